What follows belongs to an exercise in optimizing a design on an open flow for small area; a production flow would make more cautious choices.
Function was checked by simulation only, so behaviour that the tests miss may differ from the original.
Order is by start time. A run may have started before the one above it ended, and the first run may already hold edits.
Not every run is shown, and edits may drop behaviour that the tests do not exercise.
No activity file was given, so power comes from the tool's default toggle rates.

==> design/flow/design.v <==
module buzzer(clk, rst, pitch, note, buzz);
parameter CLK_HZ = 50_000_000;
localparam HALF = CLK_HZ / 2;
input clk;
input rst;
input [2:0] note;
input pitch;
output reg buzz;
reg [25:0] limiter;
reg [25:0] counter;
always @(*) begin
	case (note)
		1:  limiter = HALF / (pitch == 1 ? 523 : 261);  
		2:  limiter = HALF / (pitch == 1 ? 587 : 293);  
		3:  limiter = HALF / (pitch == 1 ? 622 : 311);  
		4:  limiter = HALF / (pitch == 1 ? 698 : 349);  
		5:  limiter = HALF / (pitch == 1 ? 784 : 392);  
		6:  limiter = HALF / (pitch == 1 ? 830 : 415);  
		7:  limiter = HALF / (pitch == 1 ? 932 : 466);  
		default: limiter = 0;
	endcase
end
always @(posedge clk) begin
	if (rst) begin
		counter = 0;
		buzz = 0;
	end else begin
	counter = counter + 1;
	if (counter >= limiter) begin
		if (limiter > 0)
			buzz = ~buzz;
		else
			buzz = 0;
		counter = 0;
	end
	end
end
endmodule
module musicbox(clk, rst, buzz);
input clk;
input rst;
output buzz;
parameter CLK_HZ = 100_000;
reg [25:0] counter;
parameter base_limiter = CLK_HZ / 4;	 
parameter delay = CLK_HZ * 3 / 100;		 
reg [29:0] limiter;
reg [6:0] index;
reg [2:0] note;
reg pitch;
reg [3:0] length;
reg [3:0] len;
reg [2:0] rom_note;
reg rom_pitch;
always @(*) begin
    begin
        case(index)
            0:  begin rom_note = 5;  rom_pitch = 0;  length = 2;  end
            1:  begin rom_note = 7;  rom_pitch = 0;  length = 1;  end
            2:  begin rom_note = 1;  rom_pitch = 1;  length = 1;  end
            3:  begin rom_note = 0;  rom_pitch = 0;  length = 1;  end
            4:  begin rom_note = 2;  rom_pitch = 1;  length = 2;  end
            5:  begin rom_note = 7;  rom_pitch = 0;  length = 9;  end
            6:  begin rom_note = 5;  rom_pitch = 0;  length = 2;  end
            7:  begin rom_note = 7;  rom_pitch = 0;  length = 1;  end
            8:  begin rom_note = 1;  rom_pitch = 1;  length = 1;  end
            9:  begin rom_note = 0;  rom_pitch = 0;  length = 1;  end
            10: begin rom_note = 2;  rom_pitch = 1;  length = 2;  end
            11: begin rom_note = 7;  rom_pitch = 0;  length = 9;  end
            12: begin rom_note = 7;  rom_pitch = 0;  length = 3;  end
            13: begin rom_note = 1;  rom_pitch = 1;  length = 3;  end
            14: begin rom_note = 2;  rom_pitch = 1;  length = 3;  end
            15: begin rom_note = 3;  rom_pitch = 1;  length = 3;  end
            16: begin rom_note = 2;  rom_pitch = 1;  length = 1;  end
            17: begin rom_note = 0;  rom_pitch = 0;  length = 1;  end
            18: begin rom_note = 1;  rom_pitch = 1;  length = 1;  end
            19: begin rom_note = 0;  rom_pitch = 0;  length = 1;  end
            20: begin rom_note = 4;  rom_pitch = 1;  length = 3;  end
            21: begin rom_note = 3;  rom_pitch = 1;  length = 3;  end
            22: begin rom_note = 2;  rom_pitch = 1;  length = 3;  end
            23: begin rom_note = 1;  rom_pitch = 1;  length = 3;  end
            24: begin rom_note = 7;  rom_pitch = 0;  length = 4;  end
			25: begin rom_note = 7;  rom_pitch = 0;  length = 3;  end
            26: begin rom_note = 1;  rom_pitch = 1;  length = 2;  end
            27: begin rom_note = 0;  rom_pitch = 0;  length = 1;  end
            28: begin rom_note = 7;  rom_pitch = 0;  length = 3;  end
            29: begin rom_note = 1;  rom_pitch = 1;  length = 2;  end
            30: begin rom_note = 0;  rom_pitch = 0;  length = 1;  end
            31: begin rom_note = 7;  rom_pitch = 0;  length = 2;  end
            32: begin rom_note = 4;  rom_pitch = 0;  length = 2;  end
            33: begin rom_note = 5;  rom_pitch = 0;  length = 3;  end
            34: begin rom_note = 7;  rom_pitch = 0;  length = 2;  end
            35: begin rom_note = 0;  rom_pitch = 0;  length = 1;  end
            36: begin rom_note = 5;  rom_pitch = 0;  length = 3;  end
            37: begin rom_note = 7;  rom_pitch = 0;  length = 2;  end
            38: begin rom_note = 0;  rom_pitch = 0;  length = 1;  end
            39: begin rom_note = 5;  rom_pitch = 0;  length = 2;  end
            40: begin rom_note = 7;  rom_pitch = 0;  length = 5;  end
            41: begin rom_note = 1;  rom_pitch = 1;  length = 2;  end
            42: begin rom_note = 0;  rom_pitch = 0;  length = 1;  end
            43: begin rom_note = 7;  rom_pitch = 0;  length = 3;  end
            44: begin rom_note = 1;  rom_pitch = 1;  length = 2;  end
            45: begin rom_note = 0;  rom_pitch = 0;  length = 1;  end
            46: begin rom_note = 7;  rom_pitch = 0;  length = 2;  end
            47: begin rom_note = 4;  rom_pitch = 0;  length = 2;  end
            48: begin rom_note = 5;  rom_pitch = 0;  length = 3;  end
            49: begin rom_note = 7;  rom_pitch = 0;  length = 2;  end
            50: begin rom_note = 0;  rom_pitch = 0;  length = 1;  end
            51: begin rom_note = 5;  rom_pitch = 0;  length = 3;  end
            52: begin rom_note = 7;  rom_pitch = 0;  length = 2;  end
            53: begin rom_note = 0;  rom_pitch = 0;  length = 1;  end
            54: begin rom_note = 7;  rom_pitch = 0;  length = 1;  end
            55: begin rom_note = 1;  rom_pitch = 1;  length = 1;  end
            56: begin rom_note = 3;  rom_pitch = 1;  length = 3;  end
            57: begin rom_note = 5;  rom_pitch = 0;  length = 1;  end
            58: begin rom_note = 4;  rom_pitch = 0;  length = 1;  end
            59: begin rom_note = 5;  rom_pitch = 0;  length = 1;  end
            60: begin rom_note = 7;  rom_pitch = 0;  length = 1;  end
            61: begin rom_note = 4;  rom_pitch = 0;  length = 1;  end
            62: begin rom_note = 0;  rom_pitch = 0;  length = 1;  end
            63: begin rom_note = 5;  rom_pitch = 0;  length = 1;  end
            64: begin rom_note = 4;  rom_pitch = 0;  length = 1;  end
            65: begin rom_note = 5;  rom_pitch = 0;  length = 1;  end
            66: begin rom_note = 7;  rom_pitch = 0;  length = 1;  end
            67: begin rom_note = 1;  rom_pitch = 0;  length = 1;  end
            68: begin rom_note = 0;  rom_pitch = 0;  length = 1;  end
            69: begin rom_note = 4;  rom_pitch = 0;  length = 1;  end
            70: begin rom_note = 3;  rom_pitch = 0;  length = 1;  end
            71: begin rom_note = 2;  rom_pitch = 0;  length = 1;  end
            72: begin rom_note = 3;  rom_pitch = 0;  length = 1;  end
            73: begin rom_note = 4;  rom_pitch = 0;  length = 1;  end
            74: begin rom_note = 3;  rom_pitch = 0;  length = 1;  end
            75: begin rom_note = 4;  rom_pitch = 0;  length = 1;  end
            76: begin rom_note = 5;  rom_pitch = 0;  length = 1;  end
            77: begin rom_note = 1;  rom_pitch = 0;  length = 1;  end
            78: begin rom_note = 0;  rom_pitch = 0;  length = 1;  end
            79: begin rom_note = 4;  rom_pitch = 0;  length = 1;  end
            80: begin rom_note = 3;  rom_pitch = 0;  length = 1;  end
            81: begin rom_note = 4;  rom_pitch = 0;  length = 1;  end
            82: begin rom_note = 5;  rom_pitch = 0;  length = 1;  end
            83: begin rom_note = 1;  rom_pitch = 0;  length = 2;  end
            84: begin rom_note = 2;  rom_pitch = 0;  length = 2;  end
            85: begin rom_note = 3;  rom_pitch = 0;  length = 2;  end
            86: begin rom_note = 5;  rom_pitch = 0;  length = 1;  end
            87: begin rom_note = 4;  rom_pitch = 0;  length = 1;  end
            88: begin rom_note = 5;  rom_pitch = 0;  length = 1;  end
            89: begin rom_note = 7;  rom_pitch = 0;  length = 1;  end
            90: begin rom_note = 4;  rom_pitch = 0;  length = 1;  end
            91: begin rom_note = 0;  rom_pitch = 0;  length = 1;  end
            92: begin rom_note = 5;  rom_pitch = 0;  length = 1;  end
            93: begin rom_note = 4;  rom_pitch = 0;  length = 1;  end
            94: begin rom_note = 5;  rom_pitch = 0;  length = 1;  end
            95: begin rom_note = 7;  rom_pitch = 0;  length = 2;  end
            96: begin rom_note = 1;  rom_pitch = 0;  length = 1;  end
            97: begin rom_note = 0;  rom_pitch = 0;  length = 1;  end
            98: begin rom_note = 5;  rom_pitch = 0;  length = 1;  end
            99: begin rom_note = 4;  rom_pitch = 0;  length = 1;  end
           100: begin rom_note = 3;  rom_pitch = 0;  length = 1;  end
           101: begin rom_note = 4;  rom_pitch = 0;  length = 1;  end
           102: begin rom_note = 3;  rom_pitch = 0;  length = 1;  end
           103: begin rom_note = 4;  rom_pitch = 0;  length = 1;  end
           104: begin rom_note = 5;  rom_pitch = 0;  length = 1;  end
           105: begin rom_note = 4;  rom_pitch = 0;  length = 2;  end
           106: begin rom_note = 5;  rom_pitch = 0;  length = 1;  end
           107: begin rom_note = 7;  rom_pitch = 0;  length = 1;  end
           108: begin rom_note = 7;  rom_pitch = 0;  length = 1;  end
           109: begin rom_note = 3;  rom_pitch = 1;  length = 1;  end
           110: begin rom_note = 3;  rom_pitch = 1;  length = 1;  end
           111: begin rom_note = 2;  rom_pitch = 1;  length = 1;  end
           112: begin rom_note = 2;  rom_pitch = 1;  length = 1;  end
           113: begin rom_note = 1;  rom_pitch = 1;  length = 1;  end
           114: begin rom_note = 7;  rom_pitch = 0;  length = 1;  end
            default: begin rom_note = 0;  rom_pitch = 0;  length = 6; end
        endcase
    end
    if (len >= length) begin
        note = 0;
        pitch = 0;
    end else begin
        note = rom_note;
        pitch = rom_pitch;
    end
end
always @(posedge clk) begin
    if (rst) begin
        counter = 0;
        len = 0;
        index = 0;
    end else if (index > 115) begin
        index = 0;
    end else begin
		counter = counter + 1;
		if (len >= length) begin
			if (counter >= delay) begin
				counter = 0;
				len = 0;
                index = index + 1;
			end
		end else begin
			if (counter >= base_limiter) begin
				counter = 0;
				len = len + 1;
			end
		end
    end
end
buzzer #(.CLK_HZ(CLK_HZ)) bz1(clk, rst, pitch, note, buzz);
endmodule
==> design/flow/run.sh <==
#!/bin/bash
# synth_recipe.tcl (not shown) runs the flow's synth.tcl, then flattens the netlist and writes it again
# the make line also repeats each setting of config.mk as NAME=value (left out here)
make -C /OpenROAD-flow-scripts/flow DESIGN_CONFIG=/design/flow/config.mk WORK_HOME=/design/flow/orfs CLKGATE_MAP_FILE= SYNTH_SCRIPT=/design/flow/synth_recipe.tcl finish
==> design/flow/config.mk <==
export PLATFORM = sky130hd
export DESIGN_NAME = musicbox
export DESIGN_NICKNAME = musicbox
export VERILOG_FILES = /design/flow/design.v
export SDC_FILE = /design/flow/constraint.sdc
export NUM_CORES = 4
export LEC_CHECK = 0
export CAP_MARGIN = 20
export CORE_MARGIN = 2
export CORE_UTILIZATION = 40
export SLEW_MARGIN = 20
==> design/flow/constraint.sdc <==
create_clock -name core_clock -period 100.0 [get_ports {clk}]
set_input_delay 20.0000 -clock core_clock [delete_from_list [all_inputs] [get_ports {clk}]]
set_output_delay 20.0000 -clock core_clock [all_outputs]
set_load 0.01 [all_outputs]
==> results of run 1 <==
sequential cells by signal (all words and copies together), names as in the netlist:
signal       count
bz1.buzz         1
bz1.counter     26
counter         26
index            7
len              4
length           4
rom_note         3
rom_pitch        1
critical path, delay by kind of cell (launching register included):
kind                       cells  cell delay, ns
muxes                          4            1.58
adders and majority gates     26            8.24
and+or+nand+nor              117           24.52
buffers and inverters          6            1.07
DFF                            1            0.38
AOI/OAI and AO/OA            184           39.29
per-stage QoR:
step | worst slack, ns | hold WS, ns
3_5_place_dp | 25.71 | 0.489
5_1_grt | 16.65 | 0.520
4_1_cts | 25.40 | 0.499
2_1_floorplan | 33.78 | 0.454
6_report | 24.71 | 0.499
3_3_place_gp | 27.27 | 0.485
logic make-up (layout without fill, tap and decap cells):
kind of cell	after synthesis	count (layout)	synth area share
mux	46	46	0.0230
fa+ha+maj	243	243	0.134
simple gates	1388	1388	0.312
buf+inv	217	127	0.0395
compound gates	1102	1102	0.332
flops	72	72	0.0633
xor+xnor	249	249	0.0962
other cells	2	10	0.000330
final cells by class:
class                      count  area (µm²)  share of cell area
multi-input combinational   3038       20500               0.865
timing repair buffer          32         245              0.0103
clock inverter                 5        40.0             0.00169
sequential                    72        1440              0.0608
tap                          756         946              0.0399
inverter                      79         297              0.0125
clock buffer                  11         243              0.0102
routing by layer:
layer	up-vias	GRT usage	part of all wire
met4	0	0.0507	0.019
met2	793	0.382	0.45
met5	-	0	0
li1	12300	-	-
met1	11200	0.318	0.48
met3	104	0.0176	0.054
cell usage after synthesis (26+ instances only):
master | count | share of area
sky130_fd_sc_hd__o21a_1 | 77 | 0.025
sky130_fd_sc_hd__and2_1 | 49 | 0.013
sky130_fd_sc_hd__and3_1 | 49 | 0.013
sky130_fd_sc_hd__a211oi_1 | 37 | 0.012
sky130_fd_sc_hd__o211ai_1 | 38 | 0.013
sky130_fd_sc_hd__ha_1 | 243 | 0.13
sky130_fd_sc_hd__a21oi_1 | 286 | 0.063
sky130_fd_sc_hd__xnor2_1 | 155 | 0.060
sky130_fd_sc_hd__nand3_1 | 92 | 0.020
sky130_fd_sc_hd__o31ai_1 | 37 | 0.012
sky130_fd_sc_hd__nor4_1 | 36 | 0.0099
sky130_fd_sc_hd__xor2_1 | 93 | 0.036
sky130_fd_sc_hd__nand2b_1 | 74 | 0.020
sky130_fd_sc_hd__inv_1 | 74 | 0.012
sky130_fd_sc_hd__o21bai_1 | 26 | 0.0086
sky130_fd_sc_hd__a31oi_1 | 65 | 0.018
sky130_fd_sc_hd__nor2b_1 | 67 | 0.018
sky130_fd_sc_hd__clkbuf_1 | 93 | 0.015
sky130_fd_sc_hd__nor3_1 | 127 | 0.028
sky130_fd_sc_hd__or3_1 | 34 | 0.0093
sky130_fd_sc_hd__nor2_1 | 372 | 0.061
sky130_fd_sc_hd__o21ai_1 | 26 | 0.0057
sky130_fd_sc_hd__a21o_1 | 89 | 0.029
sky130_fd_sc_hd__dfxtp_1 | 72 | 0.063
sky130_fd_sc_hd__or2_2 | 26 | 0.0071
sky130_fd_sc_hd__nand4_1 | 64 | 0.018
sky130_fd_sc_hd__nand2_1 | 290 | 0.048
sky130_fd_sc_hd__o21ai_0 | 164 | 0.036
path summary, 6_finish.rpt:
| path | startpoint | to | cells after the start |
|---|---|---|---|
| min | counter[24] | counter[24] | 1 |
| max | len[0] | bz1.counter[7] | 337 |
| max reg2reg | len[0] | bz1.counter[7] | 337 |
| min reg2reg | counter[24] | counter[24] | 1 |
==> flow_metrics.tcl, run 1 <==
set metrics [dict create \
    outcome "no timing/DRC/antenna violations" \
    detail_route.vias_per_cell 6.11 \
    portBuffers 2 \
    startpoint_kind_of_the_worst_setup_timing_path "flop" \
    cts.clk_slew.worst_paths_ns 0.06 \
    track_usage 0.228 \
    num_io_pins 3 \
    cts_resized 0 \
    gp_congestion 0.909 \
    postSynth.asyncResetShare 0 \
    post_synth_edffs 0 \
    clk_path_buf_depth 2 \
    min_period_over_period 0.753 \
    slowest_stage "sky130_fd_sc_hd__o21a_2" \
    timing.critical_path.mode_cell "sky130_fd_sc_hd__a21oi_1" \
    layout_commonest_cell "sky130_fd_sc_hd__nor2_1" \
    hp-class "reg -> reg" \
    die-height_um 243 \
    clockRootBuffer "sky130_fd_sc_hd__clkbuf_16" \
    most-common-layout-cells "sky130_fd_sc_hd__nor2_1 (369), sky130_fd_sc_hd__nand2_1 (290), sky130_fd_sc_hd__a21oi_1 (285)" \
    synth_ff_type "sky130_fd_sc_hd__dfxtp_1" \
    worst_slew_pin_slew_ns 0.976 \
    dieArea_um2 58800 \
    cts_inserted_buffers 9 \
    critical_path_peak_fanout 33 \
    postRouteAntennaNets 0 \
    final.setup_skew_ns 0.00812 \
    postLayoutCoreUtil 0.421 \
    grt_first_pass_wirelength_um 115000 \
    count_of_distinct_cell_types_in_the_synthesized_netlist 124 \
    cts.htree.levels 3 \
    worstSetupEndpointType "flop" \
    pre_repair_dr_iteration_count 7 \
    number_of_max_cap_violations 0 \
    setup_slack_of_the_worst_register_to_register_path_ns 24.71 \
    worstSetupPathType "reg -> reg" \
    timing.critical_path.required_ns 100.26 \
    timing.critical_path.slowest_cell_delay_ns 0.78 \
    rsz0062_at_grt "no" \
    mappedNetlistArea_um2 22800 \
    antennaDiodeCount 0 \
    tritoncts "built" \
    floorplan.initialDensity 0.404 \
    nNetsFinal 3477 \
    routedWlPerCell_um 17.6 \
    synth.yosys.seq_area_share 0.0633 \
    achievable-frequency_mhz 13.3 \
    dp.cells 3977 \
    area_growth_syn_to_layout_pct 4.21 \
    finalWorstPathRequiredPeriod_ns 75.29 \
    total_global_routing_overflow 0 \
    post_detailed_placement_half_perimeter_wirelength_um 53800 \
    final-instance-count-excl-fill 3993 \
    slew-limit-headroom 0.333 \
    dieWidth_um 243 \
    routed_wl_um 70100 \
    largest_net_degree_at_the_start_of_global_routing 50 \
    synthesis.instances 3319 \
    synthesis.yosys.warnings 2 \
    cts_hold_repair.buffers 0 \
    cts_setup_buffers 0 \
    finalHoldViolCount 0 \
    std_cell_rows 87 \
    worstPathArrival_ns 75.55 \
    fin_area_um2 23700 \
    detailed_place.area_um2 23400 \
    drc_errors 0 \
    timing.final.setup_violations 0 \
    synth.avg_cell_area_um2 6.86 \
    setup_tns_ns 0 \
    grt_antenna_before_repair 0 \
    vias_in_the_first_global_route 22400 \
    drv_slew 0 \
    clkLatencyLatePin_ns 0.34 \
    clock-sinks 72 \
    drive_above_1_share 0.0602 \
    dr_total_vias 24400 \
    drt_iter0_markers 2075 \
    total_of_flip_flops_plus_latches_after_synthesis 72 \
    filler_cell_count 5939 \
    core-area_um2 56300 \
]
Power of run 1 is left out: the tool's default activity adds up to more than one toggle a clock period on the data nets, which glitch-free logic cannot reach.
==> run 2, diff against run 1 <==
==> design/flow/design.v (replaced) <==
module songrom(a, y);
input [7:0] a;
output [4:0] y;
wire n14, n15, n16, n17, n18, n19, n20,
    n21, n22, n23, n24, n25, n26, n27, n28,
    n29, n30, n31, n32, n33, n34, n35, n36,
    n37, n38, n39, n40, n41, n42, n43, n44,
    n45, n46, n47, n48, n49, n50, n51, n52,
    n53, n54, n55, n56, n57, n58, n59, n60,
    n61, n62, n63, n64, n65, n66, n67, n68,
    n69, n70, n71, n72, n73, n74, n75, n76,
    n77, n78, n79, n80, n81, n82, n84, n85,
    n86, n87, n88, n89, n90, n91, n92, n93,
    n94, n95, n96, n97, n98, n99, n100,
    n101, n102, n103, n104, n105, n106, n107,
    n108, n109, n110, n111, n112, n113, n114,
    n115, n116, n117, n118, n119, n120, n121,
    n122, n123, n124, n125, n126, n127, n128,
    n129, n130, n131, n132, n133, n134, n135,
    n136, n137, n138, n139, n140, n141, n142,
    n143, n144, n145, n146, n147, n148, n149,
    n150, n152, n153, n154, n155, n157, n158,
    n159, n160, n161, n162, n163, n164, n165,
    n166, n168, n169, n170, n171, n172, n173,
    n174, n175, n176, n177, n178, n179, n180,
    n181, n182, n183, n184, n185, n186, n187,
    n188, n189, n190, n191, n192, n193, n194,
    n195, n196, n197, n198, n199, n200, n201;
  assign n14 = ~a[6] & a[3];
  assign n15 = a[4] & a[2];
  assign n16 = a[5] & ~n15;
  assign n17 = n14 & ~n16;
  assign n18 = a[3] & a[1];
  assign n19 = ~a[3] & ~a[1];
  assign n20 = ~n18 & ~n19;
  assign n21 = a[6] & a[0];
  assign n22 = a[2] & ~a[1];
  assign n23 = ~n18 & ~n22;
  assign n24 = a[0] & n23;
  assign n25 = ~a[2] & ~n20;
  assign n26 = ~n24 & n25;
  assign n27 = n21 & n26;
  assign n28 = a[5] & a[4];
  assign n29 = a[3] & ~n28;
  assign n30 = ~n21 & ~n29;
  assign n31 = n22 & ~n30;
  assign n32 = a[2] & a[1];
  assign n33 = a[0] & n32;
  assign n34 = ~n28 & n33;
  assign n35 = ~a[6] & n34;
  assign n36 = ~a[2] & a[0];
  assign n37 = ~n19 & n36;
  assign n38 = n23 & ~n37;
  assign n39 = ~n35 & ~n38;
  assign n40 = ~n31 & n39;
  assign n41 = ~n27 & n40;
  assign n42 = ~n20 & ~n41;
  assign n43 = ~a[4] & n41;
  assign n44 = a[0] & n22;
  assign n45 = ~n29 & n44;
  assign n46 = a[5] & a[3];
  assign n47 = n32 & n46;
  assign n48 = a[6] & ~n47;
  assign n49 = ~n45 & n48;
  assign n50 = ~n43 & n49;
  assign n51 = ~n42 & n50;
  assign n52 = a[2] & ~a[0];
  assign n53 = ~n22 & ~n52;
  assign n54 = a[1] & a[0];
  assign n55 = ~a[5] & a[2];
  assign n56 = n54 & ~n55;
  assign n57 = ~a[3] & ~n56;
  assign n58 = n53 & n57;
  assign n59 = ~n51 & ~n58;
  assign n60 = ~n17 & n59;
  assign n61 = ~a[7] & ~n60;
  assign n62 = ~a[3] & n22;
  assign n63 = ~a[0] & n62;
  assign n64 = ~a[4] & n46;
  assign n65 = ~n33 & ~n64;
  assign n66 = ~n63 & n65;
  assign n67 = ~n34 & ~n66;
  assign n68 = ~a[4] & n24;
  assign n69 = ~a[1] & n46;
  assign n70 = ~a[5] & a[3];
  assign n71 = a[1] & n70;
  assign n72 = ~n69 & ~n71;
  assign n73 = ~a[2] & ~n54;
  assign n74 = ~n72 & n73;
  assign n75 = ~n68 & ~n74;
  assign n76 = ~n67 & n75;
  assign n77 = a[7] & ~a[6];
  assign n78 = ~a[0] & n20;
  assign n79 = ~n44 & ~n78;
  assign n80 = ~a[4] & ~n79;
  assign n81 = n77 & ~n80;
  assign n82 = ~n76 & n81;
  assign y[4] = n61 | n82;
  assign n84 = ~a[3] & n55;
  assign n85 = n32 & ~n84;
  assign n86 = a[0] & n85;
  assign n87 = ~n24 & ~n85;
  assign n88 = a[4] & ~n87;
  assign n89 = ~n86 & n88;
  assign n90 = ~a[2] & ~a[0];
  assign n91 = a[5] & ~a[1];
  assign n92 = ~a[4] & ~n91;
  assign n93 = ~n46 & ~n92;
  assign n94 = n90 & ~n93;
  assign n95 = ~a[4] & a[3];
  assign n96 = a[2] & n95;
  assign n97 = ~n46 & ~n96;
  assign n98 = n54 & ~n97;
  assign n99 = a[5] & a[0];
  assign n100 = a[4] & ~n99;
  assign n101 = n62 & ~n100;
  assign n102 = n44 & n70;
  assign n103 = ~n101 & ~n102;
  assign n104 = ~n98 & n103;
  assign n105 = ~n94 & n104;
  assign n106 = ~n89 & n105;
  assign n107 = n77 & ~n106;
  assign n108 = a[7] & ~n107;
  assign n109 = ~a[4] & ~a[0];
  assign n110 = ~a[4] & ~n59;
  assign n111 = ~a[6] & ~a[5];
  assign n112 = ~n41 & ~n111;
  assign n113 = ~n110 & n112;
  assign n114 = n109 & n113;
  assign n115 = n23 & n52;
  assign n116 = ~n19 & ~n115;
  assign n117 = n111 & ~n116;
  assign n118 = n45 & n117;
  assign n119 = ~n14 & n32;
  assign n120 = n59 & n119;
  assign n121 = ~n118 & ~n120;
  assign n122 = ~n114 & n121;
  assign n123 = ~n108 & ~n122;
  assign n124 = ~n64 & ~n100;
  assign n125 = n33 & ~n124;
  assign n126 = ~n16 & ~n33;
  assign n127 = n96 & n126;
  assign n128 = ~n125 & ~n127;
  assign n129 = ~a[4] & ~n44;
  assign n130 = n46 & ~n129;
  assign n131 = n22 & ~n46;
  assign n132 = n109 & n131;
  assign n133 = n77 & ~n132;
  assign n134 = ~n130 & n133;
  assign n135 = ~n128 & n134;
  assign n136 = ~n55 & ~n71;
  assign n137 = n76 & n136;
  assign n138 = a[7] & ~n137;
  assign n139 = ~a[1] & ~a[0];
  assign n140 = a[4] & ~n139;
  assign n141 = ~n22 & n46;
  assign n142 = ~n140 & n141;
  assign n143 = ~a[3] & n28;
  assign n144 = ~n73 & n143;
  assign n145 = ~a[7] & ~n144;
  assign n146 = ~n142 & n145;
  assign n147 = ~a[6] & ~n32;
  assign n148 = ~n146 & n147;
  assign n149 = ~n138 & n148;
  assign n150 = ~n135 & ~n149;
  assign y[3] = n123 | ~n150;
  assign n152 = n69 & n140;
  assign n153 = n113 & ~n152;
  assign n154 = ~a[7] & ~n117;
  assign n155 = ~n153 & n154;
  assign y[2] = n107 | n155;
  assign n157 = ~a[6] & a[5];
  assign n158 = n61 & ~n157;
  assign n159 = n26 & ~n106;
  assign n160 = n106 & n115;
  assign n161 = n134 & ~n160;
  assign n162 = ~n159 & n161;
  assign n163 = ~n158 & ~n162;
  assign n164 = ~n155 & ~n163;
  assign n165 = ~a[4] & n120;
  assign n166 = n155 & n165;
  assign y[1] = n164 | n166;
  assign n168 = ~n73 & ~n126;
  assign n169 = n14 & ~n168;
  assign n170 = ~n113 & n169;
  assign n171 = ~a[5] & ~a[0];
  assign n172 = ~a[6] & ~n99;
  assign n173 = ~n171 & n172;
  assign n174 = ~n53 & ~n173;
  assign n175 = ~a[2] & ~n99;
  assign n176 = ~n139 & n175;
  assign n177 = ~a[3] & ~n176;
  assign n178 = ~n174 & n177;
  assign n179 = a[4] & n32;
  assign n180 = ~n28 & n52;
  assign n181 = ~n179 & ~n180;
  assign n182 = ~n24 & n181;
  assign n183 = a[6] & ~n62;
  assign n184 = ~n182 & n183;
  assign n185 = ~n178 & ~n184;
  assign n186 = ~n170 & n185;
  assign n187 = n64 & n90;
  assign n188 = ~n44 & ~n54;
  assign n189 = a[4] & n70;
  assign n190 = ~n188 & n189;
  assign n191 = ~n187 & ~n190;
  assign n192 = n77 & n191;
  assign n193 = ~n186 & n192;
  assign n194 = ~a[6] & ~n45;
  assign n195 = n191 & n194;
  assign n196 = a[7] & ~n195;
  assign n197 = n186 & ~n196;
  assign n198 = a[6] & ~n84;
  assign n199 = a[7] & ~n198;
  assign n200 = n80 & n199;
  assign n201 = ~n197 & ~n200;
  assign y[0] = n193 | ~n201;
endmodule
module musicbox(clk, rst, buzz);
input clk;
input rst;
output reg buzz;
reg [7:0] pos;
reg gap;
reg [14:0] cnt;
reg [7:0] bcnt;
wire [3:0] code;
wire last;
wire [4:0] rom;
songrom r(.a(pos), .y(rom));
assign {code,last} = rom;
wire tb = ~gap & (cnt[0] & ~cnt[1] & ~cnt[2] & cnt[4] & cnt[5] & ~cnt[6] & cnt[7] & cnt[8] & cnt[9] & cnt[10] & cnt[11] & cnt[12] & cnt[13] & cnt[14]);
wire wrap = (pos[1] & pos[2] & pos[6] & pos[7]);
wire tg = gap & (~cnt[3] & cnt[5] & cnt[6] & ~cnt[7] & cnt[8] & cnt[9] & cnt[10] & cnt[11]);
wire clr = rst | tb | tg | wrap;
wire pclr = rst | wrap;
wire adv = tg | (tb & ~last);
wire silent = gap | (code == 4'd0);
reg bterm;
always @(*) begin
  case(code)
    4'd1: bterm = (~bcnt[0] & bcnt[1] & bcnt[2] & ~bcnt[3] & ~bcnt[5] & ~bcnt[6] & bcnt[7]);
    4'd2: bterm = (~bcnt[3] & ~bcnt[4] & ~bcnt[5] & bcnt[6] & bcnt[7]);
    4'd3: bterm = (~bcnt[0] & bcnt[2] & bcnt[3] & bcnt[4] & ~bcnt[5] & ~bcnt[6]);
    4'd4: bterm = (bcnt[0] & bcnt[2] & ~bcnt[4] & bcnt[5] & ~bcnt[6] & bcnt[7]);
    4'd5: bterm = (bcnt[0] & bcnt[2] & ~bcnt[3] & ~bcnt[5] & bcnt[6] & ~bcnt[7]);
    4'd6: bterm = (bcnt[1] & bcnt[3] & bcnt[5] & bcnt[6] & ~bcnt[7]);
    4'd7: bterm = (bcnt[0] & ~bcnt[1] & bcnt[3] & bcnt[5] & bcnt[6] & bcnt[7]);
    4'd8: bterm = (~bcnt[2] & ~bcnt[4] & ~bcnt[5] & bcnt[6] & bcnt[7]);
    4'd9: bterm = (bcnt[0] & bcnt[1] & bcnt[2] & bcnt[3] & ~bcnt[6] & bcnt[7]);
    4'd10: bterm = (bcnt[2] & ~bcnt[3] & ~bcnt[5] & ~bcnt[6] & ~bcnt[7]);
    default: bterm = 1'b0;
  endcase
end
wire bclr = rst | silent | bterm;
always @(posedge clk) begin
  cnt <= clr ? 15'd0 : {cnt[13:0] ^ 14'd16383, (cnt[14] ^ cnt[0])};
  gap <= ~rst & (gap ? ~tg : (tb & last));
  pos <= pclr ? 8'd0 : pos + {7'd0, adv};
  bcnt <= bclr ? 8'd0 : {bcnt[6:0] ^ 7'd127, (bcnt[7] ^ bcnt[2])};
  buzz <= ~(rst | silent) & (buzz ^ bterm);
end
endmodule
--- a/design/flow/config.mk
+++ b/design/flow/config.mk
@@ -6,6 +6,7 @@
 export NUM_CORES = 4
 export LEC_CHECK = 0
+export ABC_AREA = 1
 export CAP_MARGIN = 20
 export CORE_MARGIN = 2
-export CORE_UTILIZATION = 40
+export CORE_UTILIZATION = 60
 export SLEW_MARGIN = 20
==> flow_metrics.tcl, run 2 <==
set metrics [dict create \
    post_synth_edffs 0 \
    relative_contribution_of_the_clock_network_to_total_power 0.302 \
    achievable-frequency_mhz 47.1 \
    antennaDiodeCount 0 \
    cts_hold_repair.buffers 0 \
    drive_above_1_share 0.149 \
    netlist_top_cells_count "sky130_fd_sc_hd__nand2_1 (62), sky130_fd_sc_hd__nor2_1 (48), sky130_fd_sc_hd__nand3_1 (34), sky130_fd_sc_hd__dfxtp_1 (33), sky130_fd_sc_hd__inv_1 (31)" \
    final_critical_path_setup_slack_ns 78.77 \
    track_usage 0.272 \
    p_per_area_nw_per_um2 10.1 \
    yosys.area.top_type_share 0.301 \
    total_global_routing_overflow 0 \
    timing.final.setup_violations 0 \
    postSynth.asyncResetShare 0 \
    clock-sinks 33 \
    cts_resized 0 \
    grt_first_pass_wirelength_um 8960 \
    final.setup_skew_ns 0.00337 \
    worstPathArrival_ns 1.23 \
    total_of_flip_flops_plus_latches_after_synthesis 33 \
    largest_net_degree_at_the_start_of_global_routing 16 \
    worstSetupPathType "reg -> out" \
    num_io_pins 3 \
    post-place-ws_ns 78.76 \
    startpoint_kind_of_the_worst_setup_timing_path "flop" \
    leakage_nw 0.956 \
    power_frac_comb 0.061 \
    hp-class "reg -> reg" \
    grt_most_used_layer "met2" \
    most-common-layout-cells "sky130_fd_sc_hd__nand2_1 (62), sky130_fd_sc_hd__nor2_1 (48), sky130_fd_sc_hd__nand3_1 (34)" \
    switching_share 0.250 \
    slew-limit-headroom 0.642 \
    power_uw 22.9 \
    count_of_distinct_cell_types_in_the_synthesized_netlist 38 \
    nNetsFinal 347 \
    pre_repair_dr_iteration_count 5 \
    setup_tns_ns 0 \
    largest_reg_flops 15 \
    postRouteAntennaNets 0 \
    cts.htree.levels 2 \
    timing.critical_path.slowest_cell_delay_ns 0.54 \
    synthDominantAreaCellType "sky130_fd_sc_hd__dfxtp_1" \
    finalWorstPathRequiredPeriod_ns 21.23 \
    drc_errors 0 \
    mappedNetlistArea_um2 2190 \
    floorplan.initialDensity 0.642 \
    finalHoldViolCount 0 \
    top_register "cnt" \
    dieWidth_um 64.5 \
    outcome "no timing/DRC/antenna violations" \
    synthMostInstantiatedCell "sky130_fd_sc_hd__nand2_1" \
    drv_slew 0 \
    power.share.sequential 0.637 \
    routedWlPerCell_um 13.0 \
    dr_total_vias 2243 \
    grt_antenna_before_repair 0 \
    detail_route.vias_per_cell 5.77 \
    synth.avg_cell_area_um2 6.41 \
    worstSetupEndpointType "output port" \
    die-height_um 64.5 \
    dieArea_um2 4160 \
    hold_slack_ns 0.427 \
    post_detailed_placement_half_perimeter_wirelength_um 3920 \
    synth.yosys.seq_area_share 0.301 \
    clkLatencyLatePin_ns 0.33 \
    worstPathCellList "clkdlybuf4s50_1" \
    vias_in_the_first_global_route 2042 \
    portBuffers 2 \
    r2r_start "pos[3]" \
    groute.layer.met2.usage 0.430 \
    synth_ff_type "sky130_fd_sc_hd__dfxtp_1" \
    layout_commonest_cell "sky130_fd_sc_hd__nand2_1" \
    critical_path_peak_fanout 3 \
    globalRouteMet3Util 0.0365 \
    clockRootBuffer "sky130_fd_sc_hd__clkbuf_4" \
    synthesis.instances 342 \
    clk_path_buf_depth 2 \
    rsz0062_at_grt "no" \
    core-area_um2 3420 \
    min_period_over_period 0.212 \
    slowest_stage "sky130_fd_sc_hd__clkdlybuf4s50_1" \
    std_cell_rows 21 \
    crit_start "buzz" \
    number_of_max_cap_violations 0 \
    switching_power_uw 5.73 \
    routed_wl_um 5050 \
    yosys-top-cells-area "sky130_fd_sc_hd__dfxtp_1 (30%), sky130_fd_sc_hd__nand2_1 (11%), sky130_fd_sc_hd__nor2_1 (8.2%)" \
    internal_power_uw 17.2 \
    worst_slew_pin_slew_ns 0.536 \
    cp_top_family "buffers and inverters" \
    tritoncts "built" \
    cts_setup_buffers 0 \
    cts_inserted_buffers 5 \
    min_from "cnt[1]" \
    grt_util_met1 0.377 \
    synthesis.yosys.warnings 1 \
    peakVddDrop_uv 10.9 \
    postLayoutCoreUtil 0.667 \
    cts.clk_slew.worst_paths_ns 0.09 \
    timing.critical_path.required_ns 80.00 \
    area_growth_syn_to_layout_pct 3.94 \
    drt_iter0_markers 286 \
    path_buf_inv 1 \
    gp_congestion 1.04 \
]
==> run 2: through the flow <==
stage	area, µm²	instances
floorplan	2190	342
global placement	2230	381
detailed placement	2230	381
CTS	2280	389
global route	2280	389
finish	2280	389
==> run 2: kinds of logic after synthesis <==
| logic type | Yosys count | synth area share |
|---|---|---|
| simple gates | 204 | 0.451 |
| buf+inv | 51 | 0.0913 |
| compound gates | 49 | 0.132 |
| flops | 33 | 0.301 |
| fa+ha+maj | 3 | 0.0171 |
| xor+xnor | 2 | 0.00799 |
==> run 2: path summary, 6_finish.rpt <==
path	endpoint	slack, ns	cells after the start
worst max-delay path	buzz	78.77	1
worst min-delay path	cnt[2]	0.43	1
worst max register to register	pos[6]	96.33	22
worst min register to register	cnt[2]	0.43	1
==> run 2: cell type report <==
class / instances / area (µm²)
clock inverters: 2 / 10.0
inverters: 42 / 158
flip-flops and latches: 33 / 661
clock buffers: 6 / 41.3
well taps: 46 / 57.6
multi-input cells: 258 / 1330
fillers: 345 / 1140
repair buffers: 2 / 20.0
==> run 2: worst register-to-register path, stage by stage, from the launching register on <==
cell,delay [ns]
sky130_fd_sc_hd__dfxtp_1,0.56
sky130_fd_sc_hd__inv_2,0.20
sky130_fd_sc_hd__ha_1,0.35
sky130_fd_sc_hd__nor2_1,0.21
sky130_fd_sc_hd__nand2_1,0.08
sky130_fd_sc_hd__nor2_1,0.09
sky130_fd_sc_hd__o21bai_1,0.10
sky130_fd_sc_hd__nand3_2,0.09
sky130_fd_sc_hd__nand2_1,0.07
sky130_fd_sc_hd__nand2_2,0.08
sky130_fd_sc_hd__nand2_1,0.07
sky130_fd_sc_hd__nand3_1,0.09
sky130_fd_sc_hd__o311ai_0,0.19
sky130_fd_sc_hd__nand3_1,0.12
sky130_fd_sc_hd__o211ai_1,0.11
sky130_fd_sc_hd__a21oi_1,0.22
sky130_fd_sc_hd__ha_1,0.22
sky130_fd_sc_hd__ha_1,0.18
sky130_fd_sc_hd__nand2_1,0.07
sky130_fd_sc_hd__nor2_1,0.16
sky130_fd_sc_hd__inv_1,0.08
sky130_fd_sc_hd__o21ai_0,0.15
sky130_fd_sc_hd__a21oi_1,0.08
==> run 2: power by group through the flow <==
stage | clock network (mW) | registers [mW] | logic, mW
after floorplan | 0 | 0.0147 | 0.00114
after global placement | 0 | 0.0149 | 0.00134
after detailed placement | 0 | 0.0149 | 0.00141
after CTS | 0.00726 | 0.0146 | 0.00143
after global routing | 0.00782 | 0.0147 | 0.00164
final | 0.00692 | 0.0146 | 0.00140
==> run 2: layer usage <==
layer | routed length (µm) | vias to the layer above
li1 | - | 1131
met1 | 2350 | 1005
met2 | 2210 | 96
met3 | 398 | 11
met4 | 93 | 0
met5 | 0 | -
==> run 3, diff against run 2 <==
==> design/flow/design.v (replaced) <==
module musicbox(clk, rst, buzz);
  input clk;
  wire clk;
  input rst;
  wire rst;
  output buzz;
  reg buzz;
  wire _000_;
  wire _001_;
  wire _002_;
  wire _003_;
  wire _004_;
  wire _005_;
  wire _006_;
  wire _007_;
  wire _008_;
  wire _009_;
  wire _010_;
  wire _011_;
  wire _012_;
  wire _013_;
  wire _014_;
  wire _015_;
  wire _016_;
  wire _017_;
  wire _018_;
  wire _019_;
  wire _020_;
  wire _021_;
  wire _022_;
  wire _023_;
  wire _024_;
  wire _025_;
  wire _026_;
  wire _027_;
  wire _028_;
  wire _029_;
  wire _030_;
  wire _031_;
  wire _032_;
  wire _033_;
  wire _034_;
  wire _035_;
  wire _036_;
  wire _037_;
  wire _038_;
  wire _039_;
  wire _040_;
  wire _041_;
  wire _042_;
  wire _043_;
  wire _044_;
  wire _045_;
  wire _046_;
  wire _047_;
  wire _048_;
  wire _049_;
  wire _050_;
  wire _051_;
  wire _052_;
  wire _053_;
  wire _054_;
  wire _055_;
  wire _056_;
  wire _057_;
  wire _058_;
  wire _059_;
  wire _060_;
  wire _061_;
  wire _062_;
  wire _063_;
  wire _064_;
  wire _065_;
  wire _066_;
  wire _067_;
  wire _068_;
  wire _069_;
  wire _070_;
  wire _071_;
  wire _072_;
  wire _073_;
  wire _074_;
  wire _075_;
  wire _076_;
  wire _077_;
  wire _078_;
  wire _079_;
  wire _080_;
  wire _081_;
  wire _082_;
  wire _083_;
  wire _084_;
  wire _085_;
  wire _086_;
  wire _087_;
  wire _088_;
  wire _089_;
  wire _090_;
  wire _091_;
  wire _092_;
  wire _093_;
  wire _094_;
  wire _095_;
  wire _096_;
  wire _097_;
  wire _098_;
  wire _099_;
  wire _100_;
  wire _101_;
  wire _102_;
  wire _103_;
  wire _104_;
  wire _105_;
  wire _106_;
  wire _107_;
  wire _108_;
  wire _109_;
  wire _110_;
  wire _111_;
  wire _112_;
  wire _113_;
  wire _114_;
  wire _115_;
  wire _116_;
  wire _117_;
  wire _118_;
  wire _119_;
  wire _120_;
  wire _121_;
  wire _122_;
  wire _123_;
  wire _124_;
  wire _125_;
  wire _126_;
  wire _127_;
  wire _128_;
  wire _129_;
  wire _130_;
  wire _131_;
  wire _132_;
  wire _133_;
  wire _134_;
  wire _135_;
  wire _136_;
  wire _137_;
  wire _138_;
  wire _139_;
  wire _140_;
  wire _141_;
  wire _142_;
  wire _143_;
  wire _144_;
  wire _145_;
  wire _146_;
  wire _147_;
  wire _148_;
  wire _149_;
  wire _150_;
  wire _151_;
  wire _152_;
  wire _153_;
  wire _154_;
  wire _155_;
  wire _156_;
  wire _157_;
  wire _158_;
  wire _159_;
  wire _160_;
  wire _161_;
  wire _162_;
  wire _163_;
  wire _164_;
  wire _165_;
  wire _166_;
  wire _167_;
  wire _168_;
  wire _169_;
  wire _170_;
  wire _171_;
  wire _172_;
  wire _173_;
  wire _174_;
  wire _175_;
  wire _176_;
  wire _177_;
  wire _178_;
  wire _179_;
  wire _180_;
  wire _181_;
  wire _182_;
  wire _183_;
  wire _184_;
  wire _185_;
  wire _186_;
  wire _187_;
  wire _188_;
  wire _189_;
  wire _190_;
  wire _191_;
  wire _192_;
  wire _193_;
  wire _194_;
  wire _195_;
  wire _196_;
  wire _197_;
  wire _198_;
  wire _199_;
  wire _200_;
  wire _201_;
  wire _202_;
  wire _203_;
  wire _204_;
  wire _205_;
  wire _206_;
  wire _207_;
  wire _208_;
  wire _209_;
  wire _210_;
  wire _211_;
  wire _212_;
  wire _213_;
  wire _214_;
  wire _215_;
  wire _216_;
  wire _217_;
  wire _218_;
  wire _219_;
  wire _220_;
  wire _221_;
  wire _222_;
  wire _223_;
  wire _224_;
  wire _225_;
  wire _226_;
  wire _227_;
  wire _228_;
  wire _229_;
  wire _230_;
  wire _231_;
  wire _232_;
  wire _233_;
  wire _234_;
  wire _235_;
  wire _236_;
  wire _237_;
  wire _238_;
  wire _239_;
  wire _240_;
  wire _241_;
  wire _242_;
  wire _243_;
  wire _244_;
  wire _245_;
  wire _246_;
  wire _247_;
  wire _248_;
  wire _249_;
  wire _250_;
  wire _251_;
  wire _252_;
  wire _253_;
  wire _254_;
  wire _255_;
  wire _256_;
  wire _257_;
  wire _258_;
  wire _259_;
  wire _260_;
  wire _261_;
  wire _262_;
  wire _263_;
  wire _264_;
  wire _265_;
  wire _266_;
  wire _267_;
  wire _268_;
  wire _269_;
  wire _270_;
  wire _271_;
  wire _272_;
  wire _273_;
  wire _274_;
  wire _275_;
  wire _276_;
  wire _277_;
  wire _278_;
  wire _279_;
  wire _280_;
  wire _281_;
  wire _282_;
  wire _283_;
  wire _284_;
  wire _285_;
  wire _286_;
  wire _287_;
  wire _288_;
  wire _289_;
  wire _290_;
  wire _291_;
  wire _292_;
  wire _293_;
  wire _294_;
  wire _295_;
  wire _296_;
  wire _297_;
  wire _298_;
  wire _299_;
  wire _300_;
  wire _301_;
  wire _302_;
  wire _303_;
  wire _304_;
  wire _305_;
  wire _306_;
  wire _307_;
  wire _308_;
  wire _309_;
  wire _310_;
  wire _311_;
  wire _312_;
  wire _313_;
  wire _314_;
  wire _315_;
  wire _316_;
  wire _317_;
  wire _318_;
  wire _319_;
  wire _320_;
  wire _321_;
  wire _322_;
  wire _323_;
  wire _324_;
  wire _325_;
  wire _326_;
  wire _327_;
  wire _328_;
  wire _329_;
  wire _330_;
  wire _331_;
  wire _332_;
  wire _333_;
  wire _334_;
  wire _335_;
  wire _336_;
  wire _337_;
  wire _338_;
  wire _339_;
  wire _340_;
  wire _341_;
  wire _342_;
  wire _343_;
  wire _344_;
  wire _345_;
  wire _346_;
  wire _347_;
  reg [7:0] bcnt;
  reg [14:0] cnt;
  reg gap;
  reg [7:0] pos;
  assign _316_ = ~pos[7];
  assign _317_ = pos[3] & ~(pos[6]);
  assign _318_ = ~_317_;
  assign _319_ = pos[2] & pos[4];
  assign _320_ = pos[5] & ~(_319_);
  assign _321_ = _320_ | _318_;
  assign _322_ = pos[2] & ~(pos[1]);
  assign _323_ = ~_322_;
  assign _324_ = pos[5] & pos[4];
  assign _325_ = pos[3] & ~(_324_);
  assign _326_ = ~(_325_ | _323_);
  assign _327_ = ~pos[0];
  assign _328_ = ~pos[4];
  assign _329_ = pos[2] & pos[1];
  assign _330_ = _329_ & ~(_328_);
  assign _331_ = _327_ & ~(_330_);
  assign _332_ = ~pos[3];
  assign _333_ = pos[0] & ~(pos[2]);
  assign _334_ = ~_333_;
  assign _335_ = ~pos[5];
  assign _336_ = pos[1] & pos[0];
  assign _337_ = _336_ | _335_;
  assign _338_ = _334_ & ~(_337_);
  assign _339_ = _332_ & ~(_338_);
  assign _340_ = _339_ | _331_;
  assign _341_ = ~pos[2];
  assign _342_ = pos[5] & pos[3];
  assign _343_ = ~(pos[4] | pos[0]);
  assign _344_ = ~(_343_ & pos[1]);
  assign _345_ = _344_ & ~(_342_);
  assign _346_ = _341_ & ~(_345_);
  assign _347_ = ~(pos[1] | pos[4]);
  assign _033_ = ~_347_;
  assign _034_ = pos[2] & ~(pos[3]);
  assign _035_ = ~(pos[5] | pos[2]);
  assign _036_ = ~(_035_ | _034_);
  assign _037_ = ~(_036_ | _033_);
  assign _038_ = _336_ & ~(pos[5]);
  assign _039_ = _334_ & ~(_038_);
  assign _040_ = pos[4] & ~(_039_);
  assign _041_ = _040_ | _037_;
  assign _042_ = _041_ | _346_;
  assign _043_ = _340_ & ~(_042_);
  assign _044_ = _326_ & ~(_043_);
  assign _045_ = pos[1] | pos[3];
  assign _046_ = pos[0] & ~(_045_);
  assign _047_ = ~pos[6];
  assign _048_ = pos[1] & pos[3];
  assign _049_ = _048_ & _333_;
  assign _050_ = _049_ | _047_;
  assign _051_ = ~(_050_ | _046_);
  assign _052_ = _342_ & _329_;
  assign _053_ = ~(_048_ | _333_);
  assign _054_ = _328_ & ~(_053_);
  assign _055_ = ~(_054_ | _052_);
  assign _056_ = ~(_055_ & _051_);
  assign _057_ = _056_ | _044_;
  assign _058_ = ~(_034_ & _335_);
  assign _059_ = _336_ & ~(_058_);
  assign _060_ = ~(pos[2] | pos[3]);
  assign _061_ = _060_ & ~(_336_);
  assign _062_ = _061_ | _059_;
  assign _063_ = _057_ & ~(_062_);
  assign _064_ = _063_ & _321_;
  assign _065_ = _316_ & ~(_064_);
  assign _066_ = pos[5] & ~(pos[6]);
  assign _067_ = _065_ & ~(_066_);
  assign _068_ = pos[0] | ~(pos[2]);
  assign _069_ = ~_329_;
  assign _070_ = _048_ & ~(pos[5]);
  assign _071_ = _069_ & ~(_070_);
  assign _072_ = _068_ & ~(_071_);
  assign _073_ = pos[5] & ~(pos[1]);
  assign _074_ = _073_ & ~(pos[2]);
  assign _075_ = _074_ & ~(_332_);
  assign _076_ = _034_ & ~(pos[0]);
  assign _077_ = _076_ & ~(pos[1]);
  assign _078_ = _077_ | _054_;
  assign _079_ = _078_ | _075_;
  assign _080_ = _079_ | _072_;
  assign _081_ = ~(pos[2] | pos[0]);
  assign _082_ = _070_ & ~(_081_);
  assign _083_ = pos[6] | ~(pos[7]);
  assign _084_ = _083_ | _082_;
  assign _085_ = _084_ | ~(_080_);
  assign _086_ = _085_ & ~(_065_);
  assign _087_ = _329_ & ~(_317_);
  assign _088_ = ~(pos[5] | pos[6]);
  assign _089_ = ~(_034_ & pos[0]);
  assign _090_ = _088_ & ~(_089_);
  assign _091_ = ~(_090_ | _087_);
  assign _092_ = _063_ & ~(_091_);
  assign _093_ = _328_ & ~(_063_);
  assign _094_ = _038_ & _319_;
  assign _095_ = pos[2] & ~(pos[4]);
  assign _096_ = _095_ & ~(_332_);
  assign _097_ = _038_ | ~(_337_);
  assign _098_ = _096_ & ~(_097_);
  assign _099_ = _098_ | _094_;
  assign _100_ = _047_ & ~(_099_);
  assign _101_ = _100_ | _051_;
  assign _102_ = _053_ | ~(_045_);
  assign _103_ = _102_ & ~(_326_);
  assign _104_ = _101_ & ~(_103_);
  assign _105_ = _104_ | _088_;
  assign _106_ = _105_ | _093_;
  assign _107_ = _343_ & ~(_106_);
  assign _108_ = ~(_107_ | _092_);
  assign _109_ = _033_ & ~(_070_);
  assign _110_ = _095_ | _327_;
  assign _111_ = ~(_110_ | _109_);
  assign _112_ = _342_ & _322_;
  assign _113_ = _112_ | pos[6];
  assign _114_ = _113_ | _111_;
  assign _115_ = ~(_114_ | _043_);
  assign _116_ = pos[7] & ~(_115_);
  assign _117_ = ~(_116_ | _108_);
  assign _118_ = _322_ & ~(_327_);
  assign _119_ = _328_ & ~(_118_);
  assign _120_ = _342_ & ~(_119_);
  assign _121_ = pos[1] | pos[0];
  assign _122_ = _342_ | _121_;
  assign _123_ = _095_ & ~(_122_);
  assign _124_ = _123_ | _083_;
  assign _125_ = _124_ | _120_;
  assign _126_ = _099_ & ~(_125_);
  assign _127_ = _342_ | _324_;
  assign _128_ = ~(pos[3] & pos[4]);
  assign _129_ = _121_ & ~(_128_);
  assign _130_ = _127_ & ~(_129_);
  assign _131_ = _316_ & ~(_130_);
  assign _132_ = _070_ | pos[6];
  assign _133_ = pos[2] & ~(_073_);
  assign _134_ = _133_ | _096_;
  assign _135_ = _134_ | _132_;
  assign _136_ = _135_ | _131_;
  assign _137_ = _086_ & ~(_136_);
  assign _138_ = _137_ | _126_;
  assign _139_ = ~(_138_ | _117_);
  assign _140_ = _139_ & _086_;
  assign _141_ = ~(_140_ | _037_);
  assign _142_ = pos[3] | pos[0];
  assign _143_ = _142_ | _141_;
  assign _144_ = _048_ & _346_;
  assign _145_ = _144_ | _125_;
  assign _146_ = _143_ & ~(_145_);
  assign _147_ = _146_ | _067_;
  assign _148_ = _045_ & ~(_076_);
  assign _149_ = _088_ & ~(_148_);
  assign _150_ = _106_ & ~(_149_);
  assign _151_ = _316_ & ~(_150_);
  assign _152_ = ~(_151_ | _116_);
  assign _153_ = ~_152_;
  assign _154_ = ~(_153_ & _140_);
  assign _155_ = _154_ | _147_;
  assign _156_ = rst | gap;
  assign _157_ = _155_ & ~(_156_);
  assign _158_ = ~bcnt[0];
  assign _159_ = ~(bcnt[1] & bcnt[3]);
  assign _160_ = _159_ | _158_;
  assign _161_ = _160_ | _086_;
  assign _162_ = bcnt[3] | bcnt[5];
  assign _163_ = _140_ & ~(_162_);
  assign _164_ = bcnt[0] | ~(bcnt[1]);
  assign _165_ = _163_ & ~(_164_);
  assign _166_ = _161_ & ~(_165_);
  assign _167_ = _147_ & ~(_166_);
  assign _168_ = ~bcnt[5];
  assign _169_ = _139_ | _168_;
  assign _170_ = bcnt[0] & ~(_169_);
  assign _171_ = ~bcnt[4];
  assign _172_ = _171_ & ~(_147_);
  assign _173_ = _172_ & _170_;
  assign _174_ = _173_ | _167_;
  assign _175_ = bcnt[6] | ~(bcnt[2]);
  assign _176_ = _175_ | _152_;
  assign _177_ = _174_ & ~(_176_);
  assign _178_ = ~bcnt[6];
  assign _179_ = _096_ & _087_;
  assign _180_ = ~(_179_ | _146_);
  assign _181_ = ~(_152_ & bcnt[3]);
  assign _182_ = _181_ | _180_;
  assign _183_ = ~bcnt[1];
  assign _184_ = ~(_170_ & _183_);
  assign _185_ = _184_ | _182_;
  assign _186_ = bcnt[2] | bcnt[5];
  assign _187_ = _186_ | _086_;
  assign _188_ = _187_ | _152_;
  assign _189_ = _188_ & ~(_163_);
  assign _190_ = _172_ & ~(_189_);
  assign _191_ = _185_ & ~(_190_);
  assign _192_ = _191_ | _178_;
  assign _193_ = ~(_192_ & bcnt[7]);
  assign _194_ = _193_ | _177_;
  assign _195_ = ~(bcnt[0] & bcnt[2]);
  assign _196_ = _195_ | _178_;
  assign _197_ = _196_ | _162_;
  assign _198_ = _197_ | _152_;
  assign _199_ = _198_ | _139_;
  assign _200_ = _199_ | _180_;
  assign _201_ = _159_ | _178_;
  assign _202_ = _201_ | _169_;
  assign _203_ = _175_ | _162_;
  assign _204_ = ~(_203_ | _086_);
  assign _205_ = _202_ & ~(_204_);
  assign _206_ = _205_ | _153_;
  assign _207_ = _180_ & ~(_206_);
  assign _208_ = _207_ | bcnt[7];
  assign _209_ = _200_ & ~(_208_);
  assign _210_ = _194_ & ~(_209_);
  assign _211_ = bcnt[5] | ~(bcnt[4]);
  assign _212_ = ~(_211_ | _175_);
  assign _213_ = ~(_212_ & _140_);
  assign _214_ = _213_ | _182_;
  assign _215_ = _158_ & ~(_214_);
  assign _216_ = _215_ | _210_;
  assign _217_ = ~(_216_ ^ buzz);
  assign _000_ = _157_ & ~(_217_);
  assign _218_ = pos[4] & ~(pos[5]);
  assign _219_ = _047_ & ~(_218_);
  assign _220_ = _058_ & ~(_219_);
  assign _221_ = _220_ | _316_;
  assign _222_ = _095_ & ~(_335_);
  assign _223_ = _336_ & ~(_035_);
  assign _224_ = _223_ | _318_;
  assign _225_ = _224_ | _222_;
  assign _226_ = _106_ & ~(_225_);
  assign _227_ = ~(_336_ & pos[5]);
  assign _228_ = _066_ & ~(_068_);
  assign _229_ = _227_ & ~(_228_);
  assign _230_ = _341_ & ~(_121_);
  assign _231_ = _230_ | _074_;
  assign _232_ = _229_ & ~(_231_);
  assign _233_ = _332_ & ~(_232_);
  assign _234_ = _233_ | _090_;
  assign _235_ = ~(_234_ | _226_);
  assign _236_ = _235_ & ~(_347_);
  assign _237_ = _236_ ^ _343_;
  assign _238_ = _237_ | _221_;
  assign _239_ = pos[0] | ~(pos[1]);
  assign _240_ = _342_ & ~(_239_);
  assign _241_ = _083_ | _118_;
  assign _242_ = ~(_241_ | _240_);
  assign _243_ = _242_ & ~(_111_);
  assign _244_ = _323_ & ~(_096_);
  assign _245_ = _244_ | _327_;
  assign _246_ = _081_ | _326_;
  assign _247_ = _246_ | _050_;
  assign _248_ = _245_ & ~(_247_);
  assign _249_ = _248_ | pos[7];
  assign _250_ = _235_ & ~(_249_);
  assign _251_ = _250_ | _243_;
  assign _252_ = _238_ & ~(_251_);
  assign _253_ = ~(cnt[10] & cnt[11]);
  assign _254_ = cnt[8] & cnt[9];
  assign _255_ = ~(_254_ & cnt[5]);
  assign _256_ = _255_ | _253_;
  assign _257_ = cnt[1] | ~(cnt[4]);
  assign _258_ = cnt[2] | ~(cnt[13]);
  assign _259_ = _258_ | _257_;
  assign _260_ = ~(cnt[14] & cnt[0]);
  assign _261_ = cnt[6] | ~(cnt[7]);
  assign _262_ = gap | ~(cnt[12]);
  assign _263_ = _262_ | _261_;
  assign _264_ = _263_ | _260_;
  assign _265_ = _264_ | _259_;
  assign _266_ = _265_ | _256_;
  assign _267_ = ~(_266_ | _252_);
  assign _268_ = _267_ | gap;
  assign _269_ = cnt[3] | ~(cnt[6]);
  assign _270_ = cnt[7] | ~(gap);
  assign _271_ = _270_ | _269_;
  assign _272_ = ~(_271_ | _256_);
  assign _273_ = _272_ | rst;
  assign _001_ = _268_ & ~(_273_);
  assign _274_ = ~_272_;
  assign _275_ = gap | cnt[6];
  assign _276_ = ~(cnt[12] & cnt[7]);
  assign _277_ = _276_ | _260_;
  assign _278_ = _277_ | _259_;
  assign _279_ = _278_ | _256_;
  assign _280_ = _279_ | _275_;
  assign _281_ = _252_ & ~(_280_);
  assign _282_ = _274_ & ~(_281_);
  assign _283_ = pos[0] & ~(_282_);
  assign _284_ = _283_ & ~(_069_);
  assign _285_ = _284_ | pos[3];
  assign _286_ = ~(pos[7] & pos[6]);
  assign _287_ = _329_ & ~(_286_);
  assign _288_ = ~(_287_ | rst);
  assign _289_ = ~_288_;
  assign _290_ = _285_ & ~(_289_);
  assign _291_ = _284_ & ~(_332_);
  assign _002_ = _290_ & ~(_291_);
  assign _292_ = _252_ & ~(_266_);
  assign _293_ = _274_ & ~(_292_);
  assign _294_ = _293_ | _327_;
  assign _295_ = pos[1] & ~(_294_);
  assign _296_ = _295_ | pos[2];
  assign _297_ = _296_ & ~(_289_);
  assign _003_ = _297_ & ~(_284_);
  assign _298_ = _283_ | pos[1];
  assign _299_ = _289_ | _295_;
  assign _004_ = _298_ & ~(_299_);
  assign _300_ = _282_ ^ pos[0];
  assign _005_ = ~(_300_ | _289_);
  assign _301_ = _289_ | _272_;
  assign _302_ = _301_ | ~(_266_);
  assign _006_ = ~(_302_ | cnt[12]);
  assign _007_ = ~(_302_ | cnt[11]);
  assign _008_ = ~(_302_ | cnt[10]);
  assign _009_ = ~(_302_ | cnt[9]);
  assign _010_ = ~(_302_ | cnt[8]);
  assign _011_ = ~(_302_ | cnt[7]);
  assign _012_ = ~(_302_ | cnt[6]);
  assign _013_ = _288_ & ~(cnt[5]);
  assign _014_ = ~(_302_ | cnt[4]);
  assign _015_ = ~(_302_ | cnt[3]);
  assign _016_ = ~(_302_ | cnt[2]);
  assign _017_ = ~(_302_ | cnt[1]);
  assign _018_ = ~(_302_ | cnt[0]);
  assign _303_ = ~(cnt[14] ^ cnt[0]);
  assign _019_ = ~(_303_ | _302_);
  assign _304_ = _216_ | ~(_157_);
  assign _020_ = _168_ & ~(_304_);
  assign _021_ = _171_ & ~(_304_);
  assign _022_ = ~(_304_ | bcnt[3]);
  assign _023_ = _178_ & ~(_304_);
  assign _024_ = ~(_302_ | cnt[13]);
  assign _305_ = _291_ & _324_;
  assign _306_ = _305_ & ~(_047_);
  assign _307_ = _316_ & ~(_306_);
  assign _025_ = _288_ & ~(_307_);
  assign _026_ = ~(_304_ | bcnt[2]);
  assign _027_ = _183_ & ~(_304_);
  assign _028_ = _158_ & ~(_304_);
  assign _308_ = ~(bcnt[7] ^ bcnt[2]);
  assign _029_ = ~(_308_ | _304_);
  assign _309_ = _288_ & ~(_305_);
  assign _310_ = ~(rst | pos[6]);
  assign _311_ = _310_ & ~(_309_);
  assign _312_ = _309_ & ~(_047_);
  assign _030_ = _312_ | _311_;
  assign _313_ = _291_ & ~(_328_);
  assign _314_ = _335_ & ~(_313_);
  assign _031_ = _309_ & ~(_314_);
  assign _315_ = _291_ ^ _328_;
  assign _032_ = _288_ & ~(_315_);
  always @(posedge clk)
    bcnt[0] <= _029_;
  always @(posedge clk)
    bcnt[1] <= _028_;
  always @(posedge clk)
    bcnt[2] <= _027_;
  always @(posedge clk)
    bcnt[3] <= _026_;
  always @(posedge clk)
    bcnt[4] <= _022_;
  always @(posedge clk)
    bcnt[5] <= _021_;
  always @(posedge clk)
    bcnt[6] <= _020_;
  always @(posedge clk)
    bcnt[7] <= _023_;
  always @(posedge clk)
    cnt[0] <= _019_;
  always @(posedge clk)
    cnt[1] <= _018_;
  always @(posedge clk)
    cnt[2] <= _017_;
  always @(posedge clk)
    cnt[3] <= _016_;
  always @(posedge clk)
    cnt[4] <= _015_;
  always @(posedge clk)
    cnt[5] <= _014_;
  always @(posedge clk)
    cnt[6] <= _013_;
  always @(posedge clk)
    cnt[7] <= _012_;
  always @(posedge clk)
    cnt[8] <= _011_;
  always @(posedge clk)
    cnt[9] <= _010_;
  always @(posedge clk)
    cnt[10] <= _009_;
  always @(posedge clk)
    cnt[11] <= _008_;
  always @(posedge clk)
    cnt[12] <= _007_;
  always @(posedge clk)
    cnt[13] <= _006_;
  always @(posedge clk)
    cnt[14] <= _024_;
  always @(posedge clk)
    pos[0] <= _005_;
  always @(posedge clk)
    pos[1] <= _004_;
  always @(posedge clk)
    pos[2] <= _003_;
  always @(posedge clk)
    pos[3] <= _002_;
  always @(posedge clk)
    pos[4] <= _032_;
  always @(posedge clk)
    pos[5] <= _031_;
  always @(posedge clk)
    pos[6] <= _030_;
  always @(posedge clk)
    pos[7] <= _025_;
  always @(posedge clk)
    buzz <= _000_;
  always @(posedge clk)
    gap <= _001_;
endmodule
==> design/flow/flow/run.sh (new file) <==
#!/bin/bash
cp standard.sh synth_recipe.tcl config.mk out/ 2>/dev/null
bash standard.sh > standard.log 2>&1
==> design/flow/standard.sh (new file) <==
#!/bin/bash
# synth_recipe.tcl (not shown) runs the flow's synth.tcl, then flattens the netlist and writes it again
# the make line also repeats each setting of config.mk as NAME=value (left out here)
make -C /OpenROAD-flow-scripts/flow DESIGN_CONFIG=/design/flow/config.mk WORK_HOME=/design/flow/orfs CLKGATE_MAP_FILE= SYNTH_SCRIPT=/design/flow/synth_recipe.tcl "${@:-finish}"
removed: design/flow/run.sh
==> flow_metrics.tcl, run 3 <==
set metrics [dict create \
    outcome "no timing/DRC/antenna violations" \
    routed_wl_um 4740 \
    nNetsFinal 315 \
    layout_commonest_cell "sky130_fd_sc_hd__nand2_1" \
    timing.critical_path.required_ns 100.22 \
    synthDominantAreaCellType "sky130_fd_sc_hd__dfxtp_1" \
    final_critical_path_setup_slack_ns 78.78 \
    top_register "cnt" \
    post_synth_edffs 1 \
    synthesis.instances 308 \
    peakVddDrop_uv 12.0 \
    cts_inserted_buffers 5 \
    most-common-layout-cells "sky130_fd_sc_hd__nand2_1 (72), sky130_fd_sc_hd__nor2_1 (47), sky130_fd_sc_hd__inv_1 (34)" \
    post-place-ws_ns 78.43 \
    yosys-top-cells-area "sky130_fd_sc_hd__dfxtp_1 (32%), sky130_fd_sc_hd__nand2_1 (13%), sky130_fd_sc_hd__nor2_1 (8.8%)" \
    critical_path_peak_fanout 14 \
    timing.final.setup_violations 0 \
    netlist_top_cells_count "sky130_fd_sc_hd__nand2_1 (72), sky130_fd_sc_hd__nor2_1 (47), sky130_fd_sc_hd__inv_1 (34), sky130_fd_sc_hd__dfxtp_1 (32), sky130_fd_sc_hd__nand3_1 (23)" \
    number_of_max_cap_violations 0 \
    total_of_flip_flops_plus_latches_after_synthesis 33 \
    synth.avg_cell_area_um2 6.51 \
    largest_reg_flops 15 \
    cts_resized 0 \
    leakage_nw 0.913 \
    area_growth_syn_to_layout_pct 3.93 \
    grt_first_pass_wirelength_um 7670 \
    std_cell_rows 20 \
    post_detailed_placement_half_perimeter_wirelength_um 3600 \
    vias_in_the_first_global_route 1697 \
    cts.clk_slew.worst_paths_ns 0.10 \
    worst_slew_pin_slew_ns 0.516 \
    count_of_distinct_cell_types_in_the_synthesized_netlist 33 \
    portBuffers 2 \
    floorplan.initialDensity 0.641 \
    finalHoldViolCount 0 \
    worst_hold_path.num_cells 1 \
    min_from "cnt[10]" \
    p_per_area_nw_per_um2 12.0 \
    tritoncts "built" \
    num_io_pins 3 \
    postLayoutCoreUtil 0.666 \
    dr_total_vias 1998 \
    finalWorstPathRequiredPeriod_ns 21.22 \
    dp.cells 347 \
    min_period_over_period 0.212 \
    worstSetupEndpointType "flop" \
    worstSetupPathType "in -> reg" \
    pre_repair_dr_iteration_count 5 \
    gp_congestion 0.955 \
    final.setup_skew_ns 0.00717 \
    crit_start "rst" \
    cts_setup_buffers 0 \
    cts_hold_repair.buffers 0 \
    dieArea_um2 3820 \
    total_global_routing_overflow 0 \
    postRouteAntennaNets 0 \
    mappedNetlistArea_um2 2010 \
    worstPathArrival_ns 21.43 \
    drive_above_1_share 0.125 \
    clk_path_buf_depth 2 \
    yosys.area.top_type_share 0.319 \
    antennaDiodeCount 0 \
    hp-class "reg -> reg" \
    synth.yosys.seq_area_share 0.334 \
    clockRootBuffer "sky130_fd_sc_hd__clkbuf_4" \
    slew-limit-headroom 0.656 \
    clock-sinks 33 \
    final-instance-count-excl-fill 355 \
    detail_route.vias_per_cell 5.63 \
    rsz0062_at_grt "no" \
    drv_slew 0 \
    largest_net_degree_at_the_start_of_global_routing 16 \
    startpoint_kind_of_the_worst_setup_timing_path "input port" \
    die-height_um 61.8 \
    postSynth.asyncResetShare 0 \
    setup_tns_ns 0 \
    synth_ff_type "sky130_fd_sc_hd__dfxtp_1" \
    dieWidth_um 61.8 \
    clkLatencyLatePin_ns 0.33 \
    track_usage 0.276 \
    cts.htree.levels 2 \
    drc_errors 0 \
    filler_cell_count 304 \
    r2r_start "pos[5]" \
    routedWlPerCell_um 13.3 \
    achievable-frequency_mhz 47.1 \
    grt_antenna_before_repair 0 \
    synthMostInstantiatedCell "sky130_fd_sc_hd__nand2_1" \
    core-area_um2 3130 \
    synthesis.yosys.warnings 1 \
    ff2ff_path_depth 25 \
    drt_iter0_markers 240 \
]
## run 3: changes by cell type after synthesis, sizes merged, moves of 6 or more
cell,before,now
nor2,64,57
nand3,37,26
nor3,12,6
a21oi,18,12
nand2,72,80
## run 3: cell type report
cell class	instances	area, µm²	share of cell area
well taps	44	55.1	0.0264
inverters	41	156	0.0750
multi-input cells	227	1130	0.543
clock inverters	2	10.0	0.00480
flip-flops and latches	33	671	0.322
repair buffers	2	20.0	0.00960
clock buffers	6	41.3	0.0198
## run 3: per-layer routing
metal  global-route usage  wire (µm)
met3               0.0745        428
met1                0.386       2220
met5                    0          0
met2                0.411       1990
met4               0.0973        101
## run 3: kinds of logic (layout without fill, tap and decap cells)
logic type	after synthesis	after routing	share of synthesized area
compound gates	42	42	0.134
buf+inv	48	51	0.102
simple gates	181	181	0.407
xor+xnor	1	1	0.00437
flops	33	33	0.334
fa+ha+maj	3	3	0.0187
## run 3: report_power, final
group          total [mW]  internal [mW]  switching (mW)
logic             0.00282        0.00107         0.00175
clock network     0.00695        0.00267         0.00428
registers          0.0153         0.0143         0.00102
## run 3: worst max-delay path: stages
cell and delay [ns]:
sky130_fd_sc_hd__clkdlybuf4s50_1 0.50, sky130_fd_sc_hd__inv_1 0.07, sky130_fd_sc_hd__o21ai_0 0.19, sky130_fd_sc_hd__inv_1 0.21, sky130_fd_sc_hd__nand2_1 0.38, sky130_fd_sc_hd__nor2_1 0.08
## run 3: worst paths after layout
path | to | slack (ns)
setup / recovery | cnt[7] | 78.78
hold / removal | cnt[11] | 0.42
setup reg to reg | pos[4] | 96.46
hold reg to reg | cnt[11] | 0.42
## run 3: stage by stage
| step | hold WS [ns] | power, mW | area, µm² |
|---|---|---|---|
| 2_1_floorplan | 0.392 | 0.0175 | 2010 |
| 3_3_place_gp | 0.403 | 0.0183 | 2030 |
| 3_5_place_dp | 0.406 | 0.0184 | 2030 |
| 4_1_cts | 0.420 | 0.0254 | 2080 |
| 5_1_grt | 0.429 | 0.0264 | 2080 |
| 6_report | 0.418 | 0.0251 | 2080 |
==> run 4, diff against run 3 <==
==> design/flow/run.sh (new file) <==
#!/bin/bash
# synth_recipe.tcl (not shown) runs the flow's synth.tcl, then flattens the netlist and writes it again
# the make line also repeats each setting of config.mk as NAME=value (left out here)
make -C /OpenROAD-flow-scripts/flow DESIGN_CONFIG=/design/flow/config.mk WORK_HOME=/design/flow/orfs CLKGATE_MAP_FILE= SYNTH_SCRIPT=/design/flow/synth_recipe.tcl finish
removed: design/flow/flow/run.sh
removed: design/flow/standard.sh
==> flow_metrics.tcl, run 4 <==
set metrics [dict create \
    nNetsFinal 315 \
    synth.avg_cell_area_um2 6.51 \
    synth.yosys.seq_area_share 0.334 \
    peakVddDrop_uv 12.0 \
    filler_cell_count 304 \
    synthDominantAreaCellType "sky130_fd_sc_hd__dfxtp_1" \
    multi_input_comb_area_um2 1130 \
    total_of_flip_flops_plus_latches_after_synthesis 33 \
    postRouteAntennaNets 0 \
    sequential_cell_area_um2 671 \
    worstPathCellList "clkdlybuf4s50_1, inv_1, o21ai_0, inv_1, nand2_1, nor2_1" \
    routed_wl_um 4740 \
    post_synth_edffs 1 \
    cts_resized 0 \
    finalHoldViolCount 0 \
    timing.critical_path.required_ns 100.22 \
    setup_slack_of_the_worst_register_to_register_path_ns 96.46 \
    netlist_top_cells_count "sky130_fd_sc_hd__nand2_1 (72), sky130_fd_sc_hd__nor2_1 (47), sky130_fd_sc_hd__inv_1 (34), sky130_fd_sc_hd__dfxtp_1 (32), sky130_fd_sc_hd__nand3_1 (23)" \
    std_cell_rows 20 \
    gp_congestion 0.955 \
    num_io_pins 3 \
    largest_reg_flops 15 \
    mappedNetlistArea_um2 2010 \
    setup_tns_ns 0 \
    crit_start "rst" \
    critical_path_peak_fanout 14 \
    top_register "cnt" \
    portBuffers 2 \
    timing.critical_path.mode_cell "sky130_fd_sc_hd__inv_1" \
    pre_repair_dr_iteration_count 5 \
    timing.final.setup_violations 0 \
    worstPathArrival_ns 21.43 \
    clk_path_buf_depth 2 \
    ff2ff_path_depth 25 \
    area_growth_syn_to_layout_pct 3.93 \
    synthesis.instances 308 \
    hp-class "reg -> reg" \
    grt_first_pass_wirelength_um 7670 \
    drc_errors 0 \
    cts_setup_buffers 0 \
    synthMostInstantiatedCell "sky130_fd_sc_hd__nand2_1" \
    clock-sinks 33 \
    postLayoutCoreUtil 0.666 \
    tritoncts "built" \
    yosys-top-cells-area "sky130_fd_sc_hd__dfxtp_1 (32%), sky130_fd_sc_hd__nand2_1 (13%), sky130_fd_sc_hd__nor2_1 (8.8%)" \
    count_of_distinct_cell_types_in_the_synthesized_netlist 33 \
    final-instance-count-excl-fill 355 \
    floorplan.initialDensity 0.641 \
    leakage_nw 0.913 \
    startpoint_kind_of_the_worst_setup_timing_path "input port" \
    core-area_um2 3130 \
    track_usage 0.276 \
    drive_above_1_share 0.125 \
    min_from "cnt[10]" \
    synth_ff_type "sky130_fd_sc_hd__dfxtp_1" \
    layout_commonest_cell "sky130_fd_sc_hd__nand2_1" \
    worst_slew_pin_slew_ns 0.516 \
    timing.critical_path.slowest_cell_delay_ns 0.50 \
    clockRootBuffer "sky130_fd_sc_hd__clkbuf_4" \
    cts.clk_slew.worst_paths_ns 0.10 \
    final.setup_skew_ns 0.00717 \
    slowest_stage "sky130_fd_sc_hd__clkdlybuf4s50_1" \
    dr_total_vias 1998 \
    cts_inserted_buffers 5 \
    rsz0062_at_grt "no" \
    drv_slew 0 \
    clkLatencyLatePin_ns 0.33 \
    yosys.area.top_type_share 0.319 \
    fin_area_um2 2080 \
    most-common-layout-cells "sky130_fd_sc_hd__nand2_1 (72), sky130_fd_sc_hd__nor2_1 (47), sky130_fd_sc_hd__inv_1 (34)" \
    cts_hold_repair.buffers 0 \
    postSynth.asyncResetShare 0 \
    cts.htree.levels 2 \
    die-height_um 61.8 \
    globalRouteMet3Util 0.0745 \
    number_of_max_cap_violations 0 \
    dieArea_um2 3820 \
    p_per_area_nw_per_um2 12.0 \
    worst_hold_path.num_cells 1 \
    slew-limit-headroom 0.656 \
    finalWorstPathRequiredPeriod_ns 21.22 \
    vias_in_the_first_global_route 1697 \
    outcome "no timing/DRC/antenna violations" \
    worstSetupEndpointType "flop" \
    achievable-frequency_mhz 47.1 \
    grt_most_used_layer "met2" \
    min_period_over_period 0.212 \
    routedWlPerCell_um 13.3 \
    dieWidth_um 61.8 \
    groute.layer.met2.usage 0.411 \
    post_detailed_placement_half_perimeter_wirelength_um 3600 \
    grt_antenna_before_repair 0 \
    detailed_place.area_um2 2030 \
    largest_net_degree_at_the_start_of_global_routing 16 \
    drt_iter0_markers 240 \
    worstSetupPathType "in -> reg" \
    antennaDiodeCount 0 \
    grt_util_met1 0.386 \
    total_global_routing_overflow 0 \
    synthesis.yosys.warnings 1 \
    detail_route.vias_per_cell 5.63 \
    r2r_start "pos[5]" \
    dp.cells 347 \
]
==> run 4: where the power goes <==
group	total [mW]	switching (mW)	internal [mW]
Sequential	0.0153	0.00102	0.0143
Clock	0.00695	0.00428	0.00267
Combinational	0.00282	0.00175	0.00107
Total	0.0251	0.00705	0.0180
==> run 4: cells by family (layout without fill, tap and decap cells) <==
kind of cell / Yosys count / count (layout) / synth area share
and+or+nand+nor: 181 / 181 / 0.407
xor gates and xnor gates: 1 / 1 / 0.00437
AOI/OAI and AO/OA: 42 / 42 / 0.134
DFF: 33 / 33 / 0.334
adders and majority gates: 3 / 3 / 0.0187
buffers and inverters: 48 / 51 / 0.102
==> run 4: final cells by class <==
cell class / instances / share of cell area
inverter: 41 / 0.0750
timing repair buffer: 2 / 0.00960
multi-input combinational: 227 / 0.543
clock inverter: 2 / 0.00480
clock buffer: 6 / 0.0198
tap: 44 / 0.0264
sequential: 33 / 0.322
==> run 4: stage by stage <==
| step | setup slack, ns | power, mW | hold slack (ns) |
|---|---|---|---|
| floorplan | 79.05 | 0.0175 | 0.392 |
| finish | 78.78 | 0.0251 | 0.418 |
| global placement | 78.51 | 0.0183 | 0.403 |
| global route | 78.63 | 0.0264 | 0.429 |
| detailed placement | 78.43 | 0.0184 | 0.406 |
| CTS | 78.77 | 0.0254 | 0.420 |
==> run 4: critical path, delay by kind of cell <==
kind            cells  cell delay [ns]
buf+inv             3             0.78
compound gates      1             0.19
simple gates        2             0.46
==> run 4: worst paths after layout <==
path | end
min reg2reg | cnt[11]
max reg2reg | pos[4]
max | cnt[7]
min | cnt[11]
==> run 4: routing by layer <==
metal | vias up | share of wire
met5 | - | 0
met4 | 0 | 0.021
met3 | 12 | 0.090
met2 | 101 | 0.42
met1 | 862 | 0.47
li1 | 1023 | -
==> run 5, diff against run 4 <==
==> design/flow/flow/run.sh (new file) <==
#!/bin/bash
# Own layout flow: the standard synthesis, then the combinational logic between the
# standard synthesis's registers is re-mapped with a stronger ABC area script (registers,
# their names and cell types are kept as the standard synthesis made them), then the standard flow's
# standard layout from floorplan to finish.
set -euo pipefail
HERE=$(pwd)
YOSYS=${YOSYS_EXE:-/OpenROAD-flow-scripts/tools/install/yosys/bin/yosys}
LIB=$FLOW_HOME/platforms/sky130hd/lib/sky130_fd_sc_hd__tt_025C_1v80.lib
R=$HERE/orfs/results/sky130hd/musicbox/base

bash standard.sh synth > $HERE/flow_synth.log 2>&1
cp $R/1_2_yosys.v $HERE/std_synth.v

DU=""
for c in $(grep -o 'sky130_fd_sc_hd__\(probe\|lpflow\)[a-z0-9_]*' $FLOW_HOME/platforms/sky130hd/config.mk | sort -u); do DU="$DU -dont_use $c"; done
SEQ=$(echo $(grep -o 'sky130_fd_sc_hd__[a-z0-9_]*' $HERE/std_synth.v | sort -u | grep -E '__(df|edf|sdf|dl|sedf|conb)' || true))
cat > $HERE/resynth.abc <<EOS
strash; dc2; &get -n; &deepsyn -T ${RESYN_T:-60} -S 1; &put; strash; dch -f; map -a; topo
EOS
cat > $HERE/resynth.ys <<EOS
read_liberty -ignore_miss_func $LIB
read_verilog $HERE/std_synth.v
hierarchy -top musicbox
setattr -mod -set keep_hierarchy 1 $SEQ
flatten
opt_clean
abc -liberty $LIB $DU -script $HERE/resynth.abc
opt_clean -purge
rename -hide w:*.*
stat -liberty $LIB
select musicbox
write_verilog -noattr -noexpr -selected $HERE/resynth.v
EOS
$YOSYS -s $HERE/resynth.ys > $HERE/flow_resynth.log 2>&1
cp $HERE/resynth.v $R/1_2_yosys.v
rm -f $R/1_synth.odb $R/1_synth.sdc
bash standard.sh finish > $HERE/flow_finish.log 2>&1
==> design/flow/standard.sh (new file) <==
#!/bin/bash
# synth_recipe.tcl (not shown) runs the flow's synth.tcl, then flattens the netlist and writes it again
# the make line also repeats each setting of config.mk as NAME=value (left out here)
make -C /OpenROAD-flow-scripts/flow DESIGN_CONFIG=/design/flow/config.mk WORK_HOME=/design/flow/orfs CLKGATE_MAP_FILE= SYNTH_SCRIPT=/design/flow/synth_recipe.tcl "${@:-finish}"
removed: design/flow/run.sh
==> flow_metrics.tcl, run 5 <==
set metrics [dict create \
    drt_iter0_markers 158 \
    clkLatencyLatePin_ns 0.34 \
    worstPathArrival_ns 21.57 \
    largest_reg_flops 15 \
    grt_first_pass_wirelength_um 7760 \
    filler_cell_count 234 \
    tritoncts "built" \
    crit_path_end "cnt[0]" \
    final.setup_skew_ns 0.0141 \
    outcome "no timing/DRC/antenna violations" \
    antennaDiodeCount 0 \
    pre_repair_dr_iteration_count 5 \
    ff2ff_path_depth 25 \
    timing.critical_path.required_ns 100.26 \
    portBuffers 2 \
    postRouteAntennaNets 0 \
    crit_start "rst" \
    worst_slew_pin_slew_ns 0.464 \
    drv_slew 0 \
    mappedNetlistArea_um2 1780 \
    worstPathCellList "clkdlybuf4s50_1, a31oi_1, nand3_1, nor3_1" \
    total_global_routing_overflow 0 \
    achievable-frequency_mhz 46.9 \
    floorplan.initialDensity 0.641 \
    largest_net_degree_at_the_start_of_global_routing 14 \
    final-instance-count-excl-fill 315 \
    min_period_over_period 0.213 \
    top_register "cnt" \
    routed_wl_um 4620 \
    timing.final.setup_violations 0 \
    most-common-layout-cells "sky130_fd_sc_hd__nor2_1 (66), sky130_fd_sc_hd__nand2_1 (35), sky130_fd_sc_hd__clkinv_1 (33)" \
    grt_antenna_before_repair 0 \
    detail_route.vias_per_cell 6.26 \
    routedWlPerCell_um 14.7 \
    synth.avg_cell_area_um2 6.51 \
    cts_resized 0 \
    std_cell_rows 19 \
    slowest_stage "sky130_fd_sc_hd__clkdlybuf4s50_1" \
    drc_errors 0 \
    cts_setup_buffers 0 \
    dp.cells 307 \
    nNetsFinal 285 \
    die-height_um 58.5 \
    cts_inserted_buffers 5 \
    startpoint_kind_of_the_worst_setup_timing_path "input port" \
    post_detailed_placement_half_perimeter_wirelength_um 3490 \
    drive_above_1_share 0.0317 \
    finalHoldViolCount 0 \
    vias_in_the_first_global_route 1778 \
    track_usage 0.303 \
    worstSetupEndpointType "flop" \
    cts.htree.levels 2 \
    critical_path_peak_fanout 13 \
    core-area_um2 2780 \
    number_of_max_cap_violations 0 \
    timing.critical_path.slowest_cell_delay_ns 0.49 \
    crit-reg2reg-capture "bcnt[0]" \
    slew-limit-headroom 0.690 \
    num_io_pins 3 \
    setup_tns_ns 0 \
    postLayoutCoreUtil 0.691 \
    dieWidth_um 58.5 \
    synthesis.yosys.warnings 1 \
    hp-class "reg -> reg" \
    layout_commonest_cell "sky130_fd_sc_hd__nor2_1" \
    worstSetupPathType "in -> reg" \
    cts.clk_slew.worst_paths_ns 0.10 \
    clk_path_buf_depth 2 \
    peakVddDrop_uv 16.3 \
    clock-sinks 33 \
    finalWorstPathRequiredPeriod_ns 21.31 \
    dr_total_vias 1971 \
    r2r_start "pos[1]" \
    synthesis.instances 274 \
    cts_hold_repair.buffers 0 \
    dieArea_um2 3420 \
    p_per_area_nw_per_um2 13.3 \
    rsz0062_at_grt "no" \
    setup_slack_of_the_worst_register_to_register_path_ns 95.33 \
    clockRootBuffer "sky130_fd_sc_hd__clkbuf_4" \
    leakage_nw 0.689 \
    gp_congestion 1.05 \
    area_growth_syn_to_layout_pct 7.79 \
]
[run 5: cell types whose count changed in the layout (fill, tap and decap cells not counted), moves of 8 or more]
cell,delta
sky130_fd_sc_hd__o21ai_0,+14
sky130_fd_sc_hd__nand2_2,-8
sky130_fd_sc_hd__inv_1,-34
sky130_fd_sc_hd__nand3_1,-9
sky130_fd_sc_hd__nor3_1,+9
sky130_fd_sc_hd__clkinv_1,+32
sky130_fd_sc_hd__a21oi_1,+10
sky130_fd_sc_hd__nand2_1,-37
sky130_fd_sc_hd__nor2_1,+19
sky130_fd_sc_hd__nor2_2,-10
[run 5: cell type report]
cell class | instances | area [µm²] | share of cell area
sequential | 33 | 671 | 0.349
tap | 31 | 38.8 | 0.0202
timing repair buffer | 2 | 20.0 | 0.0104
inverter | 33 | 124 | 0.0645
multi-input combinational | 208 | 988 | 0.514
clock buffer | 8 | 80.1 | 0.0417
[run 5: critical path: cells and delay by family]
kind	cells	cell delay [ns]
AOI/OAI and AO/OA	1	0.39
and+or+nand+nor	2	0.68
buffers and inverters	1	0.49
[run 5: how the worst min path moves through the flow]
stage	start	to	depth (start not counted)
finish	cnt[11]	cnt[12]	1
global route	cnt[11]	cnt[12]	1
CTS	cnt[11]	cnt[12]	1
detailed placement	cnt[11]	cnt[12]	1
global placement	cnt[11]	cnt[12]	1
floorplan	cnt[8]	cnt[9]	1
[run 5: metal layers]
layer | GRT usage | wire [µm]
met1 | 0.363 | 1910
met2 | 0.480 | 2130
met3 | 0.0725 | 354
met4 | 0.203 | 228
met5 | 0 | 0
[run 5: metrics by stage]
step	area, µm²	power (mW)	hold WS, ns	setup slack, ns
final	1920	0.0255	0.418	78.69
after global routing	1920	0.0264	0.436	78.50
after CTS	1920	0.0256	0.421	78.70
after detailed placement	1840	0.0166	0.407	78.33
after global placement	1840	0.0165	0.396	78.42
after floorplan	1780	0.0160	0.392	79.12
[run 5: power breakdown]
| part | switching (mW) | internal, mW |
|---|---|---|
| clock network | 0.00428 | 0.00496 |
| logic | 0.000973 | 0.000598 |
| registers | 0.000702 | 0.0140 |
| total | 0.00595 | 0.0196 |
==> run 6, diff against run 5 <==
--- a/design/flow/config.mk
+++ b/design/flow/config.mk
@@ -10,3 +10,6 @@
 export CORE_MARGIN = 2
 export CORE_UTILIZATION = 60
+export CTS_BUF_LIST = sky130_fd_sc_hd__clkbuf_8
+export CTS_CLUSTER_DIAMETER = 100
+export CTS_CLUSTER_SIZE = 50
 export SLEW_MARGIN = 20
==> flow_metrics.tcl, run 6 <==
set metrics [dict create \
    power_frac_comb 0.057 \
    post_detailed_placement_half_perimeter_wirelength_um 3490 \
    mappedNetlistArea_um2 1780 \
    cts_setup_buffers 0 \
    detailed_place.area_um2 1840 \
    power.share.sequential 0.505 \
    cts.htree.levels 2 \
    finalWorstPathRequiredPeriod_ns 21.40 \
    drc_errors 0 \
    drive_above_1_share 0.0317 \
    internal_power_uw 22.6 \
    detail_route.vias_per_cell 6.40 \
    min_period_over_period 0.214 \
    portBuffers 2 \
    layout_commonest_cell "sky130_fd_sc_hd__nor2_1" \
    dieArea_um2 3420 \
    peakVddDrop_uv 16.0 \
    worst_slew_pin_slew_ns 0.484 \
    cts_hold_repair.buffers 0 \
    cts.clk_slew.worst_paths_ns 0.07 \
    relative_contribution_of_the_clock_network_to_total_power 0.438 \
    top_register "cnt" \
    cts_inserted_buffers 5 \
    slew-limit-headroom 0.677 \
    timing.final.setup_violations 0 \
    finalHoldViolCount 0 \
    vias_in_the_first_global_route 1887 \
    clk_path_buf_depth 2 \
    synth.avg_cell_area_um2 6.51 \
    clockRootBuffer "sky130_fd_sc_hd__clkbuf_8" \
    dieWidth_um 58.5 \
    switching_share 0.227 \
    hp-class "reg -> reg" \
    cts_resized 0 \
    critical_path_peak_fanout 13 \
    dr_total_vias 2016 \
    timing.critical_path.required_ns 100.20 \
    floorplan.initialDensity 0.641 \
    final.setup_skew_ns 0.0116 \
    total_global_routing_overflow 0 \
    dp.cells 307 \
    outcome "no timing/DRC/antenna violations" \
    track_usage 0.338 \
    num_io_pins 3 \
    startpoint_kind_of_the_worst_setup_timing_path "input port" \
    synthesis.yosys.warnings 1 \
    leakage_nw 0.708 \
    nNetsFinal 285 \
    routedWlPerCell_um 16.3 \
    p_per_area_nw_per_um2 14.9 \
    pre_repair_dr_iteration_count 5 \
    final-instance-count-excl-fill 315 \
    achievable-frequency_mhz 46.7 \
    drv_slew 0 \
    fin_area_um2 1960 \
    switching_power_uw 6.65 \
    postRouteAntennaNets 0 \
    tritoncts "built" \
    grt_first_pass_wirelength_um 8580 \
    synthesis.instances 274 \
    largest_reg_flops 15 \
    rsz0062_at_grt "no" \
    routed_wl_um 5120 \
    largest_net_degree_at_the_start_of_global_routing 14 \
    setup_slack_of_the_worst_register_to_register_path_ns 95.25 \
    drt_iter0_markers 178 \
    most-common-layout-cells "sky130_fd_sc_hd__nor2_1 (66), sky130_fd_sc_hd__nand2_1 (35), sky130_fd_sc_hd__clkinv_1 (33)" \
    area_growth_syn_to_layout_pct 9.82 \
    worstSetupPathType "in -> reg" \
    number_of_max_cap_violations 0 \
    grt_antenna_before_repair 0 \
    clock-sinks 33 \
    worstPathArrival_ns 21.61 \
    die-height_um 58.5 \
    gp_congestion 1.05 \
    setup_tns_ns 0 \
    clkLatencyLatePin_ns 0.29 \
    std_cell_rows 19 \
    antennaDiodeCount 0 \
    core-area_um2 2780 \
    worstSetupEndpointType "flop" \
]
run 6: metal layers:
layer,wire length (µm),vias to the layer above,GRT usage
li1,-,964,-
met1,1970,873,0.383
met2,2450,144,0.576
met3,466,35,0.0791
met4,238,0,0.199
met5,0,-,0
run 6: area by class of cell:
cell class,instances,area [µm²]
clock buffers,6,82.6
flip-flops and latches,33,671
inverters,33,124
fillers,223,823
well taps,31,38.8
clock inverters,2,33.8
multi-input cells,208,988
repair buffers,2,20.0
run 6: power by group through the flow:
stage	clock network [mW]	logic, mW	registers (mW)
detailed placement	0	0.00157	0.0150
floorplan	0	0.00121	0.0148
finish	0.0128	0.00167	0.0148
CTS	0.0129	0.00165	0.0147
global placement	0	0.00151	0.0150
global route	0.0132	0.00188	0.0148
run 6: worst paths after layout:
| check | from | end | cells after the start |
|---|---|---|---|
| setup / recovery | rst | cnt[10] | 4 |
| hold / removal | cnt[13] | cnt[14] | 1 |
| setup reg to reg | pos[1] | bcnt[0] | 25 |
| hold reg to reg | cnt[13] | cnt[14] | 1 |
run 6: critical path, cell delays in order:
cell,delay (ns)
sky130_fd_sc_hd__clkdlybuf4s50_1,0.49
sky130_fd_sc_hd__a31oi_1,0.40
sky130_fd_sc_hd__nand3_1,0.45
sky130_fd_sc_hd__nor2_1,0.26
run 6: per-stage QoR:
stage                     total power, mW  hold slack (ns)  utilization  setup slack (ns)
after floorplan                    0.0160            0.392            -             79.12
after global placement             0.0165            0.396        0.662             78.42
after detailed placement           0.0166            0.407        0.662             78.33
after CTS                          0.0293            0.423        0.704             78.64
after global routing               0.0299            0.426        0.704             78.45
final                              0.0293            0.420        0.704             78.60
==> run 7, diff against run 6 <==
--- a/design/flow/flow/run.sh
+++ b/design/flow/flow/run.sh
@@ -36,3 +36,7 @@
 cp $HERE/resynth.v $R/1_2_yosys.v
 rm -f $R/1_synth.odb $R/1_synth.sdc
-bash standard.sh finish > $HERE/flow_finish.log 2>&1
+if [[ -f $HERE/flow/cts_args.txt ]]; then
+  bash standard.sh "CTS_ARGS=$(cat $HERE/flow/cts_args.txt)" finish > $HERE/flow_finish.log 2>&1
+else
+  bash standard.sh finish > $HERE/flow_finish.log 2>&1
+fi
==> design/flow/flow/cts_args.txt (new file) <==
-repair_clock_nets -dont_use_dummy_load -buf_list sky130_fd_sc_hd__clkbuf_8 -root_buf sky130_fd_sc_hd__clkbuf_8 -sink_clustering_enable -sink_clustering_size 50 -sink_clustering_max_diameter 500
--- a/design/flow/config.mk
+++ b/design/flow/config.mk
@@ -10,6 +10,3 @@
 export CORE_MARGIN = 2
 export CORE_UTILIZATION = 60
-export CTS_BUF_LIST = sky130_fd_sc_hd__clkbuf_8
-export CTS_CLUSTER_DIAMETER = 100
-export CTS_CLUSTER_SIZE = 50
 export SLEW_MARGIN = 20
==> flow_metrics.tcl, run 7 <==
set metrics [dict create \
    min_from "cnt[13]" \
    internal_power_uw 19.1 \
    layout_commonest_cell "sky130_fd_sc_hd__nor2_1" \
    dr_total_vias 1964 \
    clk_path_buf_depth 2 \
    clock-sinks 33 \
    clockRootBuffer "sky130_fd_sc_hd__clkbuf_8" \
    drive_above_1_share 0.0249 \
    outcome "no timing/DRC/antenna violations" \
    detail_route.vias_per_cell 6.29 \
    largest_reg_flops 15 \
    power_uw 24.8 \
    detailed_place.area_um2 1840 \
    pre_repair_dr_iteration_count 6 \
    portBuffers 2 \
    timing.critical_path.required_ns 100.20 \
    most-common-layout-cells "sky130_fd_sc_hd__nor2_1 (66), sky130_fd_sc_hd__nand2_1 (35), sky130_fd_sc_hd__clkinv_1 (33)" \
    achievable-frequency_mhz 46.8 \
    synthesis.yosys.warnings 1 \
    cts.htree.levels 2 \
    worstSetupPathType "in -> reg" \
    timing.final.setup_violations 0 \
    switching_power_uw 5.73 \
    grt_first_pass_wirelength_um 7840 \
    antennaDiodeCount 0 \
    dieArea_um2 3420 \
    ff2ff_path_depth 25 \
    clkLatencyLatePin_ns 0.28 \
    drc_errors 0 \
    largest_net_degree_at_the_start_of_global_routing 14 \
    startpoint_kind_of_the_worst_setup_timing_path "input port" \
    worst_slew_pin_slew_ns 0.496 \
    finalHoldViolCount 0 \
    rsz0062_at_grt "no" \
    cts_setup_buffers 0 \
    hp-class "reg -> reg" \
    area_growth_syn_to_layout_pct 7.16 \
    min_period_over_period 0.214 \
    relative_contribution_of_the_clock_network_to_total_power 0.342 \
    drt_iter0_markers 150 \
    mappedNetlistArea_um2 1780 \
    synth.avg_cell_area_um2 6.51 \
    total_global_routing_overflow 0 \
    postRouteAntennaNets 0 \
    tritoncts "built" \
    post_detailed_placement_half_perimeter_wirelength_um 3490 \
    gp_congestion 1.05 \
    setup_tns_ns 0 \
    die-height_um 58.5 \
    std_cell_rows 19 \
    vias_in_the_first_global_route 1779 \
    nNetsFinal 285 \
    number_of_max_cap_violations 0 \
    core-area_um2 2780 \
    switching_share 0.231 \
    routedWlPerCell_um 15.0 \
    cts_inserted_buffers 5 \
    leakage_nw 0.682 \
    fin_area_um2 1910 \
    power.share.sequential 0.594 \
    routed_wl_um 4680 \
    p_per_area_nw_per_um2 13.0 \
    dieWidth_um 58.5 \
    slew-limit-headroom 0.668 \
    worstHoldEndpoint "cnt[14]" \
    worst_hold_path.num_cells 1 \
    peakVddDrop_uv 14.8 \
    grt_antenna_before_repair 0 \
    cts.clk_slew.worst_paths_ns 0.07 \
    setup_slack_of_the_worst_register_to_register_path_ns 95.33 \
    worstSetupEndpointType "flop" \
    crit-reg2reg-capture "bcnt[0]" \
    r2r_start "pos[1]" \
    finalWorstPathRequiredPeriod_ns 21.36 \
    cts_hold_repair.buffers 0 \
    final.setup_skew_ns 0.0152 \
    floorplan.initialDensity 0.641 \
    drv_slew 0 \
    synthesis.instances 274 \
    worstPathArrival_ns 21.56 \
    cts_resized 0 \
    critical_path_peak_fanout 13 \
    num_io_pins 3 \
    track_usage 0.307 \
    power_frac_comb 0.064 \
    top_register "cnt" \
]
## run 7: changes by cell type in the layout (fill, tap and decap cells not counted), sizes merged
cell,change
inv,-1
clkbuf,-1
bufinv,-1
## run 7: worst max path at each step
stage / from / endpoint / slack [ns]
3_5_place_dp: rst / cnt[0] / 78.33
6_report: rst / cnt[0] / 78.64
5_1_grt: rst / cnt[13] / 78.42
2_1_floorplan: rst / cnt[0] / 79.12
4_1_cts: rst / cnt[0] / 78.63
3_3_place_gp: rst / cnt[0] / 78.42
## run 7: power by group through the flow
stage | Clock, mW | Combinational (mW) | Sequential [mW]
floorplan | 0 | 0.00121 | 0.0148
global placement | 0 | 0.00151 | 0.0150
detailed placement | 0 | 0.00157 | 0.0150
CTS | 0.00859 | 0.00158 | 0.0147
global route | 0.00907 | 0.00183 | 0.0148
finish | 0.00849 | 0.00158 | 0.0147
## run 7: metal layers
layer,track usage,wire (µm),part of all wire
met2,0.485,2160,0.46
met4,0.209,260,0.056
met3,0.0791,349,0.075
met1,0.366,1910,0.41
met5,0,0,0
## run 7: final cells by class
type	instances	area, µm²
Timing Repair Buffer	2	20.0
Fill cell	234	871
Clock buffer	5	68.8
Multi-Input combinational cell	208	988
Tap cell	31	38.8
Sequential cell	33	671
Inverter	33	124
## run 7: worst max-delay path, cell delays in order
cell and delay (ns):
sky130_fd_sc_hd__clkdlybuf4s50_1 0.49, sky130_fd_sc_hd__a31oi_1 0.39, sky130_fd_sc_hd__nand3_1 0.43, sky130_fd_sc_hd__nor3_1 0.25
## run 7: through the flow
stage / std cells / setup WS, ns / hold slack (ns) / utilization
floorplan: 274 / 79.12 / 0.392 / -
global placement: 307 / 78.42 / 0.396 / 0.662
detailed placement: 307 / 78.33 / 0.407 / 0.662
CTS: 312 / 78.63 / 0.418 / 0.687
global route: 312 / 78.42 / 0.424 / 0.687
finish: 312 / 78.64 / 0.416 / 0.687
==> run 8, diff against run 7 <==
==> design/flow/flow/cts_args.txt (replaced) <==
-repair_clock_nets -dont_use_dummy_load -buf_list sky130_fd_sc_hd__clkbuf_4 -root_buf sky130_fd_sc_hd__clkbuf_4 -sink_clustering_enable -sink_clustering_size 12 -sink_clustering_max_diameter 100
==> flow_metrics.tcl, run 8 <==
set metrics [dict create \
    vias_in_the_first_global_route 1764 \
    hp-class "reg -> reg" \
    slowest_stage "sky130_fd_sc_hd__clkdlybuf4s50_1" \
    power_uw 22.5 \
    floorplan.initialDensity 0.641 \
    post_detailed_placement_half_perimeter_wirelength_um 3490 \
    worstSetupPathType "in -> reg" \
    routedWlPerCell_um 14.7 \
    finalWorstPathRequiredPeriod_ns 21.32 \
    dieArea_um2 3420 \
    p_per_area_nw_per_um2 12.0 \
    cts_resized 0 \
    std_cell_rows 19 \
    pre_repair_dr_iteration_count 5 \
    grt_first_pass_wirelength_um 7730 \
    crit_path_end "cnt[0]" \
    slew-limit-headroom 0.673 \
    layout_commonest_cell "sky130_fd_sc_hd__nor2_1" \
    clockRootBuffer "sky130_fd_sc_hd__clkbuf_4" \
    track_usage 0.303 \
    filler_cell_count 241 \
    worstSetupPathDepth 4 \
    timing.final.setup_violations 0 \
    worstSetupEndpointType "flop" \
    r2r_start "pos[1]" \
    mappedNetlistArea_um2 1780 \
    timing.critical_path.slowest_cell_delay_ns 0.50 \
    synthesis.instances 274 \
    core-area_um2 2780 \
    gp_congestion 1.05 \
    leakage_nw 0.669 \
    outcome "no timing/DRC/antenna violations" \
    die-height_um 58.5 \
    number_of_max_cap_violations 0 \
    rsz0062_at_grt "no" \
    tritoncts "built" \
    timing.critical_path.required_ns 100.26 \
    clkLatencyLatePin_ns 0.34 \
    largest_reg_flops 15 \
    crit_start "rst" \
    antennaDiodeCount 0 \
    largest_net_degree_at_the_start_of_global_routing 14 \
    drc_errors 0 \
    grt_antenna_before_repair 0 \
    peakVddDrop_uv 13.1 \
    setup_slack_of_the_worst_register_to_register_path_ns 95.36 \
    synth.avg_cell_area_um2 6.51 \
    critical_path_peak_fanout 13 \
    cts_hold_repair.buffers 0 \
    worstPathCellList "clkdlybuf4s50_1, a31oi_1, nand3_1, nor3_1" \
    cts_setup_buffers 0 \
    clock-sinks 33 \
    final.setup_skew_ns 0.0232 \
    worst_slew_pin_slew_ns 0.488 \
    portBuffers 2 \
    min_period_over_period 0.213 \
    detail_route.vias_per_cell 6.24 \
    drive_above_1_share 0.0249 \
    crit-reg2reg-capture "bcnt[0]" \
    area_growth_syn_to_layout_pct 5.40 \
    ff2ff_path_depth 25 \
    nNetsFinal 285 \
    cp_top_family "simple AND/OR/NAND/NOR gates" \
    achievable-frequency_mhz 46.9 \
    clk_path_buf_depth 2 \
    routed_wl_um 4600 \
    setup_tns_ns 0 \
    hold_slack_ns 0.417 \
    worstPathArrival_ns 21.59 \
    top_register "cnt" \
    finalHoldViolCount 0 \
    cts.htree.levels 2 \
    postRouteAntennaNets 0 \
    num_io_pins 3 \
    cts_inserted_buffers 5 \
    synthesis.yosys.warnings 1 \
    path_buf_inv 1 \
    dieWidth_um 58.5 \
    cts.clk_slew.worst_paths_ns 0.10 \
    drt_iter0_markers 130 \
    most-common-layout-cells "sky130_fd_sc_hd__nor2_1 (66), sky130_fd_sc_hd__nand2_1 (35), sky130_fd_sc_hd__clkinv_1 (33)" \
    total_global_routing_overflow 0 \
    dr_total_vias 1948 \
    drv_slew 0 \
    startpoint_kind_of_the_worst_setup_timing_path "input port" \
]
run 8: cell type report:
cell class	instances	area, µm²	area share
clock buffer	5	37.5	0.0200
timing repair buffer	2	20.0	0.0107
tap	31	38.8	0.0206
inverter	33	124	0.0659
multi-input combinational	208	988	0.526
sequential	33	671	0.357
run 8: layer usage:
layer  vias to the layer above  share of wire  track usage
met5                         -              0            0
met4                         0          0.066        0.216
met3                        34          0.073       0.0725
met2                        95           0.46        0.475
met1                       858           0.40        0.362
li1                        961              -            -
run 8: worst min path at each step:
stage / start / to / slack, ns / depth (start not counted)
floorplan: cnt[8] / cnt[9] / 0.39 / 1
global placement: cnt[11] / cnt[12] / 0.40 / 1
detailed placement: cnt[11] / cnt[12] / 0.41 / 1
CTS: cnt[11] / cnt[12] / 0.42 / 1
global route: cnt[11] / cnt[12] / 0.43 / 1
finish: cnt[11] / cnt[12] / 0.42 / 1
run 8: worst register-to-register path, cell delays in order, from the launching register on:
cell and delay, ns:
sky130_fd_sc_hd__dfxtp_1 0.54, sky130_fd_sc_hd__clkinv_1 0.31, sky130_fd_sc_hd__nor2_1 0.30, sky130_fd_sc_hd__clkinv_1 0.24, sky130_fd_sc_hd__o21ai_0 0.19, sky130_fd_sc_hd__o21ai_0 0.10, sky130_fd_sc_hd__nand4_1 0.13, sky130_fd_sc_hd__a211oi_1 0.09
sky130_fd_sc_hd__nor2_1 0.17, sky130_fd_sc_hd__o21ai_0 0.18, sky130_fd_sc_hd__o21a_1 0.22, sky130_fd_sc_hd__o21ai_0 0.36, sky130_fd_sc_hd__nor2_1 0.11, sky130_fd_sc_hd__clkinv_1 0.11, sky130_fd_sc_hd__nand2_1 0.06, sky130_fd_sc_hd__nand3_1 0.07
sky130_fd_sc_hd__o211ai_1 0.12, sky130_fd_sc_hd__o21ai_0 0.20, sky130_fd_sc_hd__nor2_1 0.10, sky130_fd_sc_hd__a22oi_1 0.16, sky130_fd_sc_hd__nor4_1 0.07, sky130_fd_sc_hd__nor2_1 0.10, sky130_fd_sc_hd__nor2_1 0.06, sky130_fd_sc_hd__nor3_1 0.16
sky130_fd_sc_hd__clkinv_1 0.23, sky130_fd_sc_hd__a21oi_1 0.17
run 8: metrics by stage:
step	setup WS [ns]	util	area, µm²	std cells
floorplan	79.12	-	1780	274
global placement	78.42	0.662	1840	307
detailed placement	78.33	0.662	1840	307
CTS	78.70	0.676	1880	312
global route	78.50	0.676	1880	312
finish	78.68	0.676	1880	312
run 8: power breakdown:
part,leakage (nW),internal [mW],switching [mW]
combinational,0.370,0.000598,0.000974
sequential,0.275,0.0140,0.000697
clock,0.0230,0.00234,0.00388
==> run 9, diff against run 8 <==
==> design/flow/flow/run.sh (replaced) <==
#!/bin/bash
# Own layout flow: the standard synthesis, then the combinational logic between the
# standard synthesis's registers is re-mapped with stronger ABC area scripts (the registers,
# their instance names and cell types stay as the standard synthesis made them), then the standard flow's
# standard layout from floorplan to finish. Each tool writes its full output to a log here.
set -euo pipefail
HERE=$(pwd)
YOSYS=${YOSYS_EXE:-/OpenROAD-flow-scripts/tools/install/yosys/bin/yosys}
LIB=$FLOW_HOME/platforms/sky130hd/lib/sky130_fd_sc_hd__tt_025C_1v80.lib
R=$HERE/orfs/results/sky130hd/musicbox/base
T=${RESYN_T:-60}

bash standard.sh synth > $HERE/flow_synth.log 2>&1
cp $R/1_2_yosys.v $HERE/std_synth.v

DU=""
for c in $(grep -o 'sky130_fd_sc_hd__\(probe\|lpflow\)[a-z0-9_]*' $FLOW_HOME/platforms/sky130hd/config.mk | sort -u); do DU="$DU -dont_use $c"; done
SEQ=$(echo $(grep -o 'sky130_fd_sc_hd__[a-z0-9_]*' $HERE/std_synth.v | sort -u | grep -E '__(df|edf|sdf|dl|sedf|conb)' || true))

# candidate ABC scripts; the smallest result is used
SCRIPTS=(
  "strash; dc2; &get -n; &deepsyn -T $T -S 1; &put; strash; amap; topo"
  "strash; dc2; &get -n; &deepsyn -T $T -S 2; &put; strash; amap; topo"
  "strash; dc2; &get -n; &deepsyn -T $T -S 3; &put; strash; dch -f; map -a; topo"
  "strash; dc2; &get -n; &deepsyn -T $T -S 4; &put; strash; amap; topo"
)
for i in 0 1 2 3; do
  echo "${SCRIPTS[$i]}" > $HERE/resynth_$i.abc
  cat > $HERE/resynth_$i.ys <<EOS
read_liberty -ignore_miss_func $LIB
read_verilog $HERE/std_synth.v
hierarchy -top musicbox
setattr -mod -set keep_hierarchy 1 $SEQ
flatten
opt_clean
abc -liberty $LIB $DU -script $HERE/resynth_$i.abc
opt_clean -purge
rename -hide w:*.*
select musicbox
tee -o $HERE/resynth_$i.stat stat -liberty $LIB
write_verilog -noattr -noexpr -selected $HERE/resynth_$i.v
EOS
  ( $YOSYS -s $HERE/resynth_$i.ys > $HERE/flow_resynth_$i.log 2>&1 || true ) &
done
wait
BEST=""; BA=""
for i in 0 1 2 3; do
  A=$(grep -h "Chip area for" $HERE/resynth_$i.stat 2>/dev/null | tail -1 | awk '{print $NF}')
  echo "script $i: area ${A:-failed}" >> $HERE/resynth_choice.log
  if [[ -n "$A" && -s $HERE/resynth_$i.v ]]; then
    if [[ -z "$BA" ]] || awk "BEGIN{exit !($A < $BA)}"; then BA=$A; BEST=$i; fi
  fi
done
STD=$(grep -h "Chip area" $HERE/orfs/reports/sky130hd/musicbox/base/synth_stat.txt | tail -1 | awk '{print $NF}')
echo "standard synthesis: $STD; best: ${BEST:-none} $BA" >> $HERE/resynth_choice.log
if [[ -n "$BEST" ]] && awk "BEGIN{exit !($BA < $STD)}"; then
  cp $HERE/resynth_$BEST.v $R/1_2_yosys.v
  rm -f $R/1_synth.odb $R/1_synth.sdc
fi
# extra ORFS variables for the layout steps, one VAR=value per line (e.g. CTS_ARGS)
EXTRA=()
if [[ -f $HERE/flow/extra_vars.txt ]]; then
  while IFS= read -r line; do [[ -n "$line" ]] && EXTRA+=("$line"); done < $HERE/flow/extra_vars.txt
fi
bash standard.sh "${EXTRA[@]}" finish > $HERE/flow_finish.log 2>&1
==> design/flow/flow/extra_vars.txt (new file) <==
CTS_ARGS=-repair_clock_nets -dont_use_dummy_load -buf_list sky130_fd_sc_hd__clkbuf_4 -root_buf sky130_fd_sc_hd__clkbuf_4 -sink_clustering_enable -sink_clustering_size 12 -sink_clustering_max_diameter 100
BUFFER_PORTS_ARGS=-buffer_cell sky130_fd_sc_hd__buf_1
removed: design/flow/flow/cts_args.txt
==> flow_metrics.tcl, run 9 <==
set metrics [dict create \
    routedWlPerCell_um 14.6 \
    multi_input_comb_area_um2 950 \
    worstSetupEndpointType "flop" \
    worstHoldEndpoint "cnt[4]" \
    final.setup_skew_ns 0.0174 \
    core-area_um2 2760 \
    num_io_pins 3 \
    floorplan.initialDensity 0.628 \
    worst_hold_path.num_cells 1 \
    sequential_cell_area_um2 671 \
    gp_congestion 1.04 \
    cts.clk_slew.worst_paths_ns 0.09 \
    timing.critical_path.required_ns 100.24 \
    largest_net_degree_at_the_start_of_global_routing 17 \
    portBuffers 2 \
    most-common-layout-cells "sky130_fd_sc_hd__nor2_1 (62), sky130_fd_sc_hd__dfxtp_1 (32), sky130_fd_sc_hd__clkinv_1 (30)" \
    drt_iter0_markers 182 \
    ff2ff_path_depth 22 \
    startpoint_kind_of_the_worst_setup_timing_path "input port" \
    min_period_over_period 0.209 \
    cts_resized 0 \
    dieArea_um2 3330 \
    tritoncts "built" \
    filler_cell_count 266 \
    layout_commonest_cell "sky130_fd_sc_hd__nor2_1" \
    peakVddDrop_uv 14.8 \
    timing.critical_path.slowest_cell_delay_ns 0.41 \
    antennaDiodeCount 0 \
    die-height_um 57.7 \
    std_cell_rows 19 \
    outcome "no timing/DRC/antenna violations" \
    worstSetupPathType "in -> reg" \
    clk_path_buf_depth 2 \
    setup_slack_of_the_worst_register_to_register_path_ns 95.76 \
    rsz0062_at_grt "no" \
    drv_slew 0 \
    slowest_stage "sky130_fd_sc_hd__nand3_1" \
    post_detailed_placement_half_perimeter_wirelength_um 3150 \
    drc_errors 0 \
    cts_setup_buffers 0 \
    area_growth_syn_to_layout_pct 4.84 \
    achievable-frequency_mhz 47.9 \
    grt_first_pass_wirelength_um 7220 \
    synth.avg_cell_area_um2 6.82 \
    finalWorstPathRequiredPeriod_ns 20.88 \
    timing.final.setup_violations 0 \
    worst_slew_pin_slew_ns 0.520 \
    track_usage 0.277 \
    cts_inserted_buffers 5 \
    postRouteAntennaNets 0 \
    drive_above_1_share 0.0268 \
    post-place-ws_ns 78.80 \
    cts_hold_repair.buffers 0 \
    clockRootBuffer "sky130_fd_sc_hd__clkbuf_4" \
    crit-reg2reg-capture "bcnt[0]" \
    hp-class "reg -> reg" \
    worstPathCellList "buf_1, a31oi_1, nand3_1, nor3b_1" \
    top_register "cnt" \
    detailed_place.area_um2 1780 \
    total_global_routing_overflow 0 \
    critical_path_peak_fanout 13 \
    routed_wl_um 4260 \
    nNetsFinal 265 \
    p_per_area_nw_per_um2 12.2 \
    synthesis.instances 254 \
    cts.htree.levels 2 \
    dr_total_vias 1855 \
    final_critical_path_setup_slack_ns 79.12 \
    number_of_max_cap_violations 0 \
    finalHoldViolCount 0 \
    mappedNetlistArea_um2 1730 \
    hold_slack_ns 0.414 \
    pre_repair_dr_iteration_count 5 \
    clock-sinks 33 \
    postLayoutCoreUtil 0.659 \
    slew-limit-headroom 0.653 \
    vias_in_the_first_global_route 1658 \
    fin_area_um2 1820 \
    leakage_nw 0.598 \
    dieWidth_um 57.7 \
    min_from "cnt[3]" \
    largest_reg_flops 15 \
    detail_route.vias_per_cell 6.35 \
    r2r_start "pos[2]" \
    clkLatencyLatePin_ns 0.32 \
    synthesis.yosys.warnings 1 \
    worstPathArrival_ns 21.12 \
    setup_tns_ns 0 \
    grt_antenna_before_repair 0 \
]
-- run 9: power by group --
group	internal (mW)	switching (mW)	total (mW)
clock	0.00234	0.00364	0.00598
sequential	0.0140	0.000816	0.0148
combinational	0.000552	0.000812	0.00136
total	0.0169	0.00527	0.0222
-- run 9: metal layers --
layer | track usage | vias to the layer above | part of all wire | routed length, µm
met5 | 0 | - | 0 | 0
met3 | 0.0826 | 10 | 0.10 | 425
li1 | - | 922 | - | -
met1 | 0.383 | 812 | 0.44 | 1870
met2 | 0.411 | 111 | 0.44 | 1890
met4 | 0.106 | 0 | 0.016 | 69
-- run 9: area by class of cell --
type,instances,share of cell area
Sequential cell,33,0.369
Tap cell,31,0.0213
Multi-Input combinational cell,191,0.523
Timing Repair Buffer,2,0.00413
Inverter,30,0.0620
Clock buffer,5,0.0207
-- run 9: worst max-delay path, delay by kind of cell --
family,cells,cell delay [ns]
and+or+nand+nor,2,0.69
AOI/OAI and AO/OA,1,0.29
buffers and inverters,1,0.13
-- run 9: stage by stage --
stage,instances,total power [mW]
after floorplan,254,0.0160
after global placement,287,0.0164
after detailed placement,287,0.0165
after CTS,292,0.0223
after global routing,292,0.0232
final,292,0.0222
-- run 9: worst max-delay path by stage --
stage                     startpoint  slack [ns]  endpoint
after detailed placement         rst       78.80    cnt[0]
after global placement           rst       78.86    cnt[0]
final                            rst       79.12    cnt[0]
after CTS                        rst       79.13    cnt[0]
after global routing             rst       78.85    cnt[0]
after floorplan                  rst       79.06   bcnt[0]
==> run 10, diff against run 9 <==
--- a/design/flow/config.mk
+++ b/design/flow/config.mk
@@ -8,5 +8,5 @@
 export ABC_AREA = 1
 export CAP_MARGIN = 20
-export CORE_MARGIN = 2
-export CORE_UTILIZATION = 60
+export CORE_AREA = 2 2 62 62
+export DIE_AREA = 0 0 64 64
 export SLEW_MARGIN = 20
==> flow_metrics.tcl, run 10 <==
set metrics [dict create \
    outcome "no timing/DRC/antenna violations" \
    gp_congestion 0.969 \
    ff2ff_path_depth 22 \
    critical_path_peak_fanout 2 \
    cp_top_family "flip-flops" \
    synthesis.yosys.warnings 1 \
    detailed_place.area_um2 1800 \
    worstPathCellList "buf_1" \
    core-area_um2 3390 \
    timing.critical_path.slowest_cell_delay_ns 0.37 \
    num_io_pins 3 \
    timing.critical_path.required_ns 80.00 \
    dieArea_um2 4100 \
    nNetsFinal 265 \
    cts.clk_slew.worst_paths_ns 0.11 \
    largest_reg_flops 15 \
    worstSetupPathDepth 1 \
    achievable-frequency_mhz 47.9 \
    p_per_area_nw_per_um2 12.2 \
    power.share.sequential 0.663 \
    power_frac_comb 0.060 \
    cts_inserted_buffers 5 \
    routedWlPerCell_um 13.7 \
    grt_first_pass_wirelength_um 7330 \
    slew-limit-headroom 0.635 \
    switching_share 0.245 \
    rsz0062_at_grt "no" \
    crit_start "buzz" \
    drive_above_1_share 0.0268 \
    portBuffers 2 \
    filler_cell_count 344 \
    setup_slack_of_the_worst_register_to_register_path_ns 95.77 \
    final.setup_skew_ns 0.0264 \
    cts_hold_repair.buffers 0 \
    internal_power_uw 16.9 \
    drt_iter0_markers 281 \
    worst_slew_pin_slew_ns 0.547 \
    detail_route.vias_per_cell 6.04 \
    clock-sinks 33 \
    routed_wl_um 4220 \
    antennaDiodeCount 0 \
    dr_total_vias 1854 \
    drc_errors 0 \
    r2r_start "pos[2]" \
    synth.avg_cell_area_um2 6.82 \
    clockRootBuffer "sky130_fd_sc_hd__clkbuf_4" \
    hp-class "reg -> reg" \
    tritoncts "built" \
    setup_tns_ns 0 \
    number_of_max_cap_violations 0 \
    grt_antenna_before_repair 0 \
    post_detailed_placement_half_perimeter_wirelength_um 3160 \
    die-height_um 64 \
    clkLatencyLatePin_ns 0.34 \
    drv_slew 0 \
    worstPathArrival_ns 0.86 \
    multi_input_comb_area_um2 950 \
    slowest_stage "sky130_fd_sc_hd__dfxtp_1" \
    switching_power_uw 5.48 \
    most-common-layout-cells "sky130_fd_sc_hd__nor2_1 (62), sky130_fd_sc_hd__dfxtp_1 (32), sky130_fd_sc_hd__clkinv_1 (30)" \
    sequential_cell_area_um2 671 \
    peakVddDrop_uv 9.37 \
    postRouteAntennaNets 0 \
    min_period_over_period 0.209 \
    mappedNetlistArea_um2 1730 \
    startpoint_kind_of_the_worst_setup_timing_path "flop" \
    pre_repair_dr_iteration_count 5 \
    std_cell_rows 21 \
    total_global_routing_overflow 0 \
    timing.final.setup_violations 0 \
    crit-reg2reg-capture "bcnt[0]" \
    crit_path_end "buzz" \
    synthesis.instances 254 \
    finalHoldViolCount 0 \
    worstSetupPathType "reg -> out" \
    worstSetupEndpointType "output port" \
    layout_commonest_cell "sky130_fd_sc_hd__nor2_1" \
    floorplan.initialDensity 0.511 \
    clk_path_buf_depth 2 \
    top_register "cnt" \
    path_buf_inv 1 \
    cts_resized 0 \
    largest_net_degree_at_the_start_of_global_routing 17 \
    relative_contribution_of_the_clock_network_to_total_power 0.277 \
    leakage_nw 0.598 \
    track_usage 0.228 \
    vias_in_the_first_global_route 1636 \
    area_growth_syn_to_layout_pct 5.92 \
    fin_area_um2 1840 \
    finalWorstPathRequiredPeriod_ns 20.86 \
    cts.htree.levels 2 \
    dieWidth_um 64 \
    cts_setup_buffers 0 \
]
-- run 10: cell counts in the layout (fill, tap and decap cells not counted) --
No cell type changed its count.
-- run 10: per-layer routing --
layer  global-route usage  part of all wire  up-vias  wire [µm]
li1                     -                 -      922          -
met1                0.321              0.46      829       1950
met2                0.324              0.42       85       1770
met3               0.0669             0.092       18        387
met4               0.0951             0.027        0        112
met5                    0                 0        -          0
-- run 10: worst min-delay path by stage --
stage / from / to / slack (ns) / cells after the start
2_1_floorplan: cnt[8] / cnt[9] / 0.39 / 1
3_3_place_gp: cnt[10] / cnt[11] / 0.40 / 1
3_5_place_dp: cnt[10] / cnt[11] / 0.40 / 1
4_1_cts: cnt[10] / cnt[11] / 0.41 / 1
5_1_grt: cnt[1] / cnt[2] / 0.42 / 1
6_report: cnt[13] / cnt[14] / 0.40 / 1
-- run 10: layout make-up --
type | count | area share
timing repair buffer | 2 | 0.00409
tap | 46 | 0.0314
multi-input combinational | 191 | 0.517
sequential | 33 | 0.365
clock buffer | 5 | 0.0204
inverter | 30 | 0.0613
-- run 10: power groups by stage --
stage,combinational (mW),sequential [mW],clock [mW]
6_report,0.00135,0.0148,0.00619
5_1_grt,0.00162,0.0150,0.00702
4_1_cts,0.00137,0.0148,0.00640
3_5_place_dp,0.00137,0.0151,0
3_3_place_gp,0.00134,0.0152,0
2_1_floorplan,0.00110,0.0149,0
-- run 10: per-stage QoR --
stage	total power, mW	worst slack [ns]	hold WS, ns	util	cells
floorplan	0.0160	79.06	0.392	-	254
global placement	0.0165	78.84	0.402	0.530	302
detailed placement	0.0165	78.80	0.399	0.530	302
CTS	0.0226	79.12	0.411	0.542	307
global route	0.0236	79.03	0.417	0.542	307
finish	0.0224	79.14	0.400	0.542	307
==> run 11, diff against run 10 <==
==> design/flow/design.v (replaced) <==
module songrom_g(x0, x1, x2, x3, x4, x5, x6, x7, z0, z1, z2, z3, z4);
  input x0;
  wire x0;
  input x1;
  wire x1;
  input x2;
  wire x2;
  input x3;
  wire x3;
  input x4;
  wire x4;
  input x5;
  wire x5;
  input x6;
  wire x6;
  input x7;
  wire x7;
  output z0;
  wire z0;
  output z1;
  wire z1;
  output z2;
  wire z2;
  output z3;
  wire z3;
  output z4;
  wire z4;
  wire _0000_;
  wire _0001_;
  wire _0002_;
  wire _0003_;
  wire _0004_;
  wire _0005_;
  wire _0006_;
  wire _0007_;
  wire _0008_;
  wire _0009_;
  wire _0010_;
  wire _0011_;
  wire _0012_;
  wire _0013_;
  wire _0014_;
  wire _0015_;
  wire _0016_;
  wire _0017_;
  wire _0018_;
  wire _0019_;
  wire _0020_;
  wire _0021_;
  wire _0022_;
  wire _0023_;
  wire _0024_;
  wire _0025_;
  wire _0026_;
  wire _0027_;
  wire _0028_;
  wire _0029_;
  wire _0030_;
  wire _0031_;
  wire _0032_;
  wire _0033_;
  wire _0034_;
  wire _0035_;
  wire _0036_;
  wire _0037_;
  wire _0038_;
  wire _0039_;
  wire _0040_;
  wire _0041_;
  wire _0042_;
  wire _0043_;
  wire _0044_;
  wire _0045_;
  wire _0046_;
  wire _0047_;
  wire _0048_;
  wire _0049_;
  wire _0050_;
  wire _0051_;
  wire _0052_;
  wire _0053_;
  wire _0054_;
  wire _0055_;
  wire _0056_;
  wire _0057_;
  wire _0058_;
  wire _0059_;
  wire _0060_;
  wire _0061_;
  wire _0062_;
  wire _0063_;
  wire _0064_;
  wire _0065_;
  wire _0066_;
  wire _0067_;
  wire _0068_;
  wire _0069_;
  wire _0070_;
  wire _0071_;
  wire _0072_;
  wire _0073_;
  wire _0074_;
  wire _0075_;
  wire _0076_;
  wire _0077_;
  wire _0078_;
  wire _0079_;
  wire _0080_;
  wire _0081_;
  wire _0082_;
  wire _0083_;
  wire _0084_;
  wire _0085_;
  wire _0086_;
  wire _0087_;
  wire _0088_;
  wire _0089_;
  wire _0090_;
  wire _0091_;
  wire _0092_;
  wire _0093_;
  wire _0094_;
  wire _0095_;
  wire _0096_;
  wire _0097_;
  wire _0098_;
  wire _0099_;
  wire _0100_;
  wire _0101_;
  wire _0102_;
  wire _0103_;
  wire _0104_;
  wire _0105_;
  wire _0106_;
  wire _0107_;
  wire _0108_;
  wire _0109_;
  wire _0110_;
  wire _0111_;
  wire _0112_;
  wire _0113_;
  wire _0114_;
  wire _0115_;
  wire _0116_;
  wire _0117_;
  wire _0118_;
  wire _0119_;
  wire _0120_;
  wire _0121_;
  wire _0122_;
  wire _0123_;
  wire _0124_;
  wire _0125_;
  wire _0126_;
  wire _0127_;
  wire _0128_;
  wire _0129_;
  wire _0130_;
  wire _0131_;
  wire _0132_;
  wire _0133_;
  wire _0134_;
  wire _0135_;
  wire _0136_;
  wire _0137_;
  wire _0138_;
  wire _0139_;
  wire _0140_;
  wire _0141_;
  wire _0142_;
  wire _0143_;
  wire _0144_;
  wire _0145_;
  wire _0146_;
  wire _0147_;
  wire _0148_;
  wire _0149_;
  wire _0150_;
  wire _0151_;
  wire _0152_;
  wire _0153_;
  wire _0154_;
  wire _0155_;
  wire _0156_;
  wire _0157_;
  wire _0158_;
  wire _0159_;
  wire _0160_;
  wire _0161_;
  wire _0162_;
  wire _0163_;
  wire _0164_;
  wire _0165_;
  wire _0166_;
  wire _0167_;
  wire _0168_;
  wire _0169_;
  wire _0170_;
  wire _0171_;
  wire _0172_;
  wire _0173_;
  wire _0174_;
  wire _0175_;
  wire _0176_;
  wire _0177_;
  wire _0178_;
  wire _0179_;
  wire _0180_;
  wire _0181_;
  wire _0182_;
  wire _0183_;
  wire _0184_;
  wire _0185_;
  wire _0186_;
  wire _0187_;
  wire _0188_;
  wire _0189_;
  wire _0190_;
  wire _0191_;
  wire _0192_;
  wire _0193_;
  wire _0194_;
  wire _0195_;
  wire _0196_;
  wire _0197_;
  wire _0198_;
  wire _0199_;
  wire _0200_;
  wire _0201_;
  wire _0202_;
  wire _0203_;
  wire _0204_;
  wire _0205_;
  wire _0206_;
  wire _0207_;
  wire _0208_;
  wire _0209_;
  wire _0210_;
  wire _0211_;
  wire _0212_;
  wire _0213_;
  wire _0214_;
  wire _0215_;
  wire _0216_;
  wire _0217_;
  wire _0218_;
  wire _0219_;
  wire _0220_;
  wire _0221_;
  wire _0222_;
  wire _0223_;
  wire _0224_;
  wire _0225_;
  wire _0226_;
  wire _0227_;
  wire _0228_;
  wire _0229_;
  wire _0230_;
  wire _0231_;
  wire _0232_;
  wire _0233_;
  wire _0234_;
  wire _0235_;
  wire _0236_;
  wire _0237_;
  wire _0238_;
  wire _0239_;
  wire _0240_;
  wire _0241_;
  wire _0242_;
  wire _0243_;
  wire _0244_;
  wire _0245_;
  wire _0246_;
  wire _0247_;
  wire _0248_;
  wire _0249_;
  wire _0250_;
  wire _0251_;
  wire _0252_;
  wire _0253_;
  wire _0254_;
  wire _0255_;
  wire _0256_;
  wire _0257_;
  wire _0258_;
  wire _0259_;
  wire _0260_;
  wire _0261_;
  wire _0262_;
  wire _0263_;
  wire _0264_;
  wire _0265_;
  wire _0266_;
  wire _0267_;
  wire _0268_;
  wire _0269_;
  wire _0270_;
  wire _0271_;
  wire _0272_;
  wire _0273_;
  wire _0274_;
  wire _0275_;
  wire _0276_;
  wire _0277_;
  wire _0278_;
  wire _0279_;
  wire _0280_;
  wire _0281_;
  wire _0282_;
  wire _0283_;
  wire _0284_;
  wire _0285_;
  wire _0286_;
  wire _0287_;
  wire _0288_;
  wire _0289_;
  wire _0290_;
  wire _0291_;
  wire _0292_;
  wire _0293_;
  wire _0294_;
  wire _0295_;
  wire _0296_;
  wire _0297_;
  wire _0298_;
  wire _0299_;
  wire _0300_;
  wire _0301_;
  wire _0302_;
  wire _0303_;
  wire _0304_;
  wire _0305_;
  wire _0306_;
  wire _0307_;
  wire _0308_;
  wire _0309_;
  wire _0310_;
  wire _0311_;
  wire _0312_;
  wire _0313_;
  wire _0314_;
  wire _0315_;
  wire _0316_;
  wire _0317_;
  wire _0318_;
  wire _0319_;
  wire _0320_;
  wire _0321_;
  wire _0322_;
  wire _0323_;
  wire _0324_;
  wire _0325_;
  wire _0326_;
  wire _0327_;
  wire _0328_;
  wire _0329_;
  wire _0330_;
  wire _0331_;
  wire _0332_;
  wire _0333_;
  wire _0334_;
  wire _0335_;
  wire _0336_;
  wire _0337_;
  wire _0338_;
  wire _0339_;
  wire _0340_;
  wire _0341_;
  wire _0342_;
  wire _0343_;
  wire _0344_;
  wire _0345_;
  wire _0346_;
  wire _0347_;
  wire _0348_;
  wire _0349_;
  wire _0350_;
  wire _0351_;
  wire _0352_;
  wire _0353_;
  wire _0354_;
  wire _0355_;
  wire _0356_;
  wire _0357_;
  wire _0358_;
  wire _0359_;
  wire _0360_;
  wire _0361_;
  wire _0362_;
  wire _0363_;
  wire _0364_;
  wire _0365_;
  wire _0366_;
  wire _0367_;
  wire _0368_;
  wire _0369_;
  wire _0370_;
  wire _0371_;
  wire _0372_;
  wire _0373_;
  wire _0374_;
  wire _0375_;
  wire _0376_;
  wire _0377_;
  wire _0378_;
  wire _0379_;
  wire _0380_;
  wire _0381_;
  wire _0382_;
  wire _0383_;
  wire _0384_;
  wire _0385_;
  wire _0386_;
  wire _0387_;
  wire _0388_;
  wire _0389_;
  wire _0390_;
  wire _0391_;
  wire _0392_;
  wire _0393_;
  wire _0394_;
  wire _0395_;
  wire _0396_;
  wire _0397_;
  wire _0398_;
  wire _0399_;
  wire _0400_;
  wire _0401_;
  wire _0402_;
  wire _0403_;
  wire _0404_;
  wire _0405_;
  wire _0406_;
  wire _0407_;
  wire _0408_;
  wire _0409_;
  wire _0410_;
  wire _0411_;
  wire _0412_;
  wire _0413_;
  wire _0414_;
  wire _0415_;
  wire _0416_;
  wire _0417_;
  wire _0418_;
  wire _0419_;
  wire _0420_;
  wire _0421_;
  wire _0422_;
  wire _0423_;
  wire _0424_;
  wire _0425_;
  wire _0426_;
  wire _0427_;
  wire _0428_;
  wire _0429_;
  wire _0430_;
  wire _0431_;
  wire _0432_;
  wire _0433_;
  wire _0434_;
  wire _0435_;
  wire _0436_;
  wire _0437_;
  wire _0438_;
  wire _0439_;
  wire _0440_;
  wire _0441_;
  wire _0442_;
  wire _0443_;
  wire _0444_;
  wire _0445_;
  wire _0446_;
  wire _0447_;
  wire _0448_;
  wire _0449_;
  wire _0450_;
  wire _0451_;
  wire _0452_;
  wire _0453_;
  wire _0454_;
  wire _0455_;
  wire _0456_;
  wire _0457_;
  wire _0458_;
  wire _0459_;
  wire _0460_;
  wire _0461_;
  wire _0462_;
  wire _0463_;
  wire _0464_;
  wire _0465_;
  wire _0466_;
  wire _0467_;
  wire _0468_;
  wire _0469_;
  wire _0470_;
  wire _0471_;
  wire _0472_;
  wire _0473_;
  wire _0474_;
  wire _0475_;
  wire _0476_;
  wire _0477_;
  wire _0478_;
  wire _0479_;
  wire _0480_;
  wire _0481_;
  wire _0482_;
  wire _0483_;
  wire _0484_;
  wire _0485_;
  wire _0486_;
  wire _0487_;
  wire _0488_;
  wire _0489_;
  wire _0490_;
  wire _0491_;
  wire _0492_;
  wire _0493_;
  wire _0494_;
  wire _0495_;
  wire _0496_;
  wire _0497_;
  wire _0498_;
  wire _0499_;
  wire _0500_;
  wire _0501_;
  wire _0502_;
  wire _0503_;
  wire _0504_;
  wire _0505_;
  wire _0506_;
  wire _0507_;
  wire _0508_;
  wire _0509_;
  wire _0510_;
  wire _0511_;
  wire _0512_;
  wire _0513_;
  wire _0514_;
  wire _0515_;
  wire _0516_;
  wire _0517_;
  wire _0518_;
  wire _0519_;
  wire _0520_;
  wire _0521_;
  wire _0522_;
  wire _0523_;
  assign _0077_ = ~x4;
  assign _0079_ = ~x6;
  assign _0083_ = ~x5;
  assign _0084_ = ~x7;
  assign _0080_ = _0105_ & _0106_;
  assign _0105_ = ~_0083_;
  assign _0106_ = ~_0084_;
  assign _0078_ = _0107_ & _0108_;
  assign _0107_ = ~_0079_;
  assign _0108_ = ~_0080_;
  assign _0112_ = _0109_ & _0110_;
  assign _0056_ = _0112_ | _0111_;
  assign _0109_ = ~x3;
  assign _0110_ = ~_0077_;
  assign _0111_ = ~_0078_;
  assign _0073_ = _0113_ & _0114_;
  assign _0113_ = ~x4;
  assign _0114_ = ~x6;
  assign _0074_ = _0115_ & _0116_;
  assign _0115_ = ~_0083_;
  assign _0116_ = ~x6;
  assign _0072_ = _0117_ & _0118_;
  assign _0117_ = ~_0073_;
  assign _0118_ = ~_0074_;
  assign _0119_ = x3 & _0072_;
  assign _0057_ = _0119_ | _0078_;
  assign _0067_ = _0120_ | _0121_;
  assign _0120_ = ~_0079_;
  assign _0121_ = ~_0080_;
  assign _0069_ = _0122_ & _0123_;
  assign _0122_ = ~_0079_;
  assign _0123_ = ~_0084_;
  assign _0068_ = _0124_ | _0125_;
  assign _0124_ = ~x4;
  assign _0125_ = ~_0069_;
  assign _0059_ = _0126_ | _0127_;
  assign _0126_ = ~_0067_;
  assign _0127_ = ~_0068_;
  assign _0061_ = ~x3;
  assign _0064_ = _0128_ & _0129_;
  assign _0128_ = ~x2;
  assign _0129_ = ~_0077_;
  assign _0133_ = _0130_ & _0131_;
  assign _0065_ = _0133_ & _0132_;
  assign _0130_ = ~x4;
  assign _0131_ = ~x6;
  assign _0132_ = ~_0083_;
  assign _0140_ = _0134_ & _0135_;
  assign _0141_ = _0136_ & _0137_;
  assign _0142_ = _0138_ & _0139_;
  assign _0143_ = _0140_ | _0141_;
  assign _0063_ = _0143_ | _0142_;
  assign _0134_ = ~_0083_;
  assign _0135_ = ~_0065_;
  assign _0136_ = ~x6;
  assign _0137_ = ~_0065_;
  assign _0138_ = ~_0064_;
  assign _0139_ = ~_0065_;
  assign _0062_ = _0144_ & _0145_;
  assign _0144_ = ~x7;
  assign _0145_ = ~_0063_;
  assign _0150_ = _0146_ & _0147_;
  assign _0151_ = _0148_ & _0149_;
  assign _0060_ = _0150_ | _0151_;
  assign _0146_ = ~_0061_;
  assign _0147_ = ~_0062_;
  assign _0148_ = ~x7;
  assign _0149_ = ~_0062_;
  assign _0058_ = _0152_ & _0153_;
  assign _0152_ = ~_0059_;
  assign _0153_ = ~_0060_;
  assign _0160_ = _0154_ & _0155_;
  assign _0161_ = _0156_ & _0157_;
  assign _0162_ = _0158_ & _0159_;
  assign _0163_ = _0160_ | _0161_;
  assign _0039_ = _0163_ | _0162_;
  assign _0154_ = ~x2;
  assign _0155_ = ~_0058_;
  assign _0156_ = ~_0056_;
  assign _0157_ = ~_0058_;
  assign _0158_ = ~_0057_;
  assign _0159_ = ~_0058_;
  assign _0055_ = ~x1;
  assign _0009_ = _0164_ | _0165_;
  assign _0164_ = ~x0;
  assign _0165_ = ~_0055_;
  assign _0169_ = _0166_ & _0167_;
  assign _0040_ = _0169_ | _0168_;
  assign _0166_ = ~_0083_;
  assign _0167_ = ~_0079_;
  assign _0168_ = ~_0061_;
  assign _0049_ = _0170_ & _0171_;
  assign _0170_ = ~_0077_;
  assign _0171_ = ~_0083_;
  assign _0047_ = ~_0049_;
  assign _0048_ = _0172_ & _0173_;
  assign _0172_ = ~x2;
  assign _0173_ = ~_0061_;
  assign _0178_ = _0174_ & _0175_;
  assign _0179_ = _0178_ & _0176_;
  assign _0045_ = _0179_ & _0177_;
  assign _0174_ = ~x0;
  assign _0175_ = ~_0047_;
  assign _0176_ = ~_0079_;
  assign _0177_ = ~_0048_;
  assign _0041_ = _0180_ & _0181_;
  assign _0180_ = ~_0055_;
  assign _0181_ = ~_0045_;
  assign _0185_ = _0182_ & _0183_;
  assign _0027_ = _0185_ | _0184_;
  assign _0182_ = ~_0039_;
  assign _0183_ = ~_0040_;
  assign _0184_ = ~_0041_;
  assign _0037_ = _0186_ & _0187_;
  assign _0186_ = ~x4;
  assign _0187_ = ~_0069_;
  assign _0028_ = _0188_ | _0189_;
  assign _0188_ = ~_0083_;
  assign _0189_ = ~_0037_;
  assign _0035_ = ~x2;
  assign _0034_ = _0190_ & _0191_;
  assign _0190_ = ~_0035_;
  assign _0191_ = ~_0061_;
  assign _0030_ = ~_0034_;
  assign _0032_ = _0192_ & _0193_;
  assign _0192_ = ~_0077_;
  assign _0193_ = ~_0079_;
  assign _0197_ = _0194_ & _0195_;
  assign _0031_ = _0197_ | _0196_;
  assign _0194_ = ~x5;
  assign _0195_ = ~_0032_;
  assign _0196_ = ~_0047_;
  assign _0206_ = _0198_ & _0199_;
  assign _0207_ = _0200_ & _0201_;
  assign _0208_ = _0202_ & _0203_;
  assign _0209_ = _0204_ & _0205_;
  assign _0210_ = _0206_ | _0207_;
  assign _0211_ = _0210_ | _0208_;
  assign _0029_ = _0211_ | _0209_;
  assign _0198_ = ~_0067_;
  assign _0199_ = ~_0030_;
  assign _0200_ = ~_0067_;
  assign _0201_ = ~_0031_;
  assign _0202_ = ~_0068_;
  assign _0203_ = ~_0030_;
  assign _0204_ = ~_0068_;
  assign _0205_ = ~_0031_;
  assign _0216_ = _0212_ & _0213_;
  assign _0217_ = _0214_ & _0215_;
  assign _0011_ = _0216_ | _0217_;
  assign _0212_ = ~_0027_;
  assign _0213_ = ~_0029_;
  assign _0214_ = ~_0028_;
  assign _0215_ = ~_0029_;
  assign _0221_ = _0218_ & _0219_;
  assign _0020_ = _0221_ | _0220_;
  assign _0218_ = ~x5;
  assign _0219_ = ~_0079_;
  assign _0220_ = ~_0037_;
  assign _0024_ = _0222_ & _0223_;
  assign _0222_ = ~_0035_;
  assign _0223_ = ~_0077_;
  assign _0023_ = ~_0024_;
  assign _0227_ = _0224_ & _0225_;
  assign _0021_ = _0227_ | _0226_;
  assign _0224_ = ~_0083_;
  assign _0225_ = ~_0023_;
  assign _0226_ = ~x1;
  assign _0231_ = _0228_ & _0229_;
  assign _0014_ = _0231_ | _0230_;
  assign _0228_ = ~x2;
  assign _0229_ = ~_0020_;
  assign _0230_ = ~_0021_;
  assign _0235_ = _0232_ & _0233_;
  assign _0018_ = _0235_ | _0234_;
  assign _0232_ = ~x4;
  assign _0233_ = ~_0030_;
  assign _0234_ = ~_0055_;
  assign _0239_ = _0236_ & _0237_;
  assign _0017_ = _0239_ | _0238_;
  assign _0236_ = ~_0061_;
  assign _0237_ = ~_0018_;
  assign _0238_ = ~x2;
  assign _0243_ = _0240_ & _0241_;
  assign _0015_ = _0243_ | _0242_;
  assign _0240_ = ~x5;
  assign _0241_ = ~_0064_;
  assign _0242_ = ~_0017_;
  assign _0012_ = _0244_ & _0245_;
  assign _0244_ = ~_0014_;
  assign _0245_ = ~_0015_;
  assign _0013_ = ~x0;
  assign _0249_ = _0246_ & _0247_;
  assign _0010_ = _0249_ | _0248_;
  assign _0246_ = ~_0011_;
  assign _0247_ = ~_0012_;
  assign _0248_ = ~_0013_;
  assign _0253_ = _0250_ & _0251_;
  assign z0 = _0253_ | _0252_;
  assign _0250_ = ~_0039_;
  assign _0251_ = ~_0009_;
  assign _0252_ = ~_0010_;
  assign _0001_ = _0254_ & _0255_;
  assign _0254_ = ~x2;
  assign _0255_ = ~x7;
  assign _0003_ = ~_0048_;
  assign _0006_ = _0256_ & _0257_;
  assign _0256_ = ~x3;
  assign _0257_ = ~_0023_;
  assign _0004_ = ~_0006_;
  assign _0262_ = _0258_ & _0259_;
  assign _0263_ = _0260_ & _0261_;
  assign _0002_ = _0262_ | _0263_;
  assign _0258_ = ~_0003_;
  assign _0259_ = ~_0013_;
  assign _0260_ = ~_0004_;
  assign _0261_ = ~_0013_;
  assign _0267_ = _0264_ & _0265_;
  assign _0005_ = _0267_ | _0266_;
  assign _0264_ = ~_0001_;
  assign _0265_ = ~_0002_;
  assign _0266_ = ~_0074_;
  assign _0099_ = _0268_ & _0269_;
  assign _0268_ = ~_0083_;
  assign _0269_ = ~_0079_;
  assign _0273_ = _0270_ & _0271_;
  assign _0093_ = _0273_ | _0272_;
  assign _0270_ = ~x3;
  assign _0271_ = ~_0077_;
  assign _0272_ = ~_0099_;
  assign _0278_ = _0274_ & _0275_;
  assign _0279_ = _0278_ & _0276_;
  assign _0081_ = _0279_ | _0277_;
  assign _0274_ = ~x7;
  assign _0275_ = ~_0034_;
  assign _0276_ = ~_0047_;
  assign _0277_ = ~_0093_;
  assign _0288_ = _0280_ & _0281_;
  assign _0289_ = _0282_ & _0283_;
  assign _0290_ = _0284_ & _0285_;
  assign _0291_ = _0286_ & _0287_;
  assign _0292_ = _0288_ | _0289_;
  assign _0293_ = _0292_ | _0290_;
  assign _0082_ = _0293_ | _0291_;
  assign _0280_ = ~_0013_;
  assign _0281_ = ~x6;
  assign _0282_ = ~_0013_;
  assign _0283_ = ~_0064_;
  assign _0284_ = ~_0049_;
  assign _0285_ = ~x6;
  assign _0286_ = ~_0049_;
  assign _0287_ = ~_0064_;
  assign _0294_ = _0013_ & _0081_;
  assign _0295_ = _0013_ & _0082_;
  assign _0296_ = x7 & _0081_;
  assign _0297_ = _0093_ & _0081_;
  assign _0298_ = x7 & _0082_;
  assign _0299_ = _0093_ & _0082_;
  assign _0300_ = _0294_ | _0295_;
  assign _0301_ = _0300_ | _0296_;
  assign _0302_ = _0301_ | _0297_;
  assign _0303_ = _0302_ | _0298_;
  assign _0098_ = _0303_ | _0299_;
  assign _0307_ = _0304_ & _0305_;
  assign _0046_ = _0307_ | _0306_;
  assign _0304_ = ~x3;
  assign _0305_ = ~_0084_;
  assign _0306_ = ~_0032_;
  assign _0311_ = _0308_ & _0309_;
  assign _0050_ = _0311_ | _0310_;
  assign _0308_ = ~_0061_;
  assign _0309_ = ~_0065_;
  assign _0310_ = ~x1;
  assign _0317_ = _0312_ & _0313_;
  assign _0318_ = _0317_ & _0314_;
  assign _0319_ = _0318_ | _0315_;
  assign _0019_ = _0319_ | _0316_;
  assign _0312_ = ~x5;
  assign _0313_ = ~_0084_;
  assign _0314_ = ~_0073_;
  assign _0315_ = ~_0046_;
  assign _0316_ = ~_0050_;
  assign _0022_ = _0320_ & _0321_;
  assign _0320_ = ~_0035_;
  assign _0321_ = ~_0074_;
  assign _0326_ = _0322_ & _0323_;
  assign _0327_ = _0324_ & _0325_;
  assign _0094_ = _0326_ | _0327_;
  assign _0322_ = ~_0040_;
  assign _0323_ = ~_0006_;
  assign _0324_ = ~_0022_;
  assign _0325_ = ~_0006_;
  assign _0008_ = ~_0019_;
  assign _0331_ = _0328_ & _0329_;
  assign _0097_ = _0331_ | _0330_;
  assign _0328_ = ~_0029_;
  assign _0329_ = ~_0008_;
  assign _0330_ = ~_0014_;
  assign _0336_ = _0332_ & _0333_;
  assign _0337_ = _0336_ | _0334_;
  assign _0096_ = _0337_ | _0335_;
  assign _0332_ = ~_0019_;
  assign _0333_ = ~_0094_;
  assign _0334_ = ~_0013_;
  assign _0335_ = ~_0097_;
  assign _0092_ = _0338_ & _0339_;
  assign _0338_ = ~x5;
  assign _0339_ = ~_0004_;
  assign _0349_ = _0340_ & _0341_;
  assign _0350_ = _0349_ & _0342_;
  assign _0351_ = _0343_ & _0344_;
  assign _0352_ = _0351_ & _0345_;
  assign _0353_ = _0346_ & _0347_;
  assign _0354_ = _0353_ & _0348_;
  assign _0355_ = _0350_ | _0352_;
  assign _0025_ = _0355_ | _0354_;
  assign _0340_ = ~_0005_;
  assign _0341_ = ~_0018_;
  assign _0342_ = ~_0092_;
  assign _0343_ = ~_0098_;
  assign _0344_ = ~_0018_;
  assign _0345_ = ~_0092_;
  assign _0346_ = ~_0096_;
  assign _0347_ = ~_0018_;
  assign _0348_ = ~_0092_;
  assign _0359_ = _0356_ & _0357_;
  assign z1 = _0359_ & _0358_;
  assign _0356_ = ~_0041_;
  assign _0357_ = ~_0025_;
  assign _0358_ = ~z0;
  assign _0066_ = _0360_ & _0361_;
  assign _0360_ = ~_0035_;
  assign _0361_ = ~_0084_;
  assign _0365_ = _0362_ | _0363_;
  assign _0053_ = _0365_ | _0364_;
  assign _0362_ = ~_0077_;
  assign _0363_ = ~_0099_;
  assign _0364_ = ~_0066_;
  assign _0372_ = _0366_ & _0367_;
  assign _0373_ = _0368_ & _0369_;
  assign _0374_ = _0370_ & _0371_;
  assign _0375_ = _0372_ | _0373_;
  assign _0052_ = _0375_ | _0374_;
  assign _0366_ = ~_0077_;
  assign _0367_ = ~_0009_;
  assign _0368_ = ~_0099_;
  assign _0369_ = ~_0009_;
  assign _0370_ = ~_0001_;
  assign _0371_ = ~_0009_;
  assign _0000_ = _0376_ & _0377_;
  assign _0376_ = ~x5;
  assign _0377_ = ~_0084_;
  assign _0044_ = _0378_ & _0379_;
  assign _0378_ = ~_0099_;
  assign _0379_ = ~_0000_;
  assign _0007_ = _0380_ | _0381_;
  assign _0380_ = ~_0083_;
  assign _0381_ = ~_0084_;
  assign _0385_ = _0382_ & _0383_;
  assign _0016_ = _0385_ | _0384_;
  assign _0382_ = ~_0079_;
  assign _0383_ = ~_0084_;
  assign _0384_ = ~_0007_;
  assign _0394_ = _0386_ & _0387_;
  assign _0395_ = _0388_ & _0389_;
  assign _0396_ = _0390_ & _0391_;
  assign _0397_ = _0392_ & _0393_;
  assign _0398_ = _0394_ | _0395_;
  assign _0399_ = _0398_ | _0396_;
  assign _0043_ = _0399_ | _0397_;
  assign _0386_ = ~_0080_;
  assign _0387_ = ~_0024_;
  assign _0388_ = ~_0080_;
  assign _0389_ = ~_0016_;
  assign _0390_ = ~_0064_;
  assign _0391_ = ~_0024_;
  assign _0392_ = ~_0064_;
  assign _0393_ = ~_0016_;
  assign _0404_ = _0400_ & _0401_;
  assign _0405_ = _0402_ & _0403_;
  assign _0026_ = _0404_ | _0405_;
  assign _0400_ = ~x2;
  assign _0401_ = ~_0007_;
  assign _0402_ = ~_0079_;
  assign _0403_ = ~_0007_;
  assign _0409_ = _0406_ & _0407_;
  assign _0042_ = _0409_ | _0408_;
  assign _0406_ = ~_0065_;
  assign _0407_ = ~_0026_;
  assign _0408_ = ~_0061_;
  assign _0033_ = _0410_ & _0411_;
  assign _0410_ = ~x2;
  assign _0411_ = ~x4;
  assign _0415_ = _0412_ & _0413_;
  assign _0036_ = _0415_ & _0414_;
  assign _0412_ = ~_0061_;
  assign _0413_ = ~_0033_;
  assign _0414_ = ~_0067_;
  assign _0419_ = _0416_ & _0417_;
  assign _0038_ = _0419_ | _0418_;
  assign _0416_ = ~_0013_;
  assign _0417_ = ~_0036_;
  assign _0418_ = ~_0023_;
  assign _0425_ = _0420_ & _0421_;
  assign _0426_ = _0425_ | _0422_;
  assign _0427_ = _0426_ | _0423_;
  assign _0051_ = _0427_ | _0424_;
  assign _0420_ = ~_0061_;
  assign _0421_ = ~_0044_;
  assign _0422_ = ~_0043_;
  assign _0423_ = ~_0042_;
  assign _0424_ = ~_0038_;
  assign _0433_ = _0428_ & _0429_;
  assign _0434_ = _0433_ | _0430_;
  assign _0435_ = _0434_ | _0431_;
  assign _0054_ = _0435_ | _0432_;
  assign _0428_ = ~_0068_;
  assign _0429_ = ~_0003_;
  assign _0430_ = ~_0053_;
  assign _0431_ = ~_0052_;
  assign _0432_ = ~_0051_;
  assign z2 = _0436_ | _0437_;
  assign _0436_ = ~_0096_;
  assign _0437_ = ~_0054_;
  assign _0444_ = _0438_ & _0439_;
  assign _0445_ = _0440_ & _0441_;
  assign _0446_ = _0442_ & _0443_;
  assign _0447_ = _0444_ | _0445_;
  assign _0076_ = _0447_ | _0446_;
  assign _0438_ = ~_0030_;
  assign _0439_ = ~_0023_;
  assign _0440_ = ~_0031_;
  assign _0441_ = ~_0023_;
  assign _0442_ = ~_0067_;
  assign _0443_ = ~_0023_;
  assign _0451_ = _0448_ & _0449_;
  assign _0071_ = _0451_ | _0450_;
  assign _0448_ = ~x2;
  assign _0449_ = ~_0072_;
  assign _0450_ = ~_0031_;
  assign _0456_ = _0452_ & _0453_;
  assign _0457_ = _0454_ & _0455_;
  assign _0070_ = _0456_ | _0457_;
  assign _0452_ = ~x1;
  assign _0453_ = ~_0052_;
  assign _0454_ = ~_0045_;
  assign _0455_ = ~_0052_;
  assign _0458_ = _0061_ & _0084_;
  assign _0459_ = _0458_ & _0071_;
  assign _0075_ = _0459_ | _0070_;
  assign _0464_ = _0460_ & _0461_;
  assign _0465_ = _0462_ & _0463_;
  assign z3 = _0464_ | _0465_;
  assign _0460_ = ~_0076_;
  assign _0461_ = ~_0075_;
  assign _0462_ = ~_0010_;
  assign _0463_ = ~_0097_;
  assign _0469_ = _0466_ & _0467_;
  assign _0085_ = _0469_ | _0468_;
  assign _0466_ = ~x6;
  assign _0467_ = ~_0066_;
  assign _0468_ = ~_0044_;
  assign _0088_ = _0470_ | _0471_;
  assign _0470_ = ~_0016_;
  assign _0471_ = ~_0085_;
  assign _0086_ = ~_0080_;
  assign _0478_ = _0472_ & _0473_;
  assign _0479_ = _0474_ & _0475_;
  assign _0480_ = _0476_ & _0477_;
  assign _0481_ = _0478_ | _0479_;
  assign _0087_ = _0481_ | _0480_;
  assign _0472_ = ~_0086_;
  assign _0473_ = ~x1;
  assign _0474_ = ~_0033_;
  assign _0475_ = ~x1;
  assign _0476_ = ~_0007_;
  assign _0477_ = ~x1;
  assign _0482_ = x4 & _0043_;
  assign _0483_ = _0482_ & _0087_;
  assign _0484_ = _0085_ & _0043_;
  assign _0485_ = _0484_ & _0087_;
  assign _0486_ = x4 & _0088_;
  assign _0487_ = _0486_ & _0087_;
  assign _0488_ = _0085_ & _0088_;
  assign _0489_ = _0488_ & _0087_;
  assign _0490_ = _0483_ | _0485_;
  assign _0491_ = _0490_ | _0487_;
  assign _0104_ = _0491_ | _0489_;
  assign _0089_ = ~_0020_;
  assign _0492_ = _0089_ & _0031_;
  assign _0493_ = _0000_ & _0031_;
  assign _0090_ = _0492_ | _0493_;
  assign _0091_ = _0494_ & _0495_;
  assign _0494_ = ~_0081_;
  assign _0495_ = ~_0090_;
  assign _0103_ = _0496_ & _0497_;
  assign _0496_ = ~_0055_;
  assign _0497_ = ~_0091_;
  assign _0501_ = _0498_ & _0499_;
  assign _0101_ = _0501_ & _0500_;
  assign _0498_ = ~x2;
  assign _0499_ = ~x4;
  assign _0500_ = ~_0058_;
  assign _0505_ = _0502_ & _0503_;
  assign _0095_ = _0505_ & _0504_;
  assign _0502_ = ~_0034_;
  assign _0503_ = ~_0001_;
  assign _0504_ = ~_0046_;
  assign _0510_ = _0506_ & _0507_;
  assign _0511_ = _0508_ & _0509_;
  assign _0100_ = _0510_ | _0511_;
  assign _0506_ = ~_0009_;
  assign _0507_ = ~_0095_;
  assign _0508_ = ~x3;
  assign _0509_ = ~_0083_;
  assign _0516_ = _0512_ & _0513_;
  assign _0517_ = _0516_ | _0514_;
  assign _0102_ = _0517_ | _0515_;
  assign _0512_ = ~_0055_;
  assign _0513_ = ~_0101_;
  assign _0514_ = ~_0038_;
  assign _0515_ = ~_0100_;
  assign _0522_ = _0518_ & _0519_;
  assign _0523_ = _0522_ & _0520_;
  assign z4 = _0523_ | _0521_;
  assign _0518_ = ~x0;
  assign _0519_ = ~_0104_;
  assign _0520_ = ~_0103_;
  assign _0521_ = ~_0102_;
endmodule
module songrom(a, y);
input [7:0] a;
output [4:0] y;
songrom_g g(.x0(a[7]), .x1(a[6]), .x2(a[5]), .x3(a[4]), .x4(a[3]), .x5(a[2]), .x6(a[1]), .x7(a[0]), .z0(y[4]), .z1(y[3]), .z2(y[2]), .z3(y[1]), .z4(y[0]));
endmodule
module musicbox(clk, rst, buzz);
input clk;
input rst;
output reg buzz;
reg [7:0] pos;
reg gap;
reg [14:0] cnt;
reg [7:0] bcnt;
wire [3:0] code;
wire last;
wire [4:0] rom;
songrom r(.a(pos), .y(rom));
assign {code,last} = rom;
wire tb = ~gap & (cnt[0] & ~cnt[1] & ~cnt[2] & cnt[4] & cnt[5] & ~cnt[6] & cnt[7] & cnt[8] & cnt[9] & cnt[10] & cnt[11] & cnt[12] & cnt[13] & cnt[14]);
wire wrap = (pos[1] & pos[2] & pos[6] & pos[7]);
wire tg = gap & (~cnt[3] & cnt[5] & cnt[6] & ~cnt[7] & cnt[8] & cnt[9] & cnt[10] & cnt[11]);
wire clr = rst | tb | tg | wrap;
wire pclr = rst | wrap;
wire adv = tg | (tb & ~last);
wire silent = gap | (code == 4'd0);
reg bterm;
always @(*) begin
  case(code)
    4'd1: bterm = (~bcnt[0] & bcnt[1] & bcnt[2] & ~bcnt[3] & ~bcnt[5] & ~bcnt[6] & bcnt[7]);
    4'd2: bterm = (~bcnt[3] & ~bcnt[4] & ~bcnt[5] & bcnt[6] & bcnt[7]);
    4'd3: bterm = (~bcnt[0] & bcnt[2] & bcnt[3] & bcnt[4] & ~bcnt[5] & ~bcnt[6]);
    4'd4: bterm = (bcnt[0] & bcnt[2] & ~bcnt[4] & bcnt[5] & ~bcnt[6] & bcnt[7]);
    4'd5: bterm = (bcnt[0] & bcnt[2] & ~bcnt[3] & ~bcnt[5] & bcnt[6] & ~bcnt[7]);
    4'd6: bterm = (bcnt[1] & bcnt[3] & bcnt[5] & bcnt[6] & ~bcnt[7]);
    4'd7: bterm = (bcnt[0] & ~bcnt[1] & bcnt[3] & bcnt[5] & bcnt[6] & bcnt[7]);
    4'd8: bterm = (~bcnt[2] & ~bcnt[4] & ~bcnt[5] & bcnt[6] & bcnt[7]);
    4'd9: bterm = (bcnt[0] & bcnt[1] & bcnt[2] & bcnt[3] & ~bcnt[6] & bcnt[7]);
    4'd10: bterm = (bcnt[2] & ~bcnt[3] & ~bcnt[5] & ~bcnt[6] & ~bcnt[7]);
    default: bterm = 1'b0;
  endcase
end
wire bclr = rst | silent | bterm;
always @(posedge clk) begin
  cnt <= clr ? 15'd0 : {cnt[13:0] ^ 14'd16383, (cnt[14] ^ cnt[0])};
  gap <= ~rst & (gap ? ~tg : (tb & last));
  pos <= pclr ? 8'd0 : pos + {7'd0, adv};
  bcnt <= bclr ? 8'd0 : {bcnt[6:0] ^ 7'd127, (bcnt[7] ^ bcnt[2])};
  buzz <= ~(rst | silent) & (buzz ^ bterm);
end
endmodule
--- a/design/flow/flow/run.sh
+++ b/design/flow/flow/run.sh
@@ -18,13 +18,8 @@
 SEQ=$(echo $(grep -o 'sky130_fd_sc_hd__[a-z0-9_]*' $HERE/std_synth.v | sort -u | grep -E '__(df|edf|sdf|dl|sedf|conb)' || true))
 
-# candidate ABC scripts; the smallest result is used
-SCRIPTS=(
-  "strash; dc2; &get -n; &deepsyn -T $T -S 1; &put; strash; amap; topo"
-  "strash; dc2; &get -n; &deepsyn -T $T -S 2; &put; strash; amap; topo"
-  "strash; dc2; &get -n; &deepsyn -T $T -S 3; &put; strash; dch -f; map -a; topo"
-  "strash; dc2; &get -n; &deepsyn -T $T -S 4; &put; strash; amap; topo"
-)
-for i in 0 1 2 3; do
-  echo "${SCRIPTS[$i]}" > $HERE/resynth_$i.abc
+# candidate ABC scripts (different random seeds of &deepsyn); the smallest result is used
+N=${RESYN_N:-8}
+for i in $(seq 0 $((N-1))); do
+  echo "strash; dc2; &get -n; &deepsyn -T $T -S $((i+1)); &put; strash; amap; topo" > $HERE/resynth_$i.abc
   cat > $HERE/resynth_$i.ys <<EOS
 read_liberty -ignore_miss_func $LIB
@@ -41,9 +36,12 @@
 write_verilog -noattr -noexpr -selected $HERE/resynth_$i.v
 EOS
+done
+for i in $(seq 0 $((N-1))); do
   ( $YOSYS -s $HERE/resynth_$i.ys > $HERE/flow_resynth_$i.log 2>&1 || true ) &
+  if (( (i+1) % ${NUM_CORES:-4} == 0 )); then wait; fi
 done
 wait
 BEST=""; BA=""
-for i in 0 1 2 3; do
+for i in $(seq 0 $((N-1))); do
   A=$(grep -h "Chip area for" $HERE/resynth_$i.stat 2>/dev/null | tail -1 | awk '{print $NF}')
   echo "script $i: area ${A:-failed}" >> $HERE/resynth_choice.log
==> flow_metrics.tcl, run 11 <==
set metrics [dict create \
    clockRootBuffer "sky130_fd_sc_hd__clkbuf_4" \
    grt_most_used_layer "met2" \
    top_register "cnt" \
    rsz0062_at_grt "no" \
    track_usage 0.237 \
    worstSetupEndpointType "output port" \
    largest_net_degree_at_the_start_of_global_routing 15 \
    grt_antenna_before_repair 0 \
    detail_route.vias_per_cell 6.09 \
    timing.final.setup_violations 0 \
    worstPathArrival_ns 0.85 \
    clock-sinks 33 \
    dieArea_um2 4100 \
    finalWorstPathRequiredPeriod_ns 20.85 \
    cts_resized 0 \
    std_cell_rows 21 \
    finalHoldViolCount 0 \
    clk_path_buf_depth 2 \
    power_uw 22.7 \
    num_io_pins 3 \
    synthesis.instances 235 \
    cp_top_family "flip-flops" \
    area_growth_syn_to_layout_pct 6.04 \
    cts.htree.levels 2 \
    slowest_stage "sky130_fd_sc_hd__dfxtp_1" \
    final.setup_skew_ns 0.0302 \
    routedWlPerCell_um 14.8 \
    globalRouteMet3Util 0.0810 \
    timing.critical_path.required_ns 80.00 \
    mappedNetlistArea_um2 1700 \
    dr_total_vias 1753 \
    cts_inserted_buffers 5 \
    antennaDiodeCount 0 \
    postRouteAntennaNets 0 \
    drive_above_1_share 0.0207 \
    hp-class "reg -> reg" \
    outcome "no timing/DRC/antenna violations" \
    pre_repair_dr_iteration_count 5 \
    drv_slew 0 \
    synthesis.yosys.warnings 1 \
    most-common-layout-cells "sky130_fd_sc_hd__nor2_1 (60), sky130_fd_sc_hd__dfxtp_1 (33), sky130_fd_sc_hd__clkinv_1 (26)" \
    setup_tns_ns 0 \
    worstSetupPathType "reg -> out" \
    vias_in_the_first_global_route 1665 \
    routed_wl_um 4270 \
    r2r_start "pos[3]" \
    number_of_max_cap_violations 0 \
    drt_iter0_markers 190 \
    worstPathCellList "buf_1" \
    cts.clk_slew.worst_paths_ns 0.10 \
    dieWidth_um 64 \
    portBuffers 2 \
    groute.layer.met2.usage 0.344 \
    leakage_nw 0.605 \
    path_buf_inv 1 \
    peakVddDrop_uv 10.4 \
    clkLatencyLatePin_ns 0.33 \
    slew-limit-headroom 0.494 \
    tritoncts "built" \
    crit_start "buzz" \
    largest_reg_flops 15 \
    total_global_routing_overflow 0 \
    p_per_area_nw_per_um2 12.6 \
    min_period_over_period 0.208 \
    cts_hold_repair.buffers 0 \
    fin_area_um2 1800 \
    achievable-frequency_mhz 48.0 \
    gp_congestion 0.906 \
    layout_commonest_cell "sky130_fd_sc_hd__nor2_1" \
    critical_path_peak_fanout 3 \
    grt_first_pass_wirelength_um 7680 \
    die-height_um 64 \
    worst_slew_pin_slew_ns 0.752 \
    startpoint_kind_of_the_worst_setup_timing_path "flop" \
    post_detailed_placement_half_perimeter_wirelength_um 3160 \
    drc_errors 0 \
    detailed_place.area_um2 1760 \
    min_from "cnt[11]" \
    synth.avg_cell_area_um2 7.23 \
    timing.critical_path.slowest_cell_delay_ns 0.36 \
    core-area_um2 3390 \
    cts_setup_buffers 0 \
    grt_util_met1 0.320 \
    floorplan.initialDensity 0.501 \
    nNetsFinal 246 \
]
[run 11: cell type report]
type / instances / area [µm²]
multi-input combinational: 176 / 940
inverter: 26 / 97.6
sequential: 33 / 661
timing repair buffer: 2 / 7.51
tap: 46 / 57.6
clock buffer: 5 / 37.5
fill: 324 / 1590
[run 11: per-stage QoR]
stage	instances	utilization	setup WS, ns	hold WS [ns]
after floorplan	235	-	79.28	0.383
after global placement	283	0.520	79.07	0.399
after detailed placement	283	0.520	78.98	0.396
after CTS	288	0.531	79.13	0.404
after global routing	288	0.531	79.09	0.416
final	288	0.531	79.15	0.399
[run 11: per-layer routing]
layer / vias up / part of all wire
met5: - / 0
met2: 95 / 0.42
met3: 23 / 0.096
met4: 0 / 0.027
met1: 774 / 0.45
li1: 861 / -
[run 11: worst paths after layout]
path                            slack, ns  cells past startpoint  endpoint
worst min register to register       0.40                      1   cnt[12]
worst max register to register      95.73                     19   bcnt[0]
worst min-delay path                 0.40                      1   cnt[12]
worst max-delay path                79.15                      1      buzz
[run 11: report_power, final]
group / switching [mW] / internal, mW
Combinational: 0.000962 / 0.000686
Clock: 0.00377 / 0.00234
Sequential: 0.000829 / 0.0141
==> run 12, diff against run 11 <==
--- a/design/flow/design.v
+++ b/design/flow/design.v
@@ -1089,42 +1089,41 @@
 input rst;
 output reg buzz;
-reg [7:0] pos;
-reg gap;
-reg [14:0] cnt;
-reg [7:0] bcnt;
-wire [3:0] code;
-wire last;
+reg [7:0] pos;     
+reg gap;           
+reg [14:0] cnt;    
+reg [7:0] bcnt;    
+wire [3:0] code;   
+wire last;         
 wire [4:0] rom;
 songrom r(.a(pos), .y(rom));
 assign {code,last} = rom;
-wire tb = ~gap & (cnt[0] & ~cnt[1] & ~cnt[2] & cnt[4] & cnt[5] & ~cnt[6] & cnt[7] & cnt[8] & cnt[9] & cnt[10] & cnt[11] & cnt[12] & cnt[13] & cnt[14]);
-wire wrap = (pos[1] & pos[2] & pos[6] & pos[7]);
-wire tg = gap & (~cnt[3] & cnt[5] & cnt[6] & ~cnt[7] & cnt[8] & cnt[9] & cnt[10] & cnt[11]);
+wire tb = ~gap & (cnt[0] & ~cnt[1] & ~cnt[2] & cnt[4] & cnt[5] & ~cnt[6] & cnt[7] & cnt[8] & cnt[9] & cnt[10] & cnt[11] & cnt[12] & cnt[13] & cnt[14]);    
+wire tg = gap & (~cnt[3] & cnt[5] & cnt[6] & ~cnt[7] & cnt[8] & cnt[9] & cnt[10] & cnt[11]);     
+wire wrap = ~gap & (pos[1] & pos[2] & pos[6] & pos[7]);
 wire clr = rst | tb | tg | wrap;
 wire pclr = rst | wrap;
-wire adv = tg | (tb & ~last);
 wire silent = gap | (code == 4'd0);
-reg bterm;
+wire bterm = (~bcnt[0] & bcnt[1] & bcnt[2] & ~bcnt[3] & ~bcnt[5] & ~bcnt[6] & bcnt[7]);    
+reg [7:0] bstart;   
 always @(*) begin
   case(code)
-    4'd1: bterm = (~bcnt[0] & bcnt[1] & bcnt[2] & ~bcnt[3] & ~bcnt[5] & ~bcnt[6] & bcnt[7]);
-    4'd2: bterm = (~bcnt[3] & ~bcnt[4] & ~bcnt[5] & bcnt[6] & bcnt[7]);
-    4'd3: bterm = (~bcnt[0] & bcnt[2] & bcnt[3] & bcnt[4] & ~bcnt[5] & ~bcnt[6]);
-    4'd4: bterm = (bcnt[0] & bcnt[2] & ~bcnt[4] & bcnt[5] & ~bcnt[6] & bcnt[7]);
-    4'd5: bterm = (bcnt[0] & bcnt[2] & ~bcnt[3] & ~bcnt[5] & bcnt[6] & ~bcnt[7]);
-    4'd6: bterm = (bcnt[1] & bcnt[3] & bcnt[5] & bcnt[6] & ~bcnt[7]);
-    4'd7: bterm = (bcnt[0] & ~bcnt[1] & bcnt[3] & bcnt[5] & bcnt[6] & bcnt[7]);
-    4'd8: bterm = (~bcnt[2] & ~bcnt[4] & ~bcnt[5] & bcnt[6] & bcnt[7]);
-    4'd9: bterm = (bcnt[0] & bcnt[1] & bcnt[2] & bcnt[3] & ~bcnt[6] & bcnt[7]);
-    4'd10: bterm = (bcnt[2] & ~bcnt[3] & ~bcnt[5] & ~bcnt[6] & ~bcnt[7]);
-    default: bterm = 1'b0;
+    4'd1: bstart = 8'd0;
+    4'd2: bstart = 8'd19;
+    4'd3: bstart = 8'd147;
+    4'd4: bstart = 8'd5;
+    4'd5: bstart = 8'd78;
+    4'd6: bstart = 8'd94;
+    4'd7: bstart = 8'd205;
+    4'd8: bstart = 8'd154;
+    4'd9: bstart = 8'd235;
+    4'd10: bstart = 8'd173;
+    default: bstart = 8'd0;
   endcase
 end
-wire bclr = rst | silent | bterm;
 always @(posedge clk) begin
   cnt <= clr ? 15'd0 : {cnt[13:0] ^ 14'd16383, (cnt[14] ^ cnt[0])};
   gap <= ~rst & (gap ? ~tg : (tb & last));
-  pos <= pclr ? 8'd0 : pos + {7'd0, adv};
-  bcnt <= bclr ? 8'd0 : {bcnt[6:0] ^ 7'd127, (bcnt[7] ^ bcnt[2])};
+  pos <= pclr ? 8'd0 : pos + {7'd0, tb};
+  bcnt <= pclr ? 8'd235 : (silent | bterm) ? bstart : {bcnt[6:0] ^ 7'd127, (bcnt[7] ^ bcnt[2])};
   buzz <= ~(rst | silent) & (buzz ^ bterm);
 end
==> flow_metrics.tcl, run 12 <==
set metrics [dict create \
    outcome "no timing/DRC/antenna violations" \
    clkLatencyLatePin_ns 0.33 \
    worstPathArrival_ns 21.15 \
    std_cell_rows 21 \
    largest_reg_flops 15 \
    postRouteAntennaNets 0 \
    wl_met2_um 1890 \
    dieArea_um2 4100 \
    peakVddDrop_uv 10.7 \
    floorplan.initialDensity 0.488 \
    route.layer.met1.wl_um 1940 \
    synth.avg_cell_area_um2 7.28 \
    mappedNetlistArea_um2 1650 \
    timing.critical_path.required_ns 100.20 \
    area_growth_syn_to_layout_pct 6.66 \
    number_of_max_cap_violations 0 \
    drt_iter0_markers 158 \
    cts.clk_slew.worst_paths_ns 0.10 \
    cts_inserted_buffers 5 \
    worstSetupPathType "in -> reg" \
    final-instance-count-excl-fill 281 \
    pre_repair_dr_iteration_count 5 \
    routed-wl-met3_um 420 \
    grt_antenna_before_repair 0 \
    top_register "cnt" \
    achievable-frequency_mhz 47.7 \
    critical_path_peak_fanout 14 \
    gp_congestion 1.01 \
    power_uw 21.2 \
    routedWlPerCell_um 15.5 \
    portBuffers 2 \
    drc_errors 0 \
    vias_in_the_first_global_route 1698 \
    largest_net_degree_at_the_start_of_global_routing 15 \
    dieWidth_um 64 \
    drv_slew 0 \
    worstSetupEndpointType "flop" \
    cts_resized 0 \
    dr_total_vias 1754 \
    most-common-layout-cells "sky130_fd_sc_hd__nor2_1 (54), sky130_fd_sc_hd__dfxtp_1 (33), sky130_fd_sc_hd__clkinv_1 (27)" \
    leakage_nw 0.591 \
    synthesis.instances 227 \
    final.setup_skew_ns 0.0204 \
    num_io_pins 3 \
    detail_route.vias_per_cell 6.24 \
    grt_first_pass_wirelength_um 7560 \
    drive_above_1_share 0.0255 \
    rsz0062_at_grt "no" \
    hp-class "reg -> reg" \
    setup_tns_ns 0 \
    clock-sinks 33 \
    nNetsFinal 239 \
    post_detailed_placement_half_perimeter_wirelength_um 3260 \
    die-height_um 64 \
    cts.htree.levels 2 \
    worst_slew_pin_slew_ns 0.655 \
    hold_slack_ns 0.414 \
    clk_path_buf_depth 2 \
    p_per_area_nw_per_um2 12.0 \
    min_period_over_period 0.210 \
    synthesis.yosys.warnings 1 \
    routed_wl_um 4350 \
    dp.cells 276 \
    finalHoldViolCount 0 \
    core-area_um2 3390 \
    antennaDiodeCount 0 \
    track_usage 0.236 \
    cts_setup_buffers 0 \
    tritoncts "built" \
    clockRootBuffer "sky130_fd_sc_hd__clkbuf_4" \
    timing.final.setup_violations 0 \
    total_global_routing_overflow 0 \
    startpoint_kind_of_the_worst_setup_timing_path "input port" \
    cts_hold_repair.buffers 0 \
    finalWorstPathRequiredPeriod_ns 20.95 \
    routed.top_layer "met4" \
    slew-limit-headroom 0.552 \
    layout_commonest_cell "sky130_fd_sc_hd__nor2_1" \
]
-- run 12: changes by cell type in the layout (fill, tap and decap cells not counted), moves of 3 or more --
cell,change
sky130_fd_sc_hd__a21oi_1,+5
sky130_fd_sc_hd__o21a_1,-3
sky130_fd_sc_hd__o221ai_1,+4
sky130_fd_sc_hd__a31oi_1,-3
sky130_fd_sc_hd__nor2_1,-6
sky130_fd_sc_hd__nor3_1,-6
sky130_fd_sc_hd__o21ai_0,+6
-- run 12: cell type report --
cell class / count / area (µm²)
fill: 333 / 1630
multi-input combinational: 167 / 891
sequential: 33 / 661
inverter: 27 / 101
tap: 46 / 57.6
clock buffer: 5 / 37.5
timing repair buffer: 3 / 15.0
-- run 12: per-layer routing --
metal	vias to the layer above	track usage
li1	842	-
met1	812	0.305
met2	87	0.363
met3	13	0.0704
met4	0	0.103
met5	-	0
-- run 12: path summary, 6_finish.rpt --
| kind | startpoint | end | slack, ns | cells after the start |
|---|---|---|---|---|
| max | rst | cnt[0] | 79.05 | 7 |
| min | cnt[9] | cnt[10] | 0.41 | 1 |
| max reg2reg | pos[2] | bcnt[6] | 95.67 | 17 |
| min reg2reg | cnt[9] | cnt[10] | 0.41 | 1 |
-- run 12: power breakdown --
group | switching [mW] | total [mW] | internal (mW)
clock network | 0.00388 | 0.00622 | 0.00234
registers | 0.000393 | 0.0141 | 0.0137
logic | 0.000468 | 0.000828 | 0.000359
total | 0.00474 | 0.0212 | 0.0165
-- run 12: critical path, cell delays in order --
cell,delay [ns]
sky130_fd_sc_hd__buf_1,0.12
sky130_fd_sc_hd__clkinv_1,0.10
sky130_fd_sc_hd__o41ai_1,0.09
sky130_fd_sc_hd__clkinv_1,0.27
sky130_fd_sc_hd__nand2_1,0.14
sky130_fd_sc_hd__a21o_1,0.34
sky130_fd_sc_hd__a211oi_1,0.09
-- run 12: through the flow --
stage / setup slack (ns) / cell area, µm² / util
floorplan: 78.83 / 1650 / -
global placement: 78.80 / 1730 / 0.509
detailed placement: 78.70 / 1730 / 0.509
CTS: 79.05 / 1760 / 0.520
global route: 78.85 / 1760 / 0.520
finish: 79.05 / 1760 / 0.520
==> run 13, diff against run 12 <==
--- a/design/flow/flow/run.sh
+++ b/design/flow/flow/run.sh
@@ -9,5 +9,5 @@
 LIB=$FLOW_HOME/platforms/sky130hd/lib/sky130_fd_sc_hd__tt_025C_1v80.lib
 R=$HERE/orfs/results/sky130hd/musicbox/base
-T=${RESYN_T:-60}
+T=${RESYN_T:-45}
 
 bash standard.sh synth > $HERE/flow_synth.log 2>&1
@@ -19,5 +19,5 @@
 
 # candidate ABC scripts (different random seeds of &deepsyn); the smallest result is used
-N=${RESYN_N:-8}
+N=${RESYN_N:-16}
 for i in $(seq 0 $((N-1))); do
   echo "strash; dc2; &get -n; &deepsyn -T $T -S $((i+1)); &put; strash; amap; topo" > $HERE/resynth_$i.abc
==> flow_metrics.tcl, run 13 <==
set metrics [dict create \
    peakVddDrop_uv 10.7 \
    worstSetupPathType "in -> reg" \
    cts_inserted_buffers 5 \
    gp_congestion 1.01 \
    clock-sinks 33 \
    track_usage 0.236 \
    outcome "no timing/DRC/antenna violations" \
    worstSetupEndpointType "flop" \
    tritoncts "built" \
    dr_total_vias 1754 \
    postLayoutCoreUtil 0.520 \
    top_register "cnt" \
    cts.htree.levels 2 \
    core-area_um2 3390 \
    leakage_nw 0.591 \
    worstPathArrival_ns 21.15 \
    pre_repair_dr_iteration_count 5 \
    rsz0062_at_grt "no" \
    final.setup_skew_ns 0.0204 \
    die-height_um 64 \
    p_per_area_nw_per_um2 12.0 \
    drv_slew 0 \
    num_io_pins 3 \
    area_growth_syn_to_layout_pct 6.66 \
    layout_commonest_cell "sky130_fd_sc_hd__nor2_1" \
    finalHoldViolCount 0 \
    drc_errors 0 \
    clockRootBuffer "sky130_fd_sc_hd__clkbuf_4" \
    synthesis.instances 227 \
    timing.final.setup_violations 0 \
    vias_in_the_first_global_route 1698 \
    achievable-frequency_mhz 47.7 \
    total_global_routing_overflow 0 \
    cts_resized 0 \
    routed_wl_um 4350 \
    timing.critical_path.required_ns 100.20 \
    postRouteAntennaNets 0 \
    std_cell_rows 21 \
    grt_antenna_before_repair 0 \
    grt_first_pass_wirelength_um 7560 \
    slew-limit-headroom 0.552 \
    routedWlPerCell_um 15.5 \
    clkLatencyLatePin_ns 0.33 \
    mappedNetlistArea_um2 1650 \
    detail_route.vias_per_cell 6.24 \
    drive_above_1_share 0.0255 \
    most-common-layout-cells "sky130_fd_sc_hd__nor2_1 (54), sky130_fd_sc_hd__dfxtp_1 (33), sky130_fd_sc_hd__clkinv_1 (27)" \
    dieWidth_um 64 \
    number_of_max_cap_violations 0 \
    floorplan.initialDensity 0.488 \
    worst_slew_pin_slew_ns 0.655 \
    nNetsFinal 239 \
    dieArea_um2 4100 \
    clk_path_buf_depth 2 \
    cts.clk_slew.worst_paths_ns 0.10 \
    cts_setup_buffers 0 \
    largest_reg_flops 15 \
    synth.avg_cell_area_um2 7.28 \
    power_uw 21.2 \
    hp-class "reg -> reg" \
    finalWorstPathRequiredPeriod_ns 20.95 \
    drt_iter0_markers 158 \
    largest_net_degree_at_the_start_of_global_routing 15 \
    min_period_over_period 0.210 \
    setup_tns_ns 0 \
    synthesis.yosys.warnings 1 \
    cts_hold_repair.buffers 0 \
    antennaDiodeCount 0 \
    post_detailed_placement_half_perimeter_wirelength_um 3260 \
    portBuffers 2 \
    startpoint_kind_of_the_worst_setup_timing_path "input port" \
    critical_path_peak_fanout 14 \
]
-- run 13: worst max-delay path, stage by stage --
cell and delay (ns):
sky130_fd_sc_hd__buf_1 0.12, sky130_fd_sc_hd__clkinv_1 0.10, sky130_fd_sc_hd__o41ai_1 0.09, sky130_fd_sc_hd__clkinv_1 0.27, sky130_fd_sc_hd__nand2_1 0.14, sky130_fd_sc_hd__a21o_1 0.34
sky130_fd_sc_hd__a211oi_1 0.09
-- run 13: path summary, 6_finish.rpt --
check | slack (ns) | to | from | cells past startpoint
hold / removal | 0.41 | cnt[10] | cnt[9] | 1
hold reg to reg | 0.41 | cnt[10] | cnt[9] | 1
setup / recovery | 79.05 | cnt[0] | rst | 7
setup reg to reg | 95.67 | bcnt[6] | pos[2] | 17
-- run 13: power breakdown --
part | total (mW) | internal, mW | switching (mW)
sequential | 0.0141 | 0.0137 | 0.000393
clock | 0.00622 | 0.00234 | 0.00388
combinational | 0.000828 | 0.000359 | 0.000468
-- run 13: metal layers --
layer,up-vias,track usage,wire length (µm)
li1,842,-,-
met3,13,0.0704,420
met4,0,0.103,95
met2,87,0.363,1890
met5,-,0,0
met1,812,0.305,1940
-- run 13: metrics by stage --
stage          instances  setup slack [ns]  cell area [µm²]  hold WS (ns)
5_1_grt              281             78.85             1760         0.439
3_5_place_dp         276             78.70             1730         0.406
6_report             281             79.05             1760         0.414
3_3_place_gp         276             78.80             1730         0.396
2_1_floorplan        227             78.83             1650         0.383
4_1_cts              281             79.05             1760         0.418
-- run 13: cell type report --
cell class | instances | area [µm²]
clock buffer | 5 | 37.5
fill | 333 | 1630
inverter | 27 | 101
multi-input combinational | 167 | 891
sequential | 33 | 661
tap | 46 | 57.6
timing repair buffer | 3 | 15.0
==> run 14, diff against run 13 <==
==> design/flow/design.v (replaced) <==
module songrom_g(x0, x1, x2, x3, x4, x5, x6, x7, z0, z1, z2, z3, z4);
  input x0;
  wire x0;
  input x1;
  wire x1;
  input x2;
  wire x2;
  input x3;
  wire x3;
  input x4;
  wire x4;
  input x5;
  wire x5;
  input x6;
  wire x6;
  input x7;
  wire x7;
  output z0;
  wire z0;
  output z1;
  wire z1;
  output z2;
  wire z2;
  output z3;
  wire z3;
  output z4;
  wire z4;
  wire _0000_;
  wire _0001_;
  wire _0002_;
  wire _0003_;
  wire _0004_;
  wire _0005_;
  wire _0006_;
  wire _0007_;
  wire _0008_;
  wire _0009_;
  wire _0010_;
  wire _0011_;
  wire _0012_;
  wire _0013_;
  wire _0014_;
  wire _0015_;
  wire _0016_;
  wire _0017_;
  wire _0018_;
  wire _0019_;
  wire _0020_;
  wire _0021_;
  wire _0022_;
  wire _0023_;
  wire _0024_;
  wire _0025_;
  wire _0026_;
  wire _0027_;
  wire _0028_;
  wire _0029_;
  wire _0030_;
  wire _0031_;
  wire _0032_;
  wire _0033_;
  wire _0034_;
  wire _0035_;
  wire _0036_;
  wire _0037_;
  wire _0038_;
  wire _0039_;
  wire _0040_;
  wire _0041_;
  wire _0042_;
  wire _0043_;
  wire _0044_;
  wire _0045_;
  wire _0046_;
  wire _0047_;
  wire _0048_;
  wire _0049_;
  wire _0050_;
  wire _0051_;
  wire _0052_;
  wire _0053_;
  wire _0054_;
  wire _0055_;
  wire _0056_;
  wire _0057_;
  wire _0058_;
  wire _0059_;
  wire _0060_;
  wire _0061_;
  wire _0062_;
  wire _0063_;
  wire _0064_;
  wire _0065_;
  wire _0066_;
  wire _0067_;
  wire _0068_;
  wire _0069_;
  wire _0070_;
  wire _0071_;
  wire _0072_;
  wire _0073_;
  wire _0074_;
  wire _0075_;
  wire _0076_;
  wire _0077_;
  wire _0078_;
  wire _0079_;
  wire _0080_;
  wire _0081_;
  wire _0082_;
  wire _0083_;
  wire _0084_;
  wire _0085_;
  wire _0086_;
  wire _0087_;
  wire _0088_;
  wire _0089_;
  wire _0090_;
  wire _0091_;
  wire _0092_;
  wire _0093_;
  wire _0094_;
  wire _0095_;
  wire _0096_;
  wire _0097_;
  wire _0098_;
  wire _0099_;
  wire _0100_;
  wire _0101_;
  wire _0102_;
  wire _0103_;
  wire _0104_;
  wire _0105_;
  wire _0106_;
  wire _0107_;
  wire _0108_;
  wire _0109_;
  wire _0110_;
  wire _0111_;
  wire _0112_;
  wire _0113_;
  wire _0114_;
  wire _0115_;
  wire _0116_;
  wire _0117_;
  wire _0118_;
  wire _0119_;
  wire _0120_;
  wire _0121_;
  wire _0122_;
  wire _0123_;
  wire _0124_;
  wire _0125_;
  wire _0126_;
  wire _0127_;
  wire _0128_;
  wire _0129_;
  wire _0130_;
  wire _0131_;
  wire _0132_;
  wire _0133_;
  wire _0134_;
  wire _0135_;
  wire _0136_;
  wire _0137_;
  wire _0138_;
  wire _0139_;
  wire _0140_;
  wire _0141_;
  wire _0142_;
  wire _0143_;
  wire _0144_;
  wire _0145_;
  wire _0146_;
  wire _0147_;
  wire _0148_;
  wire _0149_;
  wire _0150_;
  wire _0151_;
  wire _0152_;
  wire _0153_;
  wire _0154_;
  wire _0155_;
  wire _0156_;
  wire _0157_;
  wire _0158_;
  wire _0159_;
  wire _0160_;
  wire _0161_;
  wire _0162_;
  wire _0163_;
  wire _0164_;
  wire _0165_;
  wire _0166_;
  wire _0167_;
  wire _0168_;
  wire _0169_;
  wire _0170_;
  wire _0171_;
  wire _0172_;
  wire _0173_;
  wire _0174_;
  wire _0175_;
  wire _0176_;
  wire _0177_;
  wire _0178_;
  wire _0179_;
  wire _0180_;
  wire _0181_;
  wire _0182_;
  wire _0183_;
  wire _0184_;
  wire _0185_;
  wire _0186_;
  wire _0187_;
  wire _0188_;
  wire _0189_;
  wire _0190_;
  wire _0191_;
  wire _0192_;
  wire _0193_;
  wire _0194_;
  wire _0195_;
  wire _0196_;
  wire _0197_;
  wire _0198_;
  wire _0199_;
  wire _0200_;
  wire _0201_;
  wire _0202_;
  wire _0203_;
  wire _0204_;
  wire _0205_;
  wire _0206_;
  wire _0207_;
  wire _0208_;
  wire _0209_;
  wire _0210_;
  wire _0211_;
  wire _0212_;
  wire _0213_;
  wire _0214_;
  wire _0215_;
  wire _0216_;
  wire _0217_;
  wire _0218_;
  wire _0219_;
  wire _0220_;
  wire _0221_;
  wire _0222_;
  wire _0223_;
  wire _0224_;
  wire _0225_;
  wire _0226_;
  wire _0227_;
  wire _0228_;
  wire _0229_;
  wire _0230_;
  wire _0231_;
  wire _0232_;
  wire _0233_;
  wire _0234_;
  wire _0235_;
  wire _0236_;
  wire _0237_;
  wire _0238_;
  wire _0239_;
  wire _0240_;
  wire _0241_;
  wire _0242_;
  wire _0243_;
  wire _0244_;
  wire _0245_;
  wire _0246_;
  wire _0247_;
  wire _0248_;
  wire _0249_;
  wire _0250_;
  wire _0251_;
  wire _0252_;
  wire _0253_;
  wire _0254_;
  wire _0255_;
  wire _0256_;
  wire _0257_;
  wire _0258_;
  wire _0259_;
  wire _0260_;
  wire _0261_;
  wire _0262_;
  wire _0263_;
  wire _0264_;
  wire _0265_;
  wire _0266_;
  wire _0267_;
  wire _0268_;
  wire _0269_;
  wire _0270_;
  wire _0271_;
  wire _0272_;
  wire _0273_;
  wire _0274_;
  wire _0275_;
  wire _0276_;
  wire _0277_;
  wire _0278_;
  wire _0279_;
  wire _0280_;
  wire _0281_;
  wire _0282_;
  wire _0283_;
  wire _0284_;
  wire _0285_;
  wire _0286_;
  wire _0287_;
  wire _0288_;
  wire _0289_;
  wire _0290_;
  wire _0291_;
  wire _0292_;
  wire _0293_;
  wire _0294_;
  wire _0295_;
  wire _0296_;
  wire _0297_;
  wire _0298_;
  wire _0299_;
  wire _0300_;
  wire _0301_;
  wire _0302_;
  wire _0303_;
  wire _0304_;
  wire _0305_;
  wire _0306_;
  wire _0307_;
  wire _0308_;
  wire _0309_;
  wire _0310_;
  wire _0311_;
  wire _0312_;
  wire _0313_;
  wire _0314_;
  wire _0315_;
  wire _0316_;
  wire _0317_;
  wire _0318_;
  wire _0319_;
  wire _0320_;
  wire _0321_;
  wire _0322_;
  wire _0323_;
  wire _0324_;
  wire _0325_;
  wire _0326_;
  wire _0327_;
  wire _0328_;
  wire _0329_;
  wire _0330_;
  wire _0331_;
  wire _0332_;
  wire _0333_;
  wire _0334_;
  wire _0335_;
  wire _0336_;
  wire _0337_;
  wire _0338_;
  wire _0339_;
  wire _0340_;
  wire _0341_;
  wire _0342_;
  wire _0343_;
  wire _0344_;
  wire _0345_;
  wire _0346_;
  wire _0347_;
  wire _0348_;
  wire _0349_;
  wire _0350_;
  wire _0351_;
  wire _0352_;
  wire _0353_;
  wire _0354_;
  wire _0355_;
  wire _0356_;
  wire _0357_;
  wire _0358_;
  wire _0359_;
  wire _0360_;
  wire _0361_;
  wire _0362_;
  wire _0363_;
  wire _0364_;
  wire _0365_;
  wire _0366_;
  wire _0367_;
  wire _0368_;
  wire _0369_;
  wire _0370_;
  wire _0371_;
  wire _0372_;
  wire _0373_;
  wire _0374_;
  wire _0375_;
  wire _0376_;
  wire _0377_;
  wire _0378_;
  wire _0379_;
  wire _0380_;
  wire _0381_;
  wire _0382_;
  wire _0383_;
  wire _0384_;
  wire _0385_;
  wire _0386_;
  wire _0387_;
  wire _0388_;
  wire _0389_;
  wire _0390_;
  wire _0391_;
  wire _0392_;
  wire _0393_;
  wire _0394_;
  wire _0395_;
  wire _0396_;
  wire _0397_;
  wire _0398_;
  wire _0399_;
  wire _0400_;
  wire _0401_;
  wire _0402_;
  wire _0403_;
  wire _0404_;
  wire _0405_;
  wire _0406_;
  wire _0407_;
  wire _0408_;
  wire _0409_;
  wire _0410_;
  wire _0411_;
  wire _0412_;
  wire _0413_;
  wire _0414_;
  wire _0415_;
  wire _0416_;
  wire _0417_;
  wire _0418_;
  wire _0419_;
  wire _0420_;
  wire _0421_;
  wire _0422_;
  wire _0423_;
  wire _0424_;
  wire _0425_;
  wire _0426_;
  wire _0427_;
  wire _0428_;
  wire _0429_;
  wire _0430_;
  wire _0431_;
  wire _0432_;
  wire _0433_;
  wire _0434_;
  wire _0435_;
  wire _0436_;
  wire _0437_;
  wire _0438_;
  wire _0439_;
  wire _0440_;
  wire _0441_;
  wire _0442_;
  wire _0443_;
  wire _0444_;
  wire _0445_;
  wire _0446_;
  wire _0447_;
  wire _0448_;
  wire _0449_;
  wire _0450_;
  wire _0451_;
  wire _0452_;
  wire _0453_;
  wire _0454_;
  wire _0455_;
  wire _0456_;
  wire _0457_;
  wire _0458_;
  wire _0459_;
  wire _0460_;
  wire _0461_;
  wire _0462_;
  wire _0463_;
  wire _0464_;
  wire _0465_;
  wire _0466_;
  wire _0467_;
  wire _0468_;
  wire _0469_;
  wire _0470_;
  wire _0471_;
  wire _0472_;
  wire _0473_;
  wire _0474_;
  wire _0475_;
  wire _0476_;
  wire _0477_;
  wire _0478_;
  wire _0479_;
  wire _0480_;
  wire _0481_;
  wire _0482_;
  wire _0483_;
  wire _0484_;
  wire _0485_;
  wire _0486_;
  wire _0487_;
  wire _0488_;
  wire _0489_;
  wire _0490_;
  wire _0491_;
  wire _0492_;
  wire _0493_;
  wire _0494_;
  wire _0495_;
  wire _0496_;
  wire _0497_;
  wire _0498_;
  wire _0499_;
  wire _0500_;
  wire _0501_;
  wire _0502_;
  wire _0503_;
  wire _0504_;
  wire _0505_;
  wire _0506_;
  wire _0507_;
  wire _0508_;
  wire _0509_;
  wire _0510_;
  wire _0511_;
  wire _0512_;
  wire _0513_;
  wire _0514_;
  wire _0515_;
  wire _0516_;
  wire _0517_;
  wire _0518_;
  wire _0519_;
  wire _0520_;
  assign _0084_ = ~x2;
  assign _0085_ = ~x4;
  assign _0068_ = _0103_ & _0104_;
  assign _0103_ = ~_0084_;
  assign _0104_ = ~_0085_;
  assign _0081_ = ~x5;
  assign _0070_ = _0105_ & _0106_;
  assign _0105_ = ~_0084_;
  assign _0106_ = ~_0081_;
  assign _0079_ = ~x6;
  assign _0075_ = _0107_ & _0108_;
  assign _0107_ = ~_0085_;
  assign _0108_ = ~_0079_;
  assign _0077_ = _0109_ | _0110_;
  assign _0109_ = ~x5;
  assign _0110_ = ~_0079_;
  assign _0076_ = _0111_ & _0112_;
  assign _0111_ = ~x4;
  assign _0112_ = ~_0077_;
  assign _0074_ = _0113_ & _0114_;
  assign _0113_ = ~_0075_;
  assign _0114_ = ~_0076_;
  assign _0071_ = _0115_ | _0116_;
  assign _0115_ = ~x3;
  assign _0116_ = ~_0074_;
  assign _0069_ = _0117_ & _0118_;
  assign _0117_ = ~_0070_;
  assign _0118_ = ~_0071_;
  assign _0004_ = _0119_ | _0120_;
  assign _0119_ = ~_0068_;
  assign _0120_ = ~_0069_;
  assign _0066_ = ~x3;
  assign _0067_ = ~x7;
  assign _0048_ = _0121_ & _0122_;
  assign _0121_ = ~_0066_;
  assign _0122_ = ~_0067_;
  assign _0065_ = ~_0070_;
  assign _0049_ = _0123_ & _0124_;
  assign _0123_ = ~_0079_;
  assign _0124_ = ~_0065_;
  assign _0128_ = _0125_ & _0126_;
  assign _0057_ = _0128_ | _0127_;
  assign _0125_ = ~_0081_;
  assign _0126_ = ~_0067_;
  assign _0127_ = ~x6;
  assign _0059_ = _0129_ & _0130_;
  assign _0129_ = ~x5;
  assign _0130_ = ~x7;
  assign _0061_ = _0131_ & _0132_;
  assign _0131_ = ~_0084_;
  assign _0132_ = ~_0066_;
  assign _0060_ = _0133_ & _0134_;
  assign _0133_ = ~_0085_;
  assign _0134_ = ~_0061_;
  assign _0138_ = _0135_ & _0136_;
  assign _0058_ = _0138_ | _0137_;
  assign _0135_ = ~x2;
  assign _0136_ = ~_0059_;
  assign _0137_ = ~_0060_;
  assign _0050_ = _0139_ & _0140_;
  assign _0139_ = ~_0057_;
  assign _0140_ = ~_0058_;
  assign _0052_ = ~_0076_;
  assign _0054_ = ~_0075_;
  assign _0145_ = _0141_ | _0142_;
  assign _0146_ = _0145_ | _0143_;
  assign _0053_ = _0146_ | _0144_;
  assign _0141_ = ~_0066_;
  assign _0142_ = ~_0054_;
  assign _0143_ = ~x7;
  assign _0144_ = ~_0077_;
  assign _0151_ = _0147_ & _0148_;
  assign _0152_ = _0151_ | _0149_;
  assign _0051_ = _0152_ | _0150_;
  assign _0147_ = ~x7;
  assign _0148_ = ~_0052_;
  assign _0149_ = ~x0;
  assign _0150_ = ~_0053_;
  assign _0159_ = _0153_ & _0154_;
  assign _0160_ = _0159_ & _0155_;
  assign _0161_ = _0156_ & _0157_;
  assign _0162_ = _0161_ & _0158_;
  assign _0005_ = _0160_ | _0162_;
  assign _0153_ = ~_0048_;
  assign _0154_ = ~_0050_;
  assign _0155_ = ~_0051_;
  assign _0156_ = ~_0049_;
  assign _0157_ = ~_0050_;
  assign _0158_ = ~_0051_;
  assign _0046_ = _0163_ & _0164_;
  assign _0163_ = ~x4;
  assign _0164_ = ~x6;
  assign _0044_ = ~_0046_;
  assign _0045_ = _0165_ & _0166_;
  assign _0165_ = ~x5;
  assign _0166_ = ~_0067_;
  assign _0041_ = _0167_ | _0168_;
  assign _0167_ = ~_0044_;
  assign _0168_ = ~_0045_;
  assign _0028_ = _0169_ | _0170_;
  assign _0169_ = ~_0074_;
  assign _0170_ = ~_0041_;
  assign _0038_ = _0171_ & _0172_;
  assign _0171_ = ~_0067_;
  assign _0172_ = ~_0077_;
  assign _0030_ = ~_0038_;
  assign _0031_ = ~x0;
  assign _0176_ = _0173_ & _0174_;
  assign _0032_ = _0176_ | _0175_;
  assign _0173_ = ~_0045_;
  assign _0174_ = ~_0070_;
  assign _0175_ = ~_0075_;
  assign _0035_ = ~x1;
  assign _0180_ = _0177_ | _0178_;
  assign _0036_ = _0180_ | _0179_;
  assign _0177_ = ~_0085_;
  assign _0178_ = ~_0081_;
  assign _0179_ = ~_0041_;
  assign _0033_ = _0181_ | _0182_;
  assign _0181_ = ~_0035_;
  assign _0182_ = ~_0036_;
  assign _0188_ = _0183_ & _0184_;
  assign _0189_ = _0188_ | _0185_;
  assign _0190_ = _0189_ | _0186_;
  assign _0029_ = _0190_ | _0187_;
  assign _0183_ = ~_0060_;
  assign _0184_ = ~_0030_;
  assign _0185_ = ~_0031_;
  assign _0186_ = ~_0032_;
  assign _0187_ = ~_0033_;
  assign _0195_ = _0191_ & _0192_;
  assign _0196_ = _0193_ & _0194_;
  assign _0007_ = _0195_ | _0196_;
  assign _0191_ = ~_0066_;
  assign _0192_ = ~_0029_;
  assign _0193_ = ~_0028_;
  assign _0194_ = ~_0029_;
  assign _0201_ = _0197_ | _0198_;
  assign _0202_ = _0201_ | _0199_;
  assign _0026_ = _0202_ | _0200_;
  assign _0197_ = ~x5;
  assign _0198_ = ~_0067_;
  assign _0199_ = ~_0084_;
  assign _0200_ = ~_0085_;
  assign _0206_ = _0203_ & _0204_;
  assign _0011_ = _0206_ | _0205_;
  assign _0203_ = ~_0079_;
  assign _0204_ = ~_0026_;
  assign _0205_ = ~_0035_;
  assign _0016_ = _0207_ & _0208_;
  assign _0207_ = ~x2;
  assign _0208_ = ~_0079_;
  assign _0020_ = _0209_ & _0210_;
  assign _0209_ = ~_0066_;
  assign _0210_ = ~_0081_;
  assign _0021_ = _0211_ & _0212_;
  assign _0211_ = ~_0061_;
  assign _0212_ = ~_0068_;
  assign _0019_ = _0213_ & _0214_;
  assign _0213_ = ~_0020_;
  assign _0214_ = ~_0021_;
  assign _0018_ = _0215_ & _0216_;
  assign _0215_ = ~_0085_;
  assign _0216_ = ~_0019_;
  assign _0223_ = _0217_ & _0218_;
  assign _0224_ = _0223_ & _0219_;
  assign _0225_ = _0220_ & _0221_;
  assign _0226_ = _0225_ & _0222_;
  assign _0012_ = _0224_ | _0226_;
  assign _0217_ = ~x5;
  assign _0218_ = ~x0;
  assign _0219_ = ~_0018_;
  assign _0220_ = ~_0016_;
  assign _0221_ = ~x0;
  assign _0222_ = ~_0018_;
  assign _0008_ = _0227_ & _0228_;
  assign _0227_ = ~_0011_;
  assign _0228_ = ~_0012_;
  assign _0006_ = _0229_ & _0230_;
  assign _0229_ = ~_0007_;
  assign _0230_ = ~_0008_;
  assign _0235_ = _0231_ & _0232_;
  assign _0236_ = _0233_ & _0234_;
  assign z0 = _0235_ | _0236_;
  assign _0231_ = ~_0004_;
  assign _0232_ = ~_0006_;
  assign _0233_ = ~_0005_;
  assign _0234_ = ~_0006_;
  assign _0241_ = _0237_ | _0238_;
  assign _0242_ = _0241_ | _0239_;
  assign _0091_ = _0242_ | _0240_;
  assign _0237_ = ~x5;
  assign _0238_ = ~_0067_;
  assign _0239_ = ~_0066_;
  assign _0240_ = ~_0054_;
  assign _0002_ = _0243_ & _0244_;
  assign _0243_ = ~x7;
  assign _0244_ = ~_0054_;
  assign _0094_ = _0245_ & _0246_;
  assign _0245_ = ~_0046_;
  assign _0246_ = ~_0002_;
  assign _0250_ = _0247_ & _0248_;
  assign _0000_ = _0250_ & _0249_;
  assign _0247_ = ~_0081_;
  assign _0248_ = ~_0067_;
  assign _0249_ = ~_0085_;
  assign _0256_ = _0251_ & _0252_;
  assign _0257_ = _0253_ & _0254_;
  assign _0258_ = _0256_ | _0257_;
  assign _0095_ = _0258_ | _0255_;
  assign _0251_ = ~_0059_;
  assign _0252_ = ~_0000_;
  assign _0253_ = ~_0084_;
  assign _0254_ = ~x6;
  assign _0255_ = ~_0066_;
  assign _0096_ = _0259_ & _0260_;
  assign _0259_ = ~_0031_;
  assign _0260_ = ~x1;
  assign _0264_ = _0261_ & _0262_;
  assign _0097_ = _0264_ & _0263_;
  assign _0261_ = ~x0;
  assign _0262_ = ~_0035_;
  assign _0263_ = ~_0054_;
  assign _0269_ = _0265_ & _0266_;
  assign _0270_ = _0267_ & _0268_;
  assign _0092_ = _0269_ | _0270_;
  assign _0265_ = ~_0096_;
  assign _0266_ = ~_0097_;
  assign _0267_ = ~_0094_;
  assign _0268_ = ~_0095_;
  assign _0273_ = _0271_ & _0272_;
  assign _0024_ = _0273_ | _0092_;
  assign _0271_ = ~_0019_;
  assign _0272_ = ~_0091_;
  assign _0277_ = _0274_ & _0275_;
  assign _0082_ = _0277_ | _0276_;
  assign _0274_ = ~x1;
  assign _0275_ = ~_0002_;
  assign _0276_ = ~_0071_;
  assign _0072_ = _0278_ | _0279_;
  assign _0278_ = ~_0041_;
  assign _0279_ = ~_0082_;
  assign _0039_ = _0280_ & _0281_;
  assign _0280_ = ~_0019_;
  assign _0281_ = ~_0049_;
  assign _0055_ = ~_0072_;
  assign _0284_ = _0282_ & _0283_;
  assign _0056_ = _0284_ | _0011_;
  assign _0282_ = ~x2;
  assign _0283_ = ~_0044_;
  assign _0290_ = _0285_ & _0286_;
  assign _0291_ = _0287_ & _0288_;
  assign _0292_ = _0290_ | _0291_;
  assign _0040_ = _0292_ | _0289_;
  assign _0285_ = ~_0029_;
  assign _0286_ = ~_0055_;
  assign _0287_ = ~_0085_;
  assign _0288_ = ~_0065_;
  assign _0289_ = ~_0056_;
  assign _0297_ = _0293_ & _0294_;
  assign _0298_ = _0297_ | _0295_;
  assign _0013_ = _0298_ | _0296_;
  assign _0293_ = ~_0072_;
  assign _0294_ = ~_0039_;
  assign _0295_ = ~_0031_;
  assign _0296_ = ~_0040_;
  assign _0009_ = _0299_ & _0300_;
  assign _0299_ = ~x3;
  assign _0300_ = ~_0068_;
  assign _0301_ = _0066_ | _0081_;
  assign _0022_ = _0301_ | _0057_;
  assign _0307_ = _0302_ & _0303_;
  assign _0308_ = _0307_ & _0304_;
  assign _0309_ = _0308_ | _0305_;
  assign _0001_ = _0309_ | _0306_;
  assign _0302_ = ~_0077_;
  assign _0303_ = ~_0061_;
  assign _0304_ = ~_0009_;
  assign _0305_ = ~_0091_;
  assign _0306_ = ~_0022_;
  assign _0015_ = _0310_ | _0311_;
  assign _0310_ = ~x0;
  assign _0311_ = ~_0001_;
  assign _0316_ = _0312_ & _0313_;
  assign _0317_ = _0314_ & _0315_;
  assign _0089_ = _0316_ | _0317_;
  assign _0312_ = ~_0084_;
  assign _0313_ = ~x0;
  assign _0314_ = ~x7;
  assign _0315_ = ~x0;
  assign _0017_ = _0318_ & _0319_;
  assign _0318_ = ~x2;
  assign _0319_ = ~x7;
  assign _0003_ = _0320_ & _0321_;
  assign _0320_ = ~_0085_;
  assign _0321_ = ~_0020_;
  assign _0325_ = _0322_ & _0323_;
  assign _0073_ = _0325_ | _0324_;
  assign _0322_ = ~x6;
  assign _0323_ = ~_0017_;
  assign _0324_ = ~_0003_;
  assign _0338_ = _0326_ & _0327_;
  assign _0339_ = _0328_ & _0329_;
  assign _0340_ = _0330_ & _0331_;
  assign _0341_ = _0332_ & _0333_;
  assign _0342_ = _0334_ & _0335_;
  assign _0343_ = _0336_ & _0337_;
  assign _0344_ = _0338_ | _0339_;
  assign _0345_ = _0344_ | _0340_;
  assign _0346_ = _0345_ | _0341_;
  assign _0347_ = _0346_ | _0342_;
  assign _0088_ = _0347_ | _0343_;
  assign _0326_ = ~x5;
  assign _0327_ = ~_0077_;
  assign _0328_ = ~x5;
  assign _0329_ = ~_0073_;
  assign _0330_ = ~_0067_;
  assign _0331_ = ~_0077_;
  assign _0332_ = ~_0060_;
  assign _0333_ = ~_0077_;
  assign _0334_ = ~_0067_;
  assign _0335_ = ~_0073_;
  assign _0336_ = ~_0060_;
  assign _0337_ = ~_0073_;
  assign _0351_ = _0348_ & _0349_;
  assign _0014_ = _0351_ | _0350_;
  assign _0348_ = ~_0016_;
  assign _0349_ = ~_0089_;
  assign _0350_ = ~_0088_;
  assign _0364_ = _0352_ & _0353_;
  assign _0365_ = _0364_ & _0354_;
  assign _0366_ = _0355_ & _0356_;
  assign _0367_ = _0366_ & _0357_;
  assign _0368_ = _0358_ & _0359_;
  assign _0369_ = _0368_ & _0360_;
  assign _0370_ = _0361_ & _0362_;
  assign _0371_ = _0370_ & _0363_;
  assign _0372_ = _0365_ | _0367_;
  assign _0373_ = _0372_ | _0369_;
  assign _0010_ = _0373_ | _0371_;
  assign _0352_ = ~_0066_;
  assign _0353_ = ~x3;
  assign _0354_ = ~_0021_;
  assign _0355_ = ~_0066_;
  assign _0356_ = ~x4;
  assign _0357_ = ~_0021_;
  assign _0358_ = ~x5;
  assign _0359_ = ~x3;
  assign _0360_ = ~_0021_;
  assign _0361_ = ~x5;
  assign _0362_ = ~x4;
  assign _0363_ = ~_0021_;
  assign _0380_ = _0374_ & _0375_;
  assign _0381_ = _0376_ & _0377_;
  assign _0382_ = _0378_ & _0379_;
  assign _0383_ = _0380_ | _0381_;
  assign _0023_ = _0383_ | _0382_;
  assign _0374_ = ~_0015_;
  assign _0375_ = ~_0010_;
  assign _0376_ = ~_0014_;
  assign _0377_ = ~_0010_;
  assign _0378_ = ~_0013_;
  assign _0379_ = ~_0010_;
  assign _0384_ = _0024_ & x1;
  assign _0385_ = _0013_ & x1;
  assign _0386_ = _0024_ & _0023_;
  assign _0387_ = _0013_ & _0023_;
  assign _0388_ = _0384_ | _0385_;
  assign _0389_ = _0388_ | _0386_;
  assign _0025_ = _0389_ | _0387_;
  assign z1 = _0390_ & _0391_;
  assign _0390_ = ~z0;
  assign _0391_ = ~_0025_;
  assign _0027_ = _0392_ & _0393_;
  assign _0392_ = ~_0084_;
  assign _0393_ = ~_0074_;
  assign _0034_ = _0394_ & _0395_;
  assign _0394_ = ~_0069_;
  assign _0395_ = ~_0027_;
  assign _0043_ = _0396_ & _0397_;
  assign _0396_ = ~_0067_;
  assign _0397_ = ~_0034_;
  assign _0037_ = _0398_ | _0399_;
  assign _0398_ = ~_0068_;
  assign _0399_ = ~_0059_;
  assign _0405_ = _0400_ & _0401_;
  assign _0406_ = _0405_ | _0402_;
  assign _0407_ = _0406_ | _0403_;
  assign _0042_ = _0407_ | _0404_;
  assign _0400_ = ~x3;
  assign _0401_ = ~_0052_;
  assign _0402_ = ~_0022_;
  assign _0403_ = ~_0037_;
  assign _0404_ = ~_0095_;
  assign _0047_ = _0408_ & _0409_;
  assign _0408_ = ~_0043_;
  assign _0409_ = ~_0042_;
  assign _0414_ = _0410_ & _0411_;
  assign _0415_ = _0414_ & _0412_;
  assign z2 = _0415_ | _0413_;
  assign _0410_ = ~_0011_;
  assign _0411_ = ~_0012_;
  assign _0412_ = ~_0047_;
  assign _0413_ = ~_0013_;
  assign _0064_ = ~_0007_;
  assign _0062_ = _0416_ & _0417_;
  assign _0416_ = ~x5;
  assign _0417_ = ~_0079_;
  assign _0418_ = x3 & _0011_;
  assign _0419_ = x3 & _0068_;
  assign _0420_ = _0062_ & _0011_;
  assign _0421_ = _0038_ & _0011_;
  assign _0422_ = _0062_ & _0068_;
  assign _0423_ = _0038_ & _0068_;
  assign _0424_ = _0418_ | _0419_;
  assign _0425_ = _0424_ | _0420_;
  assign _0426_ = _0425_ | _0421_;
  assign _0427_ = _0426_ | _0422_;
  assign _0063_ = _0427_ | _0423_;
  assign _0432_ = _0428_ & _0429_;
  assign _0433_ = _0430_ & _0431_;
  assign z3 = _0432_ | _0433_;
  assign _0428_ = ~_0024_;
  assign _0429_ = ~_0063_;
  assign _0430_ = ~_0064_;
  assign _0431_ = ~_0040_;
  assign _0438_ = _0434_ & _0435_;
  assign _0439_ = _0436_ & _0437_;
  assign _0087_ = _0438_ | _0439_;
  assign _0434_ = ~_0068_;
  assign _0435_ = ~_0062_;
  assign _0436_ = ~_0059_;
  assign _0437_ = ~_0062_;
  assign _0078_ = _0440_ | _0441_;
  assign _0440_ = ~_0084_;
  assign _0441_ = ~_0085_;
  assign _0446_ = _0442_ & _0443_;
  assign _0447_ = _0444_ & _0445_;
  assign _0080_ = _0446_ | _0447_;
  assign _0442_ = ~_0081_;
  assign _0443_ = ~_0054_;
  assign _0444_ = ~x5;
  assign _0445_ = ~_0078_;
  assign _0083_ = _0448_ & _0449_;
  assign _0448_ = ~_0027_;
  assign _0449_ = ~_0080_;
  assign _0450_ = _0067_ & _0026_;
  assign _0451_ = _0083_ & _0026_;
  assign _0086_ = _0450_ | _0451_;
  assign _0456_ = _0452_ & _0453_;
  assign _0457_ = _0454_ & _0455_;
  assign _0090_ = _0456_ | _0457_;
  assign _0452_ = ~x1;
  assign _0453_ = ~_0086_;
  assign _0454_ = ~_0028_;
  assign _0455_ = ~_0087_;
  assign _0458_ = x1 & _0088_;
  assign _0101_ = _0458_ | _0090_;
  assign _0093_ = _0459_ | _0460_;
  assign _0459_ = ~_0035_;
  assign _0460_ = ~_0068_;
  assign _0464_ = _0461_ & _0462_;
  assign _0100_ = _0464_ | _0463_;
  assign _0461_ = ~_0078_;
  assign _0462_ = ~_0051_;
  assign _0463_ = ~_0093_;
  assign _0468_ = _0465_ & _0466_;
  assign _0099_ = _0468_ | _0467_;
  assign _0465_ = ~x3;
  assign _0466_ = ~_0081_;
  assign _0467_ = ~_0092_;
  assign _0473_ = _0469_ & _0470_;
  assign _0474_ = _0471_ & _0472_;
  assign _0098_ = _0473_ | _0474_;
  assign _0469_ = ~_0088_;
  assign _0470_ = ~_0090_;
  assign _0471_ = ~_0068_;
  assign _0472_ = ~_0048_;
  assign _0499_ = _0475_ & _0476_;
  assign _0500_ = _0499_ & _0477_;
  assign _0501_ = _0478_ & _0479_;
  assign _0502_ = _0501_ & _0480_;
  assign _0503_ = _0481_ & _0482_;
  assign _0504_ = _0503_ & _0483_;
  assign _0505_ = _0484_ & _0485_;
  assign _0506_ = _0505_ & _0486_;
  assign _0507_ = _0487_ & _0488_;
  assign _0508_ = _0507_ & _0489_;
  assign _0509_ = _0490_ & _0491_;
  assign _0510_ = _0509_ & _0492_;
  assign _0511_ = _0493_ & _0494_;
  assign _0512_ = _0511_ & _0495_;
  assign _0513_ = _0496_ & _0497_;
  assign _0514_ = _0513_ & _0498_;
  assign _0515_ = _0500_ | _0502_;
  assign _0516_ = _0515_ | _0504_;
  assign _0517_ = _0516_ | _0506_;
  assign _0518_ = _0517_ | _0508_;
  assign _0519_ = _0518_ | _0510_;
  assign _0520_ = _0519_ | _0512_;
  assign _0102_ = _0520_ | _0514_;
  assign _0475_ = ~_0031_;
  assign _0476_ = ~_0100_;
  assign _0477_ = ~_0096_;
  assign _0478_ = ~_0031_;
  assign _0479_ = ~_0100_;
  assign _0480_ = ~_0098_;
  assign _0481_ = ~_0031_;
  assign _0482_ = ~_0099_;
  assign _0483_ = ~_0096_;
  assign _0484_ = ~_0101_;
  assign _0485_ = ~_0100_;
  assign _0486_ = ~_0096_;
  assign _0487_ = ~_0031_;
  assign _0488_ = ~_0099_;
  assign _0489_ = ~_0098_;
  assign _0490_ = ~_0101_;
  assign _0491_ = ~_0100_;
  assign _0492_ = ~_0098_;
  assign _0493_ = ~_0101_;
  assign _0494_ = ~_0099_;
  assign _0495_ = ~_0096_;
  assign _0496_ = ~_0101_;
  assign _0497_ = ~_0099_;
  assign _0498_ = ~_0098_;
  assign z4 = ~_0102_;
endmodule
module songrom(a, y);
input [7:0] a;
output [4:0] y;
songrom_g g(.x0(a[7]), .x1(a[6]), .x2(a[5]), .x3(a[4]), .x4(a[3]), .x5(a[2]), .x6(a[1]), .x7(a[0]), .z0(y[4]), .z1(y[3]), .z2(y[2]), .z3(y[1]), .z4(y[0]));
endmodule
module musicbox(clk, rst, buzz);
input clk;
input rst;
output reg buzz;
reg [7:0] pos;     
reg gap;           
reg [14:0] cnt;    
reg [7:0] bcnt;    
wire [3:0] code;   
wire last;         
wire [4:0] rom;
songrom r(.a(pos), .y(rom));
assign {code,last} = rom;
wire tb = ~gap & (cnt[0] & ~cnt[1] & ~cnt[2] & cnt[4] & cnt[5] & ~cnt[6] & cnt[7] & cnt[8] & cnt[9] & cnt[10] & cnt[11] & cnt[12] & cnt[13] & cnt[14]);    
wire tg = gap & (~cnt[3] & cnt[5] & cnt[6] & ~cnt[7] & cnt[8] & cnt[9] & cnt[10] & cnt[11]);     
wire wrap = ~gap & (pos[1] & pos[2] & pos[6] & pos[7]);
wire clr = rst | tb | tg | wrap;
wire pclr = rst | wrap;
wire silent = gap | (code == 4'd0);
wire bterm = (~bcnt[0] & bcnt[1] & bcnt[2] & ~bcnt[3] & ~bcnt[5] & ~bcnt[6] & bcnt[7]);    
reg [7:0] bstart;   
always @(*) begin
  case(code)
    4'd1: bstart = 8'd0;
    4'd2: bstart = 8'd19;
    4'd3: bstart = 8'd147;
    4'd4: bstart = 8'd5;
    4'd5: bstart = 8'd78;
    4'd6: bstart = 8'd94;
    4'd7: bstart = 8'd205;
    4'd8: bstart = 8'd154;
    4'd9: bstart = 8'd235;
    4'd10: bstart = 8'd173;
    default: bstart = 8'd0;
  endcase
end
always @(posedge clk) begin
  cnt <= clr ? 15'd0 : {cnt[13:0] ^ 14'd16383, (cnt[14] ^ cnt[0])};
  gap <= ~rst & (gap ? ~tg : (tb & last));
  pos <= pclr ? 8'd0 : pos + {7'd0, tb};
  bcnt <= pclr ? 8'd235 : (silent | bterm) ? bstart : {bcnt[6:0] ^ 7'd127, (bcnt[7] ^ bcnt[2])};
  buzz <= ~(rst | silent) & (buzz ^ bterm);
end
endmodule
--- a/design/flow/flow/run.sh
+++ b/design/flow/flow/run.sh
@@ -18,8 +18,8 @@
 SEQ=$(echo $(grep -o 'sky130_fd_sc_hd__[a-z0-9_]*' $HERE/std_synth.v | sort -u | grep -E '__(df|edf|sdf|dl|sedf|conb)' || true))
 
-# candidate ABC scripts (different random seeds of &deepsyn); the smallest result is used
-N=${RESYN_N:-16}
+SEEDS=(27 1 34 40 5 15 19 46)
+N=${#SEEDS[@]}
 for i in $(seq 0 $((N-1))); do
-  echo "strash; dc2; &get -n; &deepsyn -T $T -S $((i+1)); &put; strash; amap; topo" > $HERE/resynth_$i.abc
+  echo "strash; dc2; &get -n; &deepsyn -T $T -S ${SEEDS[$i]}; &put; strash; amap; topo" > $HERE/resynth_$i.abc
   cat > $HERE/resynth_$i.ys <<EOS
 read_liberty -ignore_miss_func $LIB
==> flow_metrics.tcl, run 14 <==
set metrics [dict create \
    outcome "no timing/DRC/antenna violations" \
    worstPathCellList "buf_1, nor2_1, clkinv_1, a31oi_1, o21ai_0" \
    largest_net_degree_at_the_start_of_global_routing 16 \
    worstSetupEndpointType "flop" \
    synthesis.instances 223 \
    std_cell_rows 21 \
    slowest_stage "sky130_fd_sc_hd__clkinv_1" \
    num_io_pins 3 \
    worstPathArrival_ns 21.16 \
    largest_reg_flops 15 \
    timing.critical_path.required_ns 100.21 \
    die-height_um 64 \
    track_usage 0.237 \
    r2r_start "pos[3]" \
    cts_hold_repair.buffers 0 \
    post_detailed_placement_half_perimeter_wirelength_um 3350 \
    peakVddDrop_uv 9.65 \
    detail_route.vias_per_cell 6.18 \
    final_critical_path_setup_slack_ns 79.05 \
    mappedNetlistArea_um2 1630 \
    synthesis.yosys.warnings 1 \
    clk_path_buf_depth 2 \
    critical_path_peak_fanout 10 \
    fin_area_um2 1730 \
    floorplan.initialDensity 0.480 \
    cts.clk_slew.worst_paths_ns 0.09 \
    slew-limit-headroom 0.646 \
    filler_cell_count 335 \
    cts_inserted_buffers 5 \
    tritoncts "built" \
    most-common-layout-cells "sky130_fd_sc_hd__nor2_1 (61), sky130_fd_sc_hd__dfxtp_1 (33), sky130_fd_sc_hd__clkinv_1 (26)" \
    pre_repair_dr_iteration_count 4 \
    dieArea_um2 4100 \
    leakage_nw 0.581 \
    min_period_over_period 0.210 \
    clockRootBuffer "sky130_fd_sc_hd__clkbuf_4" \
    antennaDiodeCount 0 \
    routed_wl_um 4400 \
    timing.final.setup_violations 0 \
    nNetsFinal 234 \
    worstSetupPathType "in -> reg" \
    top_register "cnt" \
    layout_commonest_cell "sky130_fd_sc_hd__nor2_1" \
    dieWidth_um 64 \
    clkLatencyLatePin_ns 0.33 \
    final.setup_skew_ns 0.0137 \
    routedWlPerCell_um 15.9 \
    crit_start "rst" \
    sequential_cell_area_um2 661 \
    drt_iter0_markers 156 \
    post-place-ws_ns 78.75 \
    drc_errors 0 \
    grt_first_pass_wirelength_um 7530 \
    portBuffers 2 \
    core-area_um2 3390 \
    synth.avg_cell_area_um2 7.30 \
    cts_resized 0 \
    ff2ff_path_depth 20 \
    rsz0062_at_grt "no" \
    gp_congestion 1.03 \
    total_global_routing_overflow 0 \
    dr_total_vias 1705 \
    clock-sinks 33 \
    startpoint_kind_of_the_worst_setup_timing_path "input port" \
    postRouteAntennaNets 0 \
    drive_above_1_share 0.0217 \
    achievable-frequency_mhz 47.7 \
    detailed_place.area_um2 1690 \
    setup_tns_ns 0 \
    area_growth_syn_to_layout_pct 6.30 \
    cts.htree.levels 2 \
    cts_setup_buffers 0 \
    finalHoldViolCount 0 \
    vias_in_the_first_global_route 1642 \
    number_of_max_cap_violations 0 \
    worst_hold_path.num_cells 1 \
    p_per_area_nw_per_um2 12.1 \
    worst_slew_pin_slew_ns 0.525 \
    drv_slew 0 \
    timing.critical_path.slowest_cell_delay_ns 0.34 \
    finalWorstPathRequiredPeriod_ns 20.95 \
    multi_input_comb_area_um2 870 \
    hp-class "reg -> reg" \
    grt_antenna_before_repair 0 \
    min_from "cnt[5]" \
]
==> run 14: final cells by class <==
| cell class | instances | area share |
|---|---|---|
| inverter | 26 | 0.0564 |
| timing repair buffer | 2 | 0.00434 |
| sequential | 33 | 0.382 |
| multi-input combinational | 164 | 0.503 |
| tap | 46 | 0.0333 |
| clock buffer | 5 | 0.0217 |
==> run 14: path summary, 6_finish.rpt <==
check            end  slack, ns
max reg2reg  bcnt[0]      95.24
max          bcnt[6]      79.05
min reg2reg   cnt[6]       0.41
min           cnt[6]       0.41
==> run 14: worst max-delay path: cells and delay by family <==
kind            cells  cell delay, ns
compound gates      2            0.40
buf+inv             2            0.46
simple gates        1            0.30
==> run 14: through the flow <==
| step | total power, mW | hold slack [ns] | utilization | std cells |
|---|---|---|---|---|
| after floorplan | 0.0148 | 0.384 | - | 223 |
| after CTS | 0.0212 | 0.417 | 0.511 | 276 |
| after detailed placement | 0.0151 | 0.398 | 0.499 | 271 |
| after global placement | 0.0151 | 0.398 | 0.499 | 271 |
| after global routing | 0.0221 | 0.425 | 0.511 | 276 |
| final | 0.0209 | 0.415 | 0.511 | 276 |
==> run 14: power breakdown <==
part | total, mW | leakage (nW) | switching [mW] | internal [mW]
sequential | 0.0141 | 0.273 | 0.000337 | 0.0138
combinational | 0.000714 | 0.286 | 0.000414 | 0.000300
clock | 0.00613 | 0.0230 | 0.00378 | 0.00234
==> run 14: per-layer routing <==
layer	global-route usage	up-vias	share of wire
met2	0.391	65	0.48
met3	0.0458	16	0.062
li1	-	821	-
met5	0	-	0
met4	0.152	0	0.036
met1	0.281	803	0.43

[re-timing with driven ports]
The flow's constraints put no driver on any port. The routed layouts listed below were extracted and timed again, unchanged, in two steps.
Step 1, drivers: a clkbuf_16 drives clk and a buf_2 each remaining input, both assumed.
Step 2 moves the port delays by t, midway between the first and last clock arrival at a register: inputs arrive t later, outputs are due t later. That takes back most of the time a late clock gives input paths.
a / b / c = ideal ports / drivers / drivers and shift; a / b = the first two.
run | t, ns | setup slack, ns | clock arrival spread, ns
run 1 | 0.374 | 24.710 / 24.710 / 24.710 | 0.009 / 0.009
run 2 | 0.354 | 78.765 / 78.744 / 78.757 | 0.003 / 0.004
run 3 | 0.352 | 78.784 / 78.770 / 78.434 | 0.007 / 0.007
run 4 | 0.352 | 78.784 / 78.770 / 78.434 | 0.007 / 0.007
run 5 | 0.354 | 78.695 / 78.697 / 78.343 | 0.014 / 0.014
run 6 | 0.310 | 78.596 / 78.601 / 78.291 | 0.012 / 0.012
run 7 | 0.301 | 78.642 / 78.646 / 78.345 | 0.015 / 0.015
run 8 | 0.351 | 78.678 / 78.677 / 78.327 | 0.024 / 0.023
run 9 | 0.337 | 79.123 / 79.116 / 78.780 | 0.017 / 0.017
run 10 | 0.346 | 79.138 / 79.116 / 78.789 | 0.026 / 0.027
run 11 | 0.339 | 79.152 / 79.129 / 78.979 | 0.030 / 0.030
run 12 | 0.347 | 79.047 / 79.047 / 78.700 | 0.021 / 0.021
run 13 | 0.347 | 79.047 / 79.047 / 78.700 | 0.021 / 0.021
run 14 | 0.341 | 79.049 / 79.051 / 78.711 | 0.014 / 0.013
After both steps every run listed still meets setup and hold. The setup slack of run 5, which loses most, moves by +0.002 ns with the drivers and by -0.352 ns with both steps.
